What follows belongs to an exercise in optimizing a design on an open flow for small area and a short achievable clock period; a production flow would make more cautious choices.
At most, simulation tests tie the RTL to the original design; equivalence was not proved.
Order is by start time. A run may have started before the one above it ended, and the first run may already hold edits.
Some runs may be left out. An edit can pass the tests and still lose a function that they never use.
Only the layout flow was run in runs 2 to 4; the RTL was not checked for function there.
No driver is modelled on the clock port, so clocking that relies on it looks cheaper here than on a real chip.
Power figures rest on the tool's default switching activity, not on a simulated workload.

`config.mk`:
```
export PLATFORM = sky130hd
export DESIGN_NAME = vedic_mult_reg
export DESIGN_NICKNAME = vedic_mult_reg
export VERILOG_FILES = /design/flow/design.v
export SDC_FILE = /design/flow/constraint.sdc
export NUM_CORES = 8
export LEC_CHECK = 0
export CAP_MARGIN = 20
export CORE_MARGIN = 2
export CORE_UTILIZATION = 40
export SLEW_MARGIN = 20
```
`constraint.sdc`:
```
create_clock -name core_clock -period 9.0 [get_ports {clk}]
set_input_delay 1.8000 -clock core_clock [delete_from_list [all_inputs] [get_ports {clk}]]
set_output_delay 1.8000 -clock core_clock [all_outputs]
set_load 0.01 [all_outputs]
```
`design.v`:
```
module vedic_mult_reg(clk, a, b, result);
	input clk;
	input [15:0] a;
	input [15:0] b;
	output reg [31:0] result;
	reg [15:0] a_q;
	reg [15:0] b_q;
	wire [31:0] product;
	vedicmult_16bit mult(
		.a(a_q),
		.b(b_q),
		.result(product));
	always @(posedge clk) begin
		a_q <= a;
		b_q <= b;
		result <= product;
	end
endmodule

module concatenate(a, out);
	parameter M = 8;
	parameter O = 8;
	input [M-7:0]a;
	output [O-5:0]out;
	assign out = {2'b00, a};
endmodule
module concatenate_reverse(a, out);
	parameter M = 8;
	parameter O = 8;
	input [M-7:0]a;
	output [O-5:0]out;
	assign out = {a, 2'b00};
endmodule
module concatenate_4bit(a, out);
	parameter M = 8;
	parameter O = 8;
	input [M-7:0]a;
	output [O-5:0]out;
	assign out = {4'b0000, a};
endmodule
module concatenate_reverse_4bit(a, out);
	parameter M = 8;
	parameter O = 8;
	input [M-7:0]a;
	output [O-5:0]out;
	assign out = {a, 4'b0000};
endmodule
module concatenate_8bit(a, out);
	parameter M = 8;
	parameter O = 8;
	input [M-7:0]a;
	output [O-5:0]out;
	assign out = {8'b00000000, a};
endmodule
module concatenate_reverse_8bit(a, out);
	parameter M = 8;
	parameter O = 8;
	input [M-7:0]a;
	output [O-5:0]out;
	assign out = {a, 8'b00000000};
endmodule
module concatenate_16bit_z(a, out);
	parameter M = 16;
	parameter O = 32;
	input [M-1:0]a;
	output [O-1:0]out;
	assign out = {16'b0000000000000000, a};
endmodule
module big_concatenator (stack_in, PC_in, rom_in, stack_out, PC_out, rom_out);
	input [15:0]stack_in, PC_in, rom_in;
	output [31:0]stack_out, PC_out, rom_out;
	assign stack_out = {16'b0000000000000000, stack_in}; 
	assign PC_out = {16'b0000000000000000, PC_in};
	assign rom_out = {16'b0000000000000000, rom_in};
endmodule
module HA(a, b, Sum, Cout);
	input a, b;
	output Sum, Cout;
	assign Sum = a ^ b;
	assign Cout = a & b;
endmodule
module adder4(a, b, sum);
	input [3:0] a, b;
	output [3:0] sum;
	assign sum = a + b;
endmodule
module adder6(a, b, sum);
	input [5:0] a, b;
	output [5:0] sum;
	assign sum = a + b;
endmodule
module adder8(a, b, sum);
	input [7:0] a, b;
	output [7:0] sum;
	assign sum = a + b;
endmodule
module adder12(a, b, sum);
	input [11:0] a, b;
	output [11:0] sum;
	assign sum = a + b;
endmodule
module adder16(a, b, sum);
	input [15:0] a, b;
	output [15:0] sum;
	assign sum = a + b;
endmodule
module adder24(a, b, sum);
	input [23:0] a, b;
	output [23:0] sum;
	assign sum = a + b;
endmodule
module vedicmult_2bit(
	a,
	b,
	result
);
input wire	[1:0] a;
input wire	[1:0] b;
output wire	[3:0] result;
wire	[3:0] result_ALTERA_SYNTHESIZED;
wire	SYNTHESIZED_WIRE_0;
wire	SYNTHESIZED_WIRE_1;
wire	SYNTHESIZED_WIRE_2;
wire	SYNTHESIZED_WIRE_3;
assign	result_ALTERA_SYNTHESIZED[0] = a[0] & b[0];
assign	SYNTHESIZED_WIRE_0 = a[1] & b[0];
assign	SYNTHESIZED_WIRE_1 = a[0] & b[1];
assign	SYNTHESIZED_WIRE_2 = a[1] & b[1];
HA	b2v_inst4(
	.a(SYNTHESIZED_WIRE_0),
	.b(SYNTHESIZED_WIRE_1),
	.Sum(result_ALTERA_SYNTHESIZED[1]),
	.Cout(SYNTHESIZED_WIRE_3));
HA	b2v_inst5(
	.a(SYNTHESIZED_WIRE_2),
	.b(SYNTHESIZED_WIRE_3),
	.Sum(result_ALTERA_SYNTHESIZED[2]),
	.Cout(result_ALTERA_SYNTHESIZED[3]));
assign	result = result_ALTERA_SYNTHESIZED;
endmodule
module vedicmult_4bit(
	a,
	b,
	result
);
input wire	[3:0] a;
input wire	[3:0] b;
output wire	[7:0] result;
wire	out0;
wire	out1;
wire	out2;
wire	out20;
wire	out21;
wire	out22;
wire	out23;
wire	out24;
wire	out25;
wire	out3;
wire	out30;
wire	out31;
wire	out32;
wire	out33;
wire	out34;
wire	out35;
wire	[5:0] out4;
wire	[3:0] q0;
wire	[3:0] q1;
wire	[3:0] q2;
wire	[3:0] q3;
wire	[7:0] result_ALTERA_SYNTHESIZED;
wire	[3:0] sum00;
wire	[5:0] SYNTHESIZED_WIRE_0;
wire	[5:0] GDFX_TEMP_SIGNAL_2;
wire	[5:0] GDFX_TEMP_SIGNAL_4;
wire	[5:0] GDFX_TEMP_SIGNAL_1;
wire	[5:0] GDFX_TEMP_SIGNAL_5;
wire	[3:0] GDFX_TEMP_SIGNAL_0;
wire	[3:0] GDFX_TEMP_SIGNAL_3;
assign	out35 = GDFX_TEMP_SIGNAL_2[5];
assign	out34 = GDFX_TEMP_SIGNAL_2[4];
assign	out33 = GDFX_TEMP_SIGNAL_2[3];
assign	out32 = GDFX_TEMP_SIGNAL_2[2];
assign	out31 = GDFX_TEMP_SIGNAL_2[1];
assign	out30 = GDFX_TEMP_SIGNAL_2[0];
assign	GDFX_TEMP_SIGNAL_4 = {out35,out34,out33,out32,out31,out30};
assign	out25 = GDFX_TEMP_SIGNAL_1[5];
assign	out24 = GDFX_TEMP_SIGNAL_1[4];
assign	out23 = GDFX_TEMP_SIGNAL_1[3];
assign	out22 = GDFX_TEMP_SIGNAL_1[2];
assign	out21 = GDFX_TEMP_SIGNAL_1[1];
assign	out20 = GDFX_TEMP_SIGNAL_1[0];
assign	GDFX_TEMP_SIGNAL_5 = {out25,out24,out23,out22,out21,out20};
assign	out3 = GDFX_TEMP_SIGNAL_0[3];
assign	out2 = GDFX_TEMP_SIGNAL_0[2];
assign	out1 = GDFX_TEMP_SIGNAL_0[1];
assign	out0 = GDFX_TEMP_SIGNAL_0[0];
assign	GDFX_TEMP_SIGNAL_3 = {out3,out2,out1,out0};
vedicmult_2bit	b2v_inst(
	.a(a[1:0]),
	.b(b[1:0]),
	.result(q0));
vedicmult_2bit	b2v_inst1(
	.a(a[3:2]),
	.b(b[1:0]),
	.result(q1));
concatenate	b2v_inst11(
	.a(q0[3:2]),
	.out(GDFX_TEMP_SIGNAL_0));
	defparam	b2v_inst11.M = 8;
	defparam	b2v_inst11.O = 8;
concatenate	b2v_inst12(
	.a(sum00),
	.out(GDFX_TEMP_SIGNAL_1));
	defparam	b2v_inst12.M = 10;
	defparam	b2v_inst12.O = 10;
concatenate	b2v_inst13(
	.a(q2),
	.out(GDFX_TEMP_SIGNAL_2));
	defparam	b2v_inst13.M = 10;
	defparam	b2v_inst13.O = 10;
assign	result_ALTERA_SYNTHESIZED[1] = q0[1];
assign	result_ALTERA_SYNTHESIZED[0] = q0[0];
concatenate_reverse	b2v_inst18(
	.a(q3),
	.out(out4));
	defparam	b2v_inst18.M = 10;
	defparam	b2v_inst18.O = 10;
vedicmult_2bit	b2v_inst2(
	.a(a[1:0]),
	.b(b[3:2]),
	.result(q2));
vedicmult_2bit	b2v_inst3(
	.a(a[3:2]),
	.b(b[3:2]),
	.result(q3));
adder4	b2v_inst4(
	.a(q1),
	.b(GDFX_TEMP_SIGNAL_3),
	.sum(sum00));
adder6	b2v_inst5(
	.a(GDFX_TEMP_SIGNAL_4),
	.b(out4),
	.sum(SYNTHESIZED_WIRE_0));
adder6	b2v_inst6(
	.a(GDFX_TEMP_SIGNAL_5),
	.b(SYNTHESIZED_WIRE_0),
	.sum(result_ALTERA_SYNTHESIZED[7:2]));
assign	result = result_ALTERA_SYNTHESIZED;
endmodule
module vedicmult_8bit(
	a,
	b,
	result
);
input wire	[7:0] a;
input wire	[7:0] b;
output wire	[15:0] result;
wire	[7:0] con_q0;
wire	[11:0] con_q2;
wire	[11:0] con_q3;
wire	[11:0] con_sum;
wire	[7:0] q0;
wire	[7:0] q1;
wire	[7:0] q2;
wire	[7:0] q3;
wire	[15:0] result_ALTERA_SYNTHESIZED;
wire	[7:0] sum000;
wire	[11:0] SYNTHESIZED_WIRE_0;
vedicmult_4bit	b2v_inst(
	.a(a[3:0]),
	.b(b[3:0]),
	.result(q0));
vedicmult_4bit	b2v_inst1(
	.a(a[7:4]),
	.b(b[3:0]),
	.result(q1));
assign	result_ALTERA_SYNTHESIZED[0] = q0[0];
assign	result_ALTERA_SYNTHESIZED[1] = q0[1];
assign	result_ALTERA_SYNTHESIZED[2] = q0[2];
assign	result_ALTERA_SYNTHESIZED[3] = q0[3];
concatenate_4bit	b2v_inst14(
	.a(q2),
	.out(con_q2));
	defparam	b2v_inst14.M = 14;
	defparam	b2v_inst14.O = 16;
concatenate_4bit	b2v_inst15(
	.a(sum000),
	.out(con_sum));
	defparam	b2v_inst15.M = 14;
	defparam	b2v_inst15.O = 16;
vedicmult_4bit	b2v_inst2(
	.a(a[3:0]),
	.b(b[7:4]),
	.result(q2));
vedicmult_4bit	b2v_inst3(
	.a(a[7:4]),
	.b(b[7:4]),
	.result(q3));
adder8	b2v_inst4(
	.a(con_q0),
	.b(q1),
	.sum(sum000));
adder12	b2v_inst5(
	.a(con_q2),
	.b(con_q3),
	.sum(SYNTHESIZED_WIRE_0));
adder12	b2v_inst6(
	.a(con_sum),
	.b(SYNTHESIZED_WIRE_0),
	.sum(result_ALTERA_SYNTHESIZED[15:4]));
concatenate_4bit	b2v_inst8(
	.a(q0[7:4]),
	.out(con_q0));
	defparam	b2v_inst8.M = 10;
	defparam	b2v_inst8.O = 12;
concatenate_reverse_4bit	b2v_inst9(
	.a(q3),
	.out(con_q3));
	defparam	b2v_inst9.M = 14;
	defparam	b2v_inst9.O = 16;
assign	result = result_ALTERA_SYNTHESIZED;
endmodule
module vedicmult_16bit(
	a,
	b,
	result
);
input wire	[15:0] a;
input wire	[15:0] b;
output wire	[31:0] result;
wire	[15:0] con_q0;
wire	[23:0] con_q2;
wire	[23:0] con_q3;
wire	[23:0] con_sum000;
wire	[15:0] q0;
wire	[15:0] q1;
wire	[15:0] q2;
wire	[15:0] q3;
wire	[31:0] result_ALTERA_SYNTHESIZED;
wire	[15:0] sum000;
wire	[23:0] SYNTHESIZED_WIRE_0;
assign	result_ALTERA_SYNTHESIZED[3] = q0[3];
vedicmult_8bit	b2v_inst(
	.a(a[7:0]),
	.b(b[7:0]),
	.result(q0));
vedicmult_8bit	b2v_inst1(
	.a(a[15:8]),
	.b(b[7:0]),
	.result(q1));
assign	result_ALTERA_SYNTHESIZED[4] = q0[4];
assign	result_ALTERA_SYNTHESIZED[5] = q0[5];
assign	result_ALTERA_SYNTHESIZED[6] = q0[6];
assign	result_ALTERA_SYNTHESIZED[7] = q0[7];
assign	result_ALTERA_SYNTHESIZED[1] = q0[1];
assign	result_ALTERA_SYNTHESIZED[0] = q0[0];
concatenate_reverse_8bit	b2v_inst16(
	.a(q3),
	.out(con_q3));
	defparam	b2v_inst16.M = 22;
	defparam	b2v_inst16.O = 28;
concatenate_8bit	b2v_inst17(
	.a(q2),
	.out(con_q2));
	defparam	b2v_inst17.M = 22;
	defparam	b2v_inst17.O = 28;
concatenate_8bit	b2v_inst18(
	.a(sum000),
	.out(con_sum000));
	defparam	b2v_inst18.M = 22;
	defparam	b2v_inst18.O = 28;
vedicmult_8bit	b2v_inst2(
	.a(a[7:0]),
	.b(b[15:8]),
	.result(q2));
vedicmult_8bit	b2v_inst3(
	.a(a[15:8]),
	.b(b[15:8]),
	.result(q3));
adder16	b2v_inst4(
	.a(con_q0),
	.b(q1),
	.sum(sum000));
adder24	b2v_inst5(
	.a(con_q2),
	.b(con_q3),
	.sum(SYNTHESIZED_WIRE_0));
adder24	b2v_inst6(
	.a(con_sum000),
	.b(SYNTHESIZED_WIRE_0),
	.sum(result_ALTERA_SYNTHESIZED[31:8]));
assign	result_ALTERA_SYNTHESIZED[2] = q0[2];
concatenate_8bit	b2v_inst9(
	.a(q0[15:8]),
	.out(con_q0));
	defparam	b2v_inst9.M = 14;
	defparam	b2v_inst9.O = 20;
assign	result = result_ALTERA_SYNTHESIZED;
endmodule
```
`run.sh`:
```
#!/bin/bash
# synth_recipe.tcl (not shown) runs the flow's synth.tcl, then flattens the netlist and writes it again
# the make line also repeats each setting of config.mk as NAME=value (left out here)
make -C /OpenROAD-flow-scripts/flow DESIGN_CONFIG=/design/flow/config.mk WORK_HOME=/design/flow/orfs CLKGATE_MAP_FILE= SYNTH_SCRIPT=/design/flow/synth_recipe.tcl finish
```
==> results of run 1 <==
## path summary, 6_finish.rpt
kind	slack, ps	startpoint	cells past startpoint	to
max	290	a_q[1]	37	result[24]
min	610	b_q[1]	2	result[1]
min reg2reg	610	b_q[1]	2	result[1]
max reg2reg	290	a_q[1]	37	result[24]
## through the flow
step                hold slack, ps  TNS, ps  cell area (um2)  instances
finish                         610        0            16200       2093
global route                   648     -382            16200       2093
global placement               591     -828            15300       2072
CTS                            610        0            15800       2088
floorplan                      503        0            13700       1518
detailed placement             588    -2080            15300       2072
## final cells by class
class                      count  area (um2)  area share
clock buffer                   9         225      0.0139
sequential                    64        1280      0.0793
tap                          448         561      0.0347
clock inverter                 7         143     0.00882
multi-input combinational   1229       12000       0.742
inverter                     191         717      0.0443
timing repair buffer         145        1250      0.0772
## tightest hold or removal path: cells and delay by family (launching register included)
kind / cells / cell delay (ps)
adders and majority gates: 1 / 140
and+or+nand+nor: 1 / 120
DFF: 1 / 320
## sequential cells by signal (all words and copies together) (netlist names)
register,flops
result,32
a_q,16
b_q,16
## metal layers
metal	vias up	global-route usage
met5	-	0
met4	0	0.0541
met3	29	0.0237
met2	106	0.318
met1	4929	0.240
li1	5260	-
## cell usage in the layout, fill, tap and decap left out, types with 6 or more instances in the layout
cell type        synthesis  final
clkbuf_16                0      9
fa_1                    98     93
a21o_1                  70     70
a21oi_2                  0     12
xor2_1                  48     46
xnor2_2                  1     10
xnor2_1                115    105
nor2b_1                 16     15
o21ai_0                 17     12
nand2b_1                 9      9
ha_1                   352    335
buf_4                    0     81
inv_1                  191    189
a21oi_1                 85     72
dfxtp_1                 64     63
clkdlybuf4s50_1          0     64
o21a_1                  14     14
ha_4                     0     13
nand3_1                 10     10
and2_1                 240    238
nor3_1                   6      6
nor2_1                  40     39
nand2_1                 49     49
## cell families after synthesis
group	count (synthesis)
fa+ha+maj	450
simple gates	393
buf+inv	225
compound gates	221
xor+xnor	165
flops	64
## what timing repair did
item	4_1_cts	5_1_grt
gates resized for setup	22	59
pin swaps	8	37
buffers inserted	0	5
endpoints found under the setup margin	12	12
==> flow_results.xml, run 1 <==
<?xml version="1.0" encoding="UTF-8"?>
<metrics>
  <group name="synthesis">
    <metric name="synthesis.area" unit="um2">13700</metric>
    <metric name="synth-edff-count" unit="">0</metric>
    <metric name="netlist.area_leader.share" unit="">0.322</metric>
    <metric name="netlist_top_cells_count" unit="">ha_1 (352), and2_1 (240), inv_1 (191)</metric>
    <metric name="fraction_of_registers_with_async_set_or_reset_after_synthesis" unit="">0</metric>
    <metric name="synth.yosys.seq_area_share" unit="">0.0938</metric>
    <metric name="synth-warning-count" unit="">1</metric>
    <metric name="muxShareOfSynthArea" unit="">0</metric>
    <metric name="synthDominantAreaCellType" unit="">ha_1</metric>
    <metric name="synth_ff_type" unit="">dfxtp_1</metric>
    <metric name="syn_nets" unit="">2001</metric>
    <metric name="post_synth_inst_count" unit="">1518</metric>
    <metric name="ys_seq_elements" unit="">64</metric>
    <metric name="synth.top_cells.by_area" unit="">ha_1 (32%), fa_1 (14%), and2_1 (11%)</metric>
    <metric name="synth_xor_xnor_area_share" unit="">0.107</metric>
    <metric name="synth-compound-area-share" unit="">0.105</metric>
    <metric name="arithmetic_cell_share_of_the_synthesized_area_counting_full_adders_half_adders_and_majority_gates" unit="">0.466</metric>
    <metric name="post_synth_num_cell_types" unit="">55</metric>
    <metric name="synth-simple-area-share" unit="">0.166</metric>
    <metric name="synth_area_per_inst" unit="um2">9.00</metric>
    <metric name="yosys.cell_count.top_type" unit="">ha_1</metric>
    <metric name="synth_top_family_by_area" unit="">adder cells</metric>
  </group>
  <group name="clocking">
    <metric name="tritoncts" unit="">done</metric>
    <metric name="clk_path_buf_depth" unit="">2</metric>
    <metric name="cts_made_buffers" unit="">9</metric>
    <metric name="clk_transition_reported_paths" unit="ps">50</metric>
    <metric name="clock_sink_count" unit="">64</metric>
    <metric name="insertion_delay" unit="ps">370</metric>
    <metric name="htreeDepth" unit="">3</metric>
    <metric name="cts-hold-fix-buffers" unit="">0</metric>
    <metric name="ctsRootBufferMaster" unit="">clkbuf_16</metric>
  </group>
  <group name="worst_setup_path">
    <metric name="critPathCaptureType" unit="">register</metric>
    <metric name="arrival" unit="ps">8960</metric>
    <metric name="critical_path.startpoint_type" unit="">register</metric>
    <metric name="timing.critical_path.slowest_stage_cell" unit="">fa_2</metric>
    <metric name="critPathMaxFanout" unit="">4</metric>
    <metric name="critPathBufInv" unit="">3</metric>
    <metric name="critPathTopFamily" unit="">adder cells</metric>
    <metric name="critical_path.max_stage_delay" unit="ps">580</metric>
    <metric name="cp_data_required_time" unit="ps">9250</metric>
    <metric name="crit_type" unit="">reg2reg</metric>
  </group>
  <group name="sta">
    <metric name="fin_worst_skew" unit="ps">11.2</metric>
    <metric name="worst-slew-pin-transition" unit="ps">688</metric>
    <metric name="fin_ws" unit="ps">290</metric>
    <metric name="finalSetupViolations" unit="">0</metric>
    <metric name="period_minus_slack" unit="ps">8710</metric>
    <metric name="tightest_slew_margin_relative_to_the_limit" unit="">0.541</metric>
    <metric name="period_share" unit="">0.968</metric>
    <metric name="final_max_tran_viols" unit="">0</metric>
    <metric name="achievable-frequency" unit="MHz">115</metric>
    <metric name="hold_viol" unit="">0</metric>
  </group>
  <group name="global_routing">
    <metric name="pin_count_of_the_biggest_net_entering_global_routing" unit="">17</metric>
    <metric name="grt_pass1_wl" unit="um">52200</metric>
    <metric name="grt_usage" unit="">0.184</metric>
    <metric name="first_global_vias" unit="">10700</metric>
    <metric name="gr-total-overflow" unit="">0</metric>
    <metric name="antenna_found_initial" unit="">0</metric>
  </group>
  <group name="finish">
    <metric name="insertedDiodeCount" unit="">0</metric>
    <metric name="area.growth.synth_to_final" unit="%">18.3</metric>
    <metric name="layout.filler_cells" unit="">3212</metric>
    <metric name="design.final.nets" unit="">2123</metric>
    <metric name="finalCoreUtilization" unit="">0.481</metric>
    <metric name="layout-drive-gt1-share" unit="">0.106</metric>
  </group>
  <group name="place">
    <metric name="dp.final_hpwl" unit="um">25800</metric>
    <metric name="port_buffers" unit="">64</metric>
    <metric name="detailedPlace.worstSlack" unit="ps">-331</metric>
    <metric name="gp_congestion" unit="">0.883</metric>
  </group>
  <group name="status">
    <metric name="status" unit="">complete, no violations</metric>
  </group>
  <group name="route">
    <metric name="postRouteWirelength" unit="um">31500</metric>
    <metric name="initialDrtViolationCount" unit="">339</metric>
    <metric name="highest_layer" unit="">met4</metric>
    <metric name="routed_wire_length_per_instance" unit="um">15.1</metric>
    <metric name="dr_wl_met3" unit="um">944</metric>
    <metric name="drt_pre_antenna_iters" unit="">6</metric>
    <metric name="route.vias.total" unit="">10300</metric>
    <metric name="ant_nets" unit="">0</metric>
    <metric name="met2_routed_wirelength" unit="um">15000</metric>
    <metric name="drc_errors" unit="">0</metric>
    <metric name="post_drt_via_cell_ratio" unit="">4.93</metric>
    <metric name="drt-met1-wl" unit="um">15000</metric>
  </group>
  <group name="floorplanning">
    <metric name="die_area" unit="um2">35600</metric>
    <metric name="initial_standard_cell_utilization_of_the_core" unit="">0.406</metric>
    <metric name="placeable_core_region" unit="um2">33600</metric>
    <metric name="die-width" unit="um">189</metric>
    <metric name="fp.dieH" unit="um">189</metric>
    <metric name="ios" unit="">65</metric>
    <metric name="std_cell_rows" unit="">67</metric>
  </group>
  <group name="min_path">
    <metric name="min-delay-path-class" unit="">reg2reg</metric>
  </group>
  <group name="job">
    <metric name="max-cap-violations" unit="">0</metric>
  </group>
</metrics>
Power of run 1 is not shown: default switching activity piles up to over one toggle a cycle in this logic, so the estimate is an artifact.
==> run 2: changes to the inputs <==
==> design.v (replaced) <==
module vedic_mult_reg(clk, a, b, result);
	input clk;
	input [15:0] a;
	input [15:0] b;
	output reg [31:0] result;
	reg [15:0] a_q;
	reg [15:0] b_q;
	wire [31:0] product;
	vedicmult_16bit mult(
		.a(a_q),
		.b(b_q),
		.result(product));
	always @(posedge clk) begin
		a_q <= a;
		b_q <= b;
		result <= product;
	end
endmodule

module vedicmult_16bit(a, b, result);
	input wire [15:0] a;
	input wire [15:0] b;
	output wire [31:0] result;
	assign result = a * b;
endmodule
==> flow_results.xml, run 2 <==
<?xml version="1.0" encoding="UTF-8"?>
<metrics>
  <group name="status">
    <metric name="status" unit="">complete, no violations</metric>
  </group>
  <group name="synthesis">
    <metric name="synth.top_cells.by_area" unit="">fa_1 (39%), ha_1 (13%), dfxtp_1 (13%)</metric>
    <metric name="fraction_of_registers_with_async_set_or_reset_after_synthesis" unit="">0</metric>
    <metric name="syn_nets" unit="">1407</metric>
    <metric name="yosys.cell_count.top_type" unit="">inv_1</metric>
    <metric name="post_synth_inst_count" unit="">1076</metric>
    <metric name="synth-edff-count" unit="">0</metric>
    <metric name="synth.yosys.seq_area_share" unit="">0.129</metric>
    <metric name="synthDominantAreaCellType" unit="">fa_1</metric>
    <metric name="post_synth_num_cell_types" unit="">47</metric>
    <metric name="ys_seq_elements" unit="">64</metric>
    <metric name="synth_area_per_inst" unit="um2">9.22</metric>
    <metric name="synth-warning-count" unit="">1</metric>
    <metric name="synthesis.area" unit="um2">9920</metric>
    <metric name="netlist.area_leader.share" unit="">0.391</metric>
    <metric name="synth_ff_type" unit="">dfxtp_1</metric>
    <metric name="netlist_top_cells_count" unit="">inv_1 (230), fa_1 (194), nand2_1 (156)</metric>
  </group>
  <group name="route">
    <metric name="drc_errors" unit="">0</metric>
    <metric name="drt-met1-wl" unit="um">9340</metric>
    <metric name="highest_layer" unit="">met4</metric>
    <metric name="drt_pre_antenna_iters" unit="">5</metric>
    <metric name="routed_wire_length_per_instance" unit="um">16.5</metric>
    <metric name="route.vias.total" unit="">7255</metric>
    <metric name="dr_wl_met3" unit="um">854</metric>
    <metric name="postRouteWirelength" unit="um">23800</metric>
    <metric name="initialDrtViolationCount" unit="">404</metric>
    <metric name="ant_nets" unit="">0</metric>
    <metric name="post_drt_via_cell_ratio" unit="">5.04</metric>
    <metric name="met2_routed_wirelength" unit="um">12800</metric>
  </group>
  <group name="floorplanning">
    <metric name="std_cell_rows" unit="">57</metric>
    <metric name="initial_standard_cell_utilization_of_the_core" unit="">0.408</metric>
    <metric name="fp.dieH" unit="um">162</metric>
    <metric name="ios" unit="">65</metric>
    <metric name="die-width" unit="um">162</metric>
    <metric name="placeable_core_region" unit="um2">24300</metric>
    <metric name="die_area" unit="um2">26100</metric>
  </group>
  <group name="finish">
    <metric name="area.growth.synth_to_final" unit="%">12.1</metric>
    <metric name="max_ffs_per_register" unit="">32</metric>
    <metric name="most_common_library_cell_in_the_layout_ignoring_fill_and_taps" unit="">inv_1</metric>
    <metric name="insertedDiodeCount" unit="">0</metric>
    <metric name="most-common-layout-cells" unit="">inv_1 (230), fa_1 (194), nand2_1 (156)</metric>
    <metric name="layout-drive-gt1-share" unit="">0.0206</metric>
    <metric name="design.final.nets" unit="">1441</metric>
    <metric name="finalCoreUtilization" unit="">0.457</metric>
    <metric name="largest-register" unit="">result</metric>
    <metric name="finalNonFillerCells" unit="">1439</metric>
    <metric name="reg.largest.list" unit="">result x32, a_q x16, b_q x16</metric>
  </group>
  <group name="worst_setup_path">
    <metric name="crit_type" unit="">reg2reg</metric>
    <metric name="critPathBufInv" unit="">3</metric>
    <metric name="critical_path.startpoint_type" unit="">register</metric>
    <metric name="critPathMaxFanout" unit="">16</metric>
    <metric name="cp_data_required_time" unit="ps">9280</metric>
    <metric name="critPathMostFrequentCell" unit="">fa_1</metric>
    <metric name="arrival" unit="ps">6510</metric>
    <metric name="worst-r2r-cell-count" unit="">17</metric>
    <metric name="critical_path.max_stage_delay" unit="ps">820</metric>
    <metric name="timing.critical_path.depth" unit="">17</metric>
    <metric name="critical_path.cell_chain" unit="">nand2_1, fa_1, fa_1, fa_1, fa_1, inv_1, fa_1, inv_1, fa_1, inv_1, ha_1, nand2_2, nor3_1, o21ai_0, a2111o_1, a221o_1, a221oi_2</metric>
    <metric name="critPathCaptureType" unit="">register</metric>
    <metric name="timing.critical_path.slowest_stage_cell" unit="">dfxtp_1</metric>
    <metric name="critPathTopFamily" unit="">adder cells</metric>
  </group>
  <group name="place">
    <metric name="place.detailed.instances" unit="">1423</metric>
    <metric name="port_buffers" unit="">64</metric>
    <metric name="gp_congestion" unit="">0.829</metric>
    <metric name="detailedPlace.worstSlack" unit="ps">2800</metric>
    <metric name="dp.final_hpwl" unit="um">18800</metric>
  </group>
  <group name="clocking">
    <metric name="ctsResizeCount" unit="">0</metric>
    <metric name="clk_transition_reported_paths" unit="ps">70</metric>
    <metric name="cts-hold-fix-buffers" unit="">0</metric>
    <metric name="tritoncts" unit="">done</metric>
    <metric name="htreeDepth" unit="">3</metric>
    <metric name="insertion_delay" unit="ps">360</metric>
    <metric name="clk_path_buf_depth" unit="">2</metric>
    <metric name="ctsRootBufferMaster" unit="">clkbuf_16</metric>
    <metric name="post-cts-setup-buffers" unit="">0</metric>
    <metric name="cts_made_buffers" unit="">9</metric>
    <metric name="clock_sink_count" unit="">64</metric>
  </group>
  <group name="sta">
    <metric name="hold_viol" unit="">0</metric>
    <metric name="period_share" unit="">0.693</metric>
    <metric name="period_minus_slack" unit="ps">6230</metric>
    <metric name="worst-slew-pin-transition" unit="ps">843</metric>
    <metric name="finalSetupViolations" unit="">0</metric>
    <metric name="fin_ws" unit="ps">2770</metric>
    <metric name="final_max_tran_viols" unit="">0</metric>
    <metric name="achievable-frequency" unit="MHz">160</metric>
    <metric name="tightest_slew_margin_relative_to_the_limit" unit="">0.437</metric>
    <metric name="fin_tns_setup" unit="ps">0</metric>
    <metric name="fin_worst_skew" unit="ps">14.3</metric>
    <metric name="unrepaired_setup_endpoints_after_global_routing" unit="">no</metric>
  </group>
  <group name="global_routing">
    <metric name="antenna_found_initial" unit="">0</metric>
    <metric name="pin_count_of_the_biggest_net_entering_global_routing" unit="">17</metric>
    <metric name="gr-total-overflow" unit="">0</metric>
    <metric name="first_global_vias" unit="">7715</metric>
    <metric name="grt_usage" unit="">0.195</metric>
    <metric name="grt_pass1_wl" unit="um">39300</metric>
  </group>
  <group name="min_path">
    <metric name="worst_hold_path.num_cells" unit="">1</metric>
    <metric name="min-delay-path-class" unit="">reg2reg</metric>
  </group>
  <group name="job">
    <metric name="max-cap-violations" unit="">0</metric>
  </group>
</metrics>
run 2: metal layers:
layer  vias to the layer above  track usage
li1                       3297            -
met1                      3744        0.236
met4                         0       0.0824
met3                        53       0.0277
met5                         -            0
met2                       161        0.346
run 2: worst paths after layout:
kind / slack [ps] / from / endpoint
hold reg to reg: 760 / a_q[0] / result[0]
setup reg to reg: 2770 / b_q[2] / result[30]
setup / recovery: 2770 / b_q[2] / result[30]
hold / removal: 760 / a_q[0] / result[0]
run 2: per-stage QoR:
stage                     cell area (um2)  hold slack [ps]
after floorplan                      9920              495
after global placement              10800              770
after detailed placement            10800              755
after CTS                           11100              767
after global routing                11100              813
final                               11100              764
run 2: final cells by class:
type                    count  area, um2
fillers                  2370      13200
multi-input cells         741       7590
flip-flops and latches     64       1280
inverters                 230        863
repair buffers             64        641
well taps                 324        405
clock buffers              12        267
clock inverters             4       75.1
run 2: cells by family after synthesis:
logic type | after synthesis | share of synthesized area
simple gates | 335 | 0.166
fa+ha+maj | 298 | 0.522
buf+inv | 271 | 0.106
compound gates | 81 | 0.0531
flops | 64 | 0.129
xor+xnor | 27 | 0.0238
Power of run 2 is left out for the same reason.
==> run 3: changes to the inputs <==
==> design.v (replaced) <==
module vedic_mult_reg(clk, a, b, result);
	input clk;
	input [15:0] a;
	input [15:0] b;
	output reg [31:0] result;
	reg [15:0] a_q;
	reg [15:0] b_q;
	wire [31:0] product;
	vedicmult_16bit mult(
		.a(a_q),
		.b(b_q),
		.result(product));
	always @(posedge clk) begin
		a_q <= a;
		b_q <= b;
		result <= product;
	end
endmodule

module vedicmult_16bit(a, b, result);
	input wire [15:0] a;
	input wire [15:0] b;
	output wire [31:0] result;
wire p1;
wire p2;
wire p3;
wire p4;
wire p5;
wire p6;
wire p7;
wire p8;
wire p9;
wire p10;
wire p11;
wire p12;
wire p13;
wire p14;
wire p15;
wire p16;
wire p17;
wire p18;
wire p19;
wire p20;
wire p21;
wire p22;
wire p23;
wire p24;
wire p25;
wire p26;
wire p27;
wire p28;
wire p29;
wire p30;
wire p31;
wire p32;
wire p33;
wire p34;
wire p35;
wire p36;
wire p37;
wire p38;
wire p39;
wire p40;
wire p41;
wire p42;
wire p43;
wire p44;
wire p45;
wire p46;
wire p47;
wire p48;
wire p49;
wire p50;
wire p51;
wire p52;
wire p53;
wire p54;
wire p55;
wire p56;
wire p57;
wire p58;
wire p59;
wire p60;
wire p61;
wire p62;
wire p63;
wire p64;
wire p65;
wire p66;
wire p67;
wire p68;
wire p69;
wire p70;
wire p71;
wire p72;
wire p73;
wire p74;
wire p75;
wire p76;
wire p77;
wire p78;
wire p79;
wire p80;
wire p81;
wire p82;
wire p83;
wire p84;
wire p85;
wire p86;
wire p87;
wire p88;
wire p89;
wire p90;
wire p91;
wire p92;
wire p93;
wire p94;
wire p95;
wire p96;
wire p97;
wire p98;
wire p99;
wire p100;
wire p101;
wire p102;
wire p103;
wire p104;
wire p105;
wire p106;
wire p107;
wire p108;
wire p109;
wire p110;
wire p111;
wire p112;
wire p113;
wire p114;
wire p115;
wire p116;
wire p117;
wire p118;
wire p119;
wire p120;
wire p121;
wire p122;
wire p123;
wire p124;
wire p125;
wire p126;
wire p127;
wire p128;
wire p129;
wire p130;
wire p131;
wire p132;
wire p133;
wire p134;
wire p135;
wire p136;
wire p137;
wire p138;
wire p139;
wire p140;
wire p141;
wire p142;
wire p143;
wire p144;
wire p145;
wire p146;
wire p147;
wire p148;
wire p149;
wire p150;
wire p151;
wire p152;
wire p153;
wire p154;
wire p155;
wire p156;
wire p157;
wire p158;
wire p159;
wire p160;
wire p161;
wire p162;
wire p163;
wire p164;
wire p165;
wire p166;
wire p167;
wire p168;
wire p169;
wire p170;
wire p171;
wire p172;
wire p173;
wire p174;
wire p175;
wire p176;
wire p177;
wire p178;
wire p179;
wire p180;
wire p181;
wire p182;
wire p183;
wire p184;
wire p185;
wire p186;
wire p187;
wire p188;
wire p189;
wire p190;
wire p191;
wire p192;
wire p193;
wire p194;
wire p195;
wire p196;
wire p197;
wire p198;
wire p199;
wire p200;
wire p201;
wire p202;
wire p203;
wire p204;
wire p205;
wire p206;
wire p207;
wire p208;
wire p209;
wire p210;
wire p211;
wire p212;
wire p213;
wire p214;
wire p215;
wire p216;
wire p217;
wire p218;
wire p219;
wire p220;
wire p221;
wire p222;
wire p223;
wire p224;
wire p225;
wire p226;
wire p227;
wire p228;
wire p229;
wire p230;
wire p231;
wire p232;
wire p233;
wire p234;
wire p235;
wire p236;
wire p237;
wire p238;
wire p239;
wire p240;
wire p241;
wire p242;
wire p243;
wire p244;
wire p245;
wire p246;
wire p247;
wire p248;
wire p249;
wire p250;
wire p251;
wire p252;
wire p253;
wire p254;
wire p255;
wire p256;
wire s257;
wire c258;
wire s259;
wire c260;
wire s261;
wire c262;
wire s263;
wire c264;
wire s265;
wire c266;
wire s267;
wire c268;
wire s269;
wire c270;
wire s271;
wire c272;
wire s273;
wire c274;
wire s275;
wire c276;
wire s277;
wire c278;
wire s279;
wire c280;
wire s281;
wire c282;
wire s283;
wire c284;
wire s285;
wire c286;
wire s287;
wire c288;
wire s289;
wire c290;
wire s291;
wire c292;
wire s293;
wire c294;
wire s295;
wire c296;
wire s297;
wire c298;
wire s299;
wire c300;
wire s301;
wire c302;
wire s303;
wire c304;
wire s305;
wire c306;
wire s307;
wire c308;
wire s309;
wire c310;
wire s311;
wire c312;
wire s313;
wire c314;
wire s315;
wire c316;
wire s317;
wire c318;
wire s319;
wire c320;
wire s321;
wire c322;
wire s323;
wire c324;
wire s325;
wire c326;
wire s327;
wire c328;
wire s329;
wire c330;
wire s331;
wire c332;
wire s333;
wire c334;
wire s335;
wire c336;
wire s337;
wire c338;
wire s339;
wire c340;
wire s341;
wire c342;
wire s343;
wire c344;
wire s345;
wire c346;
wire s347;
wire c348;
wire s349;
wire c350;
wire s351;
wire c352;
wire s353;
wire c354;
wire s355;
wire c356;
wire s357;
wire c358;
wire s359;
wire c360;
wire s361;
wire c362;
wire s363;
wire c364;
wire s365;
wire c366;
wire s367;
wire c368;
wire s369;
wire c370;
wire s371;
wire c372;
wire s373;
wire c374;
wire s375;
wire c376;
wire s377;
wire c378;
wire s379;
wire c380;
wire s381;
wire c382;
wire s383;
wire c384;
wire s385;
wire c386;
wire s387;
wire c388;
wire s389;
wire c390;
wire s391;
wire c392;
wire s393;
wire c394;
wire s395;
wire c396;
wire s397;
wire c398;
wire s399;
wire c400;
wire s401;
wire c402;
wire s403;
wire c404;
wire s405;
wire c406;
wire s407;
wire c408;
wire s409;
wire c410;
wire s411;
wire c412;
wire s413;
wire c414;
wire s415;
wire c416;
wire s417;
wire c418;
wire s419;
wire c420;
wire s421;
wire c422;
wire s423;
wire c424;
wire s425;
wire c426;
wire s427;
wire c428;
wire s429;
wire c430;
wire s431;
wire c432;
wire s433;
wire c434;
wire s435;
wire c436;
wire s437;
wire c438;
wire s439;
wire c440;
wire s441;
wire c442;
wire s443;
wire c444;
wire s445;
wire c446;
wire s447;
wire c448;
wire s449;
wire c450;
wire s451;
wire c452;
wire s453;
wire c454;
wire s455;
wire c456;
wire s457;
wire c458;
wire s459;
wire c460;
wire s461;
wire c462;
wire s463;
wire c464;
wire s465;
wire c466;
wire s467;
wire c468;
wire s469;
wire c470;
wire s471;
wire c472;
wire s473;
wire c474;
wire s475;
wire c476;
wire s477;
wire c478;
wire s479;
wire c480;
wire s481;
wire c482;
wire s483;
wire c484;
wire s485;
wire c486;
wire s487;
wire c488;
wire s489;
wire c490;
wire s491;
wire c492;
wire s493;
wire c494;
wire s495;
wire c496;
wire s497;
wire c498;
wire s499;
wire c500;
wire s501;
wire c502;
wire s503;
wire c504;
wire s505;
wire c506;
wire s507;
wire c508;
wire s509;
wire c510;
wire s511;
wire c512;
wire s513;
wire c514;
wire s515;
wire c516;
wire s517;
wire c518;
wire s519;
wire c520;
wire s521;
wire c522;
wire s523;
wire c524;
wire s525;
wire c526;
wire s527;
wire c528;
wire s529;
wire c530;
wire s531;
wire c532;
wire s533;
wire c534;
wire s535;
wire c536;
wire s537;
wire c538;
wire s539;
wire c540;
wire s541;
wire c542;
wire s543;
wire c544;
wire s545;
wire c546;
wire s547;
wire c548;
wire s549;
wire c550;
wire s551;
wire c552;
wire s553;
wire c554;
wire s555;
wire c556;
wire s557;
wire c558;
wire s559;
wire c560;
wire s561;
wire c562;
wire s563;
wire c564;
wire s565;
wire c566;
wire s567;
wire c568;
wire s569;
wire c570;
wire s571;
wire c572;
wire s573;
wire c574;
wire s575;
wire c576;
wire s577;
wire c578;
wire s579;
wire c580;
wire s581;
wire c582;
wire s583;
wire c584;
wire s585;
wire c586;
wire s587;
wire c588;
wire s589;
wire c590;
wire s591;
wire c592;
wire s593;
wire c594;
wire s595;
wire c596;
wire s597;
wire c598;
wire s599;
wire c600;
wire s601;
wire c602;
wire s603;
wire c604;
wire s605;
wire c606;
wire s607;
wire c608;
wire s609;
wire c610;
wire s611;
wire c612;
wire s613;
wire c614;
wire s615;
wire c616;
wire s617;
wire c618;
wire s619;
wire c620;
wire s621;
wire c622;
wire s623;
wire c624;
wire s625;
wire c626;
wire s627;
wire c628;
wire s629;
wire c630;
wire s631;
wire c632;
wire s633;
wire c634;
wire s635;
wire c636;
wire s637;
wire c638;
wire s639;
wire c640;
wire s641;
wire c642;
wire s643;
wire c644;
wire s645;
wire c646;
wire s647;
wire c648;
wire s649;
wire c650;
wire s651;
wire c652;
wire s653;
wire c654;
wire s655;
wire c656;
wire s657;
wire c658;
wire s659;
wire c660;
wire s661;
wire c662;
wire s663;
wire c664;
wire s665;
wire c666;
wire s667;
wire c668;
wire s669;
wire c670;
wire s671;
wire c672;
wire s673;
wire c674;
wire s675;
wire c676;
wire g677;
wire x678;
wire g679;
wire x680;
wire g681;
wire x682;
wire g683;
wire x684;
wire g685;
wire x686;
wire g687;
wire x688;
wire g689;
wire x690;
wire g691;
wire x692;
wire g693;
wire x694;
wire g695;
wire x696;
wire g697;
wire x698;
wire g699;
wire x700;
wire g701;
wire x702;
wire g703;
wire x704;
wire g705;
wire x706;
wire g707;
wire x708;
wire g709;
wire x710;
wire g711;
wire x712;
wire g713;
wire x714;
wire g715;
wire x716;
wire g717;
wire x718;
wire g719;
wire x720;
wire g721;
wire x722;
wire g723;
wire x724;
wire g725;
wire x726;
wire g727;
wire x728;
wire g729;
wire x730;
wire g731;
wire x732;
wire g733;
wire x734;
wire g735;
wire x736;
wire q737;
wire q738;
wire q739;
wire q740;
wire q741;
wire q742;
wire q743;
wire q744;
wire q745;
wire q746;
wire q747;
wire q748;
wire q749;
wire q750;
wire q751;
wire q752;
wire q753;
wire q754;
wire q755;
wire q756;
wire q757;
wire q758;
wire q759;
wire q760;
wire q761;
wire q762;
wire q763;
wire q764;
wire q765;
wire q766;
wire q767;
wire q768;
wire q769;
wire q770;
wire q771;
wire q772;
wire q773;
wire q774;
wire q775;
wire q776;
wire q777;
wire q778;
wire q779;
wire q780;
wire q781;
wire q782;
wire q783;
wire q784;
wire q785;
wire q786;
wire q787;
wire q788;
wire q789;
wire q790;
wire q791;
wire q792;
wire q793;
wire q794;
wire q795;
wire q796;
wire q797;
wire q798;
wire q799;
wire q800;
wire q801;
wire q802;
wire q803;
wire q804;
wire q805;
wire q806;
wire q807;
wire q808;
wire q809;
wire q810;
wire q811;
wire q812;
wire q813;
wire q814;
wire q815;
wire q816;
wire q817;
wire q818;
wire q819;
wire q820;
wire q821;
wire q822;
wire q823;
wire q824;
wire q825;
wire q826;
wire q827;
wire q828;
wire q829;
wire q830;
wire q831;
wire q832;
wire q833;
wire q834;
wire q835;
wire q836;
wire q837;
wire q838;
wire q839;
wire q840;
wire q841;
wire q842;
wire q843;
wire q844;
wire q845;
wire q846;
wire q847;
wire q848;
wire q849;
wire q850;
wire q851;
wire q852;
wire q853;
wire q854;
wire q855;
wire q856;
wire q857;
wire q858;
wire q859;
wire q860;
wire q861;
wire q862;
wire q863;
wire q864;
wire q865;
wire q866;
wire q867;
wire q868;
wire q869;
wire q870;
wire q871;
wire q872;
wire q873;
wire q874;
wire q875;
wire q876;
wire q877;
wire q878;
wire q879;
wire q880;
wire q881;
wire q882;
wire q883;
wire q884;
wire q885;
wire o886;
wire o887;
wire o888;
wire o889;
wire o890;
wire o891;
wire o892;
wire o893;
wire o894;
wire o895;
wire o896;
wire o897;
wire o898;
wire o899;
wire o900;
wire o901;
wire o902;
wire o903;
wire o904;
wire o905;
wire o906;
wire o907;
wire o908;
wire o909;
wire o910;
wire o911;
wire o912;
wire o913;
wire o914;
wire o915;
assign p1 = a[0] & b[0];
assign p2 = a[0] & b[1];
assign p3 = a[0] & b[2];
assign p4 = a[0] & b[3];
assign p5 = a[0] & b[4];
assign p6 = a[0] & b[5];
assign p7 = a[0] & b[6];
assign p8 = a[0] & b[7];
assign p9 = a[0] & b[8];
assign p10 = a[0] & b[9];
assign p11 = a[0] & b[10];
assign p12 = a[0] & b[11];
assign p13 = a[0] & b[12];
assign p14 = a[0] & b[13];
assign p15 = a[0] & b[14];
assign p16 = a[0] & b[15];
assign p17 = a[1] & b[0];
assign p18 = a[1] & b[1];
assign p19 = a[1] & b[2];
assign p20 = a[1] & b[3];
assign p21 = a[1] & b[4];
assign p22 = a[1] & b[5];
assign p23 = a[1] & b[6];
assign p24 = a[1] & b[7];
assign p25 = a[1] & b[8];
assign p26 = a[1] & b[9];
assign p27 = a[1] & b[10];
assign p28 = a[1] & b[11];
assign p29 = a[1] & b[12];
assign p30 = a[1] & b[13];
assign p31 = a[1] & b[14];
assign p32 = a[1] & b[15];
assign p33 = a[2] & b[0];
assign p34 = a[2] & b[1];
assign p35 = a[2] & b[2];
assign p36 = a[2] & b[3];
assign p37 = a[2] & b[4];
assign p38 = a[2] & b[5];
assign p39 = a[2] & b[6];
assign p40 = a[2] & b[7];
assign p41 = a[2] & b[8];
assign p42 = a[2] & b[9];
assign p43 = a[2] & b[10];
assign p44 = a[2] & b[11];
assign p45 = a[2] & b[12];
assign p46 = a[2] & b[13];
assign p47 = a[2] & b[14];
assign p48 = a[2] & b[15];
assign p49 = a[3] & b[0];
assign p50 = a[3] & b[1];
assign p51 = a[3] & b[2];
assign p52 = a[3] & b[3];
assign p53 = a[3] & b[4];
assign p54 = a[3] & b[5];
assign p55 = a[3] & b[6];
assign p56 = a[3] & b[7];
assign p57 = a[3] & b[8];
assign p58 = a[3] & b[9];
assign p59 = a[3] & b[10];
assign p60 = a[3] & b[11];
assign p61 = a[3] & b[12];
assign p62 = a[3] & b[13];
assign p63 = a[3] & b[14];
assign p64 = a[3] & b[15];
assign p65 = a[4] & b[0];
assign p66 = a[4] & b[1];
assign p67 = a[4] & b[2];
assign p68 = a[4] & b[3];
assign p69 = a[4] & b[4];
assign p70 = a[4] & b[5];
assign p71 = a[4] & b[6];
assign p72 = a[4] & b[7];
assign p73 = a[4] & b[8];
assign p74 = a[4] & b[9];
assign p75 = a[4] & b[10];
assign p76 = a[4] & b[11];
assign p77 = a[4] & b[12];
assign p78 = a[4] & b[13];
assign p79 = a[4] & b[14];
assign p80 = a[4] & b[15];
assign p81 = a[5] & b[0];
assign p82 = a[5] & b[1];
assign p83 = a[5] & b[2];
assign p84 = a[5] & b[3];
assign p85 = a[5] & b[4];
assign p86 = a[5] & b[5];
assign p87 = a[5] & b[6];
assign p88 = a[5] & b[7];
assign p89 = a[5] & b[8];
assign p90 = a[5] & b[9];
assign p91 = a[5] & b[10];
assign p92 = a[5] & b[11];
assign p93 = a[5] & b[12];
assign p94 = a[5] & b[13];
assign p95 = a[5] & b[14];
assign p96 = a[5] & b[15];
assign p97 = a[6] & b[0];
assign p98 = a[6] & b[1];
assign p99 = a[6] & b[2];
assign p100 = a[6] & b[3];
assign p101 = a[6] & b[4];
assign p102 = a[6] & b[5];
assign p103 = a[6] & b[6];
assign p104 = a[6] & b[7];
assign p105 = a[6] & b[8];
assign p106 = a[6] & b[9];
assign p107 = a[6] & b[10];
assign p108 = a[6] & b[11];
assign p109 = a[6] & b[12];
assign p110 = a[6] & b[13];
assign p111 = a[6] & b[14];
assign p112 = a[6] & b[15];
assign p113 = a[7] & b[0];
assign p114 = a[7] & b[1];
assign p115 = a[7] & b[2];
assign p116 = a[7] & b[3];
assign p117 = a[7] & b[4];
assign p118 = a[7] & b[5];
assign p119 = a[7] & b[6];
assign p120 = a[7] & b[7];
assign p121 = a[7] & b[8];
assign p122 = a[7] & b[9];
assign p123 = a[7] & b[10];
assign p124 = a[7] & b[11];
assign p125 = a[7] & b[12];
assign p126 = a[7] & b[13];
assign p127 = a[7] & b[14];
assign p128 = a[7] & b[15];
assign p129 = a[8] & b[0];
assign p130 = a[8] & b[1];
assign p131 = a[8] & b[2];
assign p132 = a[8] & b[3];
assign p133 = a[8] & b[4];
assign p134 = a[8] & b[5];
assign p135 = a[8] & b[6];
assign p136 = a[8] & b[7];
assign p137 = a[8] & b[8];
assign p138 = a[8] & b[9];
assign p139 = a[8] & b[10];
assign p140 = a[8] & b[11];
assign p141 = a[8] & b[12];
assign p142 = a[8] & b[13];
assign p143 = a[8] & b[14];
assign p144 = a[8] & b[15];
assign p145 = a[9] & b[0];
assign p146 = a[9] & b[1];
assign p147 = a[9] & b[2];
assign p148 = a[9] & b[3];
assign p149 = a[9] & b[4];
assign p150 = a[9] & b[5];
assign p151 = a[9] & b[6];
assign p152 = a[9] & b[7];
assign p153 = a[9] & b[8];
assign p154 = a[9] & b[9];
assign p155 = a[9] & b[10];
assign p156 = a[9] & b[11];
assign p157 = a[9] & b[12];
assign p158 = a[9] & b[13];
assign p159 = a[9] & b[14];
assign p160 = a[9] & b[15];
assign p161 = a[10] & b[0];
assign p162 = a[10] & b[1];
assign p163 = a[10] & b[2];
assign p164 = a[10] & b[3];
assign p165 = a[10] & b[4];
assign p166 = a[10] & b[5];
assign p167 = a[10] & b[6];
assign p168 = a[10] & b[7];
assign p169 = a[10] & b[8];
assign p170 = a[10] & b[9];
assign p171 = a[10] & b[10];
assign p172 = a[10] & b[11];
assign p173 = a[10] & b[12];
assign p174 = a[10] & b[13];
assign p175 = a[10] & b[14];
assign p176 = a[10] & b[15];
assign p177 = a[11] & b[0];
assign p178 = a[11] & b[1];
assign p179 = a[11] & b[2];
assign p180 = a[11] & b[3];
assign p181 = a[11] & b[4];
assign p182 = a[11] & b[5];
assign p183 = a[11] & b[6];
assign p184 = a[11] & b[7];
assign p185 = a[11] & b[8];
assign p186 = a[11] & b[9];
assign p187 = a[11] & b[10];
assign p188 = a[11] & b[11];
assign p189 = a[11] & b[12];
assign p190 = a[11] & b[13];
assign p191 = a[11] & b[14];
assign p192 = a[11] & b[15];
assign p193 = a[12] & b[0];
assign p194 = a[12] & b[1];
assign p195 = a[12] & b[2];
assign p196 = a[12] & b[3];
assign p197 = a[12] & b[4];
assign p198 = a[12] & b[5];
assign p199 = a[12] & b[6];
assign p200 = a[12] & b[7];
assign p201 = a[12] & b[8];
assign p202 = a[12] & b[9];
assign p203 = a[12] & b[10];
assign p204 = a[12] & b[11];
assign p205 = a[12] & b[12];
assign p206 = a[12] & b[13];
assign p207 = a[12] & b[14];
assign p208 = a[12] & b[15];
assign p209 = a[13] & b[0];
assign p210 = a[13] & b[1];
assign p211 = a[13] & b[2];
assign p212 = a[13] & b[3];
assign p213 = a[13] & b[4];
assign p214 = a[13] & b[5];
assign p215 = a[13] & b[6];
assign p216 = a[13] & b[7];
assign p217 = a[13] & b[8];
assign p218 = a[13] & b[9];
assign p219 = a[13] & b[10];
assign p220 = a[13] & b[11];
assign p221 = a[13] & b[12];
assign p222 = a[13] & b[13];
assign p223 = a[13] & b[14];
assign p224 = a[13] & b[15];
assign p225 = a[14] & b[0];
assign p226 = a[14] & b[1];
assign p227 = a[14] & b[2];
assign p228 = a[14] & b[3];
assign p229 = a[14] & b[4];
assign p230 = a[14] & b[5];
assign p231 = a[14] & b[6];
assign p232 = a[14] & b[7];
assign p233 = a[14] & b[8];
assign p234 = a[14] & b[9];
assign p235 = a[14] & b[10];
assign p236 = a[14] & b[11];
assign p237 = a[14] & b[12];
assign p238 = a[14] & b[13];
assign p239 = a[14] & b[14];
assign p240 = a[14] & b[15];
assign p241 = a[15] & b[0];
assign p242 = a[15] & b[1];
assign p243 = a[15] & b[2];
assign p244 = a[15] & b[3];
assign p245 = a[15] & b[4];
assign p246 = a[15] & b[5];
assign p247 = a[15] & b[6];
assign p248 = a[15] & b[7];
assign p249 = a[15] & b[8];
assign p250 = a[15] & b[9];
assign p251 = a[15] & b[10];
assign p252 = a[15] & b[11];
assign p253 = a[15] & b[12];
assign p254 = a[15] & b[13];
assign p255 = a[15] & b[14];
assign p256 = a[15] & b[15];
assign s257 = p3 ^ p18;
assign c258 = p3 & p18;
assign s259 = p4 ^ p19 ^ p34;
assign c260 = (p4 & p19) | (p4 & p34) | (p19 & p34);
assign s261 = p49 ^ c258;
assign c262 = p49 & c258;
assign s263 = p5 ^ p20 ^ p35;
assign c264 = (p5 & p20) | (p5 & p35) | (p20 & p35);
assign s265 = p50 ^ p65 ^ c260;
assign c266 = (p50 & p65) | (p50 & c260) | (p65 & c260);
assign s267 = c262 ^ s263;
assign c268 = c262 & s263;
assign s269 = p6 ^ p21 ^ p36;
assign c270 = (p6 & p21) | (p6 & p36) | (p21 & p36);
assign s271 = p51 ^ p66 ^ p81;
assign c272 = (p51 & p66) | (p51 & p81) | (p66 & p81);
assign s273 = c264 ^ s269 ^ s271;
assign c274 = (c264 & s269) | (c264 & s271) | (s269 & s271);
assign s275 = c268 ^ c266;
assign c276 = c268 & c266;
assign s277 = p7 ^ p22 ^ p37;
assign c278 = (p7 & p22) | (p7 & p37) | (p22 & p37);
assign s279 = p52 ^ p67 ^ p82;
assign c280 = (p52 & p67) | (p52 & p82) | (p67 & p82);
assign s281 = p97 ^ c270 ^ c272;
assign c282 = (p97 & c270) | (p97 & c272) | (c270 & c272);
assign s283 = s277 ^ s279 ^ c274;
assign c284 = (s277 & s279) | (s277 & c274) | (s279 & c274);
assign s285 = s281 ^ c276;
assign c286 = s281 & c276;
assign s287 = p8 ^ p23 ^ p38;
assign c288 = (p8 & p23) | (p8 & p38) | (p23 & p38);
assign s289 = p53 ^ p68 ^ p83;
assign c290 = (p53 & p68) | (p53 & p83) | (p68 & p83);
assign s291 = p98 ^ p113 ^ c278;
assign c292 = (p98 & p113) | (p98 & c278) | (p113 & c278);
assign s293 = c280 ^ s287 ^ s289;
assign c294 = (c280 & s287) | (c280 & s289) | (s287 & s289);
assign s295 = c282 ^ s291 ^ s293;
assign c296 = (c282 & s291) | (c282 & s293) | (s291 & s293);
assign s297 = c286 ^ c284;
assign c298 = c286 & c284;
assign s299 = p9 ^ p24 ^ p39;
assign c300 = (p9 & p24) | (p9 & p39) | (p24 & p39);
assign s301 = p54 ^ p69 ^ p84;
assign c302 = (p54 & p69) | (p54 & p84) | (p69 & p84);
assign s303 = p99 ^ p114 ^ p129;
assign c304 = (p99 & p114) | (p99 & p129) | (p114 & p129);
assign s305 = c288 ^ c290 ^ s299;
assign c306 = (c288 & c290) | (c288 & s299) | (c290 & s299);
assign s307 = s301 ^ s303 ^ c292;
assign c308 = (s301 & s303) | (s301 & c292) | (s303 & c292);
assign s309 = c294 ^ s305 ^ s307;
assign c310 = (c294 & s305) | (c294 & s307) | (s305 & s307);
assign s311 = c296 ^ c298;
assign c312 = c296 & c298;
assign s313 = p10 ^ p25 ^ p40;
assign c314 = (p10 & p25) | (p10 & p40) | (p25 & p40);
assign s315 = p55 ^ p70 ^ p85;
assign c316 = (p55 & p70) | (p55 & p85) | (p70 & p85);
assign s317 = p100 ^ p115 ^ p130;
assign c318 = (p100 & p115) | (p100 & p130) | (p115 & p130);
assign s319 = p145 ^ c300 ^ c302;
assign c320 = (p145 & c300) | (p145 & c302) | (c300 & c302);
assign s321 = c304 ^ s313 ^ s315;
assign c322 = (c304 & s313) | (c304 & s315) | (s313 & s315);
assign s323 = s317 ^ c306 ^ s319;
assign c324 = (s317 & c306) | (s317 & s319) | (c306 & s319);
assign s325 = s321 ^ c308 ^ s323;
assign c326 = (s321 & c308) | (s321 & s323) | (c308 & s323);
assign s327 = c310 ^ c312;
assign c328 = c310 & c312;
assign s329 = p11 ^ p26 ^ p41;
assign c330 = (p11 & p26) | (p11 & p41) | (p26 & p41);
assign s331 = p56 ^ p71 ^ p86;
assign c332 = (p56 & p71) | (p56 & p86) | (p71 & p86);
assign s333 = p101 ^ p116 ^ p131;
assign c334 = (p101 & p116) | (p101 & p131) | (p116 & p131);
assign s335 = p146 ^ p161 ^ c314;
assign c336 = (p146 & p161) | (p146 & c314) | (p161 & c314);
assign s337 = c316 ^ c318 ^ s329;
assign c338 = (c316 & c318) | (c316 & s329) | (c318 & s329);
assign s339 = s331 ^ s333 ^ c320;
assign c340 = (s331 & s333) | (s331 & c320) | (s333 & c320);
assign s341 = c322 ^ s335 ^ s337;
assign c342 = (c322 & s335) | (c322 & s337) | (s335 & s337);
assign s343 = c324 ^ s339 ^ s341;
assign c344 = (c324 & s339) | (c324 & s341) | (s339 & s341);
assign s345 = c326 ^ s343;
assign c346 = c326 & s343;
assign s347 = p12 ^ p27 ^ p42;
assign c348 = (p12 & p27) | (p12 & p42) | (p27 & p42);
assign s349 = p57 ^ p72 ^ p87;
assign c350 = (p57 & p72) | (p57 & p87) | (p72 & p87);
assign s351 = p102 ^ p117 ^ p132;
assign c352 = (p102 & p117) | (p102 & p132) | (p117 & p132);
assign s353 = p147 ^ p162 ^ p177;
assign c354 = (p147 & p162) | (p147 & p177) | (p162 & p177);
assign s355 = c330 ^ c332 ^ c334;
assign c356 = (c330 & c332) | (c330 & c334) | (c332 & c334);
assign s357 = s347 ^ s349 ^ s351;
assign c358 = (s347 & s349) | (s347 & s351) | (s349 & s351);
assign s359 = s353 ^ c336 ^ c338;
assign c360 = (s353 & c336) | (s353 & c338) | (c336 & c338);
assign s361 = s355 ^ s357 ^ c340;
assign c362 = (s355 & s357) | (s355 & c340) | (s357 & c340);
assign s363 = c342 ^ s359 ^ s361;
assign c364 = (c342 & s359) | (c342 & s361) | (s359 & s361);
assign s365 = c344 ^ c346;
assign c366 = c344 & c346;
assign s367 = p13 ^ p28 ^ p43;
assign c368 = (p13 & p28) | (p13 & p43) | (p28 & p43);
assign s369 = p58 ^ p73 ^ p88;
assign c370 = (p58 & p73) | (p58 & p88) | (p73 & p88);
assign s371 = p103 ^ p118 ^ p133;
assign c372 = (p103 & p118) | (p103 & p133) | (p118 & p133);
assign s373 = p148 ^ p163 ^ p178;
assign c374 = (p148 & p163) | (p148 & p178) | (p163 & p178);
assign s375 = p193 ^ c348 ^ c350;
assign c376 = (p193 & c348) | (p193 & c350) | (c348 & c350);
assign s377 = c352 ^ c354 ^ s367;
assign c378 = (c352 & c354) | (c352 & s367) | (c354 & s367);
assign s379 = s369 ^ s371 ^ s373;
assign c380 = (s369 & s371) | (s369 & s373) | (s371 & s373);
assign s381 = c356 ^ c358 ^ s375;
assign c382 = (c356 & c358) | (c356 & s375) | (c358 & s375);
assign s383 = s377 ^ s379 ^ c360;
assign c384 = (s377 & s379) | (s377 & c360) | (s379 & c360);
assign s385 = s381 ^ c362 ^ s383;
assign c386 = (s381 & c362) | (s381 & s383) | (c362 & s383);
assign s387 = c364 ^ s385;
assign c388 = c364 & s385;
assign s389 = p14 ^ p29 ^ p44;
assign c390 = (p14 & p29) | (p14 & p44) | (p29 & p44);
assign s391 = p59 ^ p74 ^ p89;
assign c392 = (p59 & p74) | (p59 & p89) | (p74 & p89);
assign s393 = p104 ^ p119 ^ p134;
assign c394 = (p104 & p119) | (p104 & p134) | (p119 & p134);
assign s395 = p149 ^ p164 ^ p179;
assign c396 = (p149 & p164) | (p149 & p179) | (p164 & p179);
assign s397 = p194 ^ p209 ^ c368;
assign c398 = (p194 & p209) | (p194 & c368) | (p209 & c368);
assign s399 = c370 ^ c372 ^ c374;
assign c400 = (c370 & c372) | (c370 & c374) | (c372 & c374);
assign s401 = s389 ^ s391 ^ s393;
assign c402 = (s389 & s391) | (s389 & s393) | (s391 & s393);
assign s403 = s395 ^ c376 ^ c378;
assign c404 = (s395 & c376) | (s395 & c378) | (c376 & c378);
assign s405 = c380 ^ s397 ^ s399;
assign c406 = (c380 & s397) | (c380 & s399) | (s397 & s399);
assign s407 = s401 ^ c382 ^ s403;
assign c408 = (s401 & c382) | (s401 & s403) | (c382 & s403);
assign s409 = s405 ^ c384 ^ s407;
assign c410 = (s405 & c384) | (s405 & s407) | (c384 & s407);
assign s411 = c386 ^ s409;
assign c412 = c386 & s409;
assign s413 = p15 ^ p30 ^ p45;
assign c414 = (p15 & p30) | (p15 & p45) | (p30 & p45);
assign s415 = p60 ^ p75 ^ p90;
assign c416 = (p60 & p75) | (p60 & p90) | (p75 & p90);
assign s417 = p105 ^ p120 ^ p135;
assign c418 = (p105 & p120) | (p105 & p135) | (p120 & p135);
assign s419 = p150 ^ p165 ^ p180;
assign c420 = (p150 & p165) | (p150 & p180) | (p165 & p180);
assign s421 = p195 ^ p210 ^ p225;
assign c422 = (p195 & p210) | (p195 & p225) | (p210 & p225);
assign s423 = c390 ^ c392 ^ c394;
assign c424 = (c390 & c392) | (c390 & c394) | (c392 & c394);
assign s425 = c396 ^ s413 ^ s415;
assign c426 = (c396 & s413) | (c396 & s415) | (s413 & s415);
assign s427 = s417 ^ s419 ^ s421;
assign c428 = (s417 & s419) | (s417 & s421) | (s419 & s421);
assign s429 = c398 ^ c400 ^ c402;
assign c430 = (c398 & c400) | (c398 & c402) | (c400 & c402);
assign s431 = s423 ^ s425 ^ s427;
assign c432 = (s423 & s425) | (s423 & s427) | (s425 & s427);
assign s433 = c404 ^ c406 ^ s429;
assign c434 = (c404 & c406) | (c404 & s429) | (c406 & s429);
assign s435 = s431 ^ c408 ^ s433;
assign c436 = (s431 & c408) | (s431 & s433) | (c408 & s433);
assign s437 = c410 ^ s435;
assign c438 = c410 & s435;
assign s439 = p16 ^ p31 ^ p46;
assign c440 = (p16 & p31) | (p16 & p46) | (p31 & p46);
assign s441 = p61 ^ p76 ^ p91;
assign c442 = (p61 & p76) | (p61 & p91) | (p76 & p91);
assign s443 = p106 ^ p121 ^ p136;
assign c444 = (p106 & p121) | (p106 & p136) | (p121 & p136);
assign s445 = p151 ^ p166 ^ p181;
assign c446 = (p151 & p166) | (p151 & p181) | (p166 & p181);
assign s447 = p196 ^ p211 ^ p226;
assign c448 = (p196 & p211) | (p196 & p226) | (p211 & p226);
assign s449 = p241 ^ c414 ^ c416;
assign c450 = (p241 & c414) | (p241 & c416) | (c414 & c416);
assign s451 = c418 ^ c420 ^ c422;
assign c452 = (c418 & c420) | (c418 & c422) | (c420 & c422);
assign s453 = s439 ^ s441 ^ s443;
assign c454 = (s439 & s441) | (s439 & s443) | (s441 & s443);
assign s455 = s445 ^ s447 ^ c424;
assign c456 = (s445 & s447) | (s445 & c424) | (s447 & c424);
assign s457 = c426 ^ c428 ^ s449;
assign c458 = (c426 & c428) | (c426 & s449) | (c428 & s449);
assign s459 = s451 ^ s453 ^ c430;
assign c460 = (s451 & s453) | (s451 & c430) | (s453 & c430);
assign s461 = s455 ^ c432 ^ s457;
assign c462 = (s455 & c432) | (s455 & s457) | (c432 & s457);
assign s463 = c434 ^ s459 ^ s461;
assign c464 = (c434 & s459) | (c434 & s461) | (s459 & s461);
assign s465 = c436 ^ s463;
assign c466 = c436 & s463;
assign s467 = p32 ^ p47 ^ p62;
assign c468 = (p32 & p47) | (p32 & p62) | (p47 & p62);
assign s469 = p77 ^ p92 ^ p107;
assign c470 = (p77 & p92) | (p77 & p107) | (p92 & p107);
assign s471 = p122 ^ p137 ^ p152;
assign c472 = (p122 & p137) | (p122 & p152) | (p137 & p152);
assign s473 = p167 ^ p182 ^ p197;
assign c474 = (p167 & p182) | (p167 & p197) | (p182 & p197);
assign s475 = p212 ^ p227 ^ p242;
assign c476 = (p212 & p227) | (p212 & p242) | (p227 & p242);
assign s477 = c440 ^ c442 ^ c444;
assign c478 = (c440 & c442) | (c440 & c444) | (c442 & c444);
assign s479 = c446 ^ c448 ^ s467;
assign c480 = (c446 & c448) | (c446 & s467) | (c448 & s467);
assign s481 = s469 ^ s471 ^ s473;
assign c482 = (s469 & s471) | (s469 & s473) | (s471 & s473);
assign s483 = s475 ^ c450 ^ c452;
assign c484 = (s475 & c450) | (s475 & c452) | (c450 & c452);
assign s485 = c454 ^ s477 ^ s479;
assign c486 = (c454 & s477) | (c454 & s479) | (s477 & s479);
assign s487 = s481 ^ c456 ^ c458;
assign c488 = (s481 & c456) | (s481 & c458) | (c456 & c458);
assign s489 = s483 ^ s485 ^ c460;
assign c490 = (s483 & s485) | (s483 & c460) | (s485 & c460);
assign s491 = c462 ^ s487 ^ s489;
assign c492 = (c462 & s487) | (c462 & s489) | (s487 & s489);
assign s493 = c464 ^ c466;
assign c494 = c464 & c466;
assign s495 = p48 ^ p63 ^ p78;
assign c496 = (p48 & p63) | (p48 & p78) | (p63 & p78);
assign s497 = p93 ^ p108 ^ p123;
assign c498 = (p93 & p108) | (p93 & p123) | (p108 & p123);
assign s499 = p138 ^ p153 ^ p168;
assign c500 = (p138 & p153) | (p138 & p168) | (p153 & p168);
assign s501 = p183 ^ p198 ^ p213;
assign c502 = (p183 & p198) | (p183 & p213) | (p198 & p213);
assign s503 = p228 ^ p243 ^ c468;
assign c504 = (p228 & p243) | (p228 & c468) | (p243 & c468);
assign s505 = c470 ^ c472 ^ c474;
assign c506 = (c470 & c472) | (c470 & c474) | (c472 & c474);
assign s507 = c476 ^ s495 ^ s497;
assign c508 = (c476 & s495) | (c476 & s497) | (s495 & s497);
assign s509 = s499 ^ s501 ^ c478;
assign c510 = (s499 & s501) | (s499 & c478) | (s501 & c478);
assign s511 = c480 ^ c482 ^ s503;
assign c512 = (c480 & c482) | (c480 & s503) | (c482 & s503);
assign s513 = s505 ^ s507 ^ c484;
assign c514 = (s505 & s507) | (s505 & c484) | (s507 & c484);
assign s515 = s509 ^ c486 ^ s511;
assign c516 = (s509 & c486) | (s509 & s511) | (c486 & s511);
assign s517 = c488 ^ s513 ^ s515;
assign c518 = (c488 & s513) | (c488 & s515) | (s513 & s515);
assign s519 = c490 ^ s517 ^ c492;
assign c520 = (c490 & s517) | (c490 & c492) | (s517 & c492);
assign s521 = p64 ^ p79 ^ p94;
assign c522 = (p64 & p79) | (p64 & p94) | (p79 & p94);
assign s523 = p109 ^ p124 ^ p139;
assign c524 = (p109 & p124) | (p109 & p139) | (p124 & p139);
assign s525 = p154 ^ p169 ^ p184;
assign c526 = (p154 & p169) | (p154 & p184) | (p169 & p184);
assign s527 = p199 ^ p214 ^ p229;
assign c528 = (p199 & p214) | (p199 & p229) | (p214 & p229);
assign s529 = p244 ^ c496 ^ c498;
assign c530 = (p244 & c496) | (p244 & c498) | (c496 & c498);
assign s531 = c500 ^ c502 ^ s521;
assign c532 = (c500 & c502) | (c500 & s521) | (c502 & s521);
assign s533 = s523 ^ s525 ^ s527;
assign c534 = (s523 & s525) | (s523 & s527) | (s525 & s527);
assign s535 = c504 ^ c506 ^ c508;
assign c536 = (c504 & c506) | (c504 & c508) | (c506 & c508);
assign s537 = s529 ^ s531 ^ s533;
assign c538 = (s529 & s531) | (s529 & s533) | (s531 & s533);
assign s539 = c510 ^ c512 ^ s535;
assign c540 = (c510 & c512) | (c510 & s535) | (c512 & s535);
assign s541 = s537 ^ c514 ^ c516;
assign c542 = (s537 & c514) | (s537 & c516) | (c514 & c516);
assign s543 = s539 ^ c518 ^ s541;
assign c544 = (s539 & c518) | (s539 & s541) | (c518 & s541);
assign s545 = p80 ^ p95 ^ p110;
assign c546 = (p80 & p95) | (p80 & p110) | (p95 & p110);
assign s547 = p125 ^ p140 ^ p155;
assign c548 = (p125 & p140) | (p125 & p155) | (p140 & p155);
assign s549 = p170 ^ p185 ^ p200;
assign c550 = (p170 & p185) | (p170 & p200) | (p185 & p200);
assign s551 = p215 ^ p230 ^ p245;
assign c552 = (p215 & p230) | (p215 & p245) | (p230 & p245);
assign s553 = c522 ^ c524 ^ c526;
assign c554 = (c522 & c524) | (c522 & c526) | (c524 & c526);
assign s555 = c528 ^ s545 ^ s547;
assign c556 = (c528 & s545) | (c528 & s547) | (s545 & s547);
assign s557 = s549 ^ s551 ^ c530;
assign c558 = (s549 & s551) | (s549 & c530) | (s551 & c530);
assign s559 = c532 ^ c534 ^ s553;
assign c560 = (c532 & c534) | (c532 & s553) | (c534 & s553);
assign s561 = s555 ^ c536 ^ s557;
assign c562 = (s555 & c536) | (s555 & s557) | (c536 & s557);
assign s563 = c538 ^ s559 ^ c540;
assign c564 = (c538 & s559) | (c538 & c540) | (s559 & c540);
assign s565 = s561 ^ c542 ^ s563;
assign c566 = (s561 & c542) | (s561 & s563) | (c542 & s563);
assign s567 = p96 ^ p111 ^ p126;
assign c568 = (p96 & p111) | (p96 & p126) | (p111 & p126);
assign s569 = p141 ^ p156 ^ p171;
assign c570 = (p141 & p156) | (p141 & p171) | (p156 & p171);
assign s571 = p186 ^ p201 ^ p216;
assign c572 = (p186 & p201) | (p186 & p216) | (p201 & p216);
assign s573 = p231 ^ p246 ^ c546;
assign c574 = (p231 & p246) | (p231 & c546) | (p246 & c546);
assign s575 = c548 ^ c550 ^ c552;
assign c576 = (c548 & c550) | (c548 & c552) | (c550 & c552);
assign s577 = s567 ^ s569 ^ s571;
assign c578 = (s567 & s569) | (s567 & s571) | (s569 & s571);
assign s579 = c554 ^ c556 ^ s573;
assign c580 = (c554 & c556) | (c554 & s573) | (c556 & s573);
assign s581 = s575 ^ s577 ^ c558;
assign c582 = (s575 & s577) | (s575 & c558) | (s577 & c558);
assign s583 = c560 ^ s579 ^ s581;
assign c584 = (c560 & s579) | (c560 & s581) | (s579 & s581);
assign s585 = c562 ^ c564 ^ s583;
assign c586 = (c562 & c564) | (c562 & s583) | (c564 & s583);
assign s587 = p112 ^ p127 ^ p142;
assign c588 = (p112 & p127) | (p112 & p142) | (p127 & p142);
assign s589 = p157 ^ p172 ^ p187;
assign c590 = (p157 & p172) | (p157 & p187) | (p172 & p187);
assign s591 = p202 ^ p217 ^ p232;
assign c592 = (p202 & p217) | (p202 & p232) | (p217 & p232);
assign s593 = p247 ^ c568 ^ c570;
assign c594 = (p247 & c568) | (p247 & c570) | (c568 & c570);
assign s595 = c572 ^ s587 ^ s589;
assign c596 = (c572 & s587) | (c572 & s589) | (s587 & s589);
assign s597 = s591 ^ c574 ^ c576;
assign c598 = (s591 & c574) | (s591 & c576) | (c574 & c576);
assign s599 = c578 ^ s593 ^ s595;
assign c600 = (c578 & s593) | (c578 & s595) | (s593 & s595);
assign s601 = c580 ^ s597 ^ s599;
assign c602 = (c580 & s597) | (c580 & s599) | (s597 & s599);
assign s603 = c582 ^ s601 ^ c584;
assign c604 = (c582 & s601) | (c582 & c584) | (s601 & c584);
assign s605 = p128 ^ p143 ^ p158;
assign c606 = (p128 & p143) | (p128 & p158) | (p143 & p158);
assign s607 = p173 ^ p188 ^ p203;
assign c608 = (p173 & p188) | (p173 & p203) | (p188 & p203);
assign s609 = p218 ^ p233 ^ p248;
assign c610 = (p218 & p233) | (p218 & p248) | (p233 & p248);
assign s611 = c588 ^ c590 ^ c592;
assign c612 = (c588 & c590) | (c588 & c592) | (c590 & c592);
assign s613 = s605 ^ s607 ^ s609;
assign c614 = (s605 & s607) | (s605 & s609) | (s607 & s609);
assign s615 = c594 ^ c596 ^ s611;
assign c616 = (c594 & c596) | (c594 & s611) | (c596 & s611);
assign s617 = s613 ^ c598 ^ c600;
assign c618 = (s613 & c598) | (s613 & c600) | (c598 & c600);
assign s619 = s615 ^ c602 ^ s617;
assign c620 = (s615 & c602) | (s615 & s617) | (c602 & s617);
assign s621 = p144 ^ p159 ^ p174;
assign c622 = (p144 & p159) | (p144 & p174) | (p159 & p174);
assign s623 = p189 ^ p204 ^ p219;
assign c624 = (p189 & p204) | (p189 & p219) | (p204 & p219);
assign s625 = p234 ^ p249 ^ c606;
assign c626 = (p234 & p249) | (p234 & c606) | (p249 & c606);
assign s627 = c608 ^ c610 ^ s621;
assign c628 = (c608 & c610) | (c608 & s621) | (c610 & s621);
assign s629 = s623 ^ c612 ^ c614;
assign c630 = (s623 & c612) | (s623 & c614) | (c612 & c614);
assign s631 = s625 ^ s627 ^ c616;
assign c632 = (s625 & s627) | (s625 & c616) | (s627 & c616);
assign s633 = s629 ^ c618 ^ s631;
assign c634 = (s629 & c618) | (s629 & s631) | (c618 & s631);
assign s635 = p160 ^ p175 ^ p190;
assign c636 = (p160 & p175) | (p160 & p190) | (p175 & p190);
assign s637 = p205 ^ p220 ^ p235;
assign c638 = (p205 & p220) | (p205 & p235) | (p220 & p235);
assign s639 = p250 ^ c622 ^ c624;
assign c640 = (p250 & c622) | (p250 & c624) | (c622 & c624);
assign s641 = s635 ^ s637 ^ c626;
assign c642 = (s635 & s637) | (s635 & c626) | (s637 & c626);
assign s643 = c628 ^ s639 ^ c630;
assign c644 = (c628 & s639) | (c628 & c630) | (s639 & c630);
assign s645 = s641 ^ c632 ^ s643;
assign c646 = (s641 & c632) | (s641 & s643) | (c632 & s643);
assign s647 = p176 ^ p191 ^ p206;
assign c648 = (p176 & p191) | (p176 & p206) | (p191 & p206);
assign s649 = p221 ^ p236 ^ p251;
assign c650 = (p221 & p236) | (p221 & p251) | (p236 & p251);
assign s651 = c636 ^ c638 ^ s647;
assign c652 = (c636 & c638) | (c636 & s647) | (c638 & s647);
assign s653 = s649 ^ c640 ^ s651;
assign c654 = (s649 & c640) | (s649 & s651) | (c640 & s651);
assign s655 = c642 ^ s653 ^ c644;
assign c656 = (c642 & s653) | (c642 & c644) | (s653 & c644);
assign s657 = p192 ^ p207 ^ p222;
assign c658 = (p192 & p207) | (p192 & p222) | (p207 & p222);
assign s659 = p237 ^ p252 ^ c648;
assign c660 = (p237 & p252) | (p237 & c648) | (p252 & c648);
assign s661 = c650 ^ s657 ^ c652;
assign c662 = (c650 & s657) | (c650 & c652) | (s657 & c652);
assign s663 = s659 ^ c654 ^ s661;
assign c664 = (s659 & c654) | (s659 & s661) | (c654 & s661);
assign s665 = p208 ^ p223 ^ p238;
assign c666 = (p208 & p223) | (p208 & p238) | (p223 & p238);
assign s667 = p253 ^ c658 ^ s665;
assign c668 = (p253 & c658) | (p253 & s665) | (c658 & s665);
assign s669 = c660 ^ s667 ^ c662;
assign c670 = (c660 & s667) | (c660 & c662) | (s667 & c662);
assign s671 = p224 ^ p239 ^ p254;
assign c672 = (p224 & p239) | (p224 & p254) | (p239 & p254);
assign s673 = c666 ^ s671 ^ c668;
assign c674 = (c666 & s671) | (c666 & c668) | (s671 & c668);
assign s675 = p240 ^ p255 ^ c672;
assign c676 = (p240 & p255) | (p240 & c672) | (p255 & c672);
assign g677 = p2 & p17;
assign x678 = p2 ^ p17;
assign g679 = p33 & s257;
assign x680 = p33 ^ s257;
assign g681 = s259 & s261;
assign x682 = s259 ^ s261;
assign g683 = s265 & s267;
assign x684 = s265 ^ s267;
assign g685 = s273 & s275;
assign x686 = s273 ^ s275;
assign g687 = s283 & s285;
assign x688 = s283 ^ s285;
assign g689 = s295 & s297;
assign x690 = s295 ^ s297;
assign g691 = s309 & s311;
assign x692 = s309 ^ s311;
assign g693 = s325 & s327;
assign x694 = s325 ^ s327;
assign g695 = c328 & s345;
assign x696 = c328 ^ s345;
assign g697 = s363 & s365;
assign x698 = s363 ^ s365;
assign g699 = c366 & s387;
assign x700 = c366 ^ s387;
assign g701 = c388 & s411;
assign x702 = c388 ^ s411;
assign g703 = c412 & s437;
assign x704 = c412 ^ s437;
assign g705 = c438 & s465;
assign x706 = c438 ^ s465;
assign g707 = s491 & s493;
assign x708 = s491 ^ s493;
assign g709 = c494 & s519;
assign x710 = c494 ^ s519;
assign g711 = c520 & s543;
assign x712 = c520 ^ s543;
assign g713 = c544 & s565;
assign x714 = c544 ^ s565;
assign g715 = c566 & s585;
assign x716 = c566 ^ s585;
assign g717 = c586 & s603;
assign x718 = c586 ^ s603;
assign g719 = c604 & s619;
assign x720 = c604 ^ s619;
assign g721 = c620 & s633;
assign x722 = c620 ^ s633;
assign g723 = c634 & s645;
assign x724 = c634 ^ s645;
assign g725 = c646 & s655;
assign x726 = c646 ^ s655;
assign g727 = c656 & s663;
assign x728 = c656 ^ s663;
assign g729 = c664 & s669;
assign x730 = c664 ^ s669;
assign g731 = c670 & s673;
assign x732 = c670 ^ s673;
assign g733 = c674 & s675;
assign x734 = c674 ^ s675;
assign g735 = p256 & c676;
assign x736 = p256 ^ c676;
assign q737 = x678 & p1;
assign q738 = g681 | (x682 & g679);
assign q739 = x682 & x680;
assign q740 = g685 | (x686 & g683);
assign q741 = x686 & x684;
assign q742 = g689 | (x690 & g687);
assign q743 = x690 & x688;
assign q744 = g693 | (x694 & g691);
assign q745 = x694 & x692;
assign q746 = g697 | (x698 & g695);
assign q747 = x698 & x696;
assign q748 = g701 | (x702 & g699);
assign q749 = x702 & x700;
assign q750 = g705 | (x706 & g703);
assign q751 = x706 & x704;
assign q752 = g709 | (x710 & g707);
assign q753 = x710 & x708;
assign q754 = g713 | (x714 & g711);
assign q755 = x714 & x712;
assign q756 = g717 | (x718 & g715);
assign q757 = x718 & x716;
assign q758 = g721 | (x722 & g719);
assign q759 = x722 & x720;
assign q760 = g725 | (x726 & g723);
assign q761 = x726 & x724;
assign q762 = g729 | (x730 & g727);
assign q763 = x730 & x728;
assign q764 = g733 | (x734 & g731);
assign q765 = x734 & x732;
assign q766 = g679 | (x680 & g677);
assign q767 = x680 & q737;
assign q768 = q738 | (q739 & g677);
assign q769 = q739 & q737;
assign q770 = g687 | (x688 & q740);
assign q771 = x688 & q741;
assign q772 = q742 | (q743 & q740);
assign q773 = q743 & q741;
assign q774 = g695 | (x696 & q744);
assign q775 = x696 & q745;
assign q776 = q746 | (q747 & q744);
assign q777 = q747 & q745;
assign q778 = g703 | (x704 & q748);
assign q779 = x704 & q749;
assign q780 = q750 | (q751 & q748);
assign q781 = q751 & q749;
assign q782 = g711 | (x712 & q752);
assign q783 = x712 & q753;
assign q784 = q754 | (q755 & q752);
assign q785 = q755 & q753;
assign q786 = g719 | (x720 & q756);
assign q787 = x720 & q757;
assign q788 = q758 | (q759 & q756);
assign q789 = q759 & q757;
assign q790 = g727 | (x728 & q760);
assign q791 = x728 & q761;
assign q792 = q762 | (q763 & q760);
assign q793 = q763 & q761;
assign q794 = g735 | (x736 & q764);
assign q795 = x736 & q765;
assign q796 = g683 | (x684 & q768);
assign q797 = x684 & q769;
assign q798 = q740 | (q741 & q768);
assign q799 = q741 & q769;
assign q800 = q770 | (q771 & q768);
assign q801 = q771 & q769;
assign q802 = q772 | (q773 & q768);
assign q803 = q773 & q769;
assign q804 = g699 | (x700 & q776);
assign q805 = x700 & q777;
assign q806 = q748 | (q749 & q776);
assign q807 = q749 & q777;
assign q808 = q778 | (q779 & q776);
assign q809 = q779 & q777;
assign q810 = q780 | (q781 & q776);
assign q811 = q781 & q777;
assign q812 = g715 | (x716 & q784);
assign q813 = x716 & q785;
assign q814 = q756 | (q757 & q784);
assign q815 = q757 & q785;
assign q816 = q786 | (q787 & q784);
assign q817 = q787 & q785;
assign q818 = q788 | (q789 & q784);
assign q819 = q789 & q785;
assign q820 = g731 | (x732 & q792);
assign q821 = x732 & q793;
assign q822 = q764 | (q765 & q792);
assign q823 = q765 & q793;
assign q824 = q794 | (q795 & q792);
assign q825 = q795 & q793;
assign q826 = g691 | (x692 & q802);
assign q827 = x692 & q803;
assign q828 = q744 | (q745 & q802);
assign q829 = q745 & q803;
assign q830 = q774 | (q775 & q802);
assign q831 = q775 & q803;
assign q832 = q776 | (q777 & q802);
assign q833 = q777 & q803;
assign q834 = q804 | (q805 & q802);
assign q835 = q805 & q803;
assign q836 = q806 | (q807 & q802);
assign q837 = q807 & q803;
assign q838 = q808 | (q809 & q802);
assign q839 = q809 & q803;
assign q840 = q810 | (q811 & q802);
assign q841 = q811 & q803;
assign q842 = g723 | (x724 & q818);
assign q843 = x724 & q819;
assign q844 = q760 | (q761 & q818);
assign q845 = q761 & q819;
assign q846 = q790 | (q791 & q818);
assign q847 = q791 & q819;
assign q848 = q792 | (q793 & q818);
assign q849 = q793 & q819;
assign q850 = q820 | (q821 & q818);
assign q851 = q821 & q819;
assign q852 = q822 | (q823 & q818);
assign q853 = q823 & q819;
assign q854 = q824 | (q825 & q818);
assign q855 = q825 & q819;
assign q856 = g707 | (x708 & q840);
assign q857 = x708 & q841;
assign q858 = q752 | (q753 & q840);
assign q859 = q753 & q841;
assign q860 = q782 | (q783 & q840);
assign q861 = q783 & q841;
assign q862 = q784 | (q785 & q840);
assign q863 = q785 & q841;
assign q864 = q812 | (q813 & q840);
assign q865 = q813 & q841;
assign q866 = q814 | (q815 & q840);
assign q867 = q815 & q841;
assign q868 = q816 | (q817 & q840);
assign q869 = q817 & q841;
assign q870 = q818 | (q819 & q840);
assign q871 = q819 & q841;
assign q872 = q842 | (q843 & q840);
assign q873 = q843 & q841;
assign q874 = q844 | (q845 & q840);
assign q875 = q845 & q841;
assign q876 = q846 | (q847 & q840);
assign q877 = q847 & q841;
assign q878 = q848 | (q849 & q840);
assign q879 = q849 & q841;
assign q880 = q850 | (q851 & q840);
assign q881 = q851 & q841;
assign q882 = q852 | (q853 & q840);
assign q883 = q853 & q841;
assign q884 = q854 | (q855 & q840);
assign q885 = q855 & q841;
assign o886 = x680 ^ g677;
assign o887 = x682 ^ q766;
assign o888 = x684 ^ q768;
assign o889 = x686 ^ q796;
assign o890 = x688 ^ q798;
assign o891 = x690 ^ q800;
assign o892 = x692 ^ q802;
assign o893 = x694 ^ q826;
assign o894 = x696 ^ q828;
assign o895 = x698 ^ q830;
assign o896 = x700 ^ q832;
assign o897 = x702 ^ q834;
assign o898 = x704 ^ q836;
assign o899 = x706 ^ q838;
assign o900 = x708 ^ q840;
assign o901 = x710 ^ q856;
assign o902 = x712 ^ q858;
assign o903 = x714 ^ q860;
assign o904 = x716 ^ q862;
assign o905 = x718 ^ q864;
assign o906 = x720 ^ q866;
assign o907 = x722 ^ q868;
assign o908 = x724 ^ q870;
assign o909 = x726 ^ q872;
assign o910 = x728 ^ q874;
assign o911 = x730 ^ q876;
assign o912 = x732 ^ q878;
assign o913 = x734 ^ q880;
assign o914 = x736 ^ q882;
assign o915 = 1'b0 ^ q884;
assign result[0] = p1;
assign result[1] = x678;
assign result[2] = o886;
assign result[3] = o887;
assign result[4] = o888;
assign result[5] = o889;
assign result[6] = o890;
assign result[7] = o891;
assign result[8] = o892;
assign result[9] = o893;
assign result[10] = o894;
assign result[11] = o895;
assign result[12] = o896;
assign result[13] = o897;
assign result[14] = o898;
assign result[15] = o899;
assign result[16] = o900;
assign result[17] = o901;
assign result[18] = o902;
assign result[19] = o903;
assign result[20] = o904;
assign result[21] = o905;
assign result[22] = o906;
assign result[23] = o907;
assign result[24] = o908;
assign result[25] = o909;
assign result[26] = o910;
assign result[27] = o911;
assign result[28] = o912;
assign result[29] = o913;
assign result[30] = o914;
assign result[31] = o915;
endmodule
==> flow_results.xml, run 3 <==
<?xml version="1.0" encoding="UTF-8"?>
<metrics>
  <group name="status">
    <metric name="status" unit="">complete, no violations</metric>
  </group>
  <group name="floorplanning">
    <metric name="fp.dieH" unit="um">152</metric>
    <metric name="ios" unit="">65</metric>
    <metric name="initial_standard_cell_utilization_of_the_core" unit="">0.406</metric>
    <metric name="placeable_core_region" unit="um2">21700</metric>
    <metric name="die-width" unit="um">152</metric>
    <metric name="std_cell_rows" unit="">54</metric>
    <metric name="die_area" unit="um2">23200</metric>
  </group>
  <group name="global_routing">
    <metric name="antenna_found_initial" unit="">1</metric>
    <metric name="met1_usage" unit="">0.261</metric>
    <metric name="grt_pass1_wl" unit="um">35000</metric>
    <metric name="global_route.usage.met2" unit="">0.321</metric>
    <metric name="gr-total-overflow" unit="">0</metric>
    <metric name="grt_use_met3" unit="">0.0358</metric>
    <metric name="first_global_vias" unit="">6580</metric>
    <metric name="grt_usage" unit="">0.194</metric>
    <metric name="grt-busiest-layer" unit="">met2</metric>
    <metric name="pin_count_of_the_biggest_net_entering_global_routing" unit="">17</metric>
  </group>
  <group name="synthesis">
    <metric name="synth-edff-count" unit="">0</metric>
    <metric name="post_synth_num_cell_types" unit="">43</metric>
    <metric name="netlist.area_leader.share" unit="">0.453</metric>
    <metric name="synth_area_per_inst" unit="um2">9.69</metric>
    <metric name="synthesis.area" unit="um2">8800</metric>
    <metric name="post_synth_inst_count" unit="">908</metric>
    <metric name="synth_ff_type" unit="">dfxtp_1</metric>
    <metric name="synth-warning-count" unit="">1</metric>
    <metric name="synth-compound-area-share" unit="">0.0389</metric>
    <metric name="synth_xor_xnor_area_share" unit="">0.0199</metric>
    <metric name="muxShareOfSynthArea" unit="">0</metric>
    <metric name="netlist_top_cells_count" unit="">fa_1 (199), inv_1 (186), and2_1 (149)</metric>
    <metric name="synth.yosys.seq_area_share" unit="">0.146</metric>
    <metric name="fraction_of_registers_with_async_set_or_reset_after_synthesis" unit="">0</metric>
    <metric name="synthDominantAreaCellType" unit="">fa_1</metric>
    <metric name="syn_nets" unit="">1185</metric>
    <metric name="synth-simple-area-share" unit="">0.185</metric>
    <metric name="yosys.cell_count.top_type" unit="">fa_1</metric>
    <metric name="synth.top_cells.by_area" unit="">fa_1 (45%), dfxtp_1 (15%), and2_1 (11%)</metric>
    <metric name="ys_seq_elements" unit="">64</metric>
    <metric name="arithmetic_cell_share_of_the_synthesized_area_counting_full_adders_half_adders_and_majority_gates" unit="">0.517</metric>
    <metric name="synth_top_family_by_area" unit="">adder cells</metric>
  </group>
  <group name="sta">
    <metric name="achievable-frequency" unit="MHz">166</metric>
    <metric name="period_minus_slack" unit="ps">6040</metric>
    <metric name="fin_tns_setup" unit="ps">0</metric>
    <metric name="unrepaired_setup_endpoints_after_global_routing" unit="">no</metric>
    <metric name="tightest_slew_margin_relative_to_the_limit" unit="">0.381</metric>
    <metric name="fin_worst_skew" unit="ps">13.9</metric>
    <metric name="worst-slew-pin-transition" unit="ps">918</metric>
    <metric name="fin_ws" unit="ps">2960</metric>
    <metric name="finalSetupViolations" unit="">0</metric>
    <metric name="hold_viol" unit="">0</metric>
    <metric name="final_max_tran_viols" unit="">0</metric>
    <metric name="period_share" unit="">0.671</metric>
  </group>
  <group name="finish">
    <metric name="most_common_library_cell_in_the_layout_ignoring_fill_and_taps" unit="">fa_1</metric>
    <metric name="max_ffs_per_register" unit="">32</metric>
    <metric name="area.growth.synth_to_final" unit="%">13.2</metric>
    <metric name="multiInputGateArea" unit="um2">6690</metric>
    <metric name="design_area_final" unit="um2">9960</metric>
    <metric name="design.final.nets" unit="">1229</metric>
    <metric name="final-seq-area" unit="um2">1280</metric>
    <metric name="largest-register" unit="">result</metric>
    <metric name="most-common-layout-cells" unit="">fa_1 (199), inv_1 (186), and2_1 (149)</metric>
    <metric name="reg.largest.list" unit="">result x32, a_q x16, b_q x16</metric>
    <metric name="layout-drive-gt1-share" unit="">0.0282</metric>
    <metric name="layout.filler_cells" unit="">2045</metric>
  </group>
  <group name="route">
    <metric name="initialDrtViolationCount" unit="">379</metric>
    <metric name="postRouteWirelength" unit="um">21100</metric>
    <metric name="ant_nets" unit="">0</metric>
    <metric name="post_drt_via_cell_ratio" unit="">4.82</metric>
    <metric name="routed_wire_length_per_instance" unit="um">17.0</metric>
    <metric name="drt_pre_antenna_iters" unit="">5</metric>
    <metric name="route.vias.total" unit="">5964</metric>
    <metric name="drc_errors" unit="">0</metric>
  </group>
  <group name="worst_setup_path">
    <metric name="timing.critical_path.slowest_stage_cell" unit="">dfxtp_1</metric>
    <metric name="critPathMostFrequentCell" unit="">fa_1</metric>
    <metric name="critPathCaptureType" unit="">register</metric>
    <metric name="critical_path.cell_chain" unit="">nand2_1, fa_1, inv_1, fa_1, fa_1, inv_1, fa_1, fa_1, inv_1, ha_1, ha_1, and4_1, nand2_1, o21ai_0, o21ai_1, nand2b_1, inv_1, fa_1, xnor2_1</metric>
    <metric name="arrival" unit="ps">6270</metric>
    <metric name="critPathMaxFanout" unit="">16</metric>
    <metric name="critical_path.max_stage_delay" unit="ps">710</metric>
    <metric name="crit_type" unit="">reg2reg</metric>
    <metric name="cp_data_required_time" unit="ps">9230</metric>
    <metric name="critical_path.startpoint_type" unit="">register</metric>
  </group>
  <group name="clocking">
    <metric name="clk_transition_reported_paths" unit="ps">60</metric>
    <metric name="clock_sink_count" unit="">64</metric>
    <metric name="clk_path_buf_depth" unit="">2</metric>
    <metric name="ctsRootBufferMaster" unit="">clkbuf_16</metric>
    <metric name="cts_made_buffers" unit="">9</metric>
    <metric name="cts-hold-fix-buffers" unit="">0</metric>
    <metric name="htreeDepth" unit="">3</metric>
    <metric name="ctsResizeCount" unit="">0</metric>
    <metric name="post-cts-setup-buffers" unit="">0</metric>
    <metric name="insertion_delay" unit="ps">360</metric>
    <metric name="tritoncts" unit="">done</metric>
  </group>
  <group name="place">
    <metric name="dp.final_hpwl" unit="um">16600</metric>
    <metric name="port_buffers" unit="">64</metric>
    <metric name="detailedPlace.worstSlack" unit="ps">3010</metric>
    <metric name="dpl-instance-area" unit="um2">9680</metric>
    <metric name="gp_congestion" unit="">0.838</metric>
  </group>
  <group name="job">
    <metric name="max-cap-violations" unit="">0</metric>
  </group>
  <group name="min_path">
    <metric name="min-delay-path-class" unit="">reg2reg</metric>
  </group>
</metrics>
## run 3: cell type report
| type | instances | share of cell area |
|---|---|---|
| clock inverter | 6 | 0.00440 |
| tap | 280 | 0.0352 |
| inverter | 186 | 0.0701 |
| clock buffer | 10 | 0.0240 |
| antenna | 1 | 0.000251 |
| multi-input combinational | 625 | 0.672 |
| sequential | 64 | 0.129 |
| timing repair buffer | 66 | 0.0658 |
## run 3: critical path: cells and delay by family (launching register included)
family | cells | cell delay [ps]
DFF | 1 | 710
AOI/OAI and AO/OA | 2 | 820
buffers and inverters | 4 | 220
and+or+nand+nor | 4 | 610
xor gates and xnor gates | 1 | 140
adders and majority gates | 8 | 3410
## run 3: final timing paths
| path | startpoint | endpoint | slack [ps] | cells after the start |
|---|---|---|---|---|
| setup / recovery | b_q[12] | result[17] | 2960 | 19 |
| hold / removal | a_q[0] | result[0] | 740 | 1 |
| setup reg to reg | b_q[12] | result[17] | 2960 | 19 |
| hold reg to reg | a_q[0] | result[0] | 740 | 1 |
## run 3: metrics by stage
stage               hold WS (ps)   util  instances
floorplan                    495      -        908
global route                 802  0.459       1237
finish                       742  0.459       1238
detailed placement           737  0.446       1221
global placement             727  0.446       1221
CTS                          743  0.459       1237
## run 3: per-layer routing
layer / up-vias / part of all wire
li1: 2753 / -
met1: 3054 / 0.44
met2: 125 / 0.48
met3: 30 / 0.056
met4: 2 / 0.026
met5: - / 0.00062
## run 3: kinds of logic (layout without fill, tap and decap cells)
logic type | after synthesis | count (layout)
adders and majority gates | 244 | 244
AOI/OAI and AO/OA | 52 | 52
DFF | 64 | 64
xor gates and xnor gates | 20 | 20
and+or+nand+nor | 309 | 309
buffers and inverters | 219 | 268
other | 0 | 1
Power of run 3 is not shown: the default activity estimate is doubtful for this run.
==> run 4: changes to the inputs <==
==> design.v (replaced) <==
module vedic_mult_reg(clk, a, b, result);
	input clk;
	input [15:0] a;
	input [15:0] b;
	output reg [31:0] result;
	reg [15:0] a_q;
	reg [15:0] b_q;
	wire [31:0] product;
	vedicmult_16bit mult(
		.a(a_q),
		.b(b_q),
		.result(product));
	always @(posedge clk) begin
		a_q <= a;
		b_q <= b;
		result <= product;
	end
endmodule

module vedicmult_16bit(a, b, result);
	input wire [15:0] a;
	input wire [15:0] b;
	output wire [31:0] result;
wire e1;
wire e2;
wire p3;
wire p4;
wire p5;
wire p6;
wire p7;
wire p8;
wire p9;
wire p10;
wire p11;
wire p12;
wire p13;
wire p14;
wire p15;
wire p16;
wire p17;
wire p18;
wire p19;
wire n20;
wire e21;
wire e22;
wire p23;
wire p24;
wire p25;
wire p26;
wire p27;
wire p28;
wire p29;
wire p30;
wire p31;
wire p32;
wire p33;
wire p34;
wire p35;
wire p36;
wire p37;
wire p38;
wire p39;
wire n40;
wire e41;
wire e42;
wire p43;
wire p44;
wire p45;
wire p46;
wire p47;
wire p48;
wire p49;
wire p50;
wire p51;
wire p52;
wire p53;
wire p54;
wire p55;
wire p56;
wire p57;
wire p58;
wire p59;
wire n60;
wire e61;
wire e62;
wire p63;
wire p64;
wire p65;
wire p66;
wire p67;
wire p68;
wire p69;
wire p70;
wire p71;
wire p72;
wire p73;
wire p74;
wire p75;
wire p76;
wire p77;
wire p78;
wire p79;
wire n80;
wire e81;
wire e82;
wire p83;
wire p84;
wire p85;
wire p86;
wire p87;
wire p88;
wire p89;
wire p90;
wire p91;
wire p92;
wire p93;
wire p94;
wire p95;
wire p96;
wire p97;
wire p98;
wire p99;
wire n100;
wire e101;
wire e102;
wire p103;
wire p104;
wire p105;
wire p106;
wire p107;
wire p108;
wire p109;
wire p110;
wire p111;
wire p112;
wire p113;
wire p114;
wire p115;
wire p116;
wire p117;
wire p118;
wire p119;
wire n120;
wire e121;
wire e122;
wire p123;
wire p124;
wire p125;
wire p126;
wire p127;
wire p128;
wire p129;
wire p130;
wire p131;
wire p132;
wire p133;
wire p134;
wire p135;
wire p136;
wire p137;
wire p138;
wire p139;
wire n140;
wire e141;
wire e142;
wire p143;
wire p144;
wire p145;
wire p146;
wire p147;
wire p148;
wire p149;
wire p150;
wire p151;
wire p152;
wire p153;
wire p154;
wire p155;
wire p156;
wire p157;
wire p158;
wire p159;
wire n160;
wire p161;
wire p162;
wire p163;
wire p164;
wire p165;
wire p166;
wire p167;
wire p168;
wire p169;
wire p170;
wire p171;
wire p172;
wire p173;
wire p174;
wire p175;
wire p176;
wire s177;
wire c178;
wire s179;
wire c180;
wire s181;
wire c182;
wire s183;
wire c184;
wire s185;
wire c186;
wire s187;
wire c188;
wire s189;
wire c190;
wire s191;
wire c192;
wire s193;
wire c194;
wire s195;
wire c196;
wire s197;
wire c198;
wire s199;
wire c200;
wire s201;
wire c202;
wire s203;
wire c204;
wire s205;
wire c206;
wire s207;
wire c208;
wire s209;
wire c210;
wire s211;
wire c212;
wire s213;
wire c214;
wire s215;
wire c216;
wire s217;
wire c218;
wire s219;
wire c220;
wire s221;
wire c222;
wire s223;
wire c224;
wire s225;
wire c226;
wire s227;
wire c228;
wire s229;
wire c230;
wire s231;
wire c232;
wire s233;
wire c234;
wire s235;
wire c236;
wire s237;
wire c238;
wire s239;
wire c240;
wire s241;
wire c242;
wire s243;
wire c244;
wire s245;
wire c246;
wire s247;
wire c248;
wire s249;
wire c250;
wire s251;
wire c252;
wire s253;
wire c254;
wire s255;
wire c256;
wire s257;
wire c258;
wire s259;
wire c260;
wire s261;
wire c262;
wire s263;
wire c264;
wire s265;
wire c266;
wire s267;
wire c268;
wire s269;
wire c270;
wire s271;
wire c272;
wire s273;
wire c274;
wire s275;
wire c276;
wire s277;
wire c278;
wire s279;
wire c280;
wire s281;
wire c282;
wire s283;
wire c284;
wire s285;
wire c286;
wire s287;
wire c288;
wire s289;
wire c290;
wire s291;
wire c292;
wire s293;
wire c294;
wire s295;
wire c296;
wire s297;
wire c298;
wire s299;
wire c300;
wire s301;
wire c302;
wire s303;
wire c304;
wire s305;
wire c306;
wire s307;
wire c308;
wire s309;
wire c310;
wire s311;
wire c312;
wire s313;
wire c314;
wire s315;
wire c316;
wire s317;
wire c318;
wire s319;
wire c320;
wire s321;
wire c322;
wire s323;
wire c324;
wire s325;
wire c326;
wire s327;
wire c328;
wire s329;
wire c330;
wire s331;
wire c332;
wire s333;
wire c334;
wire s335;
wire c336;
wire s337;
wire c338;
wire s339;
wire c340;
wire s341;
wire c342;
wire s343;
wire c344;
wire s345;
wire c346;
wire s347;
wire c348;
wire s349;
wire c350;
wire s351;
wire c352;
wire s353;
wire c354;
wire s355;
wire c356;
wire s357;
wire c358;
wire s359;
wire c360;
wire s361;
wire c362;
wire s363;
wire c364;
wire s365;
wire c366;
wire s367;
wire c368;
wire s369;
wire c370;
wire s371;
wire c372;
wire s373;
wire c374;
wire s375;
wire c376;
wire s377;
wire c378;
wire s379;
wire c380;
wire s381;
wire c382;
wire s383;
wire c384;
wire s385;
wire c386;
wire s387;
wire c388;
wire s389;
wire c390;
wire s391;
wire c392;
wire s393;
wire c394;
wire s395;
wire c396;
wire s397;
wire c398;
wire s399;
wire c400;
wire s401;
wire c402;
wire s403;
wire c404;
wire s405;
wire c406;
wire s407;
wire c408;
wire s409;
wire c410;
wire s411;
wire c412;
wire s413;
wire c414;
wire s415;
wire c416;
wire s417;
wire c418;
wire s419;
wire c420;
wire s421;
wire c422;
wire s423;
wire c424;
wire s425;
wire c426;
wire s427;
wire c428;
wire s429;
wire c430;
wire s431;
wire c432;
wire s433;
wire c434;
wire s435;
wire c436;
wire s437;
wire c438;
wire s439;
wire c440;
wire s441;
wire c442;
wire s443;
wire c444;
wire g445;
wire x446;
wire g447;
wire x448;
wire g449;
wire x450;
wire g451;
wire x452;
wire g453;
wire x454;
wire g455;
wire x456;
wire g457;
wire x458;
wire g459;
wire x460;
wire g461;
wire x462;
wire g463;
wire x464;
wire g465;
wire x466;
wire g467;
wire x468;
wire g469;
wire x470;
wire g471;
wire x472;
wire g473;
wire x474;
wire g475;
wire x476;
wire g477;
wire x478;
wire g479;
wire x480;
wire g481;
wire x482;
wire g483;
wire x484;
wire g485;
wire x486;
wire g487;
wire x488;
wire g489;
wire x490;
wire g491;
wire x492;
wire g493;
wire x494;
wire g495;
wire x496;
wire g497;
wire x498;
wire g499;
wire x500;
wire g501;
wire x502;
wire g503;
wire x504;
wire g505;
wire x506;
wire q507;
wire q508;
wire q509;
wire q510;
wire q511;
wire q512;
wire q513;
wire q514;
wire q515;
wire q516;
wire q517;
wire q518;
wire q519;
wire q520;
wire q521;
wire q522;
wire q523;
wire q524;
wire q525;
wire q526;
wire q527;
wire q528;
wire q529;
wire q530;
wire q531;
wire q532;
wire q533;
wire q534;
wire q535;
wire q536;
wire q537;
wire q538;
wire q539;
wire q540;
wire q541;
wire q542;
wire q543;
wire q544;
wire q545;
wire q546;
wire q547;
wire q548;
wire q549;
wire q550;
wire q551;
wire q552;
wire q553;
wire q554;
wire q555;
wire q556;
wire q557;
wire q558;
wire q559;
wire q560;
wire q561;
wire q562;
wire q563;
wire q564;
wire q565;
wire q566;
wire q567;
wire q568;
wire q569;
wire q570;
wire q571;
wire q572;
wire q573;
wire q574;
wire q575;
wire q576;
wire q577;
wire q578;
wire q579;
wire q580;
wire q581;
wire q582;
wire q583;
wire q584;
wire q585;
wire q586;
wire q587;
wire q588;
wire q589;
wire q590;
wire q591;
wire q592;
wire q593;
wire q594;
wire q595;
wire q596;
wire q597;
wire q598;
wire q599;
wire q600;
wire q601;
wire q602;
wire q603;
wire q604;
wire q605;
wire q606;
wire q607;
wire q608;
wire q609;
wire q610;
wire q611;
wire q612;
wire q613;
wire q614;
wire q615;
wire q616;
wire q617;
wire q618;
wire q619;
wire q620;
wire q621;
wire q622;
wire q623;
wire q624;
wire q625;
wire q626;
wire q627;
wire q628;
wire q629;
wire q630;
wire q631;
wire q632;
wire q633;
wire q634;
wire q635;
wire q636;
wire q637;
wire q638;
wire q639;
wire q640;
wire q641;
wire q642;
wire q643;
wire q644;
wire q645;
wire q646;
wire q647;
wire q648;
wire q649;
wire q650;
wire q651;
wire q652;
wire q653;
wire q654;
wire q655;
wire q656;
wire q657;
wire q658;
wire q659;
wire q660;
wire q661;
wire q662;
wire q663;
wire q664;
wire q665;
wire q666;
wire o667;
wire o668;
wire o669;
wire o670;
wire o671;
wire o672;
wire o673;
wire o674;
wire o675;
wire o676;
wire o677;
wire o678;
wire o679;
wire o680;
wire o681;
wire o682;
wire o683;
wire o684;
wire o685;
wire o686;
wire o687;
wire o688;
wire o689;
wire o690;
wire o691;
wire o692;
wire o693;
wire o694;
wire o695;
wire o696;
wire o697;
assign e1 = b[0];
assign e2 = b[1] & ~b[0];
assign p3 = ((e1 & a[0])) ^ b[1];
assign p4 = ((e1 & a[1]) | (e2 & a[0])) ^ b[1];
assign p5 = ((e1 & a[2]) | (e2 & a[1])) ^ b[1];
assign p6 = ((e1 & a[3]) | (e2 & a[2])) ^ b[1];
assign p7 = ((e1 & a[4]) | (e2 & a[3])) ^ b[1];
assign p8 = ((e1 & a[5]) | (e2 & a[4])) ^ b[1];
assign p9 = ((e1 & a[6]) | (e2 & a[5])) ^ b[1];
assign p10 = ((e1 & a[7]) | (e2 & a[6])) ^ b[1];
assign p11 = ((e1 & a[8]) | (e2 & a[7])) ^ b[1];
assign p12 = ((e1 & a[9]) | (e2 & a[8])) ^ b[1];
assign p13 = ((e1 & a[10]) | (e2 & a[9])) ^ b[1];
assign p14 = ((e1 & a[11]) | (e2 & a[10])) ^ b[1];
assign p15 = ((e1 & a[12]) | (e2 & a[11])) ^ b[1];
assign p16 = ((e1 & a[13]) | (e2 & a[12])) ^ b[1];
assign p17 = ((e1 & a[14]) | (e2 & a[13])) ^ b[1];
assign p18 = ((e1 & a[15]) | (e2 & a[14])) ^ b[1];
assign p19 = ((e2 & a[15])) ^ b[1];
assign n20 = ~b[1];
assign e21 = b[2] ^ b[1];
assign e22 = (b[3] & ~b[2] & ~b[1]) | (~b[3] & b[2] & b[1]);
assign p23 = ((e21 & a[0])) ^ b[3];
assign p24 = ((e21 & a[1]) | (e22 & a[0])) ^ b[3];
assign p25 = ((e21 & a[2]) | (e22 & a[1])) ^ b[3];
assign p26 = ((e21 & a[3]) | (e22 & a[2])) ^ b[3];
assign p27 = ((e21 & a[4]) | (e22 & a[3])) ^ b[3];
assign p28 = ((e21 & a[5]) | (e22 & a[4])) ^ b[3];
assign p29 = ((e21 & a[6]) | (e22 & a[5])) ^ b[3];
assign p30 = ((e21 & a[7]) | (e22 & a[6])) ^ b[3];
assign p31 = ((e21 & a[8]) | (e22 & a[7])) ^ b[3];
assign p32 = ((e21 & a[9]) | (e22 & a[8])) ^ b[3];
assign p33 = ((e21 & a[10]) | (e22 & a[9])) ^ b[3];
assign p34 = ((e21 & a[11]) | (e22 & a[10])) ^ b[3];
assign p35 = ((e21 & a[12]) | (e22 & a[11])) ^ b[3];
assign p36 = ((e21 & a[13]) | (e22 & a[12])) ^ b[3];
assign p37 = ((e21 & a[14]) | (e22 & a[13])) ^ b[3];
assign p38 = ((e21 & a[15]) | (e22 & a[14])) ^ b[3];
assign p39 = ((e22 & a[15])) ^ b[3];
assign n40 = ~b[3];
assign e41 = b[4] ^ b[3];
assign e42 = (b[5] & ~b[4] & ~b[3]) | (~b[5] & b[4] & b[3]);
assign p43 = ((e41 & a[0])) ^ b[5];
assign p44 = ((e41 & a[1]) | (e42 & a[0])) ^ b[5];
assign p45 = ((e41 & a[2]) | (e42 & a[1])) ^ b[5];
assign p46 = ((e41 & a[3]) | (e42 & a[2])) ^ b[5];
assign p47 = ((e41 & a[4]) | (e42 & a[3])) ^ b[5];
assign p48 = ((e41 & a[5]) | (e42 & a[4])) ^ b[5];
assign p49 = ((e41 & a[6]) | (e42 & a[5])) ^ b[5];
assign p50 = ((e41 & a[7]) | (e42 & a[6])) ^ b[5];
assign p51 = ((e41 & a[8]) | (e42 & a[7])) ^ b[5];
assign p52 = ((e41 & a[9]) | (e42 & a[8])) ^ b[5];
assign p53 = ((e41 & a[10]) | (e42 & a[9])) ^ b[5];
assign p54 = ((e41 & a[11]) | (e42 & a[10])) ^ b[5];
assign p55 = ((e41 & a[12]) | (e42 & a[11])) ^ b[5];
assign p56 = ((e41 & a[13]) | (e42 & a[12])) ^ b[5];
assign p57 = ((e41 & a[14]) | (e42 & a[13])) ^ b[5];
assign p58 = ((e41 & a[15]) | (e42 & a[14])) ^ b[5];
assign p59 = ((e42 & a[15])) ^ b[5];
assign n60 = ~b[5];
assign e61 = b[6] ^ b[5];
assign e62 = (b[7] & ~b[6] & ~b[5]) | (~b[7] & b[6] & b[5]);
assign p63 = ((e61 & a[0])) ^ b[7];
assign p64 = ((e61 & a[1]) | (e62 & a[0])) ^ b[7];
assign p65 = ((e61 & a[2]) | (e62 & a[1])) ^ b[7];
assign p66 = ((e61 & a[3]) | (e62 & a[2])) ^ b[7];
assign p67 = ((e61 & a[4]) | (e62 & a[3])) ^ b[7];
assign p68 = ((e61 & a[5]) | (e62 & a[4])) ^ b[7];
assign p69 = ((e61 & a[6]) | (e62 & a[5])) ^ b[7];
assign p70 = ((e61 & a[7]) | (e62 & a[6])) ^ b[7];
assign p71 = ((e61 & a[8]) | (e62 & a[7])) ^ b[7];
assign p72 = ((e61 & a[9]) | (e62 & a[8])) ^ b[7];
assign p73 = ((e61 & a[10]) | (e62 & a[9])) ^ b[7];
assign p74 = ((e61 & a[11]) | (e62 & a[10])) ^ b[7];
assign p75 = ((e61 & a[12]) | (e62 & a[11])) ^ b[7];
assign p76 = ((e61 & a[13]) | (e62 & a[12])) ^ b[7];
assign p77 = ((e61 & a[14]) | (e62 & a[13])) ^ b[7];
assign p78 = ((e61 & a[15]) | (e62 & a[14])) ^ b[7];
assign p79 = ((e62 & a[15])) ^ b[7];
assign n80 = ~b[7];
assign e81 = b[8] ^ b[7];
assign e82 = (b[9] & ~b[8] & ~b[7]) | (~b[9] & b[8] & b[7]);
assign p83 = ((e81 & a[0])) ^ b[9];
assign p84 = ((e81 & a[1]) | (e82 & a[0])) ^ b[9];
assign p85 = ((e81 & a[2]) | (e82 & a[1])) ^ b[9];
assign p86 = ((e81 & a[3]) | (e82 & a[2])) ^ b[9];
assign p87 = ((e81 & a[4]) | (e82 & a[3])) ^ b[9];
assign p88 = ((e81 & a[5]) | (e82 & a[4])) ^ b[9];
assign p89 = ((e81 & a[6]) | (e82 & a[5])) ^ b[9];
assign p90 = ((e81 & a[7]) | (e82 & a[6])) ^ b[9];
assign p91 = ((e81 & a[8]) | (e82 & a[7])) ^ b[9];
assign p92 = ((e81 & a[9]) | (e82 & a[8])) ^ b[9];
assign p93 = ((e81 & a[10]) | (e82 & a[9])) ^ b[9];
assign p94 = ((e81 & a[11]) | (e82 & a[10])) ^ b[9];
assign p95 = ((e81 & a[12]) | (e82 & a[11])) ^ b[9];
assign p96 = ((e81 & a[13]) | (e82 & a[12])) ^ b[9];
assign p97 = ((e81 & a[14]) | (e82 & a[13])) ^ b[9];
assign p98 = ((e81 & a[15]) | (e82 & a[14])) ^ b[9];
assign p99 = ((e82 & a[15])) ^ b[9];
assign n100 = ~b[9];
assign e101 = b[10] ^ b[9];
assign e102 = (b[11] & ~b[10] & ~b[9]) | (~b[11] & b[10] & b[9]);
assign p103 = ((e101 & a[0])) ^ b[11];
assign p104 = ((e101 & a[1]) | (e102 & a[0])) ^ b[11];
assign p105 = ((e101 & a[2]) | (e102 & a[1])) ^ b[11];
assign p106 = ((e101 & a[3]) | (e102 & a[2])) ^ b[11];
assign p107 = ((e101 & a[4]) | (e102 & a[3])) ^ b[11];
assign p108 = ((e101 & a[5]) | (e102 & a[4])) ^ b[11];
assign p109 = ((e101 & a[6]) | (e102 & a[5])) ^ b[11];
assign p110 = ((e101 & a[7]) | (e102 & a[6])) ^ b[11];
assign p111 = ((e101 & a[8]) | (e102 & a[7])) ^ b[11];
assign p112 = ((e101 & a[9]) | (e102 & a[8])) ^ b[11];
assign p113 = ((e101 & a[10]) | (e102 & a[9])) ^ b[11];
assign p114 = ((e101 & a[11]) | (e102 & a[10])) ^ b[11];
assign p115 = ((e101 & a[12]) | (e102 & a[11])) ^ b[11];
assign p116 = ((e101 & a[13]) | (e102 & a[12])) ^ b[11];
assign p117 = ((e101 & a[14]) | (e102 & a[13])) ^ b[11];
assign p118 = ((e101 & a[15]) | (e102 & a[14])) ^ b[11];
assign p119 = ((e102 & a[15])) ^ b[11];
assign n120 = ~b[11];
assign e121 = b[12] ^ b[11];
assign e122 = (b[13] & ~b[12] & ~b[11]) | (~b[13] & b[12] & b[11]);
assign p123 = ((e121 & a[0])) ^ b[13];
assign p124 = ((e121 & a[1]) | (e122 & a[0])) ^ b[13];
assign p125 = ((e121 & a[2]) | (e122 & a[1])) ^ b[13];
assign p126 = ((e121 & a[3]) | (e122 & a[2])) ^ b[13];
assign p127 = ((e121 & a[4]) | (e122 & a[3])) ^ b[13];
assign p128 = ((e121 & a[5]) | (e122 & a[4])) ^ b[13];
assign p129 = ((e121 & a[6]) | (e122 & a[5])) ^ b[13];
assign p130 = ((e121 & a[7]) | (e122 & a[6])) ^ b[13];
assign p131 = ((e121 & a[8]) | (e122 & a[7])) ^ b[13];
assign p132 = ((e121 & a[9]) | (e122 & a[8])) ^ b[13];
assign p133 = ((e121 & a[10]) | (e122 & a[9])) ^ b[13];
assign p134 = ((e121 & a[11]) | (e122 & a[10])) ^ b[13];
assign p135 = ((e121 & a[12]) | (e122 & a[11])) ^ b[13];
assign p136 = ((e121 & a[13]) | (e122 & a[12])) ^ b[13];
assign p137 = ((e121 & a[14]) | (e122 & a[13])) ^ b[13];
assign p138 = ((e121 & a[15]) | (e122 & a[14])) ^ b[13];
assign p139 = ((e122 & a[15])) ^ b[13];
assign n140 = ~b[13];
assign e141 = b[14] ^ b[13];
assign e142 = (b[15] & ~b[14] & ~b[13]) | (~b[15] & b[14] & b[13]);
assign p143 = ((e141 & a[0])) ^ b[15];
assign p144 = ((e141 & a[1]) | (e142 & a[0])) ^ b[15];
assign p145 = ((e141 & a[2]) | (e142 & a[1])) ^ b[15];
assign p146 = ((e141 & a[3]) | (e142 & a[2])) ^ b[15];
assign p147 = ((e141 & a[4]) | (e142 & a[3])) ^ b[15];
assign p148 = ((e141 & a[5]) | (e142 & a[4])) ^ b[15];
assign p149 = ((e141 & a[6]) | (e142 & a[5])) ^ b[15];
assign p150 = ((e141 & a[7]) | (e142 & a[6])) ^ b[15];
assign p151 = ((e141 & a[8]) | (e142 & a[7])) ^ b[15];
assign p152 = ((e141 & a[9]) | (e142 & a[8])) ^ b[15];
assign p153 = ((e141 & a[10]) | (e142 & a[9])) ^ b[15];
assign p154 = ((e141 & a[11]) | (e142 & a[10])) ^ b[15];
assign p155 = ((e141 & a[12]) | (e142 & a[11])) ^ b[15];
assign p156 = ((e141 & a[13]) | (e142 & a[12])) ^ b[15];
assign p157 = ((e141 & a[14]) | (e142 & a[13])) ^ b[15];
assign p158 = ((e141 & a[15]) | (e142 & a[14])) ^ b[15];
assign p159 = ((e142 & a[15])) ^ b[15];
assign n160 = ~b[15];
assign p161 = a[0] & b[15];
assign p162 = a[1] & b[15];
assign p163 = a[2] & b[15];
assign p164 = a[3] & b[15];
assign p165 = a[4] & b[15];
assign p166 = a[5] & b[15];
assign p167 = a[6] & b[15];
assign p168 = a[7] & b[15];
assign p169 = a[8] & b[15];
assign p170 = a[9] & b[15];
assign p171 = a[10] & b[15];
assign p172 = a[11] & b[15];
assign p173 = a[12] & b[15];
assign p174 = a[13] & b[15];
assign p175 = a[14] & b[15];
assign p176 = a[15] & b[15];
assign s177 = b[3] ^ p5;
assign c178 = b[3] & p5;
assign s179 = p6 ^ p24;
assign c180 = p6 & p24;
assign s181 = b[5] ^ p7 ^ p25;
assign c182 = (b[5] & p7) | (b[5] & p25) | (p7 & p25);
assign s183 = p43 ^ c180;
assign c184 = p43 & c180;
assign s185 = p8 ^ p26 ^ p44;
assign c186 = (p8 & p26) | (p8 & p44) | (p26 & p44);
assign s187 = c182 ^ c184;
assign c188 = c182 & c184;
assign s189 = b[7] ^ p9 ^ p27;
assign c190 = (b[7] & p9) | (b[7] & p27) | (p9 & p27);
assign s191 = p45 ^ p63 ^ c186;
assign c192 = (p45 & p63) | (p45 & c186) | (p63 & c186);
assign s193 = s189 ^ c188;
assign c194 = s189 & c188;
assign s195 = p10 ^ p28 ^ p46;
assign c196 = (p10 & p28) | (p10 & p46) | (p28 & p46);
assign s197 = p64 ^ c190 ^ s195;
assign c198 = (p64 & c190) | (p64 & s195) | (c190 & s195);
assign s199 = c192 ^ c194;
assign c200 = c192 & c194;
assign s201 = b[9] ^ p11 ^ p29;
assign c202 = (b[9] & p11) | (b[9] & p29) | (p11 & p29);
assign s203 = p47 ^ p65 ^ p83;
assign c204 = (p47 & p65) | (p47 & p83) | (p65 & p83);
assign s205 = c196 ^ s201 ^ s203;
assign c206 = (c196 & s201) | (c196 & s203) | (s201 & s203);
assign s207 = c198 ^ s205;
assign c208 = c198 & s205;
assign s209 = p12 ^ p30 ^ p48;
assign c210 = (p12 & p30) | (p12 & p48) | (p30 & p48);
assign s211 = p66 ^ p84 ^ c202;
assign c212 = (p66 & p84) | (p66 & c202) | (p84 & c202);
assign s213 = c204 ^ s209 ^ c206;
assign c214 = (c204 & s209) | (c204 & c206) | (s209 & c206);
assign s215 = s211 ^ c208;
assign c216 = s211 & c208;
assign s217 = b[11] ^ p13 ^ p31;
assign c218 = (b[11] & p13) | (b[11] & p31) | (p13 & p31);
assign s219 = p49 ^ p67 ^ p85;
assign c220 = (p49 & p67) | (p49 & p85) | (p67 & p85);
assign s221 = p103 ^ c210 ^ s217;
assign c222 = (p103 & c210) | (p103 & s217) | (c210 & s217);
assign s223 = s219 ^ c212 ^ s221;
assign c224 = (s219 & c212) | (s219 & s221) | (c212 & s221);
assign s225 = c214 ^ c216;
assign c226 = c214 & c216;
assign s227 = p14 ^ p32 ^ p50;
assign c228 = (p14 & p32) | (p14 & p50) | (p32 & p50);
assign s229 = p68 ^ p86 ^ p104;
assign c230 = (p68 & p86) | (p68 & p104) | (p86 & p104);
assign s231 = c218 ^ c220 ^ s227;
assign c232 = (c218 & c220) | (c218 & s227) | (c220 & s227);
assign s233 = s229 ^ c222 ^ s231;
assign c234 = (s229 & c222) | (s229 & s231) | (c222 & s231);
assign s235 = c224 ^ s233;
assign c236 = c224 & s233;
assign s237 = b[13] ^ p15 ^ p33;
assign c238 = (b[13] & p15) | (b[13] & p33) | (p15 & p33);
assign s239 = p51 ^ p69 ^ p87;
assign c240 = (p51 & p69) | (p51 & p87) | (p69 & p87);
assign s241 = p105 ^ p123 ^ c228;
assign c242 = (p105 & p123) | (p105 & c228) | (p123 & c228);
assign s243 = c230 ^ s237 ^ s239;
assign c244 = (c230 & s237) | (c230 & s239) | (s237 & s239);
assign s245 = c232 ^ s241 ^ s243;
assign c246 = (c232 & s241) | (c232 & s243) | (s241 & s243);
assign s247 = c234 ^ s245;
assign c248 = c234 & s245;
assign s249 = p16 ^ p34 ^ p52;
assign c250 = (p16 & p34) | (p16 & p52) | (p34 & p52);
assign s251 = p70 ^ p88 ^ p106;
assign c252 = (p70 & p88) | (p70 & p106) | (p88 & p106);
assign s253 = p124 ^ c238 ^ c240;
assign c254 = (p124 & c238) | (p124 & c240) | (c238 & c240);
assign s255 = s249 ^ s251 ^ c242;
assign c256 = (s249 & s251) | (s249 & c242) | (s251 & c242);
assign s257 = c244 ^ s253 ^ s255;
assign c258 = (c244 & s253) | (c244 & s255) | (s253 & s255);
assign s259 = c246 ^ c248;
assign c260 = c246 & c248;
assign s261 = b[15] ^ p17 ^ p35;
assign c262 = (b[15] & p17) | (b[15] & p35) | (p17 & p35);
assign s263 = p53 ^ p71 ^ p89;
assign c264 = (p53 & p71) | (p53 & p89) | (p71 & p89);
assign s265 = p107 ^ p125 ^ p143;
assign c266 = (p107 & p125) | (p107 & p143) | (p125 & p143);
assign s267 = c250 ^ c252 ^ s261;
assign c268 = (c250 & c252) | (c250 & s261) | (c252 & s261);
assign s269 = s263 ^ s265 ^ c254;
assign c270 = (s263 & s265) | (s263 & c254) | (s265 & c254);
assign s271 = s267 ^ c256 ^ s269;
assign c272 = (s267 & c256) | (s267 & s269) | (c256 & s269);
assign s273 = c258 ^ s271;
assign c274 = c258 & s271;
assign s275 = p18 ^ p36 ^ p54;
assign c276 = (p18 & p36) | (p18 & p54) | (p36 & p54);
assign s277 = p72 ^ p90 ^ p108;
assign c278 = (p72 & p90) | (p72 & p108) | (p90 & p108);
assign s279 = p126 ^ p144 ^ c262;
assign c280 = (p126 & p144) | (p126 & c262) | (p144 & c262);
assign s281 = c264 ^ c266 ^ s275;
assign c282 = (c264 & c266) | (c264 & s275) | (c266 & s275);
assign s283 = s277 ^ c268 ^ s279;
assign c284 = (s277 & c268) | (s277 & s279) | (c268 & s279);
assign s285 = s281 ^ c270 ^ s283;
assign c286 = (s281 & c270) | (s281 & s283) | (c270 & s283);
assign s287 = c272 ^ s285;
assign c288 = c272 & s285;
assign s289 = p161 ^ p19 ^ p37;
assign c290 = (p161 & p19) | (p161 & p37) | (p19 & p37);
assign s291 = p55 ^ p73 ^ p91;
assign c292 = (p55 & p73) | (p55 & p91) | (p73 & p91);
assign s293 = p109 ^ p127 ^ p145;
assign c294 = (p109 & p127) | (p109 & p145) | (p127 & p145);
assign s295 = c276 ^ c278 ^ s289;
assign c296 = (c276 & c278) | (c276 & s289) | (c278 & s289);
assign s297 = s291 ^ s293 ^ c280;
assign c298 = (s291 & s293) | (s291 & c280) | (s293 & c280);
assign s299 = c282 ^ s295 ^ c284;
assign c300 = (c282 & s295) | (c282 & c284) | (s295 & c284);
assign s301 = s297 ^ c286 ^ s299;
assign c302 = (s297 & c286) | (s297 & s299) | (c286 & s299);
assign s303 = ~(n20 ^ p162);
assign c304 = n20 | p162;
assign s305 = s303 ^ p38 ^ p56;
assign c306 = (s303 & p38) | (s303 & p56) | (p38 & p56);
assign s307 = p74 ^ p92 ^ p110;
assign c308 = (p74 & p92) | (p74 & p110) | (p92 & p110);
assign s309 = p128 ^ p146 ^ c290;
assign c310 = (p128 & p146) | (p128 & c290) | (p146 & c290);
assign s311 = c292 ^ c294 ^ s305;
assign c312 = (c292 & c294) | (c292 & s305) | (c294 & s305);
assign s313 = s307 ^ c296 ^ s309;
assign c314 = (s307 & c296) | (s307 & s309) | (c296 & s309);
assign s315 = s311 ^ c298 ^ s313;
assign c316 = (s311 & c298) | (s311 & s313) | (c298 & s313);
assign s317 = c300 ^ s315;
assign c318 = c300 & s315;
assign s319 = ~(p163 ^ c304);
assign c320 = p163 | c304;
assign s321 = p39 ^ p57 ^ p75;
assign c322 = (p39 & p57) | (p39 & p75) | (p57 & p75);
assign s323 = p93 ^ p111 ^ p129;
assign c324 = (p93 & p111) | (p93 & p129) | (p111 & p129);
assign s325 = p147 ^ s319 ^ c306;
assign c326 = (p147 & s319) | (p147 & c306) | (s319 & c306);
assign s327 = c308 ^ s321 ^ s323;
assign c328 = (c308 & s321) | (c308 & s323) | (s321 & s323);
assign s329 = c310 ^ c312 ^ s325;
assign c330 = (c310 & c312) | (c310 & s325) | (c312 & s325);
assign s331 = s327 ^ c314 ^ s329;
assign c332 = (s327 & c314) | (s327 & s329) | (c314 & s329);
assign s333 = c316 ^ s331;
assign c334 = c316 & s331;
assign s335 = n40 ^ p164 ^ p58;
assign c336 = (n40 & p164) | (n40 & p58) | (p164 & p58);
assign s337 = p76 ^ p94 ^ p112;
assign c338 = (p76 & p94) | (p76 & p112) | (p94 & p112);
assign s339 = p130 ^ p148 ^ c320;
assign c340 = (p130 & p148) | (p130 & c320) | (p148 & c320);
assign s341 = c322 ^ c324 ^ s335;
assign c342 = (c322 & c324) | (c322 & s335) | (c324 & s335);
assign s343 = s337 ^ s339 ^ c326;
assign c344 = (s337 & s339) | (s337 & c326) | (s339 & c326);
assign s345 = c328 ^ s341 ^ c330;
assign c346 = (c328 & s341) | (c328 & c330) | (s341 & c330);
assign s347 = s343 ^ c332 ^ s345;
assign c348 = (s343 & c332) | (s343 & s345) | (c332 & s345);
assign s349 = ~(p165 ^ p59);
assign c350 = p165 | p59;
assign s351 = p77 ^ p95 ^ p113;
assign c352 = (p77 & p95) | (p77 & p113) | (p95 & p113);
assign s353 = p131 ^ p149 ^ s349;
assign c354 = (p131 & p149) | (p131 & s349) | (p149 & s349);
assign s355 = c336 ^ c338 ^ c340;
assign c356 = (c336 & c338) | (c336 & c340) | (c338 & c340);
assign s357 = s351 ^ s353 ^ c342;
assign c358 = (s351 & s353) | (s351 & c342) | (s353 & c342);
assign s359 = s355 ^ c344 ^ s357;
assign c360 = (s355 & c344) | (s355 & s357) | (c344 & s357);
assign s361 = c346 ^ s359;
assign c362 = c346 & s359;
assign s363 = n60 ^ p166 ^ p78;
assign c364 = (n60 & p166) | (n60 & p78) | (p166 & p78);
assign s365 = p96 ^ p114 ^ p132;
assign c366 = (p96 & p114) | (p96 & p132) | (p114 & p132);
assign s367 = p150 ^ c350 ^ c352;
assign c368 = (p150 & c350) | (p150 & c352) | (c350 & c352);
assign s369 = s363 ^ s365 ^ c354;
assign c370 = (s363 & s365) | (s363 & c354) | (s365 & c354);
assign s371 = c356 ^ s367 ^ s369;
assign c372 = (c356 & s367) | (c356 & s369) | (s367 & s369);
assign s373 = c358 ^ s371 ^ c360;
assign c374 = (c358 & s371) | (c358 & c360) | (s371 & c360);
assign s375 = ~(p167 ^ p79);
assign c376 = p167 | p79;
assign s377 = p97 ^ p115 ^ p133;
assign c378 = (p97 & p115) | (p97 & p133) | (p115 & p133);
assign s379 = p151 ^ s375 ^ c364;
assign c380 = (p151 & s375) | (p151 & c364) | (s375 & c364);
assign s381 = c366 ^ s377 ^ c368;
assign c382 = (c366 & s377) | (c366 & c368) | (s377 & c368);
assign s383 = s379 ^ c370 ^ s381;
assign c384 = (s379 & c370) | (s379 & s381) | (c370 & s381);
assign s385 = c372 ^ s383;
assign c386 = c372 & s383;
assign s387 = n80 ^ p168 ^ p98;
assign c388 = (n80 & p168) | (n80 & p98) | (p168 & p98);
assign s389 = p116 ^ p134 ^ p152;
assign c390 = (p116 & p134) | (p116 & p152) | (p134 & p152);
assign s391 = c376 ^ c378 ^ s387;
assign c392 = (c376 & c378) | (c376 & s387) | (c378 & s387);
assign s393 = s389 ^ c380 ^ s391;
assign c394 = (s389 & c380) | (s389 & s391) | (c380 & s391);
assign s395 = c382 ^ s393 ^ c384;
assign c396 = (c382 & s393) | (c382 & c384) | (s393 & c384);
assign s397 = ~(p169 ^ p99);
assign c398 = p169 | p99;
assign s399 = p117 ^ p135 ^ p153;
assign c400 = (p117 & p135) | (p117 & p153) | (p135 & p153);
assign s401 = s397 ^ c388 ^ c390;
assign c402 = (s397 & c388) | (s397 & c390) | (c388 & c390);
assign s403 = s399 ^ c392 ^ s401;
assign c404 = (s399 & c392) | (s399 & s401) | (c392 & s401);
assign s405 = c394 ^ s403;
assign c406 = c394 & s403;
assign s407 = n100 ^ p170 ^ p118;
assign c408 = (n100 & p170) | (n100 & p118) | (p170 & p118);
assign s409 = p136 ^ p154 ^ c398;
assign c410 = (p136 & p154) | (p136 & c398) | (p154 & c398);
assign s411 = c400 ^ s407 ^ s409;
assign c412 = (c400 & s407) | (c400 & s409) | (s407 & s409);
assign s413 = c402 ^ s411 ^ c404;
assign c414 = (c402 & s411) | (c402 & c404) | (s411 & c404);
assign s415 = ~(p171 ^ p119);
assign c416 = p171 | p119;
assign s417 = p137 ^ p155 ^ s415;
assign c418 = (p137 & p155) | (p137 & s415) | (p155 & s415);
assign s419 = c408 ^ c410 ^ s417;
assign c420 = (c408 & c410) | (c408 & s417) | (c410 & s417);
assign s421 = c412 ^ s419;
assign c422 = c412 & s419;
assign s423 = n120 ^ p172 ^ p138;
assign c424 = (n120 & p172) | (n120 & p138) | (p172 & p138);
assign s425 = p156 ^ c416 ^ s423;
assign c426 = (p156 & c416) | (p156 & s423) | (c416 & s423);
assign s427 = c418 ^ s425 ^ c420;
assign c428 = (c418 & s425) | (c418 & c420) | (s425 & c420);
assign s429 = ~(p173 ^ p139);
assign c430 = p173 | p139;
assign s431 = p157 ^ s429 ^ c424;
assign c432 = (p157 & s429) | (p157 & c424) | (s429 & c424);
assign s433 = c426 ^ s431;
assign c434 = c426 & s431;
assign s435 = n140 ^ p174 ^ p158;
assign c436 = (n140 & p174) | (n140 & p158) | (p174 & p158);
assign s437 = c430 ^ s435 ^ c432;
assign c438 = (c430 & s435) | (c430 & c432) | (s435 & c432);
assign s439 = ~(p175 ^ p159);
assign c440 = p175 | p159;
assign s441 = s439 ^ c436;
assign c442 = s439 & c436;
assign s443 = n160 ^ p176 ^ c440;
assign c444 = (n160 & p176) | (n160 & c440) | (p176 & c440);
assign g445 = p3 & b[1];
assign x446 = p3 ^ b[1];
assign g447 = p23 & s177;
assign x448 = p23 ^ s177;
assign g449 = c178 & s179;
assign x450 = c178 ^ s179;
assign g451 = s181 & s183;
assign x452 = s181 ^ s183;
assign g453 = s185 & s187;
assign x454 = s185 ^ s187;
assign g455 = s191 & s193;
assign x456 = s191 ^ s193;
assign g457 = s197 & s199;
assign x458 = s197 ^ s199;
assign g459 = c200 & s207;
assign x460 = c200 ^ s207;
assign g461 = s213 & s215;
assign x462 = s213 ^ s215;
assign g463 = s223 & s225;
assign x464 = s223 ^ s225;
assign g465 = c226 & s235;
assign x466 = c226 ^ s235;
assign g467 = c236 & s247;
assign x468 = c236 ^ s247;
assign g469 = s257 & s259;
assign x470 = s257 ^ s259;
assign g471 = c260 & s273;
assign x472 = c260 ^ s273;
assign g473 = c274 & s287;
assign x474 = c274 ^ s287;
assign g475 = c288 & s301;
assign x476 = c288 ^ s301;
assign g477 = c302 & s317;
assign x478 = c302 ^ s317;
assign g479 = c318 & s333;
assign x480 = c318 ^ s333;
assign g481 = c334 & s347;
assign x482 = c334 ^ s347;
assign g483 = c348 & s361;
assign x484 = c348 ^ s361;
assign g485 = c362 & s373;
assign x486 = c362 ^ s373;
assign g487 = c374 & s385;
assign x488 = c374 ^ s385;
assign g489 = c386 & s395;
assign x490 = c386 ^ s395;
assign g491 = c396 & s405;
assign x492 = c396 ^ s405;
assign g493 = c406 & s413;
assign x494 = c406 ^ s413;
assign g495 = c414 & s421;
assign x496 = c414 ^ s421;
assign g497 = c422 & s427;
assign x498 = c422 ^ s427;
assign g499 = c428 & s433;
assign x500 = c428 ^ s433;
assign g501 = c434 & s437;
assign x502 = c434 ^ s437;
assign g503 = c438 & s441;
assign x504 = c438 ^ s441;
assign g505 = c442 & s443;
assign x506 = c442 ^ s443;
assign q507 = p4 & g445;
assign q508 = p4 & x446;
assign q509 = g449 | (x450 & g447);
assign q510 = x450 & x448;
assign q511 = g453 | (x454 & g451);
assign q512 = x454 & x452;
assign q513 = g457 | (x458 & g455);
assign q514 = x458 & x456;
assign q515 = g461 | (x462 & g459);
assign q516 = x462 & x460;
assign q517 = g465 | (x466 & g463);
assign q518 = x466 & x464;
assign q519 = g469 | (x470 & g467);
assign q520 = x470 & x468;
assign q521 = g473 | (x474 & g471);
assign q522 = x474 & x472;
assign q523 = g477 | (x478 & g475);
assign q524 = x478 & x476;
assign q525 = g481 | (x482 & g479);
assign q526 = x482 & x480;
assign q527 = g485 | (x486 & g483);
assign q528 = x486 & x484;
assign q529 = g489 | (x490 & g487);
assign q530 = x490 & x488;
assign q531 = g493 | (x494 & g491);
assign q532 = x494 & x492;
assign q533 = g497 | (x498 & g495);
assign q534 = x498 & x496;
assign q535 = g501 | (x502 & g499);
assign q536 = x502 & x500;
assign q537 = g505 | (x506 & g503);
assign q538 = x506 & x504;
assign q539 = g447 | (x448 & q507);
assign q540 = x448 & q508;
assign q541 = q509 | (q510 & q507);
assign q542 = q510 & q508;
assign q543 = g455 | (x456 & q511);
assign q544 = x456 & q512;
assign q545 = q513 | (q514 & q511);
assign q546 = q514 & q512;
assign q547 = g463 | (x464 & q515);
assign q548 = x464 & q516;
assign q549 = q517 | (q518 & q515);
assign q550 = q518 & q516;
assign q551 = g471 | (x472 & q519);
assign q552 = x472 & q520;
assign q553 = q521 | (q522 & q519);
assign q554 = q522 & q520;
assign q555 = g479 | (x480 & q523);
assign q556 = x480 & q524;
assign q557 = q525 | (q526 & q523);
assign q558 = q526 & q524;
assign q559 = g487 | (x488 & q527);
assign q560 = x488 & q528;
assign q561 = q529 | (q530 & q527);
assign q562 = q530 & q528;
assign q563 = g495 | (x496 & q531);
assign q564 = x496 & q532;
assign q565 = q533 | (q534 & q531);
assign q566 = q534 & q532;
assign q567 = g503 | (x504 & q535);
assign q568 = x504 & q536;
assign q569 = q537 | (q538 & q535);
assign q570 = q538 & q536;
assign q571 = g451 | (x452 & q541);
assign q572 = x452 & q542;
assign q573 = q511 | (q512 & q541);
assign q574 = q512 & q542;
assign q575 = q543 | (q544 & q541);
assign q576 = q544 & q542;
assign q577 = q545 | (q546 & q541);
assign q578 = q546 & q542;
assign q579 = g467 | (x468 & q549);
assign q580 = x468 & q550;
assign q581 = q519 | (q520 & q549);
assign q582 = q520 & q550;
assign q583 = q551 | (q552 & q549);
assign q584 = q552 & q550;
assign q585 = q553 | (q554 & q549);
assign q586 = q554 & q550;
assign q587 = g483 | (x484 & q557);
assign q588 = x484 & q558;
assign q589 = q527 | (q528 & q557);
assign q590 = q528 & q558;
assign q591 = q559 | (q560 & q557);
assign q592 = q560 & q558;
assign q593 = q561 | (q562 & q557);
assign q594 = q562 & q558;
assign q595 = g499 | (x500 & q565);
assign q596 = x500 & q566;
assign q597 = q535 | (q536 & q565);
assign q598 = q536 & q566;
assign q599 = q567 | (q568 & q565);
assign q600 = q568 & q566;
assign q601 = q569 | (q570 & q565);
assign q602 = q570 & q566;
assign q603 = g459 | (x460 & q577);
assign q604 = x460 & q578;
assign q605 = q515 | (q516 & q577);
assign q606 = q516 & q578;
assign q607 = q547 | (q548 & q577);
assign q608 = q548 & q578;
assign q609 = q549 | (q550 & q577);
assign q610 = q550 & q578;
assign q611 = q579 | (q580 & q577);
assign q612 = q580 & q578;
assign q613 = q581 | (q582 & q577);
assign q614 = q582 & q578;
assign q615 = q583 | (q584 & q577);
assign q616 = q584 & q578;
assign q617 = q585 | (q586 & q577);
assign q618 = q586 & q578;
assign q619 = g491 | (x492 & q593);
assign q620 = x492 & q594;
assign q621 = q531 | (q532 & q593);
assign q622 = q532 & q594;
assign q623 = q563 | (q564 & q593);
assign q624 = q564 & q594;
assign q625 = q565 | (q566 & q593);
assign q626 = q566 & q594;
assign q627 = q595 | (q596 & q593);
assign q628 = q596 & q594;
assign q629 = q597 | (q598 & q593);
assign q630 = q598 & q594;
assign q631 = q599 | (q600 & q593);
assign q632 = q600 & q594;
assign q633 = q601 | (q602 & q593);
assign q634 = q602 & q594;
assign q635 = g475 | (x476 & q617);
assign q636 = x476 & q618;
assign q637 = q523 | (q524 & q617);
assign q638 = q524 & q618;
assign q639 = q555 | (q556 & q617);
assign q640 = q556 & q618;
assign q641 = q557 | (q558 & q617);
assign q642 = q558 & q618;
assign q643 = q587 | (q588 & q617);
assign q644 = q588 & q618;
assign q645 = q589 | (q590 & q617);
assign q646 = q590 & q618;
assign q647 = q591 | (q592 & q617);
assign q648 = q592 & q618;
assign q649 = q593 | (q594 & q617);
assign q650 = q594 & q618;
assign q651 = q619 | (q620 & q617);
assign q652 = q620 & q618;
assign q653 = q621 | (q622 & q617);
assign q654 = q622 & q618;
assign q655 = q623 | (q624 & q617);
assign q656 = q624 & q618;
assign q657 = q625 | (q626 & q617);
assign q658 = q626 & q618;
assign q659 = q627 | (q628 & q617);
assign q660 = q628 & q618;
assign q661 = q629 | (q630 & q617);
assign q662 = q630 & q618;
assign q663 = q631 | (q632 & q617);
assign q664 = q632 & q618;
assign q665 = q633 | (q634 & q617);
assign q666 = q634 & q618;
assign o667 = p4 ^ g445;
assign o668 = x448 ^ q507;
assign o669 = x450 ^ q539;
assign o670 = x452 ^ q541;
assign o671 = x454 ^ q571;
assign o672 = x456 ^ q573;
assign o673 = x458 ^ q575;
assign o674 = x460 ^ q577;
assign o675 = x462 ^ q603;
assign o676 = x464 ^ q605;
assign o677 = x466 ^ q607;
assign o678 = x468 ^ q609;
assign o679 = x470 ^ q611;
assign o680 = x472 ^ q613;
assign o681 = x474 ^ q615;
assign o682 = x476 ^ q617;
assign o683 = x478 ^ q635;
assign o684 = x480 ^ q637;
assign o685 = x482 ^ q639;
assign o686 = x484 ^ q641;
assign o687 = x486 ^ q643;
assign o688 = x488 ^ q645;
assign o689 = x490 ^ q647;
assign o690 = x492 ^ q649;
assign o691 = x494 ^ q651;
assign o692 = x496 ^ q653;
assign o693 = x498 ^ q655;
assign o694 = x500 ^ q657;
assign o695 = x502 ^ q659;
assign o696 = x504 ^ q661;
assign o697 = x506 ^ q663;
assign result[0] = x446;
assign result[1] = o667;
assign result[2] = o668;
assign result[3] = o669;
assign result[4] = o670;
assign result[5] = o671;
assign result[6] = o672;
assign result[7] = o673;
assign result[8] = o674;
assign result[9] = o675;
assign result[10] = o676;
assign result[11] = o677;
assign result[12] = o678;
assign result[13] = o679;
assign result[14] = o680;
assign result[15] = o681;
assign result[16] = o682;
assign result[17] = o683;
assign result[18] = o684;
assign result[19] = o685;
assign result[20] = o686;
assign result[21] = o687;
assign result[22] = o688;
assign result[23] = o689;
assign result[24] = o690;
assign result[25] = o691;
assign result[26] = o692;
assign result[27] = o693;
assign result[28] = o694;
assign result[29] = o695;
assign result[30] = o696;
assign result[31] = o697;
endmodule
==> flow_results.xml, run 4 <==
<?xml version="1.0" encoding="UTF-8"?>
<metrics>
  <group name="status">
    <metric name="status" unit="">complete, no violations</metric>
  </group>
  <group name="clocking">
    <metric name="clk_path_buf_depth" unit="">2</metric>
    <metric name="cts_made_buffers" unit="">9</metric>
    <metric name="cts-hold-fix-buffers" unit="">0</metric>
    <metric name="clk_transition_reported_paths" unit="ps">60</metric>
    <metric name="ctsRootBufferMaster" unit="">clkbuf_16</metric>
    <metric name="htreeDepth" unit="">3</metric>
    <metric name="ctsResizeCount" unit="">0</metric>
    <metric name="post-cts-setup-buffers" unit="">0</metric>
    <metric name="clock_sink_count" unit="">64</metric>
    <metric name="insertion_delay" unit="ps">360</metric>
    <metric name="tritoncts" unit="">done</metric>
  </group>
  <group name="pwr">
    <metric name="power.clock.fraction" unit="">0.108</metric>
    <metric name="switching_power" unit="mW">1.79</metric>
    <metric name="pwr-share-seq" unit="">0.116</metric>
    <metric name="p_total" unit="mW">3.84</metric>
    <metric name="switching_share" unit="">0.467</metric>
    <metric name="leakage_power_total" unit="nW">4.81</metric>
    <metric name="max-vdd-ir-drop" unit="V">0.000301</metric>
    <metric name="share_comb_of_total_power" unit="">0.777</metric>
    <metric name="p_int" unit="mW">2.04</metric>
    <metric name="power_density" unit="nW/um2">327</metric>
  </group>
  <group name="global_routing">
    <metric name="antenna_found_initial" unit="">0</metric>
    <metric name="pin_count_of_the_biggest_net_entering_global_routing" unit="">88</metric>
    <metric name="grt_pass1_wl" unit="um">52300</metric>
    <metric name="gr-total-overflow" unit="">0</metric>
    <metric name="first_global_vias" unit="">9650</metric>
    <metric name="grt_usage" unit="">0.235</metric>
  </group>
  <group name="worst_setup_path">
    <metric name="timing.critical_path.slowest_stage_cell" unit="">nor2_1</metric>
    <metric name="critical_path.cell_chain" unit="">inv_2, nor2_1, a22oi_1, o22ai_1, a21oi_1, fa_1, fa_1, inv_1, fa_1, fa_1, fa_1, inv_1, ha_1, nand3_1, a211o_1, a211oi_1, nor4bb_1, buf_4, or3_1, nand3_1</metric>
    <metric name="cp_data_required_time" unit="ps">9310</metric>
    <metric name="arrival" unit="ps">6750</metric>
    <metric name="critPathMostFrequentCell" unit="">fa_1</metric>
    <metric name="critical_path.max_stage_delay" unit="ps">750</metric>
    <metric name="crit_type" unit="">reg2reg</metric>
    <metric name="critPathCaptureType" unit="">register</metric>
    <metric name="critical_path.startpoint_type" unit="">register</metric>
    <metric name="critPathMaxFanout" unit="">28</metric>
  </group>
  <group name="floorplanning">
    <metric name="ios" unit="">65</metric>
    <metric name="initial_standard_cell_utilization_of_the_core" unit="">0.408</metric>
    <metric name="die-width" unit="um">167</metric>
    <metric name="std_cell_rows" unit="">59</metric>
    <metric name="die_area" unit="um2">28000</metric>
    <metric name="fp.dieH" unit="um">167</metric>
    <metric name="placeable_core_region" unit="um2">26100</metric>
  </group>
  <group name="synthesis">
    <metric name="synth_xor_xnor_area_share" unit="">0.0460</metric>
    <metric name="fraction_of_registers_with_async_set_or_reset_after_synthesis" unit="">0</metric>
    <metric name="syn_nets" unit="">1616</metric>
    <metric name="ys_seq_elements" unit="">64</metric>
    <metric name="synth_top_family_by_area" unit="">adder cells</metric>
    <metric name="yosys.cell_count.top_type" unit="">a21oi_1</metric>
    <metric name="synth.top_cells.by_area" unit="">fa_1 (20%), dfxtp_1 (12%), a21oi_1 (8.3%)</metric>
    <metric name="synth-warning-count" unit="">1</metric>
    <metric name="synth-edff-count" unit="">0</metric>
    <metric name="synthDominantAreaCellType" unit="">fa_1</metric>
    <metric name="synth-simple-area-share" unit="">0.122</metric>
    <metric name="synth_area_per_inst" unit="um2">7.53</metric>
    <metric name="muxShareOfSynthArea" unit="">0.000940</metric>
    <metric name="synth.yosys.seq_area_share" unit="">0.120</metric>
    <metric name="synth-compound-area-share" unit="">0.290</metric>
    <metric name="arithmetic_cell_share_of_the_synthesized_area_counting_full_adders_half_adders_and_majority_gates" unit="">0.314</metric>
    <metric name="synth_ff_type" unit="">dfxtp_1</metric>
    <metric name="netlist_top_cells_count" unit="">a21oi_1 (176), inv_1 (139), nand2_1 (134)</metric>
    <metric name="synthesis.area" unit="um2">10700</metric>
    <metric name="post_synth_num_cell_types" unit="">53</metric>
    <metric name="post_synth_inst_count" unit="">1415</metric>
    <metric name="netlist.area_leader.share" unit="">0.201</metric>
  </group>
  <group name="route">
    <metric name="route.vias.total" unit="">10200</metric>
    <metric name="initialDrtViolationCount" unit="">1122</metric>
    <metric name="ant_nets" unit="">0</metric>
    <metric name="routed_wire_length_per_instance" unit="um">19.0</metric>
    <metric name="drt_pre_antenna_iters" unit="">17</metric>
    <metric name="postRouteWirelength" unit="um">32400</metric>
    <metric name="drc_errors" unit="">0</metric>
    <metric name="post_drt_via_cell_ratio" unit="">5.95</metric>
  </group>
  <group name="finish">
    <metric name="largest-register" unit="">result</metric>
    <metric name="layout-drive-gt1-share" unit="">0.0473</metric>
    <metric name="reg.largest.list" unit="">result x32, a_q x16, b_q x16</metric>
    <metric name="insertedDiodeCount" unit="">0</metric>
    <metric name="design_area_final" unit="um2">11700</metric>
    <metric name="design.final.nets" unit="">1569</metric>
    <metric name="final-seq-area" unit="um2">1290</metric>
    <metric name="area.growth.synth_to_final" unit="%">10.1</metric>
    <metric name="max_ffs_per_register" unit="">32</metric>
    <metric name="multiInputGateArea" unit="um2">8240</metric>
    <metric name="most_common_library_cell_in_the_layout_ignoring_fill_and_taps" unit="">a21oi_1</metric>
    <metric name="most-common-layout-cells" unit="">a21oi_1 (176), inv_1 (139), nand2_1 (134)</metric>
    <metric name="layout.filler_cells" unit="">2650</metric>
  </group>
  <group name="sta">
    <metric name="final_max_tran_viols" unit="">0</metric>
    <metric name="period_minus_slack" unit="ps">6450</metric>
    <metric name="period_share" unit="">0.716</metric>
    <metric name="fin_ws" unit="ps">2550</metric>
    <metric name="worst_hold_slack" unit="ps">816</metric>
    <metric name="fin_worst_skew" unit="ps">15.1</metric>
    <metric name="tightest_slew_margin_relative_to_the_limit" unit="">0.323</metric>
    <metric name="hold_viol" unit="">0</metric>
    <metric name="unrepaired_setup_endpoints_after_global_routing" unit="">no</metric>
    <metric name="fin_tns_setup" unit="ps">0</metric>
    <metric name="finalSetupViolations" unit="">0</metric>
    <metric name="worst-slew-pin-transition" unit="ps">1010</metric>
    <metric name="achievable-frequency" unit="MHz">155</metric>
  </group>
  <group name="place">
    <metric name="dpl-instance-area" unit="um2">11400</metric>
    <metric name="dp.final_hpwl" unit="um">21900</metric>
    <metric name="gp_congestion" unit="">0.856</metric>
    <metric name="port_buffers" unit="">64</metric>
    <metric name="detailedPlace.worstSlack" unit="ps">2640</metric>
  </group>
  <group name="min_path">
    <metric name="min-delay-path-class" unit="">reg2reg</metric>
  </group>
  <group name="job">
    <metric name="max-cap-violations" unit="">0</metric>
  </group>
</metrics>
-- run 4: area by class of cell --
cell class	count	area share
repair buffers	101	0.0783
well taps	335	0.0357
inverters	143	0.0458
flip-flops and latches	64	0.110
clock inverters	2	0.00512
multi-input cells	1049	0.702
clock buffers	14	0.0234
-- run 4: power groups by stage --
stage | sequential [mW] | clock (mW) | combinational (mW)
floorplan | 0.491 | 0 | 2.22
global placement | 0.451 | 0 | 2.97
detailed placement | 0.452 | 0 | 2.99
CTS | 0.446 | 0.428 | 3.02
global route | 0.454 | 0.436 | 3.43
finish | 0.445 | 0.413 | 2.98
-- run 4: kinds of logic (layout without fill, tap and decap cells) --
group	after synthesis	in the layout
fa+ha+maj	212	212
mux	1	1
buf+inv	302	260
compound gates	484	484
xor+xnor	56	56
flops	64	64
simple gates	296	296
-- run 4: layer usage --
layer  wire length (um)  up-vias  track usage  share of wire
met1              13500     4830        0.303           0.42
li1                   -     4811            -              -
met5                  0        -            0              0
met4               1150        0        0.104          0.035
met2              15200      436        0.384           0.47
met3               2550       81       0.0461          0.078
-- run 4: critical path, delay by kind of cell, from the launching register on --
kind / cells / cell delay, ps
fa+ha+maj: 6 / 2610
flops: 1 / 710
compound gates: 5 / 970
buf+inv: 4 / 710
simple gates: 5 / 1370
-- run 4: stage by stage --
stage	util	instances
after global placement	0.436	1692
final	0.449	1708
after detailed placement	0.436	1692
after CTS	0.449	1708
after global routing	0.449	1708
after floorplan	-	1415
-- run 4: path summary, 6_finish.rpt --
check	start	end	slack [ps]	cells past startpoint
max reg2reg	b_q[11]	result[31]	2550	20
min reg2reg	b_q[1]	result[0]	820	2
max	b_q[11]	result[31]	2550	20
min	b_q[1]	result[0]	820	2
==> run 5: changes to the inputs <==
==> design.v (replaced) <==
module vedic_mult_reg(clk, a, b, result);
	input clk;
	input [15:0] a;
	input [15:0] b;
	output reg [31:0] result;
	reg [15:0] a_q;
	reg [15:0] b_q;
	wire [31:0] product;
	vedicmult_16bit mult(
		.a(a_q),
		.b(b_q),
		.result(product));
	always @(posedge clk) begin
		a_q <= a;
		b_q <= b;
		result <= product;
	end
endmodule

module vedicmult_16bit(a, b, result);
	input wire [15:0] a;
	input wire [15:0] b;
	output wire [31:0] result;
wire p1, p2, p3, p4, p5, p6, p7, p8, p9, p10, p11, p12, p13, p14, p15, p16;
wire p17, p18, p19, p20, p21, p22, p23, p24, p25, p26, p27, p28, p29, p30, p31, p32;
wire p33, p34, p35, p36, p37, p38, p39, p40, p41, p42, p43, p44, p45, p46, p47, p48;
wire p49, p50, p51, p52, p53, p54, p55, p56, p57, p58, p59, p60, p61, p62, p63, p64;
wire p65, p66, p67, p68, p69, p70, p71, p72, p73, p74, p75, p76, p77, p78, p79, p80;
wire p81, p82, p83, p84, p85, p86, p87, p88, p89, p90, p91, p92, p93, p94, p95, p96;
wire p97, p98, p99, p100, p101, p102, p103, p104, p105, p106, p107, p108, p109, p110, p111, p112;
wire p113, p114, p115, p116, p117, p118, p119, p120, p121, p122, p123, p124, p125, p126, p127, p128;
wire p129, p130, p131, p132, p133, p134, p135, p136, p137, p138, p139, p140, p141, p142, p143, p144;
wire p145, p146, p147, p148, p149, p150, p151, p152, p153, p154, p155, p156, p157, p158, p159, p160;
wire p161, p162, p163, p164, p165, p166, p167, p168, p169, p170, p171, p172, p173, p174, p175, p176;
wire p177, p178, p179, p180, p181, p182, p183, p184, p185, p186, p187, p188, p189, p190, p191, p192;
wire p193, p194, p195, p196, p197, p198, p199, p200, p201, p202, p203, p204, p205, p206, p207, p208;
wire p209, p210, p211, p212, p213, p214, p215, p216, p217, p218, p219, p220, p221, p222, p223, p224;
wire p225, p226, p227, p228, p229, p230, p231, p232, p233, p234, p235, p236, p237, p238, p239, p240;
wire p241, p242, p243, p244, p245, p246, p247, p248, p249, p250, p251, p252, p253, p254, p255, h257;
wire h258, f259_0, f259_1, h260, h261, f262_0, f262_1, f263_0, f263_1, h264, h265, f266_0, f266_1, f267_0, f267_1, h268;
wire h269, f270_0, f270_1, f271_0, f271_1, f272_0, f272_1, h273, h274, f275_0, f275_1, h276, h277, f278_0, f278_1, f279_0;
wire f279_1, h280, h281, f282_0, f282_1, f283_0, f283_1, f284_0, f284_1, h285, h286, f287_0, f287_1, f288_0, f288_1, f289_0;
wire f289_1, f290_0, f290_1, f291_0, f291_1, f292_0, f292_1, f293_0, f293_1, f294_0, f294_1, f295_0, f295_1, f296_0, f296_1, f297_0;
wire f297_1, f298_0, f298_1, f299_0, f299_1, f300_0, f300_1, f301_0, f301_1, f302_0, f302_1, f303_0, f303_1, f304_0, f304_1, f305_0;
wire f305_1, f306_0, f306_1, f307_0, f307_1, f308_0, f308_1, f309_0, f309_1, f310_0, f310_1, f311_0, f311_1, f312_0, f312_1, f313_0;
wire f313_1, f314_0, f314_1, f315_0, f315_1, f316_0, f316_1, f317_0, f317_1, f318_0, f318_1, f319_0, f319_1, f320_0, f320_1, h321;
wire h322, f323_0, f323_1, h324, h325, f326_0, f326_1, f327_0, f327_1, h328, h329, f330_0, f330_1, f331_0, f331_1, f332_0;
wire f332_1, f333_0, f333_1, f334_0, f334_1, f335_0, f335_1, f336_0, f336_1, f337_0, f337_1, f338_0, f338_1, f339_0, f339_1, f340_0;
wire f340_1, f341_0, f341_1, f342_0, f342_1, f343_0, f343_1, f344_0, f344_1, f345_0, f345_1, f346_0, f346_1, f347_0, f347_1, f348_0;
wire f348_1, f349_0, f349_1, f350_0, f350_1, f351_0, f351_1, f352_0, f352_1, f353_0, f353_1, f354_0, f354_1, f355_0, f355_1, f356_0;
wire f356_1, f357_0, f357_1, f358_0, f358_1, f359_0, f359_1, f360_0, f360_1, f361_0, f361_1, f362_0, f362_1, f363_0, f363_1, f364_0;
wire f364_1, f365_0, f365_1, f366_0, f366_1, f367_0, f367_1, f368_0, f368_1, f369_0, f369_1, f370_0, f370_1, f371_0, f371_1, f372_0;
wire f372_1, f373_0, f373_1, f374_0, f374_1, f375_0, f375_1, f376_0, f376_1, f377_0, f377_1, h378, h379, f380_0, f380_1, h381;
wire h382, f383_0, f383_1, f384_0, f384_1, f385_0, f385_1, f386_0, f386_1, f387_0, f387_1, f388_0, f388_1, f389_0, f389_1, f390_0;
wire f390_1, f391_0, f391_1, f392_0, f392_1, f393_0, f393_1, f394_0, f394_1, f395_0, f395_1, f396_0, f396_1, f397_0, f397_1, f398_0;
wire f398_1, f399_0, f399_1, f400_0, f400_1, f401_0, f401_1, f402_0, f402_1, f403_0, f403_1, f404_0, f404_1, f405_0, f405_1, f406_0;
wire f406_1, f407_0, f407_1, f408_0, f408_1, f409_0, f409_1, f410_0, f410_1, f411_0, f411_1, f412_0, f412_1, f413_0, f413_1, f414_0;
wire f414_1, f415_0, f415_1, f416_0, f416_1, f417_0, f417_1, f418_0, f418_1, f419_0, f419_1, f420_0, f420_1, f421_0, f421_1, f422_0;
wire f422_1, f423_0, f423_1, f424_0, f424_1, f425_0, f425_1, h426, h427, f428_0, f428_1, f429_0, f429_1, f430_0, f430_1, f431_0;
wire f431_1, f432_0, f432_1, f433_0, f433_1, f434_0, f434_1, f435_0, f435_1, f436_0, f436_1, f437_0, f437_1, f438_0, f438_1, f439_0;
wire f439_1, f440_0, f440_1, f441_0, f441_1, f442_0, f442_1, f443_0, f443_1, f444_0, f444_1, f445_0, f445_1, f446_0, f446_1, f447_0;
wire f447_1, f448_0, f448_1, f449_0, f449_1, f450_0, f450_1, f451_0, f451_1, f452_0, f452_1, h453, h454, f455_0, f455_1, f456_0;
wire f456_1, f457_0, f457_1, f458_0, f458_1, f459_0, f459_1, f460_0, f460_1, f461_0, f461_1, f462_0, f462_1, f463_0, f463_1, f464_0;
wire f464_1, f465_0, f465_1, f466_0, f466_1, f467_0, f467_1, f468_0, f468_1, f469_0, f469_1, f470_0, f470_1, f471_0, f471_1, f472_0;
wire f472_1, f473_0, f473_1, f474_0, f474_1, f475_0, f475_1, f476_0, f476_1, f477_0, f477_1, f478_0, f478_1, f479_0, f479_1, f480_0;
wire f480_1, f481_0, f481_1, g483, x484, g485, x486, g487, x488, g489, x490, g491, x492, g493, x494, g495;
wire x496, g497, x498, g499, x500, g501, x502, g503, x504, g505, x506, g507, x508, g509, x510, g511;
wire x512, g513, x514, g515, x516, g517, x518, g519, x520, g521, x522, g523, x524, g525, x526, g527;
wire x528, g529, x530, g531, x532, g533, x534, g535, x536, g537, x538, g539, x540, g541, q542, i543;
wire q544, q545, q546, q547, q548, q549, q550, q551, q552, q553, q554, q555, q556, q557, q558, q559;
wire q560, q561, q562, q563, q564, q565, q566, q567, q568, q569, q570, i571, q572, q573, i574, q575;
wire i576, q577, q578, q579, i580, q581, i582, q583, q584, q585, i586, q587, i588, q589, q590, q591;
wire i592, q593, i594, q595, q596, q597, i598, q599, i600, q601, q602, q603, i604, q605, i606, q607;
wire q608, q609, q610, i611, q612, q613, q614, q615, q616, i617, q618, i619, q620, q621, q622, q623;
wire q624, q625, q626, i627, q628, i629, q630, q631, q632, q633, q634, q635, q636, i637, q638, q639;
wire q640, q641, q642, q643, q644, q645, i646, q647, i648, q649, q650, q651, q652, q653, q654, q655;
wire q656, q657, q658, i659, q660, q661, q662, q663, q664, q665, q666, q667, q668, q669, q670, q671;
vm_nand2 u1(a[0], b[1], p1);
vm_nand2 u2(a[0], b[2], p2);
vm_nand2 u3(a[0], b[3], p3);
vm_nand2 u4(a[0], b[4], p4);
vm_nand2 u5(a[0], b[5], p5);
vm_nand2 u6(a[0], b[6], p6);
vm_nand2 u7(a[0], b[7], p7);
vm_nand2 u8(a[0], b[8], p8);
vm_nand2 u9(a[0], b[9], p9);
vm_nand2 u10(a[0], b[10], p10);
vm_nand2 u11(a[0], b[11], p11);
vm_nand2 u12(a[0], b[12], p12);
vm_nand2 u13(a[0], b[13], p13);
vm_nand2 u14(a[0], b[14], p14);
vm_nand2 u15(a[0], b[15], p15);
vm_nand2 u16(a[1], b[0], p16);
vm_nand2 u17(a[1], b[1], p17);
vm_nand2 u18(a[1], b[2], p18);
vm_nand2 u19(a[1], b[3], p19);
vm_nand2 u20(a[1], b[4], p20);
vm_nand2 u21(a[1], b[5], p21);
vm_nand2 u22(a[1], b[6], p22);
vm_nand2 u23(a[1], b[7], p23);
vm_nand2 u24(a[1], b[8], p24);
vm_nand2 u25(a[1], b[9], p25);
vm_nand2 u26(a[1], b[10], p26);
vm_nand2 u27(a[1], b[11], p27);
vm_nand2 u28(a[1], b[12], p28);
vm_nand2 u29(a[1], b[13], p29);
vm_nand2 u30(a[1], b[14], p30);
vm_nand2 u31(a[1], b[15], p31);
vm_nand2 u32(a[2], b[0], p32);
vm_nand2 u33(a[2], b[1], p33);
vm_nand2 u34(a[2], b[2], p34);
vm_nand2 u35(a[2], b[3], p35);
vm_nand2 u36(a[2], b[4], p36);
vm_nand2 u37(a[2], b[5], p37);
vm_nand2 u38(a[2], b[6], p38);
vm_nand2 u39(a[2], b[7], p39);
vm_nand2 u40(a[2], b[8], p40);
vm_nand2 u41(a[2], b[9], p41);
vm_nand2 u42(a[2], b[10], p42);
vm_nand2 u43(a[2], b[11], p43);
vm_nand2 u44(a[2], b[12], p44);
vm_nand2 u45(a[2], b[13], p45);
vm_nand2 u46(a[2], b[14], p46);
vm_nand2 u47(a[2], b[15], p47);
vm_nand2 u48(a[3], b[0], p48);
vm_nand2 u49(a[3], b[1], p49);
vm_nand2 u50(a[3], b[2], p50);
vm_nand2 u51(a[3], b[3], p51);
vm_nand2 u52(a[3], b[4], p52);
vm_nand2 u53(a[3], b[5], p53);
vm_nand2 u54(a[3], b[6], p54);
vm_nand2 u55(a[3], b[7], p55);
vm_nand2 u56(a[3], b[8], p56);
vm_nand2 u57(a[3], b[9], p57);
vm_nand2 u58(a[3], b[10], p58);
vm_nand2 u59(a[3], b[11], p59);
vm_nand2 u60(a[3], b[12], p60);
vm_nand2 u61(a[3], b[13], p61);
vm_nand2 u62(a[3], b[14], p62);
vm_nand2 u63(a[3], b[15], p63);
vm_nand2 u64(a[4], b[0], p64);
vm_nand2 u65(a[4], b[1], p65);
vm_nand2 u66(a[4], b[2], p66);
vm_nand2 u67(a[4], b[3], p67);
vm_nand2 u68(a[4], b[4], p68);
vm_nand2 u69(a[4], b[5], p69);
vm_nand2 u70(a[4], b[6], p70);
vm_nand2 u71(a[4], b[7], p71);
vm_nand2 u72(a[4], b[8], p72);
vm_nand2 u73(a[4], b[9], p73);
vm_nand2 u74(a[4], b[10], p74);
vm_nand2 u75(a[4], b[11], p75);
vm_nand2 u76(a[4], b[12], p76);
vm_nand2 u77(a[4], b[13], p77);
vm_nand2 u78(a[4], b[14], p78);
vm_nand2 u79(a[4], b[15], p79);
vm_nand2 u80(a[5], b[0], p80);
vm_nand2 u81(a[5], b[1], p81);
vm_nand2 u82(a[5], b[2], p82);
vm_nand2 u83(a[5], b[3], p83);
vm_nand2 u84(a[5], b[4], p84);
vm_nand2 u85(a[5], b[5], p85);
vm_nand2 u86(a[5], b[6], p86);
vm_nand2 u87(a[5], b[7], p87);
vm_nand2 u88(a[5], b[8], p88);
vm_nand2 u89(a[5], b[9], p89);
vm_nand2 u90(a[5], b[10], p90);
vm_nand2 u91(a[5], b[11], p91);
vm_nand2 u92(a[5], b[12], p92);
vm_nand2 u93(a[5], b[13], p93);
vm_nand2 u94(a[5], b[14], p94);
vm_nand2 u95(a[5], b[15], p95);
vm_nand2 u96(a[6], b[0], p96);
vm_nand2 u97(a[6], b[1], p97);
vm_nand2 u98(a[6], b[2], p98);
vm_nand2 u99(a[6], b[3], p99);
vm_nand2 u100(a[6], b[4], p100);
vm_nand2 u101(a[6], b[5], p101);
vm_nand2 u102(a[6], b[6], p102);
vm_nand2 u103(a[6], b[7], p103);
vm_nand2 u104(a[6], b[8], p104);
vm_nand2 u105(a[6], b[9], p105);
vm_nand2 u106(a[6], b[10], p106);
vm_nand2 u107(a[6], b[11], p107);
vm_nand2 u108(a[6], b[12], p108);
vm_nand2 u109(a[6], b[13], p109);
vm_nand2 u110(a[6], b[14], p110);
vm_nand2 u111(a[6], b[15], p111);
vm_nand2 u112(a[7], b[0], p112);
vm_nand2 u113(a[7], b[1], p113);
vm_nand2 u114(a[7], b[2], p114);
vm_nand2 u115(a[7], b[3], p115);
vm_nand2 u116(a[7], b[4], p116);
vm_nand2 u117(a[7], b[5], p117);
vm_nand2 u118(a[7], b[6], p118);
vm_nand2 u119(a[7], b[7], p119);
vm_nand2 u120(a[7], b[8], p120);
vm_nand2 u121(a[7], b[9], p121);
vm_nand2 u122(a[7], b[10], p122);
vm_nand2 u123(a[7], b[11], p123);
vm_nand2 u124(a[7], b[12], p124);
vm_nand2 u125(a[7], b[13], p125);
vm_nand2 u126(a[7], b[14], p126);
vm_nand2 u127(a[7], b[15], p127);
vm_nand2 u128(a[8], b[0], p128);
vm_nand2 u129(a[8], b[1], p129);
vm_nand2 u130(a[8], b[2], p130);
vm_nand2 u131(a[8], b[3], p131);
vm_nand2 u132(a[8], b[4], p132);
vm_nand2 u133(a[8], b[5], p133);
vm_nand2 u134(a[8], b[6], p134);
vm_nand2 u135(a[8], b[7], p135);
vm_nand2 u136(a[8], b[8], p136);
vm_nand2 u137(a[8], b[9], p137);
vm_nand2 u138(a[8], b[10], p138);
vm_nand2 u139(a[8], b[11], p139);
vm_nand2 u140(a[8], b[12], p140);
vm_nand2 u141(a[8], b[13], p141);
vm_nand2 u142(a[8], b[14], p142);
vm_nand2 u143(a[8], b[15], p143);
vm_nand2 u144(a[9], b[0], p144);
vm_nand2 u145(a[9], b[1], p145);
vm_nand2 u146(a[9], b[2], p146);
vm_nand2 u147(a[9], b[3], p147);
vm_nand2 u148(a[9], b[4], p148);
vm_nand2 u149(a[9], b[5], p149);
vm_nand2 u150(a[9], b[6], p150);
vm_nand2 u151(a[9], b[7], p151);
vm_nand2 u152(a[9], b[8], p152);
vm_nand2 u153(a[9], b[9], p153);
vm_nand2 u154(a[9], b[10], p154);
vm_nand2 u155(a[9], b[11], p155);
vm_nand2 u156(a[9], b[12], p156);
vm_nand2 u157(a[9], b[13], p157);
vm_nand2 u158(a[9], b[14], p158);
vm_nand2 u159(a[9], b[15], p159);
vm_nand2 u160(a[10], b[0], p160);
vm_nand2 u161(a[10], b[1], p161);
vm_nand2 u162(a[10], b[2], p162);
vm_nand2 u163(a[10], b[3], p163);
vm_nand2 u164(a[10], b[4], p164);
vm_nand2 u165(a[10], b[5], p165);
vm_nand2 u166(a[10], b[6], p166);
vm_nand2 u167(a[10], b[7], p167);
vm_nand2 u168(a[10], b[8], p168);
vm_nand2 u169(a[10], b[9], p169);
vm_nand2 u170(a[10], b[10], p170);
vm_nand2 u171(a[10], b[11], p171);
vm_nand2 u172(a[10], b[12], p172);
vm_nand2 u173(a[10], b[13], p173);
vm_nand2 u174(a[10], b[14], p174);
vm_nand2 u175(a[10], b[15], p175);
vm_nand2 u176(a[11], b[0], p176);
vm_nand2 u177(a[11], b[1], p177);
vm_nand2 u178(a[11], b[2], p178);
vm_nand2 u179(a[11], b[3], p179);
vm_nand2 u180(a[11], b[4], p180);
vm_nand2 u181(a[11], b[5], p181);
vm_nand2 u182(a[11], b[6], p182);
vm_nand2 u183(a[11], b[7], p183);
vm_nand2 u184(a[11], b[8], p184);
vm_nand2 u185(a[11], b[9], p185);
vm_nand2 u186(a[11], b[10], p186);
vm_nand2 u187(a[11], b[11], p187);
vm_nand2 u188(a[11], b[12], p188);
vm_nand2 u189(a[11], b[13], p189);
vm_nand2 u190(a[11], b[14], p190);
vm_nand2 u191(a[11], b[15], p191);
vm_nand2 u192(a[12], b[0], p192);
vm_nand2 u193(a[12], b[1], p193);
vm_nand2 u194(a[12], b[2], p194);
vm_nand2 u195(a[12], b[3], p195);
vm_nand2 u196(a[12], b[4], p196);
vm_nand2 u197(a[12], b[5], p197);
vm_nand2 u198(a[12], b[6], p198);
vm_nand2 u199(a[12], b[7], p199);
vm_nand2 u200(a[12], b[8], p200);
vm_nand2 u201(a[12], b[9], p201);
vm_nand2 u202(a[12], b[10], p202);
vm_nand2 u203(a[12], b[11], p203);
vm_nand2 u204(a[12], b[12], p204);
vm_nand2 u205(a[12], b[13], p205);
vm_nand2 u206(a[12], b[14], p206);
vm_nand2 u207(a[12], b[15], p207);
vm_nand2 u208(a[13], b[0], p208);
vm_nand2 u209(a[13], b[1], p209);
vm_nand2 u210(a[13], b[2], p210);
vm_nand2 u211(a[13], b[3], p211);
vm_nand2 u212(a[13], b[4], p212);
vm_nand2 u213(a[13], b[5], p213);
vm_nand2 u214(a[13], b[6], p214);
vm_nand2 u215(a[13], b[7], p215);
vm_nand2 u216(a[13], b[8], p216);
vm_nand2 u217(a[13], b[9], p217);
vm_nand2 u218(a[13], b[10], p218);
vm_nand2 u219(a[13], b[11], p219);
vm_nand2 u220(a[13], b[12], p220);
vm_nand2 u221(a[13], b[13], p221);
vm_nand2 u222(a[13], b[14], p222);
vm_nand2 u223(a[13], b[15], p223);
vm_nand2 u224(a[14], b[0], p224);
vm_nand2 u225(a[14], b[1], p225);
vm_nand2 u226(a[14], b[2], p226);
vm_nand2 u227(a[14], b[3], p227);
vm_nand2 u228(a[14], b[4], p228);
vm_nand2 u229(a[14], b[5], p229);
vm_nand2 u230(a[14], b[6], p230);
vm_nand2 u231(a[14], b[7], p231);
vm_nand2 u232(a[14], b[8], p232);
vm_nand2 u233(a[14], b[9], p233);
vm_nand2 u234(a[14], b[10], p234);
vm_nand2 u235(a[14], b[11], p235);
vm_nand2 u236(a[14], b[12], p236);
vm_nand2 u237(a[14], b[13], p237);
vm_nand2 u238(a[14], b[14], p238);
vm_nand2 u239(a[14], b[15], p239);
vm_nand2 u240(a[15], b[0], p240);
vm_nand2 u241(a[15], b[1], p241);
vm_nand2 u242(a[15], b[2], p242);
vm_nand2 u243(a[15], b[3], p243);
vm_nand2 u244(a[15], b[4], p244);
vm_nand2 u245(a[15], b[5], p245);
vm_nand2 u246(a[15], b[6], p246);
vm_nand2 u247(a[15], b[7], p247);
vm_nand2 u248(a[15], b[8], p248);
vm_nand2 u249(a[15], b[9], p249);
vm_nand2 u250(a[15], b[10], p250);
vm_nand2 u251(a[15], b[11], p251);
vm_nand2 u252(a[15], b[12], p252);
vm_nand2 u253(a[15], b[13], p253);
vm_nand2 u254(a[15], b[14], p254);
vm_nand2 u255(a[15], b[15], p255);
vm_and2 u256(a[0], b[0], result[0]);
vm_xnor2 u257(p13, p28, h257);
vm_or2 u258(p13, p28, h258);
vm_fa u259(p14, p29, p44, f259_0, f259_1);
vm_xnor2 u260(p59, p74, h260);
vm_or2 u261(p59, p74, h261);
vm_fa u262(p15, p30, p45, f262_0, f262_1);
vm_fa u263(p60, p75, p90, f263_0, f263_1);
vm_xnor2 u264(p105, p120, h264);
vm_or2 u265(p105, p120, h265);
vm_fa u266(p31, p46, p61, f266_0, f266_1);
vm_fa u267(p76, p91, p106, f267_0, f267_1);
vm_xnor2 u268(p121, p136, h268);
vm_or2 u269(p121, p136, h269);
vm_fa u270(p47, p62, p77, f270_0, f270_1);
vm_fa u271(p92, p107, p122, f271_0, f271_1);
vm_fa u272(p63, p78, p93, f272_0, f272_1);
vm_xnor2 u273(p9, p24, h273);
vm_or2 u274(p9, p24, h274);
vm_fa u275(p10, p25, p40, f275_0, f275_1);
vm_xnor2 u276(p55, p70, h276);
vm_or2 u277(p55, p70, h277);
vm_fa u278(p11, p26, p41, f278_0, f278_1);
vm_fa u279(p56, p71, p86, f279_0, f279_1);
vm_xnor2 u280(p101, p116, h280);
vm_or2 u281(p101, p116, h281);
vm_fa u282(p12, p27, p42, f282_0, f282_1);
vm_fa u283(p57, p72, p87, f283_0, f283_1);
vm_fa u284(p102, p117, p132, f284_0, f284_1);
vm_xnor2 u285(p147, p162, h285);
vm_or2 u286(p147, p162, h286);
vm_fa u287(p43, p58, p73, f287_0, f287_1);
vm_fa u288(p88, p103, p118, f288_0, f288_1);
vm_fa u289(p133, p148, p163, f289_0, f289_1);
vm_fa u290(p178, p193, p208, f290_0, f290_1);
vm_fa u291(p89, p104, p119, f291_0, f291_1);
vm_fa u292(p134, p149, p164, f292_0, f292_1);
vm_fa u293(p179, p194, p209, f293_0, f293_1);
vm_fa u294(p224, h258, h260, f294_0, f294_1);
vm_fa u295(p135, p150, p165, f295_0, f295_1);
vm_fa u296(p180, p195, p210, f296_0, f296_1);
vm_fa u297(p225, p240, h261, f297_0, f297_1);
vm_fa u298(h264, f259_1, f262_0, f298_0, f298_1);
vm_fa u299(p151, p166, p181, f299_0, f299_1);
vm_fa u300(p196, p211, p226, f300_0, f300_1);
vm_fa u301(p241, h265, h268, f301_0, f301_1);
vm_fa u302(f262_1, f263_1, f266_0, f302_0, f302_1);
vm_fa u303(p137, p152, p167, f303_0, f303_1);
vm_fa u304(p182, p197, p212, f304_0, f304_1);
vm_fa u305(p227, p242, h269, f305_0, f305_1);
vm_fa u306(f266_1, f267_1, f270_0, f306_0, f306_1);
vm_fa u307(p108, p123, p138, f307_0, f307_1);
vm_fa u308(p153, p168, p183, f308_0, f308_1);
vm_fa u309(p198, p213, p228, f309_0, f309_1);
vm_fa u310(p243, f270_1, f271_1, f310_0, f310_1);
vm_fa u311(p79, p94, p109, f311_0, f311_1);
vm_fa u312(p124, p139, p154, f312_0, f312_1);
vm_fa u313(p169, p184, p199, f313_0, f313_1);
vm_fa u314(p214, p229, p244, f314_0, f314_1);
vm_fa u315(p95, p110, p125, f315_0, f315_1);
vm_fa u316(p140, p155, p170, f316_0, f316_1);
vm_fa u317(p185, p200, p215, f317_0, f317_1);
vm_fa u318(p111, p126, p141, f318_0, f318_1);
vm_fa u319(p156, p171, p186, f319_0, f319_1);
vm_fa u320(p127, p142, p157, f320_0, f320_1);
vm_xnor2 u321(p6, p21, h321);
vm_or2 u322(p6, p21, h322);
vm_fa u323(p7, p22, p37, f323_0, f323_1);
vm_xnor2 u324(p52, p67, h324);
vm_or2 u325(p52, p67, h325);
vm_fa u326(p8, p23, p38, f326_0, f326_1);
vm_fa u327(p53, p68, p83, f327_0, f327_1);
vm_xnor2 u328(p98, p113, h328);
vm_or2 u329(p98, p113, h329);
vm_fa u330(p39, p54, p69, f330_0, f330_1);
vm_fa u331(p84, p99, p114, f331_0, f331_1);
vm_fa u332(p129, p144, h273, f332_0, f332_1);
vm_fa u333(p85, p100, p115, f333_0, f333_1);
vm_fa u334(p130, p145, p160, f334_0, f334_1);
vm_fa u335(h274, h276, f275_0, f335_0, f335_1);
vm_fa u336(p131, p146, p161, f336_0, f336_1);
vm_fa u337(p176, h277, h280, f337_0, f337_1);
vm_fa u338(f275_1, f278_0, f279_0, f338_0, f338_1);
vm_fa u339(p177, p192, h281, f339_0, f339_1);
vm_fa u340(h285, f278_1, f279_1, f340_0, f340_1);
vm_fa u341(f282_0, f283_0, f284_0, f341_0, f341_1);
vm_fa u342(h286, h257, f282_1, f342_0, f342_1);
vm_fa u343(f283_1, f284_1, f287_0, f343_0, f343_1);
vm_fa u344(f288_0, f289_0, f290_0, f344_0, f344_1);
vm_fa u345(f287_1, f288_1, f289_1, f345_0, f345_1);
vm_fa u346(f290_1, f291_0, f292_0, f346_0, f346_1);
vm_fa u347(f293_0, f259_0, f294_0, f347_0, f347_1);
vm_fa u348(f291_1, f292_1, f293_1, f348_0, f348_1);
vm_fa u349(f295_0, f296_0, f263_0, f349_0, f349_1);
vm_fa u350(f294_1, f297_0, f298_0, f350_0, f350_1);
vm_fa u351(f295_1, f296_1, f299_0, f351_0, f351_1);
vm_fa u352(f300_0, f267_0, f297_1, f352_0, f352_1);
vm_fa u353(f301_0, f298_1, f302_0, f353_0, f353_1);
vm_fa u354(f299_1, f300_1, f303_0, f354_0, f354_1);
vm_fa u355(f304_0, f271_0, f301_1, f355_0, f355_1);
vm_fa u356(f305_0, f302_1, f306_0, f356_0, f356_1);
vm_fa u357(f303_1, f304_1, f307_0, f357_0, f357_1);
vm_fa u358(f308_0, f309_0, f272_0, f358_0, f358_1);
vm_fa u359(f305_1, f306_1, f310_0, f359_0, f359_1);
vm_fa u360(f307_1, f308_1, f309_1, f360_0, f360_1);
vm_fa u361(f272_1, f311_0, f312_0, f361_0, f361_1);
vm_fa u362(f313_0, f314_0, f310_1, f362_0, f362_1);
vm_fa u363(p230, p245, f311_1, f363_0, f363_1);
vm_fa u364(f312_1, f313_1, f314_1, f364_0, f364_1);
vm_fa u365(f315_0, f316_0, f317_0, f365_0, f365_1);
vm_fa u366(p201, p216, p231, f366_0, f366_1);
vm_fa u367(p246, f315_1, f316_1, f367_0, f367_1);
vm_fa u368(f317_1, f318_0, f319_0, f368_0, f368_1);
vm_fa u369(p172, p187, p202, f369_0, f369_1);
vm_fa u370(p217, p232, p247, f370_0, f370_1);
vm_fa u371(f318_1, f319_1, f320_0, f371_0, f371_1);
vm_fa u372(p143, p158, p173, f372_0, f372_1);
vm_fa u373(p188, p203, p218, f373_0, f373_1);
vm_fa u374(p233, p248, f320_1, f374_0, f374_1);
vm_fa u375(p159, p174, p189, f375_0, f375_1);
vm_fa u376(p204, p219, p234, f376_0, f376_1);
vm_fa u377(p175, p190, p205, f377_0, f377_1);
vm_xnor2 u378(p4, p19, h378);
vm_or2 u379(p4, p19, h379);
vm_fa u380(p5, p20, p35, f380_0, f380_1);
vm_xnor2 u381(p50, p65, h381);
vm_or2 u382(p50, p65, h382);
vm_fa u383(p36, p51, p66, f383_0, f383_1);
vm_fa u384(p81, p96, h321, f384_0, f384_1);
vm_fa u385(p82, p97, p112, f385_0, f385_1);
vm_fa u386(h322, h324, f323_0, f386_0, f386_1);
vm_fa u387(p128, h325, h328, f387_0, f387_1);
vm_fa u388(f323_1, f326_0, f327_0, f388_0, f388_1);
vm_fa u389(h329, f326_1, f327_1, f389_0, f389_1);
vm_fa u390(f330_0, f331_0, f332_0, f390_0, f390_1);
vm_fa u391(f330_1, f331_1, f333_0, f391_0, f391_1);
vm_fa u392(f334_0, f332_1, f335_0, f392_0, f392_1);
vm_fa u393(f333_1, f334_1, f336_0, f393_0, f393_1);
vm_fa u394(f337_0, f335_1, f338_0, f394_0, f394_1);
vm_fa u395(f336_1, f337_1, f339_0, f395_0, f395_1);
vm_fa u396(f340_0, f338_1, f341_0, f396_0, f396_1);
vm_fa u397(f339_1, f340_1, f342_0, f397_0, f397_1);
vm_fa u398(f341_1, f343_0, f344_0, f398_0, f398_1);
vm_fa u399(f342_1, f343_1, f345_0, f399_0, f399_1);
vm_fa u400(f344_1, f346_0, f347_0, f400_0, f400_1);
vm_fa u401(f345_1, f348_0, f346_1, f401_0, f401_1);
vm_fa u402(f349_0, f347_1, f350_0, f402_0, f402_1);
vm_fa u403(f348_1, f349_1, f351_0, f403_0, f403_1);
vm_fa u404(f352_0, f350_1, f353_0, f404_0, f404_1);
vm_fa u405(f351_1, f352_1, f354_0, f405_0, f405_1);
vm_fa u406(f355_0, f353_1, f356_0, f406_0, f406_1);
vm_fa u407(f354_1, f355_1, f357_0, f407_0, f407_1);
vm_fa u408(f358_0, f356_1, f359_0, f408_0, f408_1);
vm_fa u409(f357_1, f360_0, f358_1, f409_0, f409_1);
vm_fa u410(f361_0, f359_1, f362_0, f410_0, f410_1);
vm_fa u411(f360_1, f363_0, f364_0, f411_0, f411_1);
vm_fa u412(f361_1, f365_0, f362_1, f412_0, f412_1);
vm_fa u413(f366_0, f363_1, f364_1, f413_0, f413_1);
vm_fa u414(f367_0, f365_1, f368_0, f414_0, f414_1);
vm_fa u415(f366_1, f369_0, f370_0, f415_0, f415_1);
vm_fa u416(f367_1, f368_1, f371_0, f416_0, f416_1);
vm_fa u417(f369_1, f370_1, f372_0, f417_0, f417_1);
vm_fa u418(f373_0, f371_1, f374_0, f418_0, f418_1);
vm_fa u419(p249, f372_1, f373_1, f419_0, f419_1);
vm_fa u420(f375_0, f376_0, f374_1, f420_0, f420_1);
vm_fa u421(p220, p235, p250, f421_0, f421_1);
vm_fa u422(f375_1, f376_1, f377_0, f422_0, f422_1);
vm_fa u423(p191, p206, p221, f423_0, f423_1);
vm_fa u424(p236, p251, f377_1, f424_0, f424_1);
vm_fa u425(p207, p222, p237, f425_0, f425_1);
vm_xnor2 u426(p3, p18, h426);
vm_or2 u427(p3, p18, h427);
vm_fa u428(p34, p49, p64, f428_0, f428_1);
vm_fa u429(p80, h379, h381, f429_0, f429_1);
vm_fa u430(h382, f380_1, f383_0, f430_0, f430_1);
vm_fa u431(f383_1, f385_0, f384_1, f431_0, f431_1);
vm_fa u432(f385_1, f387_0, f386_1, f432_0, f432_1);
vm_fa u433(f387_1, f389_0, f388_1, f433_0, f433_1);
vm_fa u434(f389_1, f391_0, f390_1, f434_0, f434_1);
vm_fa u435(f391_1, f393_0, f392_1, f435_0, f435_1);
vm_fa u436(f393_1, f395_0, f394_1, f436_0, f436_1);
vm_fa u437(f395_1, f397_0, f396_1, f437_0, f437_1);
vm_fa u438(f397_1, f398_1, f399_0, f438_0, f438_1);
vm_fa u439(f399_1, f401_0, f400_1, f439_0, f439_1);
vm_fa u440(f401_1, f403_0, f402_1, f440_0, f440_1);
vm_fa u441(f403_1, f405_0, f404_1, f441_0, f441_1);
vm_fa u442(f405_1, f407_0, f406_1, f442_0, f442_1);
vm_fa u443(f407_1, f409_0, f408_1, f443_0, f443_1);
vm_fa u444(f409_1, f411_0, f412_0, f444_0, f444_1);
vm_fa u445(f411_1, f413_0, f414_0, f445_0, f445_1);
vm_fa u446(f415_0, f413_1, f414_1, f446_0, f446_1);
vm_fa u447(f415_1, f417_0, f416_1, f447_0, f447_1);
vm_fa u448(f417_1, f419_0, f420_0, f448_0, f448_1);
vm_fa u449(f421_0, f419_1, f422_0, f449_0, f449_1);
vm_fa u450(f421_1, f423_0, f422_1, f450_0, f450_1);
vm_fa u451(p252, f423_1, f425_0, f451_0, f451_1);
vm_fa u452(p223, p238, p253, f452_0, f452_1);
vm_xnor2 u453(p2, p17, h453);
vm_or2 u454(p2, p17, h454);
vm_fa u455(p33, p48, h426, f455_0, f455_1);
vm_fa u456(h427, h378, f428_0, f456_0, f456_1);
vm_fa u457(f428_1, f380_0, f429_0, f457_0, f457_1);
vm_fa u458(f429_1, f384_0, f430_0, f458_0, f458_1);
vm_fa u459(f430_1, f386_0, f431_0, f459_0, f459_1);
vm_fa u460(f431_1, f388_0, f432_0, f460_0, f460_1);
vm_fa u461(f390_0, f432_1, f433_0, f461_0, f461_1);
vm_fa u462(f433_1, f392_0, f434_0, f462_0, f462_1);
vm_fa u463(f434_1, f394_0, f435_0, f463_0, f463_1);
vm_fa u464(f396_0, f435_1, f436_0, f464_0, f464_1);
vm_fa u465(f398_0, f436_1, f437_0, f465_0, f465_1);
vm_fa u466(f400_0, f437_1, f438_0, f466_0, f466_1);
vm_fa u467(f438_1, f402_0, f439_0, f467_0, f467_1);
vm_fa u468(f439_1, f404_0, f440_0, f468_0, f468_1);
vm_fa u469(f406_0, f440_1, f441_0, f469_0, f469_1);
vm_fa u470(f408_0, f441_1, f442_0, f470_0, f470_1);
vm_fa u471(f410_0, f442_1, f443_0, f471_0, f471_1);
vm_fa u472(f410_1, f443_1, f444_0, f472_0, f472_1);
vm_fa u473(f412_1, f445_0, f444_1, f473_0, f473_1);
vm_fa u474(f416_0, f445_1, f446_0, f474_0, f474_1);
vm_fa u475(f418_0, f446_1, f447_0, f475_0, f475_1);
vm_fa u476(f418_1, f447_1, f448_0, f476_0, f476_1);
vm_fa u477(f420_1, f449_0, f448_1, f477_0, f477_1);
vm_fa u478(f424_0, f449_1, f450_0, f478_0, f478_1);
vm_fa u479(f424_1, f451_0, f450_1, f479_0, f479_1);
vm_fa u480(f425_1, f452_0, f451_1, f480_0, f480_1);
vm_fa u481(p239, p254, f452_1, f481_0, f481_1);
vm_xor2 u482(p1, p16, result[1]);
vm_nor2 u483(p1, p16, g483);
vm_xor2 u484(h453, p32, x484);
vm_nor2 u485(h453, p32, g485);
vm_xor2 u486(h454, f455_0, x486);
vm_nor2 u487(h454, f455_0, g487);
vm_xor2 u488(f455_1, f456_0, x488);
vm_nor2 u489(f455_1, f456_0, g489);
vm_xor2 u490(f456_1, f457_0, x490);
vm_nor2 u491(f456_1, f457_0, g491);
vm_xor2 u492(f457_1, f458_0, x492);
vm_nor2 u493(f457_1, f458_0, g493);
vm_xor2 u494(f458_1, f459_0, x494);
vm_nor2 u495(f458_1, f459_0, g495);
vm_xor2 u496(f459_1, f460_0, x496);
vm_nor2 u497(f459_1, f460_0, g497);
vm_xor2 u498(f460_1, f461_0, x498);
vm_nor2 u499(f460_1, f461_0, g499);
vm_xor2 u500(f461_1, f462_0, x500);
vm_nor2 u501(f461_1, f462_0, g501);
vm_xor2 u502(f462_1, f463_0, x502);
vm_nor2 u503(f462_1, f463_0, g503);
vm_xor2 u504(f463_1, f464_0, x504);
vm_nor2 u505(f463_1, f464_0, g505);
vm_xor2 u506(f464_1, f465_0, x506);
vm_nor2 u507(f464_1, f465_0, g507);
vm_xor2 u508(f465_1, f466_0, x508);
vm_nor2 u509(f465_1, f466_0, g509);
vm_xor2 u510(f466_1, f467_0, x510);
vm_nor2 u511(f466_1, f467_0, g511);
vm_xor2 u512(f467_1, f468_0, x512);
vm_nor2 u513(f467_1, f468_0, g513);
vm_xor2 u514(f468_1, f469_0, x514);
vm_nor2 u515(f468_1, f469_0, g515);
vm_xor2 u516(f469_1, f470_0, x516);
vm_nor2 u517(f469_1, f470_0, g517);
vm_xor2 u518(f470_1, f471_0, x518);
vm_nor2 u519(f470_1, f471_0, g519);
vm_xor2 u520(f471_1, f472_0, x520);
vm_nor2 u521(f471_1, f472_0, g521);
vm_xor2 u522(f472_1, f473_0, x522);
vm_nor2 u523(f472_1, f473_0, g523);
vm_xor2 u524(f473_1, f474_0, x524);
vm_nor2 u525(f473_1, f474_0, g525);
vm_xor2 u526(f474_1, f475_0, x526);
vm_nor2 u527(f474_1, f475_0, g527);
vm_xor2 u528(f475_1, f476_0, x528);
vm_nor2 u529(f475_1, f476_0, g529);
vm_xor2 u530(f476_1, f477_0, x530);
vm_nor2 u531(f476_1, f477_0, g531);
vm_xor2 u532(f477_1, f478_0, x532);
vm_nor2 u533(f477_1, f478_0, g533);
vm_xor2 u534(f478_1, f479_0, x534);
vm_nor2 u535(f478_1, f479_0, g535);
vm_xor2 u536(f479_1, f480_0, x536);
vm_nor2 u537(f479_1, f480_0, g537);
vm_xor2 u538(f480_1, f481_0, x538);
vm_nor2 u539(f480_1, f481_0, g539);
vm_xor2 u540(f481_1, p255, x540);
vm_nor2 u541(f481_1, p255, g541);
vm_aoi21 u542(g485, x484, g483, q542);
vm_inv u543(q542, i543);
vm_aoi21 u544(g487, x486, i543, q544);
vm_aoi21 u545(g491, x490, g489, q545);
vm_nand2 u546(x490, x488, q546);
vm_aoi21 u547(g495, x494, g493, q547);
vm_nand2 u548(x494, x492, q548);
vm_aoi21 u549(g499, x498, g497, q549);
vm_nand2 u550(x498, x496, q550);
vm_aoi21 u551(g503, x502, g501, q551);
vm_nand2 u552(x502, x500, q552);
vm_aoi21 u553(g507, x506, g505, q553);
vm_nand2 u554(x506, x504, q554);
vm_aoi21 u555(g511, x510, g509, q555);
vm_nand2 u556(x510, x508, q556);
vm_aoi21 u557(g515, x514, g513, q557);
vm_nand2 u558(x514, x512, q558);
vm_aoi21 u559(g519, x518, g517, q559);
vm_nand2 u560(x518, x516, q560);
vm_aoi21 u561(g523, x522, g521, q561);
vm_nand2 u562(x522, x520, q562);
vm_aoi21 u563(g527, x526, g525, q563);
vm_nand2 u564(x526, x524, q564);
vm_aoi21 u565(g531, x530, g529, q565);
vm_nand2 u566(x530, x528, q566);
vm_aoi21 u567(g535, x534, g533, q567);
vm_nand2 u568(x534, x532, q568);
vm_aoi21 u569(g539, x538, g537, q569);
vm_nand2 u570(x538, x536, q570);
vm_inv u571(q544, i571);
vm_aoi21 u572(g489, x488, i571, q572);
vm_oai21 u573(q545, q546, q544, q573);
vm_inv u574(q547, i574);
vm_aoi21 u575(g497, x496, i574, q575);
vm_inv u576(q548, i576);
vm_nand2 u577(x496, i576, q577);
vm_oai21 u578(q549, q550, q547, q578);
vm_nor2 u579(q550, q548, q579);
vm_inv u580(q551, i580);
vm_aoi21 u581(g505, x504, i580, q581);
vm_inv u582(q552, i582);
vm_nand2 u583(x504, i582, q583);
vm_oai21 u584(q553, q554, q551, q584);
vm_nor2 u585(q554, q552, q585);
vm_inv u586(q555, i586);
vm_aoi21 u587(g513, x512, i586, q587);
vm_inv u588(q556, i588);
vm_nand2 u589(x512, i588, q589);
vm_oai21 u590(q557, q558, q555, q590);
vm_nor2 u591(q558, q556, q591);
vm_inv u592(q559, i592);
vm_aoi21 u593(g521, x520, i592, q593);
vm_inv u594(q560, i594);
vm_nand2 u595(x520, i594, q595);
vm_oai21 u596(q561, q562, q559, q596);
vm_nor2 u597(q562, q560, q597);
vm_inv u598(q563, i598);
vm_aoi21 u599(g529, x528, i598, q599);
vm_inv u600(q564, i600);
vm_nand2 u601(x528, i600, q601);
vm_oai21 u602(q565, q566, q563, q602);
vm_nor2 u603(q566, q564, q603);
vm_inv u604(q567, i604);
vm_aoi21 u605(g537, x536, i604, q605);
vm_inv u606(q568, i606);
vm_nand2 u607(x536, i606, q607);
vm_oai21 u608(q569, q570, q567, q608);
vm_nor2 u609(q570, q568, q609);
vm_aoi21 u610(g493, x492, q573, q610);
vm_inv u611(q573, i611);
vm_oai21 u612(q547, q548, i611, q612);
vm_oai21 u613(q575, q577, i611, q613);
vm_aoi21 u614(q578, q579, q573, q614);
vm_aoi21 u615(g509, x508, q584, q615);
vm_nand2 u616(x508, q585, q616);
vm_inv u617(q584, i617);
vm_oai21 u618(q555, q556, i617, q618);
vm_inv u619(q585, i619);
vm_nor2 u620(q556, i619, q620);
vm_oai21 u621(q587, q589, i617, q621);
vm_nor2 u622(q589, i619, q622);
vm_aoi21 u623(q590, q591, q584, q623);
vm_nand2 u624(q591, q585, q624);
vm_aoi21 u625(g525, x524, q596, q625);
vm_nand2 u626(x524, q597, q626);
vm_inv u627(q596, i627);
vm_oai21 u628(q563, q564, i627, q628);
vm_inv u629(q597, i629);
vm_nor2 u630(q564, i629, q630);
vm_oai21 u631(q599, q601, i627, q631);
vm_nor2 u632(q601, i629, q632);
vm_aoi21 u633(q602, q603, q596, q633);
vm_nand2 u634(q603, q597, q634);
vm_aoi21 u635(g541, x540, q608, q635);
vm_nand2 u636(x540, q609, q636);
vm_inv u637(q614, i637);
vm_aoi21 u638(g501, x500, i637, q638);
vm_oai21 u639(q551, q552, q614, q639);
vm_oai21 u640(q581, q583, q614, q640);
vm_aoi21 u641(q584, q585, i637, q641);
vm_oai21 u642(q615, q616, q614, q642);
vm_aoi21 u643(q618, q620, i637, q643);
vm_aoi21 u644(q621, q622, i637, q644);
vm_oai21 u645(q623, q624, q614, q645);
vm_inv u646(q633, i646);
vm_aoi21 u647(g533, x532, i646, q647);
vm_inv u648(q634, i648);
vm_nand2 u649(x532, i648, q649);
vm_oai21 u650(q567, q568, q633, q650);
vm_nor2 u651(q568, q634, q651);
vm_oai21 u652(q605, q607, q633, q652);
vm_nor2 u653(q607, q634, q653);
vm_aoi21 u654(q608, q609, i646, q654);
vm_nand2 u655(q609, i648, q655);
vm_oai21 u656(q635, q636, q633, q656);
vm_nor2 u657(q636, q634, q657);
vm_aoi21 u658(g517, x516, q645, q658);
vm_inv u659(q645, i659);
vm_oai21 u660(q559, q560, i659, q660);
vm_oai21 u661(q593, q595, i659, q661);
vm_aoi21 u662(q596, q597, q645, q662);
vm_oai21 u663(q625, q626, i659, q663);
vm_aoi21 u664(q628, q630, q645, q664);
vm_aoi21 u665(q631, q632, q645, q665);
vm_oai21 u666(q633, q634, i659, q666);
vm_oai21 u667(q647, q649, i659, q667);
vm_aoi21 u668(q650, q651, q645, q668);
vm_aoi21 u669(q652, q653, q645, q669);
vm_oai21 u670(q654, q655, i659, q670);
vm_aoi21 u671(q656, q657, q645, q671);
vm_xor2 u672(x484, g483, result[2]);
vm_xnor2 u673(x486, q542, result[3]);
vm_xnor2 u674(x488, q544, result[4]);
vm_xnor2 u675(x490, q572, result[5]);
vm_xor2 u676(x492, q573, result[6]);
vm_xnor2 u677(x494, q610, result[7]);
vm_xor2 u678(x496, q612, result[8]);
vm_xor2 u679(x498, q613, result[9]);
vm_xnor2 u680(x500, q614, result[10]);
vm_xnor2 u681(x502, q638, result[11]);
vm_xor2 u682(x504, q639, result[12]);
vm_xor2 u683(x506, q640, result[13]);
vm_xnor2 u684(x508, q641, result[14]);
vm_xor2 u685(x510, q642, result[15]);
vm_xnor2 u686(x512, q643, result[16]);
vm_xnor2 u687(x514, q644, result[17]);
vm_xor2 u688(x516, q645, result[18]);
vm_xnor2 u689(x518, q658, result[19]);
vm_xor2 u690(x520, q660, result[20]);
vm_xor2 u691(x522, q661, result[21]);
vm_xnor2 u692(x524, q662, result[22]);
vm_xor2 u693(x526, q663, result[23]);
vm_xnor2 u694(x528, q664, result[24]);
vm_xnor2 u695(x530, q665, result[25]);
vm_xor2 u696(x532, q666, result[26]);
vm_xor2 u697(x534, q667, result[27]);
vm_xnor2 u698(x536, q668, result[28]);
vm_xnor2 u699(x538, q669, result[29]);
vm_xor2 u700(x540, q670, result[30]);
vm_inv u701(q671, result[31]);
endmodule
module vm_and2(a, b, y);
	input a, b;
	output y;
	assign y = a & b;
endmodule
module vm_aoi21(a, b, c, y);
	input a, b, c;
	output y;
	assign y = ~(a | (b & c));
endmodule
module vm_fa(a, b, c, s, co);
	input a, b, c;
	output s, co;
	assign s = a ^ b ^ c;
	assign co = (a & b) | (a & c) | (b & c);
endmodule
module vm_inv(a, y);
	input a;
	output y;
	assign y = ~a;
endmodule
module vm_nand2(a, b, y);
	input a, b;
	output y;
	assign y = ~(a & b);
endmodule
module vm_nor2(a, b, y);
	input a, b;
	output y;
	assign y = ~(a | b);
endmodule
module vm_oai21(a, b, c, y);
	input a, b, c;
	output y;
	assign y = ~(a & (b | c));
endmodule
module vm_or2(a, b, y);
	input a, b;
	output y;
	assign y = a | b;
endmodule
module vm_xnor2(a, b, y);
	input a, b;
	output y;
	assign y = ~(a ^ b);
endmodule
module vm_xor2(a, b, y);
	input a, b;
	output y;
	assign y = a ^ b;
endmodule
--- a/config.mk
+++ b/config.mk
@@ -6,6 +6,8 @@
 export NUM_CORES = 8
 export LEC_CHECK = 0
+export ABC_CLOCK_PERIOD_IN_PS = 100000
 export CAP_MARGIN = 20
 export CORE_MARGIN = 2
 export CORE_UTILIZATION = 40
 export SLEW_MARGIN = 20
+export SYNTH_HIERARCHICAL = 1
==> flow_results.xml, run 5 <==
<?xml version="1.0" encoding="UTF-8"?>
<metrics>
  <group name="route">
    <metric name="postRouteWirelength" unit="um">18900</metric>
    <metric name="initialDrtViolationCount" unit="">334</metric>
    <metric name="post_drt_via_cell_ratio" unit="">5.05</metric>
    <metric name="drc_errors" unit="">0</metric>
    <metric name="ant_nets" unit="">0</metric>
    <metric name="drt_pre_antenna_iters" unit="">5</metric>
    <metric name="routed_wire_length_per_instance" unit="um">17.1</metric>
    <metric name="route.vias.total" unit="">5584</metric>
  </group>
  <group name="finish">
    <metric name="max_ffs_per_register" unit="">32</metric>
    <metric name="largest-register" unit="">result</metric>
    <metric name="area.growth.synth_to_final" unit="%">16.2</metric>
    <metric name="layout-drive-gt1-share" unit="">0.0697</metric>
    <metric name="insertedDiodeCount" unit="">0</metric>
    <metric name="layout.filler_cells" unit="">1767</metric>
    <metric name="most-common-layout-cells" unit="">nand2_1 (281), fa_1 (195), dfxtp_1 (64), clkdlybuf4s50_1 (64), xor2_1 (44)</metric>
    <metric name="reg.largest.list" unit="">result x32, a_q x16, b_q x16</metric>
    <metric name="design.final.nets" unit="">1069</metric>
    <metric name="most_common_library_cell_in_the_layout_ignoring_fill_and_taps" unit="">nand2_1</metric>
  </group>
  <group name="worst_setup_path">
    <metric name="critical_path.startpoint_type" unit="">register</metric>
    <metric name="arrival" unit="ps">5740</metric>
    <metric name="critPathMaxFanout" unit="">16</metric>
    <metric name="crit_type" unit="">reg2reg</metric>
    <metric name="cp_data_required_time" unit="ps">9280</metric>
    <metric name="critPathCaptureType" unit="">register</metric>
  </group>
  <group name="clocking">
    <metric name="cts_made_buffers" unit="">9</metric>
    <metric name="ctsRootBufferMaster" unit="">clkbuf_16</metric>
    <metric name="ctsResizeCount" unit="">0</metric>
    <metric name="clk_transition_reported_paths" unit="ps">70</metric>
    <metric name="clk_path_buf_depth" unit="">2</metric>
    <metric name="post-cts-setup-buffers" unit="">0</metric>
    <metric name="insertion_delay" unit="ps">350</metric>
    <metric name="tritoncts" unit="">done</metric>
    <metric name="cts-hold-fix-buffers" unit="">0</metric>
    <metric name="htreeDepth" unit="">3</metric>
    <metric name="clock_sink_count" unit="">64</metric>
  </group>
  <group name="synthesis">
    <metric name="synth_top_family_by_area" unit="">adder cells</metric>
    <metric name="post_synth_inst_count" unit="">765</metric>
    <metric name="synth_ff_type" unit="">dfxtp_1</metric>
    <metric name="fraction_of_registers_with_async_set_or_reset_after_synthesis" unit="">0</metric>
    <metric name="syn_nets" unit="">993</metric>
    <metric name="synth-compound-area-share" unit="">0.0644</metric>
    <metric name="muxShareOfSynthArea" unit="">0</metric>
    <metric name="yosys.cell_count.top_type" unit="">nand2_1</metric>
    <metric name="arithmetic_cell_share_of_the_synthesized_area_counting_full_adders_half_adders_and_majority_gates" unit="">0.505</metric>
    <metric name="netlist.area_leader.share" unit="">0.505</metric>
    <metric name="synth.top_cells.by_area" unit="">fa_1 (50%), dfxtp_1 (17%), nand2_1 (14%)</metric>
    <metric name="synth.yosys.seq_area_share" unit="">0.166</metric>
    <metric name="synth-simple-area-share" unit="">0.170</metric>
    <metric name="synth-warning-count" unit="">7</metric>
    <metric name="synthDominantAreaCellType" unit="">fa_1</metric>
    <metric name="synth-edff-count" unit="">0</metric>
    <metric name="post_synth_num_cell_types" unit="">11</metric>
    <metric name="netlist_top_cells_count" unit="">nand2_1 (281), fa_1 (195), dfxtp_1 (64)</metric>
    <metric name="synthesis.area" unit="um2">7740</metric>
    <metric name="synth_area_per_inst" unit="um2">10.1</metric>
    <metric name="ys_seq_elements" unit="">64</metric>
    <metric name="synth_xor_xnor_area_share" unit="">0.0838</metric>
  </group>
  <group name="sta">
    <metric name="unrepaired_setup_endpoints_after_global_routing" unit="">no</metric>
    <metric name="period_minus_slack" unit="ps">5470</metric>
    <metric name="finalSetupViolations" unit="">0</metric>
    <metric name="final_max_tran_viols" unit="">0</metric>
    <metric name="hold_viol" unit="">0</metric>
    <metric name="achievable-frequency" unit="MHz">183</metric>
    <metric name="period_share" unit="">0.608</metric>
    <metric name="worst-slew-pin-transition" unit="ps">849</metric>
    <metric name="fin_worst_skew" unit="ps">10.0</metric>
    <metric name="fin_tns_setup" unit="ps">0</metric>
    <metric name="worst_hold_slack" unit="ps">805</metric>
    <metric name="tightest_slew_margin_relative_to_the_limit" unit="">0.433</metric>
    <metric name="fin_ws" unit="ps">3530</metric>
  </group>
  <group name="floorplanning">
    <metric name="fp.dieH" unit="um">143</metric>
    <metric name="initial_standard_cell_utilization_of_the_core" unit="">0.411</metric>
    <metric name="ios" unit="">65</metric>
    <metric name="die-width" unit="um">143</metric>
    <metric name="die_area" unit="um2">20500</metric>
    <metric name="placeable_core_region" unit="um2">18800</metric>
    <metric name="std_cell_rows" unit="">50</metric>
  </group>
  <group name="global_routing">
    <metric name="grt_pass1_wl" unit="um">31900</metric>
    <metric name="antenna_found_initial" unit="">0</metric>
    <metric name="first_global_vias" unit="">6114</metric>
    <metric name="pin_count_of_the_biggest_net_entering_global_routing" unit="">17</metric>
    <metric name="grt_usage" unit="">0.204</metric>
    <metric name="gr-total-overflow" unit="">0</metric>
  </group>
  <group name="place">
    <metric name="gp_congestion" unit="">0.826</metric>
    <metric name="port_buffers" unit="">64</metric>
    <metric name="detailedPlace.worstSlack" unit="ps">3600</metric>
    <metric name="dp.final_hpwl" unit="um">14200</metric>
  </group>
  <group name="min_path">
    <metric name="min-delay-path-class" unit="">reg2reg</metric>
  </group>
  <group name="status">
    <metric name="status" unit="">complete, no violations</metric>
  </group>
  <group name="job">
    <metric name="max-cap-violations" unit="">0</metric>
  </group>
</metrics>
## run 5: path summary, 6_finish.rpt
| kind | from | to | cells after the start | slack (ps) |
|---|---|---|---|---|
| worst max-delay path | b_q[14] | result[23] | 16 | 3530 |
| worst max register to register | b_q[14] | result[23] | 16 | 3530 |
| worst min register to register | a_q[0] | result[0] | 1 | 800 |
| worst min-delay path | a_q[0] | result[0] | 1 | 800 |
## run 5: stage by stage
stage | util | cells | area, um2
floorplan | - | 765 | 7740
global placement | 0.463 | 1090 | 8710
detailed placement | 0.463 | 1090 | 8710
CTS | 0.478 | 1106 | 8990
global route | 0.478 | 1106 | 8990
finish | 0.478 | 1106 | 8990
## run 5: area by class of cell
type	count	area [um2]	share of cell area
clock inverter	6	43.8	0.00487
multi-input combinational	677	6370	0.708
timing repair buffer	65	648	0.0721
inverter	24	90.1	0.0100
tap	260	325	0.0362
clock buffer	10	239	0.0266
sequential	64	1280	0.142
## run 5: per-module statistics from Yosys, one instance, submodules excluded, a selection
module | area (um2) | flip-flops and latches | copies in the design | cells inside
vm_inv | 3.75 | 0 | 24 | 1
vm_aoi21 | 8.76 | 0 | 42 | 1
vedic_mult_reg | 1280 | 64 | 1 | 64
vm_nor2 | 3.75 | 0 | 43 | 1
vm_nand2 | 3.75 | 0 | 281 | 1
vm_xnor2 | 8.76 | 0 | 30 | 1
vm_or2 | 6.26 | 0 | 15 | 1
vm_xor2 | 8.76 | 0 | 44 | 1
## run 5: cells by family (layout without fill, tap and decap cells)
logic type / count (synthesis) / after routing
buf+inv: 24 / 105
compound gates: 68 / 68
flops: 64 / 64
xor+xnor: 74 / 74
simple gates: 340 / 340
fa+ha+maj: 195 / 195
## run 5: per-layer routing
layer,track usage,part of all wire,vias up
met3,0.0412,0.058,26
met1,0.267,0.43,2872
li1,-,-,2504
met5,0,0,-
met4,0.0698,0.021,0
met2,0.340,0.49,182
## run 5: worst max-delay path, cell delays in order, from the launching register on
cell	delay, ps
dfxtp_1	690
nand2_1	210
fa_1	500
fa_1	570
fa_1	440
fa_1	400
fa_1	470
fa_1	530
xor2_1	350
nand2_1	120
nor2_1	180
nand2_1	70
o21ai_1	140
buf_4	230
inv_1	150
o21ai_1	200
xor2_1	150
Power of run 5 is not shown: the default activity estimate is doubtful for this run.
==> run 6: changes to the inputs <==
==> flow/run.sh (new file) <==
#!/bin/bash
# Own layout flow: the standard synthesis and ORFS layout (standard.sh),
# with these changes:
#  - before floorplanning, gates that synthesis mapped to a larger drive
#    strength are set back to the smallest one (downsize.tcl); timing repair
#    later upsizes whatever needs it;
#  - the ports are buffered with small buffers (PORT_BUF) instead of the
#    delay cells buffer_ports picks by default;
#  - the global-route stage's timing repair aims at the same setup slack
#    (TARGET) as the skew.
# Each make run's output goes to its own log here; ORFS keeps one log per step
# under orfs/logs.
set -euo pipefail
F=$(cd "$(dirname "$0")" && pwd)
PORT_BUF=${PORT_BUF:-sky130_fd_sc_hd__buf_2}
export SKEW_TARGET=${TARGET:-5.0}
COMMON=("BUFFER_PORTS_ARGS=-buffer_cell $PORT_BUF" PRE_FLOORPLAN_TCL=$F/downsize.tcl POST_CTS_TCL=$F/skew.tcl)
bash standard.sh synth > synth.log 2>&1
bash standard.sh "${COMMON[@]}" cts > place_cts.log 2>&1
bash standard.sh "${COMMON[@]}" SETUP_SLACK_MARGIN=$SKEW_TARGET finish > route.log 2>&1
==> flow/downsize.tcl (new file) <==
# Set combinational gates that synthesis mapped to drive strength 2 or 4 back
# to strength 1 when the library has it: the hierarchical synthesis maps each
# small module alone and upsizes for an assumed load.
set n 0
foreach inst [[ord::get_db_block] getInsts] {
  set m [[$inst getMaster] getName]
  if { [regexp {^(sky130_fd_sc_hd__(a21oi|o21ai|a22oi|nand2|nor2|xor2|xnor2|and2|or2|inv|a21o|o21a|nand3|nor3))_[24]$} $m -> base] } {
    set lc [get_lib_cells -quiet ${base}_1]
    if { $lc != {} } {
      replace_cell [get_cells [$inst getName]] $lc
      incr n
    }
  }
}
puts "downsize: $n gates set to drive strength 1"
==> flow/skew.tcl (new file) <==

# delay classes: cells of the chain (leaf side first) and nominal delay in ns
set skew_classes {
  {{} 0.0}
  {{sky130_fd_sc_hd__clkdlybuf4s50_1} 0.62}
  {{sky130_fd_sc_hd__clkdlybuf4s50_1 sky130_fd_sc_hd__clkdlybuf4s25_1} 0.90}
  {{sky130_fd_sc_hd__clkdlybuf4s50_1 sky130_fd_sc_hd__clkdlybuf4s50_1} 1.15}
  {{sky130_fd_sc_hd__clkdlybuf4s50_1 sky130_fd_sc_hd__clkdlybuf4s50_1 sky130_fd_sc_hd__clkdlybuf4s25_1} 1.42}
}
set skew_last sky130_fd_sc_hd__clkbuf_4
set skew_hold_allow 0.5

estimate_parasitics -placement
set regs {}
for {set i 0} {$i < 32} {incr i} {
  set d [get_pins "result\\\[$i\\\]\$_DFF_P_/D"]
  set s [get_property $d slack_max]
  set h [get_property $d slack_min]
  set o [get_property [get_ports "result\[$i\]"] slack_max]
  lappend regs [list $i $s $o $h]
  puts [format "skew: result\[%d\] setup %.3f output %.3f hold %.3f" $i $s $o $h]
}

# SKEW_TARGET: the setup slack the layout aims at (the later timing repair
# aims at the same).  Each register gets the smallest delay class that brings
# its input path to the target while its output path keeps the target;
# failing that, the largest class its output path allows (timing repair then
# speeds up its input path).  Delays are also capped by the hold slack.
set target $::env(SKEW_TARGET)
set best {}
foreach r $regs {
  lassign $r i s o h
  set pick 0
  set c 0
  foreach cl $skew_classes {
    set d [lindex $cl 1]
    if { $o - $d < $target || $h - $d < -$skew_hold_allow } { break }
    set pick $c
    if { $s + $d >= $target } { break }
    incr c
  }
  lappend best [list $i $pick]
}
puts [format "skew: target slack %.2f" $target]

set groups [dict create]
foreach a $best {
  lassign $a i c
  if { $c == 0 } { continue }
  set pin [get_pins "result\\\[$i\\\]\$_DFF_P_/CLK"]
  set net [get_full_name [get_nets -of_objects $pin]]
  dict lappend groups [list $net $c] $pin
}
set dbu [[ord::get_db_block] getDbUnitsPerMicron]
set k 0
dict for {key pins} $groups {
  lassign $key net c
  set xs 0; set ys 0; set n 0
  foreach p $pins {
    set loc [[[sta::sta_to_db_pin $p] getInst] getLocation]
    set xs [expr {$xs + [lindex $loc 0]}]
    set ys [expr {$ys + [lindex $loc 1]}]
    incr n
  }
  set loc [list [expr {$xs / $n / double($dbu)}] [expr {$ys / $n / double($dbu)}]]
  set last [insert_buffer -buffer_cell $skew_last -net $net -load_pins $pins \
    -buffer_name skew_clkbuf_$k -location $loc]
  set j 0
  foreach cell [lreverse [lindex $skew_classes $c 0]] {
    set last [insert_buffer -buffer_cell $cell -net $net \
      -load_pins [get_pins [get_full_name $last]/A] \
      -buffer_name skew_dly_${k}_$j -location $loc]
    incr j
  }
  puts "skew: net $net class $c: [llength $pins] registers"
  incr k
}
detailed_placement
check_placement -verbose
estimate_parasitics -placement
report_worst_slack -max
report_worst_slack -min
==> standard.sh (new file) <==
#!/bin/bash
# synth_recipe.tcl (not shown) runs the flow's synth.tcl, then flattens the netlist and writes it again
# the make line also repeats each setting of config.mk as NAME=value (left out here)
make -C /OpenROAD-flow-scripts/flow DESIGN_CONFIG=/design/flow/config.mk WORK_HOME=/design/flow/orfs CLKGATE_MAP_FILE= SYNTH_SCRIPT=/design/flow/synth_recipe.tcl "${@:-finish}"
--- a/config.mk
+++ b/config.mk
@@ -9,5 +9,5 @@
 export CAP_MARGIN = 20
 export CORE_MARGIN = 2
-export CORE_UTILIZATION = 40
+export CORE_UTILIZATION = 60
 export SLEW_MARGIN = 20
 export SYNTH_HIERARCHICAL = 1
removed: run.sh
==> flow_results.xml, run 6 <==
<?xml version="1.0" encoding="UTF-8"?>
<metrics>
  <group name="status">
    <metric name="status" unit="">complete, no violations</metric>
  </group>
  <group name="worst_setup_path">
    <metric name="reg2reg_from" unit="">a_q[0]</metric>
    <metric name="critical_path.max_stage_delay" unit="ps">320</metric>
    <metric name="cp_data_required_time" unit="ps">7200</metric>
    <metric name="r2r_path_end" unit="">result[21]</metric>
    <metric name="setup.worst_path.end" unit="">result[28]</metric>
    <metric name="timing.critical_path.slowest_stage_cell" unit="">dfxtp_2</metric>
    <metric name="arrival" unit="ps">2120</metric>
    <metric name="timing.critical_path.depth" unit="">1</metric>
    <metric name="critPathMaxFanout" unit="">1</metric>
    <metric name="crit_type" unit="">reg2out</metric>
    <metric name="critPathLaunch" unit="">result[28]</metric>
    <metric name="critPathCaptureType" unit="">output port</metric>
    <metric name="critPathTopFamily" unit="">flip-flops</metric>
    <metric name="worst-r2r-cell-count" unit="">15</metric>
    <metric name="ff2ff_setup_slack" unit="ps">5170</metric>
    <metric name="critPathBufInv" unit="">1</metric>
    <metric name="critical_path.startpoint_type" unit="">register</metric>
    <metric name="critical_path.cell_chain" unit="">buf_6</metric>
  </group>
  <group name="global_routing">
    <metric name="grt_usage" unit="">0.310</metric>
    <metric name="pin_count_of_the_biggest_net_entering_global_routing" unit="">17</metric>
    <metric name="first_global_vias" unit="">6451</metric>
    <metric name="gr-total-overflow" unit="">0</metric>
    <metric name="antenna_found_initial" unit="">0</metric>
    <metric name="grt_pass1_wl" unit="um">31100</metric>
  </group>
  <group name="finish">
    <metric name="most_common_library_cell_in_the_layout_ignoring_fill_and_taps" unit="">nand2_1</metric>
    <metric name="final-seq-area" unit="um2">1350</metric>
    <metric name="multiInputGateArea" unit="um2">6230</metric>
    <metric name="layout.filler_cells" unit="">978</metric>
    <metric name="insertedDiodeCount" unit="">0</metric>
    <metric name="layout-drive-gt1-share" unit="">0.143</metric>
    <metric name="max_ffs_per_register" unit="">32</metric>
    <metric name="design.final.nets" unit="">1107</metric>
    <metric name="reg.largest.list" unit="">result x32, a_q x16, b_q x16</metric>
    <metric name="most-common-layout-cells" unit="">nand2_1 (281), fa_1 (195), buf_2 (61)</metric>
    <metric name="largest-register" unit="">result</metric>
  </group>
  <group name="clocking">
    <metric name="clk_transition_reported_paths" unit="ps">90</metric>
    <metric name="clock_sink_count" unit="">64</metric>
    <metric name="tritoncts" unit="">done</metric>
    <metric name="insertion_delay" unit="ps">1700</metric>
  </group>
  <group name="sta">
    <metric name="achievable-frequency" unit="MHz">255</metric>
    <metric name="hold_viol" unit="">0</metric>
    <metric name="unrepaired_setup_endpoints_after_global_routing" unit="">yes</metric>
    <metric name="worst-slew-pin-transition" unit="ps">696</metric>
    <metric name="fin_worst_skew" unit="ps">1360</metric>
    <metric name="finalSetupViolations" unit="">0</metric>
    <metric name="tightest_slew_margin_relative_to_the_limit" unit="">0.535</metric>
    <metric name="fin_tns_setup" unit="ps">0</metric>
    <metric name="period_share" unit="">0.436</metric>
    <metric name="final_max_tran_viols" unit="">0</metric>
    <metric name="period_minus_slack" unit="ps">3920</metric>
  </group>
  <group name="min_path">
    <metric name="worst_hold_path.num_cells" unit="">5</metric>
    <metric name="min-delay-path-class" unit="">reg2reg</metric>
  </group>
  <group name="route">
    <metric name="postRouteWirelength" unit="um">19100</metric>
    <metric name="drt_pre_antenna_iters" unit="">4</metric>
    <metric name="route.vias.total" unit="">5766</metric>
    <metric name="initialDrtViolationCount" unit="">260</metric>
    <metric name="ant_nets" unit="">0</metric>
    <metric name="routed_wire_length_per_instance" unit="um">18.0</metric>
    <metric name="drc_errors" unit="">0</metric>
    <metric name="post_drt_via_cell_ratio" unit="">5.46</metric>
  </group>
  <group name="synthesis">
    <metric name="syn_nets" unit="">993</metric>
    <metric name="post_synth_inst_count" unit="">765</metric>
    <metric name="synth-warning-count" unit="">7</metric>
  </group>
  <group name="place">
    <metric name="dp.final_hpwl" unit="um">14500</metric>
    <metric name="gp_congestion" unit="">0.842</metric>
    <metric name="port_buffers" unit="">64</metric>
  </group>
  <group name="job">
    <metric name="max-cap-violations" unit="">0</metric>
  </group>
  <group name="floorplanning">
    <metric name="ios" unit="">65</metric>
    <metric name="die_area" unit="um2">13500</metric>
    <metric name="initial_standard_cell_utilization_of_the_core" unit="">0.608</metric>
    <metric name="std_cell_rows" unit="">41</metric>
    <metric name="placeable_core_region" unit="um2">12500</metric>
    <metric name="die-width" unit="um">116</metric>
    <metric name="fp.dieH" unit="um">116</metric>
  </group>
</metrics>
-- run 6: through the flow --
stage	instance area, um2	std cells	setup WS (ps)	utilization	hold WS (ps)
after global routing	8920	1056	4960	0.715	73.2
after floorplan	7580	765	4070	-	627
after global placement	8120	1002	3430	0.652	713
final	8920	1056	5080	0.715	30.2
after detailed placement	8120	1002	3240	0.652	751
-- run 6: worst min-delay path by stage --
stage	startpoint	endpoint	slack, ps
global placement	a_q[0]	result[0]	710
global route	a_q[13]	result[28]	70
detailed placement	a_q[0]	result[0]	750
finish	a_q[13]	result[28]	30
floorplan	b_q[0]	result[0]	630
-- run 6: area by class of cell, without the clock buffers --
cell class	count	share of cell area
repair buffers	79	0.0540
inverters	24	0.0101
multi-input cells	677	0.699
well taps	172	0.0241
clock inverters	7	0.0114
flip-flops and latches	64	0.151
-- run 6: layer usage --
metal | GRT usage | wire length [um] | up-vias
li1 | - | - | 2585
met1 | 0.346 | 6920 | 2932
met2 | 0.565 | 10500 | 188
met3 | 0.0560 | 813 | 61
met4 | 0.166 | 857 | 0
met5 | 0 | 0 | -
-- run 6: worst reg2reg max path: cells and delay by family (launching register included) --
family	cells	cell delay (ps)
AO/OA/AOI/OAI	2	440
flip-flops	1	440
adder cells (fa/ha/maj)	6	2950
XOR/XNOR	2	380
AND/OR/NAND/NOR	4	450
buffers and inverters	1	160
Power of run 6 is not shown: the default activity estimate is doubtful for this run.
==> run 7: changes to the inputs <==
--- a/design.v
+++ b/design.v
@@ -68,12 +68,9 @@
 wire x512, g513, x514, g515, x516, g517, x518, g519, x520, g521, x522, g523, x524, g525, x526, g527;
 wire x528, g529, x530, g531, x532, g533, x534, g535, x536, g537, x538, g539, x540, g541, q542, i543;
-wire q544, q545, q546, q547, q548, q549, q550, q551, q552, q553, q554, q555, q556, q557, q558, q559;
-wire q560, q561, q562, q563, q564, q565, q566, q567, q568, q569, q570, i571, q572, q573, i574, q575;
-wire i576, q577, q578, q579, i580, q581, i582, q583, q584, q585, i586, q587, i588, q589, q590, q591;
-wire i592, q593, i594, q595, q596, q597, i598, q599, i600, q601, q602, q603, i604, q605, i606, q607;
-wire q608, q609, q610, i611, q612, q613, q614, q615, q616, i617, q618, i619, q620, q621, q622, q623;
-wire q624, q625, q626, i627, q628, i629, q630, q631, q632, q633, q634, q635, q636, i637, q638, q639;
-wire q640, q641, q642, q643, q644, q645, i646, q647, i648, q649, q650, q651, q652, q653, q654, q655;
-wire q656, q657, q658, i659, q660, q661, q662, q663, q664, q665, q666, q667, q668, q669, q670, q671;
+wire q544, i545, q546, i547, q548, i549, q550, i551, q552, i553, q554, i555, q556, q557, q558, q559;
+wire q560, q561, q562, q563, q564, q565, q566, q567, q568, q569, q570, q571, q572, q573, q574, q575;
+wire q576, q577, q578, q579, q580, q581, q582, q583, q584, q585, q586, q587, q588, q589, i590, q591;
+wire q592, i593, q594, q595, q596, i597, q598, q599, i600, q601, q602, q603, q604, q605, i606, q607;
+wire q608, q609, q610, i611, q612, q613;
 vm_nand2 u1(a[0], b[1], p1);
 vm_nand2 u2(a[0], b[2], p2);
@@ -620,161 +617,103 @@
 vm_inv u543(q542, i543);
 vm_aoi21 u544(g487, x486, i543, q544);
-vm_aoi21 u545(g491, x490, g489, q545);
-vm_nand2 u546(x490, x488, q546);
-vm_aoi21 u547(g495, x494, g493, q547);
-vm_nand2 u548(x494, x492, q548);
-vm_aoi21 u549(g499, x498, g497, q549);
-vm_nand2 u550(x498, x496, q550);
-vm_aoi21 u551(g503, x502, g501, q551);
-vm_nand2 u552(x502, x500, q552);
-vm_aoi21 u553(g507, x506, g505, q553);
-vm_nand2 u554(x506, x504, q554);
-vm_aoi21 u555(g511, x510, g509, q555);
-vm_nand2 u556(x510, x508, q556);
-vm_aoi21 u557(g515, x514, g513, q557);
-vm_nand2 u558(x514, x512, q558);
-vm_aoi21 u559(g519, x518, g517, q559);
-vm_nand2 u560(x518, x516, q560);
-vm_aoi21 u561(g523, x522, g521, q561);
-vm_nand2 u562(x522, x520, q562);
-vm_aoi21 u563(g527, x526, g525, q563);
-vm_nand2 u564(x526, x524, q564);
-vm_aoi21 u565(g531, x530, g529, q565);
-vm_nand2 u566(x530, x528, q566);
-vm_aoi21 u567(g535, x534, g533, q567);
-vm_nand2 u568(x534, x532, q568);
-vm_aoi21 u569(g539, x538, g537, q569);
-vm_nand2 u570(x538, x536, q570);
-vm_inv u571(q544, i571);
-vm_aoi21 u572(g489, x488, i571, q572);
-vm_oai21 u573(q545, q546, q544, q573);
-vm_inv u574(q547, i574);
-vm_aoi21 u575(g497, x496, i574, q575);
-vm_inv u576(q548, i576);
-vm_nand2 u577(x496, i576, q577);
-vm_oai21 u578(q549, q550, q547, q578);
-vm_nor2 u579(q550, q548, q579);
-vm_inv u580(q551, i580);
-vm_aoi21 u581(g505, x504, i580, q581);
-vm_inv u582(q552, i582);
-vm_nand2 u583(x504, i582, q583);
-vm_oai21 u584(q553, q554, q551, q584);
-vm_nor2 u585(q554, q552, q585);
-vm_inv u586(q555, i586);
-vm_aoi21 u587(g513, x512, i586, q587);
-vm_inv u588(q556, i588);
-vm_nand2 u589(x512, i588, q589);
-vm_oai21 u590(q557, q558, q555, q590);
-vm_nor2 u591(q558, q556, q591);
-vm_inv u592(q559, i592);
-vm_aoi21 u593(g521, x520, i592, q593);
-vm_inv u594(q560, i594);
-vm_nand2 u595(x520, i594, q595);
-vm_oai21 u596(q561, q562, q559, q596);
-vm_nor2 u597(q562, q560, q597);
-vm_inv u598(q563, i598);
-vm_aoi21 u599(g529, x528, i598, q599);
-vm_inv u600(q564, i600);
-vm_nand2 u601(x528, i600, q601);
-vm_oai21 u602(q565, q566, q563, q602);
-vm_nor2 u603(q566, q564, q603);
-vm_inv u604(q567, i604);
-vm_aoi21 u605(g537, x536, i604, q605);
-vm_inv u606(q568, i606);
-vm_nand2 u607(x536, i606, q607);
-vm_oai21 u608(q569, q570, q567, q608);
-vm_nor2 u609(q570, q568, q609);
-vm_aoi21 u610(g493, x492, q573, q610);
-vm_inv u611(q573, i611);
-vm_oai21 u612(q547, q548, i611, q612);
-vm_oai21 u613(q575, q577, i611, q613);
-vm_aoi21 u614(q578, q579, q573, q614);
-vm_aoi21 u615(g509, x508, q584, q615);
-vm_nand2 u616(x508, q585, q616);
-vm_inv u617(q584, i617);
-vm_oai21 u618(q555, q556, i617, q618);
-vm_inv u619(q585, i619);
-vm_nor2 u620(q556, i619, q620);
-vm_oai21 u621(q587, q589, i617, q621);
-vm_nor2 u622(q589, i619, q622);
-vm_aoi21 u623(q590, q591, q584, q623);
-vm_nand2 u624(q591, q585, q624);
-vm_aoi21 u625(g525, x524, q596, q625);
-vm_nand2 u626(x524, q597, q626);
-vm_inv u627(q596, i627);
-vm_oai21 u628(q563, q564, i627, q628);
-vm_inv u629(q597, i629);
-vm_nor2 u630(q564, i629, q630);
-vm_oai21 u631(q599, q601, i627, q631);
-vm_nor2 u632(q601, i629, q632);
-vm_aoi21 u633(q602, q603, q596, q633);
-vm_nand2 u634(q603, q597, q634);
-vm_aoi21 u635(g541, x540, q608, q635);
-vm_nand2 u636(x540, q609, q636);
-vm_inv u637(q614, i637);
-vm_aoi21 u638(g501, x500, i637, q638);
-vm_oai21 u639(q551, q552, q614, q639);
-vm_oai21 u640(q581, q583, q614, q640);
-vm_aoi21 u641(q584, q585, i637, q641);
-vm_oai21 u642(q615, q616, q614, q642);
-vm_aoi21 u643(q618, q620, i637, q643);
-vm_aoi21 u644(q621, q622, i637, q644);
-vm_oai21 u645(q623, q624, q614, q645);
-vm_inv u646(q633, i646);
-vm_aoi21 u647(g533, x532, i646, q647);
-vm_inv u648(q634, i648);
-vm_nand2 u649(x532, i648, q649);
-vm_oai21 u650(q567, q568, q633, q650);
-vm_nor2 u651(q568, q634, q651);
-vm_oai21 u652(q605, q607, q633, q652);
-vm_nor2 u653(q607, q634, q653);
-vm_aoi21 u654(q608, q609, i646, q654);
-vm_nand2 u655(q609, i648, q655);
-vm_oai21 u656(q635, q636, q633, q656);
-vm_nor2 u657(q636, q634, q657);
-vm_aoi21 u658(g517, x516, q645, q658);
-vm_inv u659(q645, i659);
-vm_oai21 u660(q559, q560, i659, q660);
-vm_oai21 u661(q593, q595, i659, q661);
-vm_aoi21 u662(q596, q597, q645, q662);
-vm_oai21 u663(q625, q626, i659, q663);
-vm_aoi21 u664(q628, q630, q645, q664);
-vm_aoi21 u665(q631, q632, q645, q665);
-vm_oai21 u666(q633, q634, i659, q666);
-vm_oai21 u667(q647, q649, i659, q667);
-vm_aoi21 u668(q650, q651, q645, q668);
-vm_aoi21 u669(q652, q653, q645, q669);
-vm_oai21 u670(q654, q655, i659, q670);
-vm_aoi21 u671(q656, q657, q645, q671);
-vm_xor2 u672(x484, g483, result[2]);
-vm_xnor2 u673(x486, q542, result[3]);
-vm_xnor2 u674(x488, q544, result[4]);
-vm_xnor2 u675(x490, q572, result[5]);
-vm_xor2 u676(x492, q573, result[6]);
-vm_xnor2 u677(x494, q610, result[7]);
-vm_xor2 u678(x496, q612, result[8]);
-vm_xor2 u679(x498, q613, result[9]);
-vm_xnor2 u680(x500, q614, result[10]);
-vm_xnor2 u681(x502, q638, result[11]);
-vm_xor2 u682(x504, q639, result[12]);
-vm_xor2 u683(x506, q640, result[13]);
-vm_xnor2 u684(x508, q641, result[14]);
-vm_xor2 u685(x510, q642, result[15]);
-vm_xnor2 u686(x512, q643, result[16]);
-vm_xnor2 u687(x514, q644, result[17]);
-vm_xor2 u688(x516, q645, result[18]);
-vm_xnor2 u689(x518, q658, result[19]);
-vm_xor2 u690(x520, q660, result[20]);
-vm_xor2 u691(x522, q661, result[21]);
-vm_xnor2 u692(x524, q662, result[22]);
-vm_xor2 u693(x526, q663, result[23]);
-vm_xnor2 u694(x528, q664, result[24]);
-vm_xnor2 u695(x530, q665, result[25]);
-vm_xor2 u696(x532, q666, result[26]);
-vm_xor2 u697(x534, q667, result[27]);
-vm_xnor2 u698(x536, q668, result[28]);
-vm_xnor2 u699(x538, q669, result[29]);
-vm_xor2 u700(x540, q670, result[30]);
-vm_inv u701(q671, result[31]);
+vm_inv u545(q544, i545);
+vm_aoi21 u546(g489, x488, i545, q546);
+vm_inv u547(q546, i547);
+vm_aoi21 u548(g491, x490, i547, q548);
+vm_inv u549(q548, i549);
+vm_aoi21 u550(g493, x492, i549, q550);
+vm_inv u551(q550, i551);
+vm_aoi21 u552(g495, x494, i551, q552);
+vm_inv u553(q552, i553);
+vm_aoi21 u554(g497, x496, i553, q554);
+vm_inv u555(q554, i555);
+vm_aoi21 u556(g499, x498, i555, q556);
+vm_aoi21 u557(g503, x502, g501, q557);
+vm_nand2 u558(x502, x500, q558);
+vm_aoi21 u559(g507, x506, g505, q559);
+vm_nand2 u560(x506, x504, q560);
+vm_aoi21 u561(g511, x510, g509, q561);
+vm_nand2 u562(x510, x508, q562);
+vm_aoi21 u563(g515, x514, g513, q563);
+vm_nand2 u564(x514, x512, q564);
+vm_aoi21 u565(g519, x518, g517, q565);
+vm_nand2 u566(x518, x516, q566);
+vm_aoi21 u567(g523, x522, g521, q567);
+vm_nand2 u568(x522, x520, q568);
+vm_aoi21 u569(g527, x526, g525, q569);
+vm_nand2 u570(x526, x524, q570);
+vm_aoi21 u571(g531, x530, g529, q571);
+vm_nand2 u572(x530, x528, q572);
+vm_aoi21 u573(g535, x534, g533, q573);
+vm_nand2 u574(x534, x532, q574);
+vm_aoi21 u575(g539, x538, g537, q575);
+vm_nand2 u576(x538, x536, q576);
+vm_oai21 u577(q557, q558, q556, q577);
+vm_oai21 u578(q561, q562, q559, q578);
+vm_nor2 u579(q562, q560, q579);
+vm_oai21 u580(q565, q566, q563, q580);
+vm_nor2 u581(q566, q564, q581);
+vm_oai21 u582(q569, q570, q567, q582);
+vm_nor2 u583(q570, q568, q583);
+vm_oai21 u584(q573, q574, q571, q584);
+vm_nor2 u585(q574, q572, q585);
+vm_aoi21 u586(q578, q579, q577, q586);
+vm_aoi21 u587(q582, q583, q580, q587);
+vm_nand2 u588(q583, q581, q588);
+vm_oai21 u589(q587, q588, q586, q589);
+vm_inv u590(q586, i590);
+vm_aoi21 u591(q580, q581, i590, q591);
+vm_aoi21 u592(q584, q585, q589, q592);
+vm_inv u593(q577, i593);
+vm_oai21 u594(q559, q560, i593, q594);
+vm_oai21 u595(q563, q564, q586, q595);
+vm_oai21 u596(q567, q568, q591, q596);
+vm_inv u597(q589, i597);
+vm_oai21 u598(q571, q572, i597, q598);
+vm_oai21 u599(q575, q576, q592, q599);
+vm_inv u600(q556, i600);
+vm_aoi21 u601(g501, x500, i600, q601);
+vm_aoi21 u602(g505, x504, q577, q602);
+vm_aoi21 u603(g509, x508, q594, q603);
+vm_aoi21 u604(g513, x512, i590, q604);
+vm_aoi21 u605(g517, x516, q595, q605);
+vm_inv u606(q591, i606);
+vm_aoi21 u607(g521, x520, i606, q607);
+vm_aoi21 u608(g525, x524, q596, q608);
+vm_aoi21 u609(g529, x528, q589, q609);
+vm_aoi21 u610(g533, x532, q598, q610);
+vm_inv u611(q592, i611);
+vm_aoi21 u612(g537, x536, i611, q612);
+vm_aoi21 u613(g541, x540, q599, q613);
+vm_xor2 u614(x484, g483, result[2]);
+vm_xnor2 u615(x486, q542, result[3]);
+vm_xnor2 u616(x488, q544, result[4]);
+vm_xnor2 u617(x490, q546, result[5]);
+vm_xnor2 u618(x492, q548, result[6]);
+vm_xnor2 u619(x494, q550, result[7]);
+vm_xnor2 u620(x496, q552, result[8]);
+vm_xnor2 u621(x498, q554, result[9]);
+vm_xnor2 u622(x500, q556, result[10]);
+vm_xnor2 u623(x502, q601, result[11]);
+vm_xor2 u624(x504, q577, result[12]);
+vm_xnor2 u625(x506, q602, result[13]);
+vm_xor2 u626(x508, q594, result[14]);
+vm_xnor2 u627(x510, q603, result[15]);
+vm_xnor2 u628(x512, q586, result[16]);
+vm_xnor2 u629(x514, q604, result[17]);
+vm_xor2 u630(x516, q595, result[18]);
+vm_xnor2 u631(x518, q605, result[19]);
+vm_xnor2 u632(x520, q591, result[20]);
+vm_xnor2 u633(x522, q607, result[21]);
+vm_xor2 u634(x524, q596, result[22]);
+vm_xnor2 u635(x526, q608, result[23]);
+vm_xor2 u636(x528, q589, result[24]);
+vm_xnor2 u637(x530, q609, result[25]);
+vm_xor2 u638(x532, q598, result[26]);
+vm_xnor2 u639(x534, q610, result[27]);
+vm_xnor2 u640(x536, q592, result[28]);
+vm_xnor2 u641(x538, q612, result[29]);
+vm_xor2 u642(x540, q599, result[30]);
+vm_inv u643(q613, result[31]);
 endmodule
 module vm_and2(a, b, y);
==> flow/run.sh (replaced) <==
#!/bin/bash
# Own layout flow: the standard synthesis and ORFS layout (standard.sh),
# with these changes:
#  - before floorplanning, gates that synthesis mapped to a larger drive
#    strength are set back to the smallest one (downsize.tcl); timing repair
#    later upsizes whatever needs it;
#  - the ports are buffered with small buffers (PORT_BUF, and buf_1 for the
#    inputs, inbuf.tcl) instead of the delay cells buffer_ports picks by
#    default;
#  - the global-route stage's timing repair aims at the same setup slack
#    (TARGET) as the skew.
# Each make run's output goes to its own log here; ORFS keeps one log per step
# under orfs/logs.
set -euo pipefail
F=$(cd "$(dirname "$0")" && pwd)
PORT_BUF=${PORT_BUF:-sky130_fd_sc_hd__buf_2}
export SKEW_TARGET=${TARGET:-4.85}
export SKEW_HOLD_ALLOW=${HOLD_ALLOW:-0.5}
HOLD_MARGIN=${HOLD_MARGIN:-0.1}
COMMON=("BUFFER_PORTS_ARGS=-buffer_cell $PORT_BUF" PRE_FLOORPLAN_TCL=$F/downsize.tcl POST_GLOBAL_PLACE_TCL=$F/inbuf.tcl POST_CTS_TCL=$F/skew.tcl)
bash standard.sh synth > synth.log 2>&1
bash standard.sh "${COMMON[@]}" cts > place_cts.log 2>&1
bash standard.sh "${COMMON[@]}" SETUP_SLACK_MARGIN=$SKEW_TARGET HOLD_SLACK_MARGIN=$HOLD_MARGIN finish > route.log 2>&1
==> flow/inbuf.tcl (new file) <==
# The input ports only feed the operand registers, whose paths have ample
# slack: give their port buffers (named input* by buffer_ports) the smallest
# buffer.
set n 0
foreach inst [get_cells input*] {
  if { [get_property $inst ref_name] == "sky130_fd_sc_hd__buf_2" } {
    replace_cell $inst sky130_fd_sc_hd__buf_1
    incr n
  }
}
puts "inbuf: $n input buffers set to buf_1"
--- a/flow/skew.tcl
+++ b/flow/skew.tcl
@@ -9,5 +9,5 @@
 }
 set skew_last sky130_fd_sc_hd__clkbuf_4
-set skew_hold_allow 0.5
+set skew_hold_allow [expr {[info exists ::env(SKEW_HOLD_ALLOW)] ? $::env(SKEW_HOLD_ALLOW) : 0.5}]
 
 estimate_parasitics -placement
--- a/config.mk
+++ b/config.mk
@@ -10,4 +10,5 @@
 export CORE_MARGIN = 2
 export CORE_UTILIZATION = 60
+export CTS_BUF_LIST = sky130_fd_sc_hd__clkbuf_8
 export SLEW_MARGIN = 20
 export SYNTH_HIERARCHICAL = 1
==> flow_results.xml, run 7 <==
<?xml version="1.0" encoding="UTF-8"?>
<metrics>
  <group name="synthesis">
    <metric name="synth-warning-count" unit="">7</metric>
    <metric name="post_synth_inst_count" unit="">707</metric>
    <metric name="syn_nets" unit="">935</metric>
  </group>
  <group name="sta">
    <metric name="final_max_tran_viols" unit="">0</metric>
    <metric name="period_minus_slack" unit="ps">4000</metric>
    <metric name="worst-slew-pin-transition" unit="ps">715</metric>
    <metric name="fin_worst_skew" unit="ps">1370</metric>
    <metric name="tightest_slew_margin_relative_to_the_limit" unit="">0.523</metric>
    <metric name="finalSetupViolations" unit="">0</metric>
    <metric name="hold_viol" unit="">0</metric>
    <metric name="period_share" unit="">0.445</metric>
    <metric name="fin_tns_setup" unit="ps">0</metric>
    <metric name="worst_hold_slack" unit="ps">69.2</metric>
    <metric name="achievable-frequency" unit="MHz">250</metric>
    <metric name="unrepaired_setup_endpoints_after_global_routing" unit="">no</metric>
  </group>
  <group name="pwr">
    <metric name="switching_power" unit="mW">1.50</metric>
    <metric name="power.clock.fraction" unit="">0.133</metric>
    <metric name="switching_share" unit="">0.475</metric>
    <metric name="max-vdd-ir-drop" unit="V">0.000839</metric>
    <metric name="power_density" unit="nW/um2">375</metric>
    <metric name="share_comb_of_total_power" unit="">0.720</metric>
    <metric name="leakage_power_total" unit="nW">3.07</metric>
    <metric name="p_int" unit="mW">1.65</metric>
    <metric name="pwr-share-seq" unit="">0.147</metric>
  </group>
  <group name="worst_setup_path">
    <metric name="critPathMaxFanout" unit="">16</metric>
    <metric name="worst-r2r-cell-count" unit="">15</metric>
    <metric name="cp_data_required_time" unit="ps">10640</metric>
    <metric name="arrival" unit="ps">5640</metric>
    <metric name="crit_type" unit="">reg2reg</metric>
    <metric name="critical_path.startpoint_type" unit="">register</metric>
    <metric name="critPathCaptureType" unit="">register</metric>
  </group>
  <group name="route">
    <metric name="drc_errors" unit="">0</metric>
    <metric name="post_drt_via_cell_ratio" unit="">5.68</metric>
    <metric name="routed_wire_length_per_instance" unit="um">19.1</metric>
    <metric name="postRouteWirelength" unit="um">18600</metric>
    <metric name="initialDrtViolationCount" unit="">351</metric>
    <metric name="route.vias.total" unit="">5531</metric>
    <metric name="drt_pre_antenna_iters" unit="">4</metric>
    <metric name="ant_nets" unit="">0</metric>
  </group>
  <group name="finish">
    <metric name="most-common-layout-cells" unit="">nand2_1 (266), fa_1 (195), xor2_1 (38), dfxtp_1 (38), xnor2_1 (36)</metric>
    <metric name="most_common_library_cell_in_the_layout_ignoring_fill_and_taps" unit="">nand2_1</metric>
    <metric name="design.final.nets" unit="">1050</metric>
    <metric name="reg.largest.list" unit="">result x32, a_q x16, b_q x16</metric>
    <metric name="largest-register" unit="">result</metric>
    <metric name="max_ffs_per_register" unit="">32</metric>
    <metric name="finalCoreUtilization" unit="">0.704</metric>
    <metric name="design_area_final" unit="um2">8420</metric>
    <metric name="insertedDiodeCount" unit="">0</metric>
    <metric name="layout-drive-gt1-share" unit="">0.102</metric>
  </group>
  <group name="place">
    <metric name="dpl-instance-area" unit="um2">7810</metric>
    <metric name="dp.final_hpwl" unit="um">13500</metric>
    <metric name="port_buffers" unit="">64</metric>
  </group>
  <group name="clocking">
    <metric name="clock_sink_count" unit="">64</metric>
    <metric name="insertion_delay" unit="ps">1720</metric>
    <metric name="clk_transition_reported_paths" unit="ps">70</metric>
    <metric name="tritoncts" unit="">done</metric>
  </group>
  <group name="floorplanning">
    <metric name="std_cell_rows" unit="">40</metric>
    <metric name="die_area" unit="um2">13100</metric>
    <metric name="placeable_core_region" unit="um2">12000</metric>
    <metric name="fp.dieH" unit="um">115</metric>
    <metric name="ios" unit="">65</metric>
    <metric name="die-width" unit="um">115</metric>
    <metric name="initial_standard_cell_utilization_of_the_core" unit="">0.613</metric>
  </group>
  <group name="status">
    <metric name="status" unit="">complete, no violations</metric>
  </group>
  <group name="global_routing">
    <metric name="first_global_vias" unit="">6165</metric>
    <metric name="pin_count_of_the_biggest_net_entering_global_routing" unit="">17</metric>
    <metric name="grt_usage" unit="">0.312</metric>
    <metric name="grt_pass1_wl" unit="um">30500</metric>
    <metric name="antenna_found_initial" unit="">0</metric>
    <metric name="gr-total-overflow" unit="">0</metric>
  </group>
  <group name="min_path">
    <metric name="min-delay-path-class" unit="">reg2reg</metric>
    <metric name="worst_hold_path.num_cells" unit="">6</metric>
  </group>
  <group name="job">
    <metric name="max-cap-violations" unit="">0</metric>
  </group>
</metrics>
==> run 7: cell type report, without the clock buffers <==
class                   count  area, um2
clock inverters             7       78.8
multi-input cells         629       6010
inverters                  14       52.6
flip-flops and latches     64       1310
well taps                 147        184
fillers                   921       3540
repair buffers             85        485
==> run 7: power by group through the flow <==
stage               sequential [mW]  combinational (mW)  clock (mW)
floorplan                     0.491                1.72           0
global placement              0.468                2.14           0
detailed placement            0.468                2.23           0
global route                  0.472                2.56       0.446
finish                        0.464                2.27       0.419
==> run 7: worst paths after layout <==
path	start	end	slack, ps
max	a_q[0]	result[30]	5000
min	b_q[15]	result[26]	70
max reg2reg	a_q[0]	result[30]	5000
min reg2reg	b_q[15]	result[26]	70
==> run 7: critical path, cell delays in order, from the launching register on <==
cell	delay, ps
dfxtp_2	560
nand2_1	140
fa_1	590
fa_1	440
fa_1	500
fa_1	400
fa_1	460
fa_1	540
xor2_1	270
nand2_1	140
nor2_1	160
nand2_1	80
o21ai_2	320
a21oi_1	200
o21ai_1	280
xor2_1	190
==> run 7: through the flow <==
step,worst slack [ps],total power [mW],std cells
floorplan,4240,2.21,707
global placement,3400,2.61,920
detailed placement,3250,2.70,920
global route,4830,3.48,974
finish,5000,3.15,974
==> run 7: layer usage <==
layer	up-vias	global-route usage	part of all wire	wire [um]
met5	-	0	0	0
met4	0	0.148	0.027	502
met3	52	0.0693	0.066	1220
met2	249	0.518	0.52	9730
met1	2830	0.392	0.38	7160
li1	2400	-	-	-
==> run 8: changes to the inputs <==
--- a/design.v
+++ b/design.v
@@ -70,7 +70,8 @@
 wire q544, i545, q546, i547, q548, i549, q550, i551, q552, i553, q554, i555, q556, q557, q558, q559;
 wire q560, q561, q562, q563, q564, q565, q566, q567, q568, q569, q570, q571, q572, q573, q574, q575;
-wire q576, q577, q578, q579, q580, q581, q582, q583, q584, q585, q586, q587, q588, q589, i590, q591;
-wire q592, i593, q594, q595, q596, i597, q598, q599, i600, q601, q602, q603, q604, q605, i606, q607;
-wire q608, q609, q610, i611, q612, q613;
+wire q576, q577, q578, q579, q580, q581, i582, q583, i584, q585, q586, q587, i588, q589, q590, q591;
+wire q592, q593, i594, q595, q596, q597, q598, i599, q600, i601, q602, i603, q604, i605, q606, i607;
+wire q608, i609, q610, i611, q612, i613, q614, i615, q616, i617, q618, q619, i620, q621, q622, q623;
+wire q624, q625, q626;
 vm_nand2 u1(a[0], b[1], p1);
 vm_nand2 u2(a[0], b[2], p2);
@@ -643,77 +644,90 @@
 vm_aoi21 u569(g527, x526, g525, q569);
 vm_nand2 u570(x526, x524, q570);
-vm_aoi21 u571(g531, x530, g529, q571);
-vm_nand2 u572(x530, x528, q572);
-vm_aoi21 u573(g535, x534, g533, q573);
-vm_nand2 u574(x534, x532, q574);
-vm_aoi21 u575(g539, x538, g537, q575);
-vm_nand2 u576(x538, x536, q576);
-vm_oai21 u577(q557, q558, q556, q577);
-vm_oai21 u578(q561, q562, q559, q578);
-vm_nor2 u579(q562, q560, q579);
-vm_oai21 u580(q565, q566, q563, q580);
-vm_nor2 u581(q566, q564, q581);
-vm_oai21 u582(q569, q570, q567, q582);
-vm_nor2 u583(q570, q568, q583);
-vm_oai21 u584(q573, q574, q571, q584);
-vm_nor2 u585(q574, q572, q585);
-vm_aoi21 u586(q578, q579, q577, q586);
-vm_aoi21 u587(q582, q583, q580, q587);
-vm_nand2 u588(q583, q581, q588);
-vm_oai21 u589(q587, q588, q586, q589);
-vm_inv u590(q586, i590);
-vm_aoi21 u591(q580, q581, i590, q591);
-vm_aoi21 u592(q584, q585, q589, q592);
-vm_inv u593(q577, i593);
-vm_oai21 u594(q559, q560, i593, q594);
-vm_oai21 u595(q563, q564, q586, q595);
-vm_oai21 u596(q567, q568, q591, q596);
-vm_inv u597(q589, i597);
-vm_oai21 u598(q571, q572, i597, q598);
-vm_oai21 u599(q575, q576, q592, q599);
-vm_inv u600(q556, i600);
-vm_aoi21 u601(g501, x500, i600, q601);
-vm_aoi21 u602(g505, x504, q577, q602);
-vm_aoi21 u603(g509, x508, q594, q603);
-vm_aoi21 u604(g513, x512, i590, q604);
-vm_aoi21 u605(g517, x516, q595, q605);
-vm_inv u606(q591, i606);
-vm_aoi21 u607(g521, x520, i606, q607);
-vm_aoi21 u608(g525, x524, q596, q608);
-vm_aoi21 u609(g529, x528, q589, q609);
-vm_aoi21 u610(g533, x532, q598, q610);
-vm_inv u611(q592, i611);
-vm_aoi21 u612(g537, x536, i611, q612);
-vm_aoi21 u613(g541, x540, q599, q613);
-vm_xor2 u614(x484, g483, result[2]);
-vm_xnor2 u615(x486, q542, result[3]);
-vm_xnor2 u616(x488, q544, result[4]);
-vm_xnor2 u617(x490, q546, result[5]);
-vm_xnor2 u618(x492, q548, result[6]);
-vm_xnor2 u619(x494, q550, result[7]);
-vm_xnor2 u620(x496, q552, result[8]);
-vm_xnor2 u621(x498, q554, result[9]);
-vm_xnor2 u622(x500, q556, result[10]);
-vm_xnor2 u623(x502, q601, result[11]);
-vm_xor2 u624(x504, q577, result[12]);
-vm_xnor2 u625(x506, q602, result[13]);
-vm_xor2 u626(x508, q594, result[14]);
-vm_xnor2 u627(x510, q603, result[15]);
-vm_xnor2 u628(x512, q586, result[16]);
-vm_xnor2 u629(x514, q604, result[17]);
-vm_xor2 u630(x516, q595, result[18]);
-vm_xnor2 u631(x518, q605, result[19]);
-vm_xnor2 u632(x520, q591, result[20]);
-vm_xnor2 u633(x522, q607, result[21]);
-vm_xor2 u634(x524, q596, result[22]);
-vm_xnor2 u635(x526, q608, result[23]);
-vm_xor2 u636(x528, q589, result[24]);
-vm_xnor2 u637(x530, q609, result[25]);
-vm_xor2 u638(x532, q598, result[26]);
-vm_xnor2 u639(x534, q610, result[27]);
-vm_xnor2 u640(x536, q592, result[28]);
-vm_xnor2 u641(x538, q612, result[29]);
-vm_xor2 u642(x540, q599, result[30]);
-vm_inv u643(q613, result[31]);
+vm_oai21 u571(q557, q558, q556, q571);
+vm_oai21 u572(q561, q562, q559, q572);
+vm_nor2 u573(q562, q560, q573);
+vm_oai21 u574(q565, q566, q563, q574);
+vm_nor2 u575(q566, q564, q575);
+vm_oai21 u576(q569, q570, q567, q576);
+vm_nor2 u577(q570, q568, q577);
+vm_aoi21 u578(q572, q573, q571, q578);
+vm_aoi21 u579(q576, q577, q574, q579);
+vm_nand2 u580(q577, q575, q580);
+vm_oai21 u581(q579, q580, q578, q581);
+vm_inv u582(q578, i582);
+vm_aoi21 u583(q574, q575, i582, q583);
+vm_inv u584(q571, i584);
+vm_oai21 u585(q559, q560, i584, q585);
+vm_oai21 u586(q563, q564, q578, q586);
+vm_oai21 u587(q567, q568, q583, q587);
+vm_inv u588(q556, i588);
+vm_aoi21 u589(g501, x500, i588, q589);
+vm_aoi21 u590(g505, x504, q571, q590);
+vm_aoi21 u591(g509, x508, q585, q591);
+vm_aoi21 u592(g513, x512, i582, q592);
+vm_aoi21 u593(g517, x516, q586, q593);
+vm_inv u594(q583, i594);
+vm_aoi21 u595(g521, x520, i594, q595);
+vm_aoi21 u596(g525, x524, q587, q596);
+vm_aoi21 u597(g531, x530, g529, q597);
+vm_nand2 u598(x530, x528, q598);
+vm_inv u599(q597, i599);
+vm_aoi21 u600(g533, x532, i599, q600);
+vm_inv u601(q598, i601);
+vm_nand2 u602(x532, i601, q602);
+vm_inv u603(q600, i603);
+vm_aoi21 u604(g535, x534, i603, q604);
+vm_inv u605(q602, i605);
+vm_nand2 u606(x534, i605, q606);
+vm_inv u607(q604, i607);
+vm_aoi21 u608(g537, x536, i607, q608);
+vm_inv u609(q606, i609);
+vm_nand2 u610(x536, i609, q610);
+vm_inv u611(q608, i611);
+vm_aoi21 u612(g539, x538, i611, q612);
+vm_inv u613(q610, i613);
+vm_nand2 u614(x538, i613, q614);
+vm_inv u615(q612, i615);
+vm_aoi21 u616(g541, x540, i615, q616);
+vm_inv u617(q614, i617);
+vm_nand2 u618(x540, i617, q618);
+vm_aoi21 u619(g529, x528, q581, q619);
+vm_inv u620(q581, i620);
+vm_oai21 u621(q597, q598, i620, q621);
+vm_oai21 u622(q600, q602, i620, q622);
+vm_oai21 u623(q604, q606, i620, q623);
+vm_oai21 u624(q608, q610, i620, q624);
+vm_oai21 u625(q612, q614, i620, q625);
+vm_oai21 u626(q616, q618, i620, q626);
+vm_xor2 u627(x484, g483, result[2]);
+vm_xnor2 u628(x486, q542, result[3]);
+vm_xnor2 u629(x488, q544, result[4]);
+vm_xnor2 u630(x490, q546, result[5]);
+vm_xnor2 u631(x492, q548, result[6]);
+vm_xnor2 u632(x494, q550, result[7]);
+vm_xnor2 u633(x496, q552, result[8]);
+vm_xnor2 u634(x498, q554, result[9]);
+vm_xnor2 u635(x500, q556, result[10]);
+vm_xnor2 u636(x502, q589, result[11]);
+vm_xor2 u637(x504, q571, result[12]);
+vm_xnor2 u638(x506, q590, result[13]);
+vm_xor2 u639(x508, q585, result[14]);
+vm_xnor2 u640(x510, q591, result[15]);
+vm_xnor2 u641(x512, q578, result[16]);
+vm_xnor2 u642(x514, q592, result[17]);
+vm_xor2 u643(x516, q586, result[18]);
+vm_xnor2 u644(x518, q593, result[19]);
+vm_xnor2 u645(x520, q583, result[20]);
+vm_xnor2 u646(x522, q595, result[21]);
+vm_xor2 u647(x524, q587, result[22]);
+vm_xnor2 u648(x526, q596, result[23]);
+vm_xor2 u649(x528, q581, result[24]);
+vm_xnor2 u650(x530, q619, result[25]);
+vm_xor2 u651(x532, q621, result[26]);
+vm_xor2 u652(x534, q622, result[27]);
+vm_xor2 u653(x536, q623, result[28]);
+vm_xor2 u654(x538, q624, result[29]);
+vm_xor2 u655(x540, q625, result[30]);
+vm_and2 u656(q626, q626, result[31]);
 endmodule
 module vm_and2(a, b, y);
--- a/flow/run.sh
+++ b/flow/run.sh
@@ -15,7 +15,7 @@
 F=$(cd "$(dirname "$0")" && pwd)
 PORT_BUF=${PORT_BUF:-sky130_fd_sc_hd__buf_2}
-export SKEW_TARGET=${TARGET:-4.85}
+export SKEW_TARGET=${TARGET:-5.0}
 export SKEW_HOLD_ALLOW=${HOLD_ALLOW:-0.5}
-HOLD_MARGIN=${HOLD_MARGIN:-0.1}
+HOLD_MARGIN=${HOLD_MARGIN:-0.05}
 COMMON=("BUFFER_PORTS_ARGS=-buffer_cell $PORT_BUF" PRE_FLOORPLAN_TCL=$F/downsize.tcl POST_GLOBAL_PLACE_TCL=$F/inbuf.tcl POST_CTS_TCL=$F/skew.tcl)
 bash standard.sh synth > synth.log 2>&1
==> flow_results.xml, run 8 <==
<?xml version="1.0" encoding="UTF-8"?>
<metrics>
  <group name="status">
    <metric name="status" unit="">complete, no violations</metric>
  </group>
  <group name="route">
    <metric name="drc_errors" unit="">0</metric>
    <metric name="ant_nets" unit="">0</metric>
    <metric name="postRouteWirelength" unit="um">17900</metric>
    <metric name="route.vias.total" unit="">5470</metric>
    <metric name="routed_wire_length_per_instance" unit="um">18.4</metric>
    <metric name="drt_pre_antenna_iters" unit="">4</metric>
    <metric name="post_drt_via_cell_ratio" unit="">5.60</metric>
    <metric name="initialDrtViolationCount" unit="">262</metric>
  </group>
  <group name="sta">
    <metric name="period_share" unit="">0.425</metric>
    <metric name="finalSetupViolations" unit="">0</metric>
    <metric name="fin_ws" unit="ps">5180</metric>
    <metric name="achievable-frequency" unit="MHz">262</metric>
    <metric name="period_minus_slack" unit="ps">3820</metric>
    <metric name="worst-slew-pin-transition" unit="ps">653</metric>
    <metric name="unrepaired_setup_endpoints_after_global_routing" unit="">no</metric>
    <metric name="fin_worst_skew" unit="ps">1120</metric>
    <metric name="final_max_tran_viols" unit="">0</metric>
    <metric name="hold_viol" unit="">0</metric>
    <metric name="tightest_slew_margin_relative_to_the_limit" unit="">0.564</metric>
    <metric name="fin_tns_setup" unit="ps">0</metric>
  </group>
  <group name="floorplanning">
    <metric name="initial_standard_cell_utilization_of_the_core" unit="">0.615</metric>
    <metric name="fp.dieH" unit="um">115</metric>
    <metric name="die_area" unit="um2">13200</metric>
    <metric name="ios" unit="">65</metric>
    <metric name="std_cell_rows" unit="">40</metric>
    <metric name="placeable_core_region" unit="um2">12000</metric>
    <metric name="die-width" unit="um">115</metric>
  </group>
  <group name="worst_setup_path">
    <metric name="critical_path.cell_chain" unit="">buf_2, nand2_1, fa_1, fa_1, fa_1, fa_1, fa_1, xor2_1, a21oi_1, o21ai_1, a21oi_4, buf_4, o21ai_4, inv_1, o21ai_1, xor2_1</metric>
    <metric name="arrival" unit="ps">5200</metric>
    <metric name="critPathCaptureType" unit="">register</metric>
    <metric name="ff2ff_setup_slack" unit="ps">5180</metric>
    <metric name="setup.worst_path.end" unit="">result[29]</metric>
    <metric name="critPathMaxFanout" unit="">9</metric>
    <metric name="timing.critical_path.depth" unit="">16</metric>
    <metric name="critPathBufInv" unit="">3</metric>
    <metric name="critPathMostFrequentCell" unit="">fa_1</metric>
    <metric name="critical_path.startpoint_type" unit="">register</metric>
    <metric name="r2r_path_end" unit="">result[29]</metric>
    <metric name="critical_path.max_stage_delay" unit="ps">550</metric>
    <metric name="worst-r2r-cell-count" unit="">16</metric>
    <metric name="critPathLaunch" unit="">a_q[1]</metric>
    <metric name="timing.critical_path.slowest_stage_cell" unit="">fa_1</metric>
    <metric name="critPathTopFamily" unit="">adder cells</metric>
    <metric name="crit_type" unit="">reg2reg</metric>
    <metric name="cp_data_required_time" unit="ps">10380</metric>
    <metric name="reg2reg_from" unit="">a_q[1]</metric>
  </group>
  <group name="finish">
    <metric name="multiInputGateArea" unit="um2">6110</metric>
    <metric name="finalCoreUtilization" unit="">0.708</metric>
    <metric name="design.final.nets" unit="">1052</metric>
    <metric name="largest-register" unit="">result</metric>
    <metric name="insertedDiodeCount" unit="">0</metric>
    <metric name="layout.filler_cells" unit="">907</metric>
    <metric name="most_common_library_cell_in_the_layout_ignoring_fill_and_taps" unit="">nand2_1</metric>
    <metric name="max_ffs_per_register" unit="">32</metric>
    <metric name="final-seq-area" unit="um2">1380</metric>
    <metric name="reg.largest.list" unit="">result x32, a_q x16, b_q x16</metric>
    <metric name="most-common-layout-cells" unit="">nand2_1 (269), fa_1 (195), xor2_1 (35)</metric>
    <metric name="layout-drive-gt1-share" unit="">0.130</metric>
  </group>
  <group name="place">
    <metric name="dp.final_hpwl" unit="um">13300</metric>
    <metric name="port_buffers" unit="">64</metric>
    <metric name="detailedPlace.worstSlack" unit="ps">3470</metric>
  </group>
  <group name="pwr">
    <metric name="p_int" unit="mW">1.73</metric>
    <metric name="pwr-share-seq" unit="">0.139</metric>
    <metric name="switching_power" unit="mW">1.58</metric>
    <metric name="share_comb_of_total_power" unit="">0.745</metric>
    <metric name="p_total" unit="mW">3.31</metric>
    <metric name="power_density" unit="nW/um2">389</metric>
    <metric name="leakage_power_total" unit="nW">3.17</metric>
    <metric name="max-vdd-ir-drop" unit="V">0.000627</metric>
    <metric name="power.clock.fraction" unit="">0.116</metric>
    <metric name="switching_share" unit="">0.476</metric>
  </group>
  <group name="synthesis">
    <metric name="post_synth_inst_count" unit="">720</metric>
    <metric name="syn_nets" unit="">948</metric>
    <metric name="synth-warning-count" unit="">7</metric>
  </group>
  <group name="clocking">
    <metric name="insertion_delay" unit="ps">1450</metric>
    <metric name="clk_transition_reported_paths" unit="ps">90</metric>
    <metric name="tritoncts" unit="">done</metric>
    <metric name="clock_sink_count" unit="">64</metric>
  </group>
  <group name="global_routing">
    <metric name="pin_count_of_the_biggest_net_entering_global_routing" unit="">17</metric>
    <metric name="antenna_found_initial" unit="">0</metric>
    <metric name="first_global_vias" unit="">6201</metric>
    <metric name="grt_pass1_wl" unit="um">30200</metric>
    <metric name="grt_usage" unit="">0.302</metric>
    <metric name="gr-total-overflow" unit="">0</metric>
  </group>
  <group name="min_path">
    <metric name="min_from" unit="">b_q[14]</metric>
    <metric name="min-delay-path-class" unit="">reg2reg</metric>
  </group>
  <group name="job">
    <metric name="max-cap-violations" unit="">0</metric>
  </group>
</metrics>
==> run 8: per-layer routing <==
metal | wire, um | GRT usage
met1 | 6720 | 0.381
met2 | 9370 | 0.516
met3 | 1300 | 0.0685
met4 | 518 | 0.111
met5 | 0 | 0
==> run 8: per-stage QoR <==
stage / area, um2 / cells / hold slack [ps]
global placement: 7890 / 931 / 799
global route: 8510 / 976 / 135
finish: 8510 / 976 / 84.2
detailed placement: 7850 / 931 / 801
floorplan: 7390 / 720 / 627
==> run 8: layout make-up, without the clock buffers <==
class / count / share of cell area
well taps: 147 / 0.0216
clock inverters: 7 / 0.0112
inverters: 22 / 0.00971
multi-input cells: 634 / 0.719
flip-flops and latches: 64 / 0.162
repair buffers: 80 / 0.0485
==> run 8: power by group through the flow <==
stage          Combinational (mW)  Clock (mW)  Sequential (mW)
6_report                     2.47       0.384            0.461
5_1_grt                      2.76       0.413            0.472
3_5_place_dp                 2.22           0            0.470
3_3_place_gp                 2.16           0            0.470
2_1_floorplan                1.74           0            0.490
==> run 8: tightest hold or removal path, delay by kind of cell, from the launching register on <==
kind	cells	cell delay [ps]
fa+ha+maj	2	410
flops	1	400
xor+xnor	2	250
simple gates	1	100
==> run 8: worst min-delay path by stage <==
| stage | endpoint | slack, ps | cells past startpoint |
|---|---|---|---|
| global placement | result[1] | 800 | 2 |
| finish | result[28] | 80 | 5 |
| floorplan | result[0] | 630 | 1 |
| detailed placement | result[1] | 800 | 2 |
| global route | result[29] | 130 | 5 |
==> run 9: changes to the inputs <==
--- a/config.mk
+++ b/config.mk
@@ -9,5 +9,5 @@
 export CAP_MARGIN = 20
 export CORE_MARGIN = 2
-export CORE_UTILIZATION = 60
+export CORE_UTILIZATION = 50
 export CTS_BUF_LIST = sky130_fd_sc_hd__clkbuf_8
 export SLEW_MARGIN = 20
==> flow_results.xml, run 9 <==
<?xml version="1.0" encoding="UTF-8"?>
<metrics>
  <group name="status">
    <metric name="status" unit="">complete, no violations</metric>
  </group>
  <group name="finish">
    <metric name="most-common-layout-cells" unit="">nand2_1 (269), fa_1 (195), xor2_1 (35)</metric>
    <metric name="insertedDiodeCount" unit="">0</metric>
    <metric name="design_area_final" unit="um2">8530</metric>
    <metric name="most_common_library_cell_in_the_layout_ignoring_fill_and_taps" unit="">nand2_1</metric>
    <metric name="max_ffs_per_register" unit="">32</metric>
    <metric name="layout-drive-gt1-share" unit="">0.129</metric>
    <metric name="reg.largest.list" unit="">result x32, a_q x16, b_q x16</metric>
    <metric name="design.final.nets" unit="">1052</metric>
    <metric name="largest-register" unit="">result</metric>
  </group>
  <group name="min_path">
    <metric name="min-delay-path-class" unit="">reg2reg</metric>
    <metric name="min_from" unit="">a_q[14]</metric>
  </group>
  <group name="global_routing">
    <metric name="pin_count_of_the_biggest_net_entering_global_routing" unit="">17</metric>
    <metric name="grt_pass1_wl" unit="um">30900</metric>
    <metric name="antenna_found_initial" unit="">0</metric>
    <metric name="gr-total-overflow" unit="">0</metric>
    <metric name="grt_usage" unit="">0.253</metric>
    <metric name="first_global_vias" unit="">6206</metric>
  </group>
  <group name="synthesis">
    <metric name="post_synth_inst_count" unit="">720</metric>
    <metric name="synth-warning-count" unit="">7</metric>
    <metric name="syn_nets" unit="">948</metric>
  </group>
  <group name="place">
    <metric name="dpl-instance-area" unit="um2">7900</metric>
    <metric name="dp.final_hpwl" unit="um">13900</metric>
    <metric name="port_buffers" unit="">64</metric>
  </group>
  <group name="route">
    <metric name="postRouteWirelength" unit="um">18800</metric>
    <metric name="met2_routed_wirelength" unit="um">9770</metric>
    <metric name="drc_errors" unit="">0</metric>
    <metric name="dr_wl_met3" unit="um">1200</metric>
    <metric name="post_drt_via_cell_ratio" unit="">5.38</metric>
    <metric name="ant_nets" unit="">0</metric>
    <metric name="routed_wire_length_per_instance" unit="um">18.6</metric>
    <metric name="route.vias.total" unit="">5452</metric>
    <metric name="initialDrtViolationCount" unit="">306</metric>
    <metric name="drt_pre_antenna_iters" unit="">6</metric>
    <metric name="highest_layer" unit="">met4</metric>
    <metric name="drt-met1-wl" unit="um">7350</metric>
  </group>
  <group name="worst_setup_path">
    <metric name="crit_type" unit="">reg2reg</metric>
    <metric name="reg2reg_from" unit="">b_q[12]</metric>
    <metric name="critPathCaptureType" unit="">register</metric>
    <metric name="ff2ff_setup_slack" unit="ps">5200</metric>
    <metric name="arrival" unit="ps">5140</metric>
    <metric name="critPathMaxFanout" unit="">16</metric>
    <metric name="critPathLaunch" unit="">b_q[12]</metric>
    <metric name="cp_data_required_time" unit="ps">10340</metric>
    <metric name="timing.critical_path.slowest_stage_cell" unit="">fa_1</metric>
    <metric name="critical_path.startpoint_type" unit="">register</metric>
    <metric name="critPathMostFrequentCell" unit="">fa_1</metric>
    <metric name="critical_path.max_stage_delay" unit="ps">550</metric>
    <metric name="critical_path.cell_chain" unit="">nand2_1, fa_1, fa_1, fa_1, fa_1, fa_1, fa_1, xor2_2, a21oi_1, o21ai_1, a21oi_2, o21ai_4, inv_2, o21ai_1, xor2_1</metric>
  </group>
  <group name="job">
    <metric name="max-cap-violations" unit="">0</metric>
  </group>
  <group name="sta">
    <metric name="achievable-frequency" unit="MHz">263</metric>
    <metric name="worst-slew-pin-transition" unit="ps">432</metric>
    <metric name="fin_tns_setup" unit="ps">0</metric>
    <metric name="tightest_slew_margin_relative_to_the_limit" unit="">0.712</metric>
    <metric name="unrepaired_setup_endpoints_after_global_routing" unit="">yes</metric>
    <metric name="period_minus_slack" unit="ps">3800</metric>
    <metric name="finalSetupViolations" unit="">0</metric>
    <metric name="fin_worst_skew" unit="ps">1120</metric>
    <metric name="final_max_tran_viols" unit="">0</metric>
    <metric name="period_share" unit="">0.422</metric>
    <metric name="hold_viol" unit="">0</metric>
  </group>
  <group name="floorplanning">
    <metric name="die_area" unit="um2">15800</metric>
    <metric name="die-width" unit="um">126</metric>
    <metric name="ios" unit="">65</metric>
    <metric name="std_cell_rows" unit="">44</metric>
    <metric name="placeable_core_region" unit="um2">14500</metric>
    <metric name="initial_standard_cell_utilization_of_the_core" unit="">0.510</metric>
    <metric name="fp.dieH" unit="um">126</metric>
  </group>
  <group name="clocking">
    <metric name="insertion_delay" unit="ps">1480</metric>
    <metric name="clk_transition_reported_paths" unit="ps">90</metric>
    <metric name="tritoncts" unit="">done</metric>
    <metric name="clock_sink_count" unit="">64</metric>
  </group>
  <group name="pwr">
    <metric name="power_density" unit="nW/um2">393</metric>
    <metric name="leakage_power_total" unit="nW">3.15</metric>
    <metric name="max-vdd-ir-drop" unit="V">0.000303</metric>
  </group>
</metrics>
-- run 9: cell count changes in the layout (fill, tap and decap cells not counted), sizes merged --
cell,change
buf,-4
bufinv,-1
clkbuf,+2
clkdlybuf4s50,+4
clkinv,-2
clkinvlp,+1
dlygate4sd3,-2
inv,+2
-- run 9: metrics by stage --
| stage | power, mW | util | instances | worst slack, ps | hold WS [ps] |
|---|---|---|---|---|---|
| finish | 3.35 | 0.589 | 1013 | 5200 | 32.0 |
| global route | 3.73 | 0.589 | 1013 | 4960 | 82.5 |
| detailed placement | 2.70 | 0.545 | 968 | 3400 | 796 |
| global placement | 2.63 | 0.548 | 968 | 3470 | 783 |
| floorplan | 2.23 | - | 720 | 4360 | 627 |
-- run 9: where the power goes --
group / total (mW) / leakage (nW) / internal (mW) / switching, mW
clock: 0.422 / 0.176 / 0.252 / 0.169
combinational: 2.46 / 2.43 / 1.09 / 1.38
sequential: 0.464 / 0.546 / 0.407 / 0.0566
-- run 9: layer usage --
metal,GRT usage,up-vias
li1,-,2398
met1,0.321,2776
met2,0.428,221
met3,0.0586,57
met4,0.0908,0
met5,0,-
-- run 9: path summary, 6_finish.rpt --
check	endpoint	cells past startpoint
worst min-delay path	result[29]	4
worst min register to register	result[29]	4
worst max-delay path	result[26]	15
worst max register to register	result[26]	15
-- run 9: worst max-delay path: cells and delay by family, from the launching register on --
kind / cells / cell delay [ps]
adders and majority gates: 6 / 2850
xor gates and xnor gates: 2 / 390
AOI/OAI and AO/OA: 5 / 790
buffers and inverters: 1 / 120
and+or+nand+nor: 1 / 120
DFF: 1 / 480
-- run 9: cell type report, without the clock buffers --
type / count / area, um2
Fill cell: 1247 / 5950
Inverter: 22 / 82.6
Multi-Input combinational cell: 634 / 6110
Sequential cell: 64 / 1370
Tap cell: 184 / 230
Clock inverter: 7 / 76.3
Timing Repair Buffer: 74 / 365

-- re-timing with driven ports --
The flow's constraints put no driver on any port. The routed layouts listed below were extracted and timed again, unchanged, in two steps.
Step 1 (the two cells are an assumption about what drives the block):
set clk [get_ports {clk}]
set_driving_cell -lib_cell sky130_fd_sc_hd__clkbuf_16 $clk
set_driving_cell -lib_cell sky130_fd_sc_hd__buf_2 [delete_from_list [all_inputs] $clk]
Step 2, shift: input delay + t, output delay - t, t = (earliest + latest rising clock arrival at the registers) / 2. This alone moves slack from input paths to output paths.
a / b / c = ideal / step 1 / step 2; a / b = the first two.
run	shift t [ns]	setup WS [ns]	latest minus earliest clock arrival (ns)	worst data-port slew with drivers (ns)	cell pins on the clock port's net
run 1	0.413	0.290 / 0.290 / 0.290	0.011 / 0.011	0.04	1
run 2	0.403	2.765 / 2.765 / 2.765	0.014 / 0.014	0.05	1
run 3	0.397	2.958 / 2.958 / 2.958	0.014 / 0.015	0.05	1
run 4	0.400	2.553 / 2.553 / 2.553	0.015 / 0.015	0.04	1
run 5	0.386	3.532 / 3.532 / 3.532	0.010 / 0.010	0.04	1
run 6	1.060	5.076 / 5.036 / 5.166	1.355 / 1.356	0.04	1
run 7	1.072	4.998 / 4.998 / 4.998	1.374 / 1.374	0.04	1
run 8	0.922	5.179 / 5.179 / 5.179	1.118 / 1.118	0.04	1
run 9	0.960	5.203 / 5.203 / 5.203	1.124 / 1.124	0.04	1
In run 6, run 7, run 8 and run 9 the clock reaches the registers at very different times; t lies between them, and the last value is a rough guide only.
